Context: an optimization exercise on an open-source flow, tuned for small area and a short achievable clock period. The choices shown serve that exercise and are no tape-out recipe.
At most, simulation tests tie the RTL to the original design; equivalence was not proved.
The runs stand in the order in which they began. Some may have run side by side, so a run need not build on the results above it, and the first need not be the original design.
Not every run is shown, and edits may drop behaviour that the tests do not exercise.
No functional check of the RTL was part of runs 1 and 2.
No activity file was given, so power comes from the tool's default toggle rates.

**flow/run.sh**
```bash
#!/bin/bash
# synth_recipe.tcl (not shown) runs the flow's synth.tcl, then flattens the netlist and writes it again
# the make line also repeats each setting of config.mk as NAME=value (left out here)
make -C /OpenROAD-flow-scripts/flow DESIGN_CONFIG=/design/flow/config.mk WORK_HOME=/design/flow/orfs CLKGATE_MAP_FILE= SYNTH_SCRIPT=/design/flow/synth_recipe.tcl finish
```
**flow/config.mk**
```make
export PLATFORM = sky130hd
export DESIGN_NAME = cpu
export DESIGN_NICKNAME = cpu
export VERILOG_FILES = /design/flow/design.v
export SDC_FILE = /design/flow/constraint.sdc
export NUM_CORES = 4
export LEC_CHECK = 0
export ABC_CLOCK_PERIOD_IN_PS = 5000
export CAP_MARGIN = 20
export CORE_MARGIN = 2
export CORE_UTILIZATION = 40
export SETUP_SLACK_MARGIN = 4
export SLEW_MARGIN = 20
```
**flow/constraint.sdc**
```tcl
create_clock -name core_clock -period 10.0 [get_ports {clk}]
set_input_delay 2.0000 -clock core_clock [delete_from_list [all_inputs] [get_ports {clk}]]
set_output_delay 2.0000 -clock core_clock [all_outputs]
set_load 0.01 [all_outputs]
```
**flow/design.v**
```verilog
`timescale 1ns / 1ps
module mux2 #(parameter WIDTH=32) (
    input [WIDTH-1:0] d0, d1,
	 input s,
	 output [WIDTH-1:0] out
    );
assign out = s === 1 ? d1 : d0;
endmodule
module mux4 #(parameter WIDTH=32) (
    input [WIDTH-1:0] d0, d1, d2, d3,
	 input [1:0] s,
	 output reg [WIDTH-1:0] out
	 );
always @(*)
case (s)
	2'b00: out = d0;
	2'b01: out = d1;
	2'b10: out = d2;
	2'b11: out = d3;
	default: out = 0;
endcase
endmodule 
module mux8 #(parameter WIDTH=32) (
    input [WIDTH-1:0] d0, d1, d2, d3, d4, d5, d6, d7,
	 input [2:0] s,
	 output reg [WIDTH-1:0] out
	 );
always @(*)
case (s)
	3'b000: out = d0;
	3'b001: out = d1;
	3'b010: out = d2;
	3'b011: out = d3;
	3'b100: out = d4;
	3'b101: out = d5;
	3'b110: out = d6;
	3'b111: out = d7;
	default: out = 0;
endcase
endmodule 
`timescale 1ns / 1ps
module adder(
    input [31:0] A,
    input [31:0] B,
    output [31:0] Out
    );
assign Out = A + B;
endmodule
`timescale 1ns / 1ps
module alu(
    input [31:0] A,
    input [31:0] B,
    input [3:0] Op,
    output reg [31:0] Out,
	 output Overflow
    );
reg t32;
assign Overflow = t32 ^ Out[31];
always @(*) begin
t32 = 1'b0;
case (Op)
	4'b0000: {t32, Out} = {A[31], A} + {B[31], B};
	4'b0001: {t32, Out} = {A[31], A} - {B[31], B};
	4'b0010: Out = A & B;
	4'b0011: Out = A | B;
	4'b0100: Out = B >> A[4:0];
	4'b0101: Out = $signed(B) >>> A[4:0];
	4'b0110: Out = B << A[4:0];
	4'b0111: Out = $signed($signed(A) < $signed(B)) ? 1 : 0;
	4'b1000: Out = A < B ? 1 : 0;
	4'b1001: Out = ~(A | B);
	4'b1010: Out = A ^ B;
	4'b1011: Out = A;
	4'b1100: Out = B;
	4'b1101: Out = (B << 32 - A[4:0])| (B >> A[4:0]);
	default: Out = 32'b0;
endcase
end
endmodule
`timescale 1ns / 1ps
module cmp(
    input [31:0] Rs,
    input [31:0] Rt,
    input [3:0] Op,
    output reg Jump
    );
always @(*) begin
case (Op)
	0: Jump = ($signed(Rs) == $signed(Rt)) ? 1 : 0;
	1: Jump = ($signed(Rs) >= 0) ? 1 : 0;
	2: Jump = ($signed(Rs) > 0) ? 1 : 0;
	3: Jump = ($signed(Rs) <= 0) ? 1 : 0;
	4: Jump = ($signed(Rs) < 0) ? 1 : 0;
	5: Jump = ($signed(Rs) != $signed(Rt)) ? 1 : 0;
	default: Jump = (Rs == Rt) ? 1 : 0;
endcase
end
endmodule
`timescale 1ns / 1ps
module ext(
    input [15:0] In,
    output reg [31:0] Out,
    input [1:0] Op
    );
always @(*)
case (Op)
	2'b00: begin
		Out = {{16{In[15]}}, In};
	end
	2'b01: begin
		Out = {{16{1'b0}}, In};
	end
	2'b10: begin
		Out = {In, {16{1'b0}}};
	end
	2'b11: begin
		Out = {{16{In[15]}}, In} << 2;
	end
	default: Out = 32'b0;
endcase
endmodule
`timescale 1ns / 1ps
module npc(
    input [31:0] PC,
    input [25:0] Add,
	 input [1:0] npcOp,
	 input Jump,
    output reg [31:0] NPC
    );
wire [31:0] PC4;
assign PC4 = PC + 4;
always @(*) begin
case (npcOp)
	0: begin
		if (Jump)
			NPC = PC + 4 + ({{16{Add[15]}}, Add[15:0]} << 2);
		else
			NPC = PC + 8;
	end
	1: NPC = {PC4[31:28], Add, 2'b00};
	default: NPC = 32'h3000;
endcase
end
endmodule
`timescale 1ns / 1ps
module grf(
    input [4:0] RA1,
    input [4:0] RA2,
    input [4:0] WA,
    input [31:0] WD,
    output [31:0] RD1,
    output [31:0] RD2,
    input Reset,
    input clk,
    input WE,
	 input [31:0] PC
    );
reg [31:0] R[0:31];
assign RD1 = R[RA1];
assign RD2 = R[RA2];
integer i;
always @(posedge clk) begin
	if (Reset) begin
		for (i = 0; i < 32; i = i + 1)
			R[i] <= 0;
	end else if (WE && WA != 5'b00000) begin
		R[WA] <= WD;
	end
end
endmodule
`timescale 1ns / 1ps
module dmInput(
		input [1:0] A,
		input [2:0] DMIOp,
		input [31:0] WD,
		input [31:0] DM_Out,
		output reg [31:0] DMIn
		);
wire [31:0] MUX_SB_Out;
mux4 MUX_SB(.out(MUX_SB_Out), .s(A[1:0]),
				.d0({DM_Out[31:8], WD[7:0]}), .d1({DM_Out[31:16], WD[7:0], DM_Out[7:0]}),
				.d2({DM_Out[31:24], WD[7:0], DM_Out[15:0]}), .d3({WD[7:0], DM_Out[23:0]}) );
wire [31:0] MUX_SH_Out;
mux2 MUX_SH(.out(MUX_SH_Out), .s(A[1]),
				.d0( {DM_Out[31:16], WD[15:0]} ),
				.d1( {WD[15:0], DM_Out[15:0]} )
				);
always @(*) begin
case (DMIOp)
	0: DMIn = WD;
	1: DMIn = MUX_SB_Out;
	2: DMIn = MUX_SH_Out;
	default: DMIn = WD;
endcase
end						  
endmodule
module dmOutput(
		input [1:0] A,
		input [2:0] DMOOp,
		input [31:0] RD,
		output reg [31:0] DMOut
		);
wire [31:0] MUX_LB_Out;
mux4 MUX_LB(.out(MUX_LB_Out), .s(A[1:0]),
			   .d0({{24{RD[7]}}, RD[7:0]}),
			   .d1({{24{RD[15]}}, RD[15:8]}),
			   .d2({{24{RD[23]}}, RD[23:16]}),
			   .d3({{24{RD[31]}}, RD[31:24]})
				);
wire [31:0] MUX_LBU_Out;
mux4 MUX_LBU(.out(MUX_LBU_Out), .s(A[1:0]),
			   .d0({{24{1'b0}}, RD[7:0]}),
			   .d1({{24{1'b0}}, RD[15:8]}),
			   .d2({{24{1'b0}}, RD[23:16]}),
			   .d3({{24{1'b0}}, RD[31:24]})
				);
wire [31:0] MUX_LH_Out;
mux2 MUX_LH(.out(MUX_LH_Out), .s(A[1]),
				.d0( {{16{RD[15]}}, RD[15:0]} ),
				.d1( {{16{RD[31]}}, RD[31:16]} )
				);
wire [31:0] MUX_LHU_Out;
mux2 MUX_LHU(.out(MUX_LHU_Out), .s(A[1]),
				.d0( {{16{1'b0}}, RD[15:0]} ),
				.d1( {{16{1'b0}}, RD[31:16]} )
				);
always @(*)
case (DMOOp)
	0: DMOut = RD;
	1: DMOut = MUX_LBU_Out;
	2: DMOut = MUX_LB_Out;
	3: DMOut = MUX_LHU_Out;
	4: DMOut = MUX_LH_Out;
	default: DMOut = RD;
endcase
endmodule
`timescale 1ns / 1ps
module pc(
    input [31:0] NPC,
    output reg [31:0] PC,
    input clk,
	 input stall,
    input Reset
    );
always @(posedge clk) begin
	if (Reset)
		PC <= 32'h0000_3000;
	else if (!stall)
		PC <= NPC;
end
endmodule
`timescale 1ns / 1ps
module exceptionF(
	 input [31:0] PC_F,
	 output Exc_F,
	 output [4:0] ExcCode_F
    );
wire overflow = !(
					(PC_F >= 32'h0000_3000 && PC_F <= 32'h0000_4FFF) 
					) ? 1 : 0;
wire not_align = PC_F[1:0] != 0;
assign Exc_F = overflow || not_align;
assign ExcCode_F = Exc_F ? 4 : 5'b0;
endmodule
module exceptionD(
	 input [31:0] IR,
	 output Exc_D,
	 output [4:0] ExcCode_D
    );
wire normal = (IR[31:26] >= 2 && IR[31:26] <= 15) ||
				  (IR[31:26] == 32) || (IR[31:26] == 33) ||
				  (IR[31:26] == 35) || (IR[31:26] == 36) || (IR[31:26] == 37) ||
				  (IR[31:26] == 40) || (IR[31:26] == 41) ||
				  (IR[31:26] == 43);
wire rs = (IR[31:26] == 16) && (
			  IR[25:21] == 0 ||
			  IR[25:21] == 4 
			 );
wire eret = IR == 32'b010000_1000_0000_0000_0000_0000_011000;
wire rt = (IR[31:26] == 1) && (
			  IR[20:16] == 0 ||
			  IR[20:16] == 1 
			 );
wire r =  (IR[31:26] == 0) && (
			  IR[5:0] == 0 || IR[5:0] == 2 || IR[5:0] == 3 || IR[5:0] == 4 || IR[5:0] == 6 || IR[5:0] == 7 ||
 IR[5:0] == 8 || IR[5:0] == 9 || IR[5:0] == 12 || IR[5:0] == 13 ||
 IR[5:0] == 32 || IR[5:0] == 33 || IR[5:0] == 34 || IR[5:0] == 35 || IR[5:0] == 36 || IR[5:0] == 37 || IR[5:0] == 38 ||
 IR[5:0] == 39 || IR[5:0] == 42 || IR[5:0] == 43
			 );
assign Exc_D = !(normal || rs || eret || rt || r);
assign ExcCode_D = Exc_D ? 10 : 5'b0;
endmodule
module exceptionE(
	 input [31:0] IR_E,
	 input Overflow,
	 output Exc_E,
	 output [4:0] ExcCode_E
    );
wire cal = IR_E[31:26] == 6'b000000 ? (
						IR_E[5:0] == 6'b100000 	? 1 :
						IR_E[5:0] == 6'b100010 	? 1 :
						0 ) : 
					 IR_E[31:26] == 6'b001000 	? 1 :
					 0;
wire load = IR_E[31:26] == 6'b100011 ? 1 :
				IR_E[31:26] == 6'b100000 ? 1 :
				IR_E[31:26] == 6'b100100 ? 1 :
				IR_E[31:26] == 6'b100001 ? 1 :
				IR_E[31:26] == 6'b100101 ? 1 :
				0;
wire save = IR_E[31:26] == 6'b101011 ? 1 :
				IR_E[31:26] == 6'b101000 ? 1 :
				IR_E[31:26] == 6'b101001 ? 1 :
				0;
assign Exc_E = Overflow === 1 && (cal || load || save);
assign ExcCode_E = cal ? 12 :
						 load ? 4 :
						 save ? 5 :
						 5'b0;
endmodule
module exceptionM(
	 input [31:0] IR_M,
	 input [31:0] A,
	 input RE, WE,
	 output Exc_M,
	 output [4:0] ExcCode_M
    );
wire load = IR_M[31:26] == 6'b100011 ? 1 :
				IR_M[31:26] == 6'b100000 ? 1 :
				IR_M[31:26] == 6'b100100 ? 1 :
				IR_M[31:26] == 6'b100001 ? 1 :
				IR_M[31:26] == 6'b100101 ? 1 :
				0;
wire save = IR_M[31:26] == 6'b101011 ? 1 :
				IR_M[31:26] == 6'b101000 ? 1 :
				IR_M[31:26] == 6'b101001 ? 1 :
				0;
wire AOverflow = !(
					(A >= 32'h0000_0000 && A <= 32'h0000_2FFF) ||
					(A >= 32'h0000_7F00 && A <= 32'h0000_7F0B) ||
					(A >= 32'h0000_7F10 && A <= 32'h0000_7F2B) ||
					(A >= 32'h0000_7F2C && A <= 32'h0000_7F33) ||
					(A >= 32'h0000_7F34 && A <= 32'h0000_7F37) ||
					(A >= 32'h0000_7F38 && A <= 32'h0000_7F3F) ||
					(A >= 32'h0000_7F40 && A <= 32'h0000_7F43) 
					);
wire NowriteA = (A >= 32'h0000_7F08 && A <= 32'h0000_7F0B) ||
					 (A >= 32'h0000_7F18 && A <= 32'h0000_7F1B);
wire illwrite = NowriteA && save;
wire w = IR_M[31:26] == 6'b101011 ||
			IR_M[31:26] == 6'b100011;
wire h = IR_M[31:26] == 6'b101001 ||
			IR_M[31:26] == 6'b100001 ||
			IR_M[31:26] == 6'b100101;
wire timer = (A >= 32'h0000_7F00 && A <= 32'h0000_7F0B) ||
					(A >= 32'h0000_7F10 && A <= 32'h0000_7F1B);
wire illtimer = timer && (IR_M[31:26] == 6'b101001 ||
								  IR_M[31:26] == 6'b101000 || 
								  IR_M[31:26] == 6'b100001 || 
								  IR_M[31:26] == 6'b100101 || 
								  IR_M[31:26] == 6'b100000 ||
								  IR_M[31:26] == 6'b100100
								  );
wire not_align_w = w && A[1:0] != 0;
wire not_align_h = h && A[1:0] != 0 && A[1:0] != 2;
assign Exc_M = (AOverflow || not_align_w || not_align_h || illwrite || illtimer) && (RE || WE);
assign ExcCode_M = load && RE ? 4 :
						 save && WE ? 5 :
						 5'b0;
endmodule
`timescale 1ns / 1ps
module control(
	 input [31:0] IR,
	 output reg [1:0] NPCsel,
	 output reg [1:0] NPCOp,
	 output reg [3:0] CMPOp,
	 output reg [1:0] ExtOp,
	 output reg [1:0] ALUasel,
	 output reg [1:0] ALUbsel,
	 output reg [3:0] ALUOp,
	 output DM_RE,
	 output DM_WE,
	 output [2:0] DMOOp, DMIOp,
	 output reg [2:0] A3sel,
	 output reg [1:0] WDsel,
	 output reg GRF_WE,
	 output reg [1:0] Tnew, Tuse_Rs, Tuse_Rt,
	 output eret,
	 output CP0_WE
    );
assign DM_RE = IR[31:26] == 6'b100011 	? 1 :
				   IR[31:26] == 6'b100000 	? 1 :
				   IR[31:26] == 6'b100100 	? 1 :
				   IR[31:26] == 6'b100001 	? 1 :
				   IR[31:26] == 6'b100101 	? 1 :
				   IR[31:26] == 6'b101000 	? 1 :
				   IR[31:26] == 6'b101001 	? 1 :
			      0;
assign DM_WE = IR[31:26] == 6'b101011 	? 1 :
				   IR[31:26] == 6'b101000 	? 1 :
				   IR[31:26] == 6'b101001 	? 1 :
			      0;
assign DMOOp = IR[31:26] == 6'b100011 	? 0 :
					IR[31:26] == 6'b100000 	? 2 :
					IR[31:26] == 6'b100100	? 1 :
					IR[31:26] == 6'b101011 	? 0 :
					IR[31:26] == 6'b101000		? 0 :
					IR[31:26] == 6'b100001 	? 4 :
					IR[31:26] == 6'b100101 	? 3 :
					32'b0 ;
assign DMIOp = IR[31:26] == 6'b100011 ? 0 :
					IR[31:26] == 6'b100000 ? 0 :
					IR[31:26] == 6'b100100 ? 0 :
					IR[31:26] == 6'b101011 ? 0 :
					IR[31:26] == 6'b101000 ? 1 :
					IR[31:26] == 6'b101001 ? 2 :
					32'b0;
assign eret = IR == 32'b010000_1000_0000_0000_0000_0000_011000;
assign CP0_WE = IR[31:26] == 6'b010000 ? (
						IR[25:21] == 5'b00100	? 1 :
						0 ) : 
					 0;
always @(*) begin
case (IR[31:26])
	6'b000000: begin
		case (IR[5:0]) 
			6'b011000: begin
				NPCsel	= 0;
				NPCOp		= 32'b0;
				CMPOp		= 32'b0;
				ExtOp		= 32'b0;
				ALUasel	= 32'b0;
				ALUbsel	= 32'b0;
				ALUOp		= 32'b0;
				A3sel		= 32'b0;
				WDsel		= 32'b0;
				GRF_WE	= 0;
				Tnew		= 0;
				Tuse_Rs	= 1;
				Tuse_Rt	= 1;
			end		
			6'b011001: begin
				NPCsel	= 0;
				NPCOp		= 32'b0;
				CMPOp		= 32'b0;
				ExtOp		= 32'b0;
				ALUasel	= 32'b0;
				ALUbsel	= 32'b0;
				ALUOp		= 32'b0;
				A3sel		= 32'b0;
				WDsel		= 32'b0;
				GRF_WE	= 0;
				Tnew		= 0;
				Tuse_Rs	= 1;
				Tuse_Rt	= 1;
			end		
			6'b011010: begin
				NPCsel	= 0;
				NPCOp		= 32'b0;
				CMPOp		= 32'b0;
				ExtOp		= 32'b0;
				ALUasel	= 32'b0;
				ALUbsel	= 32'b0;
				ALUOp		= 32'b0;
				A3sel		= 32'b0;
				WDsel		= 32'b0;
				GRF_WE	= 0;
				Tnew		= 0;
				Tuse_Rs	= 1;
				Tuse_Rt	= 1;
			end		
			6'b011011: begin
				NPCsel	= 0;
				NPCOp		= 32'b0;
				CMPOp		= 32'b0;
				ExtOp		= 32'b0;
				ALUasel	= 32'b0;
				ALUbsel	= 32'b0;
				ALUOp		= 32'b0;
				A3sel		= 32'b0;
				WDsel		= 32'b0;
				GRF_WE	= 0;
				Tnew		= 0;
				Tuse_Rs	= 1;
				Tuse_Rt	= 1;
			end		
			6'b010001: begin
				NPCsel	= 0;
				NPCOp		= 32'b0;
				CMPOp		= 32'b0;
				ExtOp		= 32'b0;
				ALUasel	= 32'b0;
				ALUbsel	= 32'b0;
				ALUOp		= 32'b0;
				A3sel		= 32'b0;
				WDsel		= 32'b0;
				GRF_WE	= 0;
				Tnew		= 0;
				Tuse_Rs	= 1;
				Tuse_Rt	= 3;
			end		
			6'b010011: begin
				NPCsel	= 0;
				NPCOp		= 32'b0;
				CMPOp		= 32'b0;
				ExtOp		= 32'b0;
				ALUasel	= 32'b0;
				ALUbsel	= 32'b0;
				ALUOp		= 32'b0;
				A3sel		= 32'b0;
				WDsel		= 32'b0;
				GRF_WE	= 0;
				Tnew		= 0;
				Tuse_Rs	= 1;
				Tuse_Rt	= 3;
			end		
			6'b010000: begin
				NPCsel	= 0;
				NPCOp		= 32'b0;
				CMPOp		= 32'b0;
				ExtOp		= 32'b0;
				ALUasel	= 2;
				ALUbsel	= 32'b0;
				ALUOp		= 4'b1011;
				A3sel		= 0;
				WDsel		= 0;
				GRF_WE	= 1;
				Tnew		= 1;
				Tuse_Rs	= 3;
				Tuse_Rt	= 3;
			end			
			6'b010010: begin
				NPCsel	= 0;
				NPCOp		= 32'b0;
				CMPOp		= 32'b0;
				ExtOp		= 32'b0;
				ALUasel	= 2;
				ALUbsel	= 32'b0;
				ALUOp		= 4'b1011;
				A3sel		= 0;
				WDsel		= 0;
				GRF_WE	= 1;
				Tnew		= 1;
				Tuse_Rs	= 3;
				Tuse_Rt	= 3;
			end	
			6'b001010: begin: movz
				NPCsel	= 0;
				NPCOp		= 32'b0;
				CMPOp		= 32'b0;
				ExtOp		= 32'b0;
				ALUasel	= 0;
				ALUbsel	= 32'b0;
				ALUOp		= 4'b1011;
				A3sel		= 4;
				WDsel		= 0;
				GRF_WE	= 1;
				Tnew		= 1;
				Tuse_Rs	= 1;
				Tuse_Rt	= 1;
			end
			6'b100001: begin: addu
				NPCsel	= 0;
				NPCOp		= 32'b0;
				CMPOp		= 32'b0;
				ExtOp		= 32'b0;
				ALUasel	= 0;
				ALUbsel	= 0;
				ALUOp		= 4'b0000;
				A3sel		= 0;
				WDsel		= 0;
				GRF_WE	= 1;
				Tnew		= 1;
				Tuse_Rs	= 1;
				Tuse_Rt	= 1;
			end	
			6'b100000: begin: add
				NPCsel	= 0;
				NPCOp		= 32'b0;
				CMPOp		= 32'b0;
				ExtOp		= 32'b0;
				ALUasel	= 0;
				ALUbsel	= 0;
				ALUOp		= 4'b0000;
				A3sel		= 0;
				WDsel		= 0;
				GRF_WE	= 1;
				Tnew		= 1;
				Tuse_Rs	= 1;
				Tuse_Rt	= 1;
			end
			6'b100011: begin: subu
				NPCsel	= 0;
				NPCOp		= 32'b0;
				CMPOp		= 32'b0;
				ExtOp		= 32'b0;
				ALUasel	= 0;
				ALUbsel	= 0;
				ALUOp		= 4'b0001;
				A3sel		= 0;
				WDsel		= 0;
				GRF_WE	= 1;
				Tnew		= 1;
				Tuse_Rs	= 1;
				Tuse_Rt	= 1;
			end
			6'b100010: begin: sub
				NPCsel	= 0;
				NPCOp		= 32'b0;
				CMPOp		= 32'b0;
				ExtOp		= 32'b0;
				ALUasel	= 0;
				ALUbsel	= 0;
				ALUOp		= 4'b0001;
				A3sel		= 0;
				WDsel		= 0;
				GRF_WE	= 1;
				Tnew		= 1;
				Tuse_Rs	= 1;
				Tuse_Rt	= 1;
			end
			6'b101010: begin: slt
				NPCsel	= 0;
				NPCOp		= 32'b0;
				CMPOp		= 32'b0;
				ExtOp		= 32'b0;
				ALUasel	= 0;
				ALUbsel	= 0;
				ALUOp		= 4'b0111;
				A3sel		= 0;
				WDsel		= 0;
				GRF_WE	= 1;
				Tnew		= 1;
				Tuse_Rs	= 1;
				Tuse_Rt	= 1;
			end
			6'b101011: begin: sltu
				NPCsel	= 0;
				NPCOp		= 32'b0;
				CMPOp		= 32'b0;
				ExtOp		= 32'b0;
				ALUasel	= 0;
				ALUbsel	= 0;
				ALUOp		= 4'b1000;
				A3sel		= 0;
				WDsel		= 0;
				GRF_WE	= 1;
				Tnew		= 1;
				Tuse_Rs	= 1;
				Tuse_Rt	= 1;
			end
			6'b000000: begin: sll
				NPCsel	= 0;
				NPCOp		= 32'b0;
				CMPOp		= 32'b0;
				ExtOp		= 32'b0;
				ALUasel	= 1;
				ALUbsel	= 0;
				ALUOp		= 4'b0110;
				A3sel		= 0;
				WDsel		= 0;
				GRF_WE	= 1;
				Tnew		= 1;
				Tuse_Rs	= 3;
				Tuse_Rt	= 1;
			end
			6'b000011: begin: sra
				NPCsel	= 0;
				NPCOp		= 32'b0;
				CMPOp		= 32'b0;
				ExtOp		= 32'b0;
				ALUasel	= 1;
				ALUbsel	= 0;
				ALUOp		= 4'b0101;
				A3sel		= 0;
				WDsel		= 0;
				GRF_WE	= 1;
				Tnew		= 1;
				Tuse_Rs	= 3;
				Tuse_Rt	= 1;
			end
			6'b00010: begin: srl
			case (IR[25:21])
				0: begin: R0
					NPCsel	= 0;
					NPCOp		= 32'b0;
					CMPOp		= 32'b0;
					ExtOp		= 32'b0;
					ALUasel	= 1;
					ALUbsel	= 0;
					ALUOp		= 4'b0100;
					A3sel		= 0;
					WDsel		= 0;
					GRF_WE	= 1;
					Tnew		= 1;
					Tuse_Rs	= 3;
					Tuse_Rt	= 1;
				end
				1: begin: R1
					NPCsel	= 0;
					NPCOp		= 32'b0;
					CMPOp		= 32'b0;
					ExtOp		= 32'b0;
					ALUasel	= 1;
					ALUbsel	= 0;
					ALUOp		= 4'b1101;
					A3sel		= 0;
					WDsel		= 0;
					GRF_WE	= 1;
					Tnew		= 1;
					Tuse_Rs	= 3;
					Tuse_Rt	= 1;
				end
				default: begin
					NPCsel	= 0;
					NPCOp		= 32'b0;
					CMPOp		= 32'b0;
					ExtOp		= 32'b0;
					ALUasel	= 32'b0;
					ALUbsel	= 32'b0;
					ALUOp		= 4'b0000;
					A3sel		= 32'b0;
					WDsel		= 32'b0;
					GRF_WE	= 32'b0;
					Tnew		= 0;
					Tuse_Rs	= 3;
					Tuse_Rt	= 3;
				end
			endcase
			end
			6'b100100: begin: and_
				NPCsel	= 0;
				NPCOp		= 32'b0;
				CMPOp		= 32'b0;
				ExtOp		= 32'b0;
				ALUasel	= 0;
				ALUbsel	= 0;
				ALUOp		= 4'b0010;
				A3sel		= 0;
				WDsel		= 0;
				GRF_WE	= 1;
				Tnew		= 1;
				Tuse_Rs	= 1;
				Tuse_Rt	= 1;
			end
			6'b100111: begin: nor_
				NPCsel	= 0;
				NPCOp		= 32'b0;
				CMPOp		= 32'b0;
				ExtOp		= 32'b0;
				ALUasel	= 0;
				ALUbsel	= 0;
				ALUOp		= 4'b1001;
				A3sel		= 0;
				WDsel		= 0;
				GRF_WE	= 1;
				Tnew		= 1;
				Tuse_Rs	= 1;
				Tuse_Rt	= 1;
			end
			6'b100101: begin: or_
				NPCsel	= 0;
				NPCOp		= 32'b0;
				CMPOp		= 32'b0;
				ExtOp		= 32'b0;
				ALUasel	= 0;
				ALUbsel	= 0;
				ALUOp		= 4'b0011;
				A3sel		= 0;
				WDsel		= 0;
				GRF_WE	= 1;
				Tnew		= 1;
				Tuse_Rs	= 1;
				Tuse_Rt	= 1;
			end
			6'b100110: begin: xor_
				NPCsel	= 0;
				NPCOp		= 32'b0;
				CMPOp		= 32'b0;
				ExtOp		= 32'b0;
				ALUasel	= 0;
				ALUbsel	= 0;
				ALUOp		= 4'b1010;
				A3sel		= 0;
				WDsel		= 0;
				GRF_WE	= 1;
				Tnew		= 1;
				Tuse_Rs	= 1;
				Tuse_Rt	= 1;
			end
			6'b000100: begin: sllv
				NPCsel	= 0;
				NPCOp		= 32'b0;
				CMPOp		= 32'b0;
				ExtOp		= 32'b0;
				ALUasel	= 0;
				ALUbsel	= 0;
				ALUOp		= 4'b0110;
				A3sel		= 0;
				WDsel		= 0;
				GRF_WE	= 1;
				Tnew		= 1;
				Tuse_Rs	= 1;
				Tuse_Rt	= 1;
			end
			6'b000111: begin: srav
				NPCsel	= 0;
				NPCOp		= 32'b0;
				CMPOp		= 32'b0;
				ExtOp		= 32'b0;
				ALUasel	= 0;
				ALUbsel	= 0;
				ALUOp		= 4'b0101;
				A3sel		= 0;
				WDsel		= 0;
				GRF_WE	= 1;
				Tnew		= 1;
				Tuse_Rs	= 1;
				Tuse_Rt	= 1;
			end
			6'b000110: begin: srlv
				NPCsel	= 0;
				NPCOp		= 32'b0;
				CMPOp		= 32'b0;
				ExtOp		= 32'b0;
				ALUasel	= 0;
				ALUbsel	= 0;
				ALUOp		= 4'b0100;
				A3sel		= 0;
				WDsel		= 0;
				GRF_WE	= 1;
				Tnew		= 1;
				Tuse_Rs	= 1;
				Tuse_Rt	= 1;
			end
			6'b001001: begin: jalr
				NPCsel	= 2;
				NPCOp		= 32'b0;
				CMPOp		= 32'b0;
				ExtOp		= 32'b0;
				ALUasel	= 32'b0;
				ALUbsel	= 2;
				ALUOp		= 4'b1100;
				A3sel		= 0;
				WDsel		= 0;
				GRF_WE	= 1;
				Tnew		= 0;
				Tuse_Rs	= 0;
				Tuse_Rt	= 3;
			end
			6'b001000: begin: jr
				NPCsel	= 2;
				NPCOp		= 32'b0;
				CMPOp		= 32'b0;
				ExtOp		= 32'b0;
				ALUasel	= 32'b0;
				ALUbsel	= 32'b0;
				ALUOp		= 32'b0;
				A3sel		= 32'b0;
				WDsel		= 32'b0;
				GRF_WE	= 0;
				Tnew		= 0;
				Tuse_Rs	= 0;
				Tuse_Rt	= 3;
			end
			default: begin
				NPCsel	= 0;
				NPCOp		= 32'b0;
				CMPOp		= 32'b0;
				ExtOp		= 32'b0;
				ALUasel	= 32'b0;
				ALUbsel	= 32'b0;
				ALUOp		= 4'b0000;
				A3sel		= 32'b0;
				WDsel		= 32'b0;
				GRF_WE	= 0;
				Tnew		= 0;
				Tuse_Rs	= 3;
				Tuse_Rt	= 3;
			end
		endcase
	end
	6'b000001: begin
		case (IR[20:16]) 
			5'b00001: begin: bgez
				NPCsel	= 1;
				NPCOp		= 0;
				CMPOp		= 1;
				ExtOp		= 32'b0;
				ALUasel	= 32'b0;
				ALUbsel	= 32'b0;
				ALUOp		= 32'b0;
				A3sel		= 32'b0;
				WDsel		= 32'b0;
				GRF_WE	= 32'b0;
				Tnew		= 0;
				Tuse_Rs	= 0;
				Tuse_Rt	= 3;
			end
			5'b00000: begin: bltz
				NPCsel	= 1;
				NPCOp		= 0;
				CMPOp		= 4;
				ExtOp		= 32'b0;
				ALUasel	= 32'b0;
				ALUbsel	= 32'b0;
				ALUOp		= 32'b0;
				A3sel		= 32'b0;
				WDsel		= 32'b0;
				GRF_WE	= 32'b0;
				Tnew		= 0;
				Tuse_Rs	= 0;
				Tuse_Rt	= 3;
			end
			5'b10001: begin: bgezal
				NPCsel	= 1;
				NPCOp		= 0;
				CMPOp		= 1;
				ExtOp		= 32'b0;
				ALUasel	= 32'b0;
				ALUbsel	= 2;
				ALUOp		= 4'b1100;
				A3sel		= 5;
				WDsel		= 0;
				GRF_WE	= 1;
				Tnew		= 1;
				Tuse_Rs	= 0;
				Tuse_Rt	= 0;
			end
			default: begin
				NPCsel	= 0;
				NPCOp		= 32'b0;
				CMPOp		= 32'b0;
				ExtOp		= 32'b0;
				ALUasel	= 32'b0;
				ALUbsel	= 32'b0;
				ALUOp		= 4'b0000;
				A3sel		= 32'b0;
				WDsel		= 32'b0;
				GRF_WE	= 0;
				Tnew		= 0;
				Tuse_Rs	= 3;
				Tuse_Rt	= 3;
			end
		endcase
	end
	6'b011100: begin: special2
	case (IR[5:0])
		0: begin: madd
			NPCsel	= 0;
			NPCOp		= 32'b0;
			CMPOp		= 32'b0;
			ExtOp		= 32'b0;
			ALUasel	= 32'b0;
			ALUbsel	= 32'b0;
			ALUOp		= 32'b0;
			A3sel		= 32'b0;
			WDsel		= 32'b0;
			GRF_WE	= 0;
			Tnew		= 0;
			Tuse_Rs	= 1;
			Tuse_Rt	= 1;
		end		
		1: begin: maddu
			NPCsel	= 0;
			NPCOp		= 32'b0;
			CMPOp		= 32'b0;
			ExtOp		= 32'b0;
			ALUasel	= 32'b0;
			ALUbsel	= 32'b0;
			ALUOp		= 32'b0;
			A3sel		= 32'b0;
			WDsel		= 32'b0;
			GRF_WE	= 0;
			Tnew		= 0;
			Tuse_Rs	= 1;
			Tuse_Rt	= 1;
		end	
		6'b000010: begin: mul
			NPCsel	= 0;
			NPCOp		= 32'b0;
			CMPOp		= 32'b0;
			ExtOp		= 32'b0;
			ALUasel	= 2;
			ALUbsel	= 32'b0;
			ALUOp		= 4'b1011;
			A3sel		= 0;
			WDsel		= 0;
			GRF_WE	= 1;
			Tnew		= 0;
			Tuse_Rs	= 1;
			Tuse_Rt	= 1;
		end
		default: begin
			NPCsel	= 0;
			NPCOp		= 32'b0;
			CMPOp		= 32'b0;
			ExtOp		= 32'b0;
			ALUasel	= 32'b0;
			ALUbsel	= 32'b0;
			ALUOp		= 4'b0000;
			A3sel		= 32'b0;
			WDsel		= 32'b0;
			GRF_WE	= 32'b0;
			Tnew		= 0;
			Tuse_Rs	= 3;
			Tuse_Rt	= 3;
		end
	endcase
	end
	6'b010000: begin: COP0
	case (IR[25:21])
		5'b10000: begin: eret
			NPCsel	= 32'b0;
			NPCOp		= 32'b0;
			CMPOp		= 32'b0;
			ExtOp		= 32'b0;
			ALUasel	= 32'b0;
			ALUbsel	= 32'b0;
			ALUOp		= 4'b0000;
			A3sel		= 32'b0;
			WDsel		= 32'b0;
			GRF_WE	= 0;
			Tnew		= 0;
			Tuse_Rs	= 3;
			Tuse_Rt	= 3;
		end
		5'b00100: begin: mtc0
			NPCsel	= 0;
			NPCOp		= 32'b0;
			CMPOp		= 32'b0;
			ExtOp		= 32'b0;
			ALUasel	= 32'b0;
			ALUbsel	= 32'b0;
			ALUOp		= 32'b0;
			A3sel		= 32'b0;
			WDsel		= 32'b0;
			GRF_WE	= 0;
			Tnew		= 0;
			Tuse_Rs	= 3;
			Tuse_Rt	= 1;
		end
		5'b00000: begin: mfc0
			NPCsel	= 0;
			NPCOp		= 32'b0;
			CMPOp		= 32'b0;
			ExtOp		= 32'b0;
			ALUasel	= 32'b0;
			ALUbsel	= 32'b0;
			ALUOp		= 32'b0;
			A3sel		= 1;
			WDsel		= 3;
			GRF_WE	= 1;
			Tnew		= 2;
			Tuse_Rs	= 3;
			Tuse_Rt	= 3;
		end
		default: begin
			NPCsel	= 0;
			NPCOp		= 32'b0;
			CMPOp		= 32'b0;
			ExtOp		= 32'b0;
			ALUasel	= 32'b0;
			ALUbsel	= 32'b0;
			ALUOp		= 4'b0000;
			A3sel		= 32'b0;
			WDsel		= 32'b0;
			GRF_WE	= 32'b0;
			Tnew		= 0;
			Tuse_Rs	= 3;
			Tuse_Rt	= 3;
		end
	endcase
	end
	6'b101011: begin: sw
		NPCsel	= 0;
		NPCOp		= 32'b0;
		CMPOp		= 32'b0;
		ExtOp		= 0;
		ALUasel	= 0;
	   ALUbsel	= 1;
		ALUOp		= 4'b0000;
		A3sel		= 32'b0;
		WDsel		= 32'b0;
		GRF_WE	= 0;
		Tnew		= 0;
		Tuse_Rs	= 1;
		Tuse_Rt	= 2;
	end
	6'b101000: begin: sb
		NPCsel	= 0;
		NPCOp		= 32'b0;
		CMPOp		= 32'b0;
		ExtOp		= 0;
		ALUasel	= 0;
	   ALUbsel	= 1;
		ALUOp		= 4'b0000;
		A3sel		= 32'b0;
		WDsel		= 32'b0;
		GRF_WE	= 0;
		Tnew		= 0;
		Tuse_Rs	= 1;
		Tuse_Rt	= 1;
	end
	6'b101001: begin: sh
		NPCsel	= 0;
		NPCOp		= 32'b0;
		CMPOp		= 32'b0;
		ExtOp		= 0;
		ALUasel	= 0;
	   ALUbsel	= 1;
		ALUOp		= 4'b0000;
		A3sel		= 32'b0;
		WDsel		= 32'b0;
		GRF_WE	= 0;
		Tnew		= 0;
		Tuse_Rs	= 1;
		Tuse_Rt	= 1;
	end
	6'b100011: begin: lw
		NPCsel	= 0;
		NPCOp		= 32'b0;
		CMPOp		= 32'b0;
		ExtOp		= 0;
		ALUasel	= 0;
	   ALUbsel	= 1;
		ALUOp		= 4'b0000;
		A3sel		= 1;
		WDsel		= 1;
		GRF_WE	= 1;
		Tnew		= 2;
		Tuse_Rs	= 1;
		Tuse_Rt	= 3;
	end
	6'b100000: begin: lb
		NPCsel	= 0;
		NPCOp		= 32'b0;
		CMPOp		= 32'b0;
		ExtOp		= 0;
		ALUasel	= 0;
	   ALUbsel	= 1;
		ALUOp		= 4'b0000;
		A3sel		= 1;
		WDsel		= 1;
		GRF_WE	= 1;
		Tnew		= 2;
		Tuse_Rs	= 1;
		Tuse_Rt	= 3;
	end
	6'b100100: begin: lbu
		NPCsel	= 0;
		NPCOp		= 32'b0;
		CMPOp		= 32'b0;
		ExtOp		= 0;
		ALUasel	= 0;
	   ALUbsel	= 1;
		ALUOp		= 4'b0000;
		A3sel		= 1;
		WDsel		= 1;
		GRF_WE	= 1;
		Tnew		= 2;
		Tuse_Rs	= 1;
		Tuse_Rt	= 3;
	end
	6'b100001: begin: lh
		NPCsel	= 0;
		NPCOp		= 32'b0;
		CMPOp		= 32'b0;
		ExtOp		= 0;
		ALUasel	= 0;
	   ALUbsel	= 1;
		ALUOp		= 4'b0000;
		A3sel		= 1;
		WDsel		= 1;
		GRF_WE	= 1;
		Tnew		= 2;
		Tuse_Rs	= 1;
		Tuse_Rt	= 3;
	end
	6'b100101: begin: lhu
		NPCsel	= 0;
		NPCOp		= 32'b0;
		CMPOp		= 32'b0;
		ExtOp		= 0;
		ALUasel	= 0;
	   ALUbsel	= 1;
		ALUOp		= 4'b0000;
		A3sel		= 1;
		WDsel		= 1;
		GRF_WE	= 1;
		Tnew		= 2;
		Tuse_Rs	= 1;
		Tuse_Rt	= 3;
	end
	6'b001010: begin: slti
		NPCsel	= 0;
		NPCOp		= 32'b0;
		CMPOp		= 32'b0;
		ExtOp		= 0;
		ALUasel	= 0;
	   ALUbsel	= 1;
		ALUOp		= 4'b0111;
		A3sel		= 1;
		WDsel		= 0;
		GRF_WE	= 1;
		Tnew		= 1;
		Tuse_Rs	= 1;
		Tuse_Rt	= 3;
	end
	6'b001011: begin: sltiu
		NPCsel	= 0;
		NPCOp		= 32'b0;
		CMPOp		= 32'b0;
		ExtOp		= 0;
		ALUasel	= 0;
	   ALUbsel	= 1;
		ALUOp		= 4'b1000;
		A3sel		= 1;
		WDsel		= 0;
		GRF_WE	= 1;
		Tnew		= 1;
		Tuse_Rs	= 1;
		Tuse_Rt	= 3;
	end
	6'b001100: begin: andi
		NPCsel	= 0;
		NPCOp		= 32'b0;
		CMPOp		= 32'b0;
		ExtOp		= 1;
		ALUasel	= 0;
	   ALUbsel	= 1;
		ALUOp		= 4'b0010;
		A3sel		= 1;
		WDsel		= 0;
		GRF_WE	= 1;
		Tnew		= 1;
		Tuse_Rs	= 1;
		Tuse_Rt	= 3;
	end
	6'b001101: begin: ori
		NPCsel	= 0;
		NPCOp		= 32'b0;
		CMPOp		= 32'b0;
		ExtOp		= 1;
		ALUasel	= 0;
	   ALUbsel	= 1;
		ALUOp		= 4'b0011;
		A3sel		= 1;
		WDsel		= 0;
		GRF_WE	= 1;
		Tnew		= 1;
		Tuse_Rs	= 1;
		Tuse_Rt	= 3;
	end
	6'b001110: begin: xori
		NPCsel	= 0;
		NPCOp		= 32'b0;
		CMPOp		= 32'b0;
		ExtOp		= 1;
		ALUasel	= 0;
	   ALUbsel	= 1;
		ALUOp		= 4'b1010;
		A3sel		= 1;
		WDsel		= 0;
		GRF_WE	= 1;
		Tnew		= 1;
		Tuse_Rs	= 1;
		Tuse_Rt	= 3;
	end
	6'b001111: begin: lui
		NPCsel	= 0;
		NPCOp		= 32'b0;
		CMPOp		= 32'b0;
		ExtOp		= 2;
		ALUasel	= 32'b0;
	   ALUbsel	= 1;
		ALUOp		= 4'b1100;
		A3sel		= 1;
		WDsel		= 0;
		GRF_WE	= 1;
		Tnew		= 1;
		Tuse_Rs	= 1;
		Tuse_Rt	= 3;
	end
	6'b001001: begin: addiu
		NPCsel	= 0;
		NPCOp		= 32'b0;
		CMPOp		= 32'b0;
		ExtOp		= 0;
		ALUasel	= 0;
	   ALUbsel	= 1;
		ALUOp		= 4'b0000;
		A3sel		= 1;
		WDsel		= 0;
		GRF_WE	= 1;
		Tnew		= 1;
		Tuse_Rs	= 1;
		Tuse_Rt	= 3;
	end
	6'b001000: begin: addi
		NPCsel	= 0;
		NPCOp		= 32'b0;
		CMPOp		= 32'b0;
		ExtOp		= 0;
		ALUasel	= 0;
	   ALUbsel	= 1;
		ALUOp		= 4'b0000;
		A3sel		= 1;
		WDsel		= 0;
		GRF_WE	= 1;
		Tnew		= 1;
		Tuse_Rs	= 1;
		Tuse_Rt	= 3;
	end
	6'b000100: begin: beq
		NPCsel	= 1;
		NPCOp		= 0;
		CMPOp		= 0;
		ExtOp		= 32'b0;
		ALUasel	= 32'b0;
	   ALUbsel	= 32'b0;
		ALUOp		= 32'b0;
		A3sel		= 32'b0;
		WDsel		= 32'b0;
		GRF_WE	= 0;
		Tnew		= 0;
		Tuse_Rs	= 0;
		Tuse_Rt	= 0;
	end
	6'b010100: begin: beql
		NPCsel	= 1;
		NPCOp		= 0;
		CMPOp		= 0;
		ExtOp		= 32'b0;
		ALUasel	= 32'b0;
	   ALUbsel	= 32'b0;
		ALUOp		= 32'b0;
		A3sel		= 32'b0;
		WDsel		= 32'b0;
		GRF_WE	= 0;
		Tnew		= 0;
		Tuse_Rs	= 0;
		Tuse_Rt	= 0;
	end
	6'b000111: begin: bgtz
		NPCsel	= 1;
		NPCOp		= 0;
		CMPOp		= 2;
		ExtOp		= 32'b0;
		ALUasel	= 32'b0;
	   ALUbsel	= 32'b0;
		ALUOp		= 32'b0;
		A3sel		= 32'b0;
		WDsel		= 32'b0;
		GRF_WE	= 0;
		Tnew		= 0;
		Tuse_Rs	= 0;
		Tuse_Rt	= 0;
	end
	6'b000110: begin: blez
		NPCsel	= 1;
		NPCOp		= 0;
		CMPOp		= 3;
		ExtOp		= 32'b0;
		ALUasel	= 32'b0;
	   ALUbsel	= 32'b0;
		ALUOp		= 32'b0;
		A3sel		= 32'b0;
		WDsel		= 32'b0;
		GRF_WE	= 0;
		Tnew		= 0;
		Tuse_Rs	= 0;
		Tuse_Rt	= 0;
	end
	6'b000101: begin: bne
		NPCsel	= 1;
		NPCOp		= 0;
		CMPOp		= 5;
		ExtOp		= 32'b0;
		ALUasel	= 32'b0;
	   ALUbsel	= 32'b0;
		ALUOp		= 32'b0;
		A3sel		= 32'b0;
		WDsel		= 32'b0;
		GRF_WE	= 0;
		Tnew		= 0;
		Tuse_Rs	= 0;
		Tuse_Rt	= 0;
	end
	6'b000010: begin: j
		NPCsel	= 1;
		NPCOp		= 1;
		CMPOp		= 32'b0;
		ExtOp		= 32'b0;
		ALUasel	= 32'b0;
	   ALUbsel	= 32'b0;
		ALUOp		= 32'b0;
		A3sel		= 32'b0;
		WDsel		= 32'b0;
		GRF_WE	= 0;
		Tnew		= 0;
		Tuse_Rs	= 3;
		Tuse_Rt	= 3;
	end
	6'b000011: begin: jal
		NPCsel	= 1;
		NPCOp		= 1;
		CMPOp		= 32'b0;
		ExtOp		= 32'b0;
		ALUasel	= 32'b0;
	   ALUbsel	= 2;
		ALUOp		= 4'b1100;
		A3sel		= 3;
		WDsel		= 0;
		GRF_WE	= 1;
		Tnew		= 0;
		Tuse_Rs	= 3;
		Tuse_Rt	= 3;
	end
	default: begin
		NPCsel	= 0;
		NPCOp		= 32'b0;
		CMPOp		= 32'b0;
		ExtOp		= 32'b0;
		ALUasel	= 32'b0;
	   ALUbsel	= 32'b0;
		ALUOp		= 4'b0000;
		A3sel		= 32'b0;
		WDsel		= 32'b0;
		GRF_WE	= 32'b0;
		Tnew		= 0;
		Tuse_Rs	= 3;
		Tuse_Rt	= 3;
	end
endcase
end
endmodule
`timescale 1ns / 1ps
module forward(
	 input [31:0] IR_D,
	 input [31:0] IR_E,
	 input [31:0] IR_M,
	 input [31:0] IR_W,
	 input RWE_E,
	 input RWE_M,
	 input RWE_W,
	 input [4:0] A3_E, A3_M, A3_W,
	 output reg [1:0] ForwardRS_D,
	 output reg [1:0] ForwardRT_D,
	 output reg [1:0] ForwardRS_E,
	 output reg [1:0] ForwardRT_E,
	 output reg [1:0] ForwardRT_M,
	 output reg Forward_RD1,
	 output reg Forward_RD2,
	 input CP0_WE_E, CP0_WE_M,
	 output reg [1:0] Forward_EPC
    );
always @(*) begin
	if (IR_D == 32'b010000_1000_0000_0000_0000_0000_011000 && CP0_WE_E && IR_E[15:11] == 14)
		Forward_EPC = 1;
	else if (IR_D == 32'b010000_1000_0000_0000_0000_0000_011000 && CP0_WE_M && IR_M[15:11] == 14) 
		Forward_EPC = 2;
	else
		Forward_EPC = 0;
	if ((IR_D[25:21] == A3_W) && (A3_W != 0) && RWE_W)  
		Forward_RD1 = 1;
	else 
		Forward_RD1 = 0;
	if ((IR_D[20:16] == A3_W) && (A3_W != 0) && RWE_W)  
		Forward_RD2 = 1;
	else 
		Forward_RD2 = 0;
	if ((A3_M != 0) && (IR_D[25:21] == A3_M) && RWE_M) begin
		ForwardRS_D = 1;
	end else if ((A3_W != 0) && (IR_D[25:21] == A3_W) && RWE_W) begin
		ForwardRS_D = 2;
	end else if ((A3_E != 0) && (IR_D[25:21] == A3_E) && RWE_E) begin
		ForwardRS_D = 3;
	end else begin
		ForwardRS_D = 0;
	end
	if ((A3_M != 0) && (IR_D[20:16] == A3_M) && RWE_M) begin
		ForwardRT_D = 1;
	end else if ((A3_W != 0) && (IR_D[20:16] == A3_W) && RWE_W) begin
		ForwardRT_D = 2;
	end else if ((A3_E != 0) && (IR_D[20:16] == A3_E) && RWE_E) begin
		ForwardRT_D = 3;
	end else begin
		ForwardRT_D = 0;
	end
	if ((A3_M != 0) && (IR_E[25:21] == A3_M) && RWE_M) begin
		ForwardRS_E = 1;
	end else if ((A3_W != 0) && (IR_E[25:21] == A3_W) && RWE_W) begin
		ForwardRS_E = 2;
	end else begin
		ForwardRS_E = 0;
	end
	if ((A3_M != 0) && (IR_E[20:16] == A3_M) && RWE_M) begin
		ForwardRT_E = 1;
	end else if ((A3_W != 0) && (IR_E[20:16] == A3_W) && RWE_W) begin
		ForwardRT_E = 2;
	end else begin
		ForwardRT_E = 0;
	end
	if ((A3_W != 0) && (IR_M[20:16] == A3_W) && RWE_W) begin
		ForwardRT_M = 1;
	end else begin
		ForwardRT_M = 0;
	end
end
endmodule
`timescale 1ns / 1ps
module pause(
	 input [1:0] Tuse_Rs_D, Tuse_Rt_D,
	 input [1:0] Tnew_E, Tnew_M, Tnew_W,
	 input [31:0] IR_D, IR_E, IR_M, IR_W,
	 input GRF_WE_E, GRF_WE_M, GRF_WE_W,
	 input CP0_WE_E, CP0_WE_M, 
	 input [4:0] A3_E, A3_M, A3_W,
	 input DM_WE_D,
	 input [1:0] WDsel_E,
	 input DM_RE_E,
	 input [1:0] WDsel_M,
	 input DM_RE_M,
	 input [1:0] NPCsel_D,
	 input IntReq,
    output pause
    );
wire eret = 
				(IR_D == 32'b010000_1000_0000_0000_0000_0000_011000 && CP0_WE_E && IR_E[15:11] == 14) ||
				(IR_D == 32'b010000_1000_0000_0000_0000_0000_011000 && CP0_WE_M && IR_M[15:11] == 14) 
				;
wire stall_Rs = 
					((IR_D[25:21] == A3_E) && (A3_E != 0) && (GRF_WE_E) && (Tuse_Rs_D < Tnew_E)) ||
					((IR_D[25:21] == A3_M) && (A3_M != 0) && (GRF_WE_M) && (Tuse_Rs_D < Tnew_M)) ||
					((IR_D[25:21] == A3_W) && (A3_W != 0) && (GRF_WE_W) && (Tuse_Rs_D < Tnew_W)) ;
wire stall_Rt = 
					((IR_D[20:16] == A3_E) && (A3_E != 0) && (GRF_WE_E) && (Tuse_Rt_D < Tnew_E)) ||
					((IR_D[20:16] == A3_M) && (A3_M != 0) && (GRF_WE_M) && (Tuse_Rt_D < Tnew_M)) ||
					((IR_D[20:16] == A3_W) && (A3_W != 0) && (GRF_WE_W) && (Tuse_Rt_D < Tnew_W)) ;
assign pause = !(IntReq === 1) && (eret === 1 || stall_Rs === 1 || stall_Rt === 1);
endmodule
`timescale 1ns / 1ps
module F_D_reg(
    input [31:0] IR_F,
    input [31:0] PC_F,
    input [31:0] PC8_F,
	 input Exc_F, slot_F,
	 input [4:0] ExcCode_F,
    output reg [31:0] IR_D,
    output reg [31:0] PC_D,
    output reg [31:0] PC8_D,
	 output reg Exc_D, slot_D,
	 output reg [4:0] ExcCode_D,
	 input clk,
    input stall,
	 input clr,
	 input reset
    );
always @(posedge clk) begin
	if (reset || clr) begin
		IR_D <= 32'b0;
		PC_D <= 32'b0;
		PC8_D <= 32'b0;
		Exc_D <= 0;
		slot_D <= 0;
	end else
	if (!stall) begin
		IR_D  <= IR_F ;
		PC_D <= PC_F;
		PC8_D <= PC8_F;
		Exc_D <= Exc_F;
		ExcCode_D <= ExcCode_F;
		slot_D <= slot_F;
	end
end
endmodule
module D_E_reg(
    input [31:0] IR_D,
    input [31:0] PC_D,
    input [31:0] PC8_D,
    input [31:0] Rs_D,
    input [31:0] Rt_D,
    input [31:0] Ext_D,
	 input [1:0] Tnew_D,
	 input Jump_D,
	 input pause_D,
	 output reg [31:0] IR_E,
	 output reg [31:0] PC_E,
	 output reg [31:0] PC8_E,
	 output reg [31:0] Rs_E,
	 output reg [31:0] Rt_E,
	 output reg [31:0] Ext_E,
	 output reg [1:0] Tnew_E,
	 output reg Jump_E,
	 output reg pause_E,
	 input Exc_D, slot_D,
	 input [4:0] ExcCode_D,
	 output reg Exc_E, slot_E,
	 output reg [4:0] ExcCode_E,
	 input clk,
	 input clr,
	 input reset,
	 input [1:0] NPCsel_D,
	 input [1:0] NPCOp_D,
	 input [3:0] CMPOp_D,
	 input [1:0] ExtOp_D,
	 input [1:0] ALUasel_D,
	 input [1:0] ALUbsel_D,
	 input [3:0] ALUOp_D,
	 input DM_RE_D,
	 input DM_WE_D,
	 input [2:0] DMOOp_D, DMIOp_D,
	 input [2:0] A3sel_D,
	 input [1:0] WDsel_D,
	 input GRF_WE_D,
	 input [1:0] Tuse_Rs_D, Tuse_Rt_D,
	 input eret_D,
	 input CP0_WE_D,
	 output reg [1:0] NPCsel_E,
	 output reg [1:0] NPCOp_E,
	 output reg [3:0] CMPOp_E,
	 output reg [1:0] ExtOp_E,
	 output reg [1:0] ALUasel_E,
	 output reg [1:0] ALUbsel_E,
	 output reg [3:0] ALUOp_E,
	 output reg DM_RE_E,
	 output reg DM_WE_E,
	 output reg [2:0] DMOOp_E, DMIOp_E,
	 output reg [2:0] A3sel_E,
	 output reg [1:0] WDsel_E,
	 output reg GRF_WE_E,
	 output reg [1:0] Tuse_Rs_E, Tuse_Rt_E,
	 output reg eret_E,
	 output reg CP0_WE_E
    );
always @(posedge clk) begin
	if (reset || clr) begin
		IR_E	<= 32'b0; 
		PC_E	<= 32'b0; 
		PC8_E	<= 32'b0; 
		Rs_E	<= 32'b0; 
		Rt_E	<= 32'b0; 
		Ext_E	<= 32'b0; 
		Tnew_E <= 0;
		Jump_E <= 0;
		Exc_E <= 0;
		slot_E <= 0;
		ExcCode_E <= 0;
		pause_E <= pause_D;
		NPCsel_E <= 0; NPCOp_E <= 0; CMPOp_E <= 0; ExtOp_E <= 0; ALUasel_E <= 0; ALUbsel_E <= 0; ALUOp_E <= 0; DM_RE_E <= 0; DM_WE_E <= 0;
 DMOOp_E <= 0; DMIOp_E <= 0; A3sel_E <= 0; WDsel_E <= 0; GRF_WE_E <= 0; Tuse_Rs_E <= 0; Tuse_Rt_E <= 0; eret_E <= 0; CP0_WE_E <= 0;
	end else begin
		IR_E	<= IR_D; 
		PC_E	<= PC_D; 
		PC8_E	<= PC8_D; 
		Rs_E	<= Rs_D; 
		Rt_E	<= Rt_D; 
		Ext_E	<= Ext_D; 
		Jump_E <= Jump_D;
		Exc_E <= Exc_D;
		slot_E <= slot_D;
		ExcCode_E <= ExcCode_D;
		pause_E <= pause_D;
		if (Tnew_D > 0)
			Tnew_E <= Tnew_D;
		else
			Tnew_E <= 0;
		NPCsel_E <= NPCsel_D; NPCOp_E <= NPCOp_D; CMPOp_E <= CMPOp_D; ExtOp_E <= ExtOp_D; ALUasel_E <= ALUasel_D;
 ALUbsel_E <= ALUbsel_D; ALUOp_E <= ALUOp_D; DM_RE_E <= DM_RE_D; DM_WE_E <= DM_WE_D;
 DMOOp_E <= DMOOp_D; DMIOp_E <= DMIOp_D; A3sel_E <= A3sel_D; WDsel_E <= WDsel_D; GRF_WE_E <= GRF_WE_D; Tuse_Rs_E <= Tuse_Rs_D;
 Tuse_Rt_E <= Tuse_Rt_D; eret_E <= eret_D; CP0_WE_E <= CP0_WE_D;
	end
end
endmodule
module E_M_reg(
    input [31:0] IR_E,
    input [31:0] PC_E,
    input [31:0] PC8_E,
    input [31:0] ALUOut_E,
    input [31:0] Rt_E,
	 input [4:0] A3_E,
	 input [1:0] Tnew_E,
	 input Exc_E, slot_E,
	 input [4:0] ExcCode_E,
	 input pause_E,
	 output reg Exc_M, slot_M,
	 output reg [4:0] ExcCode_M,
	 output reg [31:0] IR_M,
	 output reg [31:0] PC_M,
	 output reg [31:0] PC8_M,
	 output reg [31:0] ALUOut_M,
	 output reg [31:0] Rt_M,
	 output reg [4:0] A3_M,
	 output reg [1:0] Tnew_M,
	 output reg pause_M,
	 input clk,
	 input reset,
	 input [1:0] NPCsel_E,
	 input [1:0] NPCOp_E,
	 input [3:0] CMPOp_E,
	 input [1:0] ExtOp_E,
	 input [1:0] ALUasel_E,
	 input [1:0] ALUbsel_E,
	 input [3:0] ALUOp_E,
	 input DM_RE_E,
	 input DM_WE_E,
	 input [2:0] DMOOp_E, DMIOp_E,
	 input [2:0] A3sel_E,
	 input [1:0] WDsel_E,
	 input GRF_WE_E,
	 input [1:0] Tuse_Rs_E, Tuse_Rt_E,
	 input eret_E,
	 input CP0_WE_E,
	 output reg [1:0] NPCsel_M,
	 output reg [1:0] NPCOp_M,
	 output reg [3:0] CMPOp_M,
	 output reg [1:0] ExtOp_M,
	 output reg [1:0] ALUasel_M,
	 output reg [1:0] ALUbsel_M,
	 output reg [3:0] ALUOp_M,
	 output reg DM_RE_M,
	 output reg DM_WE_M,
	 output reg [2:0] DMOOp_M, DMIOp_M,
	 output reg [2:0] A3sel_M,
	 output reg [1:0] WDsel_M,
	 output reg GRF_WE_M,
	 output reg [1:0] Tuse_Rs_M, Tuse_Rt_M,
	 output reg eret_M,
	 output reg CP0_WE_M
    );
always @(posedge clk) begin
	if (reset) begin
		IR_M	<= 32'b0;
		PC_M <= 32'b0;
		PC8_M <= 32'b0;
		ALUOut_M <= 32'b0;
		Rt_M <= 32'b0;
		Tnew_M <= 0;
		A3_M <= 0;
		Exc_M <= 0;
		slot_M <= 0;
		ExcCode_M <= 0;
		pause_M <= 0;
		NPCsel_M <= 0; NPCOp_M <= 0; CMPOp_M <= 0; ExtOp_M <= 0; ALUasel_M <= 0; ALUbsel_M <= 0; ALUOp_M <= 0; DM_RE_M <= 0; DM_WE_M <= 0;
 DMOOp_M <= 0; DMIOp_M <= 0; A3sel_M <= 0; WDsel_M <= 0; GRF_WE_M <= 0; Tuse_Rs_M <= 0; Tuse_Rt_M <= 0; eret_M <= 0; CP0_WE_M <= 0;
	end else begin
		IR_M	<= 		IR_E;
		PC_M <=       PC_E;
		PC8_M <=       PC8_E;
		ALUOut_M <=    ALUOut_E;
		Rt_M <=        Rt_E;
		A3_M <=	A3_E;
		Exc_M <= Exc_E;
		slot_M <= slot_E;
		ExcCode_M <= ExcCode_E;
		pause_M <= pause_E;
		if (Tnew_E > 0)
			Tnew_M <= Tnew_E - 1;
		else 
			Tnew_M <= 0;
		NPCsel_M <= NPCsel_E; NPCOp_M <= NPCOp_E; CMPOp_M <= CMPOp_E; ExtOp_M <= ExtOp_E; ALUasel_M <= ALUasel_E;
 ALUbsel_M <= ALUbsel_E; ALUOp_M <= ALUOp_E; DM_RE_M <= DM_RE_E; DM_WE_M <= DM_WE_E;
 DMOOp_M <= DMOOp_E; DMIOp_M <= DMIOp_E; A3sel_M <= A3sel_E; WDsel_M <= WDsel_E; GRF_WE_M <= GRF_WE_E; Tuse_Rs_M <= Tuse_Rs_E;
 Tuse_Rt_M <= Tuse_Rt_E; eret_M <= eret_E; CP0_WE_M <= CP0_WE_E;
	end
end
endmodule
module M_W_reg(
    input [31:0] IR_M,
    input [31:0] PC_M,
    input [31:0] PC8_M,
    input [31:0] ALUOut_M,
    input [31:0] DM_M,
    input [31:0] CP0_M,
	 input [4:0] A3_M,
	 input [1:0] Tnew_M,
	 output reg [31:0] IR_W,
	 output reg [31:0] PC_W,
	 output reg [31:0] PC8_W,
	 output reg [31:0] ALUOut_W,
	 output reg [31:0] DM_W,
	 output reg [31:0] CP0_W,
	 output reg [4:0] A3_W,
	 output reg [1:0] Tnew_W,
	 input clk,
	 input reset,
	 input [1:0] NPCsel_M,
	 input [1:0] NPCOp_M,
	 input [3:0] CMPOp_M,
	 input [1:0] ExtOp_M,
	 input [1:0] ALUasel_M,
	 input [1:0] ALUbsel_M,
	 input [3:0] ALUOp_M,
	 input DM_RE_M,
	 input DM_WE_M,
	 input [2:0] DMOOp_M, DMIOp_M,
	 input [2:0] A3sel_M,
	 input [1:0] WDsel_M,
	 input GRF_WE_M,
	 input [1:0] Tuse_Rs_M, Tuse_Rt_M,
	 input eret_M,
	 input CP0_WE_M,
	 output reg [1:0] NPCsel_W,
	 output reg [1:0] NPCOp_W,
	 output reg [3:0] CMPOp_W,
	 output reg [1:0] ExtOp_W,
	 output reg [1:0] ALUasel_W,
	 output reg [1:0] ALUbsel_W,
	 output reg [3:0] ALUOp_W,
	 output reg DM_RE_W,
	 output reg DM_WE_W,
	 output reg [2:0] DMOOp_W, DMIOp_W,
	 output reg [2:0] A3sel_W,
	 output reg [1:0] WDsel_W,
	 output reg GRF_WE_W,
	 output reg [1:0] Tuse_Rs_W, Tuse_Rt_W,
	 output reg eret_W,
	 output reg CP0_WE_W
    );
always @(posedge clk) begin
	if (reset) begin
		IR_W		<= 32'b0;
		PC_W		<= 32'b0;
		PC8_W		<= 32'b0;
		ALUOut_W	<= 32'b0;
		DM_W		<= 32'b0;
		CP0_W		<= 32'b0;
		Tnew_W	<= 0;
		A3_W		<= 0;
		NPCsel_W <= 0; NPCOp_W <= 0; CMPOp_W <= 0; ExtOp_W <= 0; ALUasel_W <= 0; ALUbsel_W <= 0; ALUOp_W <= 0; DM_RE_W <= 0; DM_WE_W <= 0;
 DMOOp_W <= 0; DMIOp_W <= 0; A3sel_W <= 0; WDsel_W <= 0; GRF_WE_W <= 0; Tuse_Rs_W <= 0; Tuse_Rt_W <= 0; eret_W <= 0; CP0_WE_W <= 0;
	end else begin
		IR_W		<= IR_M;
		PC_W		<= PC_M;
		PC8_W		<= PC8_M;
		ALUOut_W	<= ALUOut_M;
		DM_W		<= DM_M;
		CP0_W		<= CP0_M;
		A3_W 		<= A3_M;
		if (Tnew_M > 0)
			Tnew_W <= Tnew_M - 1;
		else 
			Tnew_W <= 0;
		NPCsel_W <= NPCsel_M; NPCOp_W <= NPCOp_M; CMPOp_W <= CMPOp_M; ExtOp_W <= ExtOp_M; ALUasel_W <= ALUasel_M;
 ALUbsel_W <= ALUbsel_M; ALUOp_W <= ALUOp_M; DM_RE_W <= DM_RE_M; DM_WE_W <= DM_WE_M;
 DMOOp_W <= DMOOp_M; DMIOp_W <= DMIOp_M; A3sel_W <= A3sel_M; WDsel_W <= WDsel_M; GRF_WE_W <= GRF_WE_M; Tuse_Rs_W <= Tuse_Rs_M;
 Tuse_Rt_W <= Tuse_Rt_M; eret_W <= eret_M; CP0_WE_W <= CP0_WE_M;
	end
end
endmodule
`timescale 1ns / 1ps
module stageF(
	 input [31:0] PC,
	 input [31:0] Instr,
    output [31:0] IR_F,
    output [31:0] PC4_F,
    output [31:0] PC8_F,
	 input clk,
	 input reset
    );
assign IR_F = Instr;
adder ADD4(.A(PC), .B(32'd4), .Out(PC4_F));
adder ADD8(.A(PC4_F), .B(32'd4), .Out(PC8_F));
endmodule
module stageD(
	 input [4:0] GRF_A1,
	 input [4:0] GRF_A2,
	 output [31:0] GRF_RD1,
	 output [31:0] GRF_RD2,
	 input [31:0] CMP_D1,
	 input [31:0] CMP_D2,
	 input [3:0] CMPOp,
	 input [15:0] Ext_In,
	 output [31:0] Ext_Out,
	 input [1:0] ExtOp,
	 input [31:0] NPC_PC,
	 input [25:0] NPC_Addr,
	 input [1:0] npcOp,
	 output [31:0] NPCOut,
	 input clk,
	 input reset,
	 output Jump,
	 input [4:0] GRF_A3,
	 input [31:0] GRF_WD,
	 input GRF_WE,
	 input [31:0] PC
    );
grf GRF(.RA1(GRF_A1), .RA2(GRF_A2), .WA(GRF_A3), .WD(GRF_WD), .RD1(GRF_RD1), .RD2(GRF_RD2), .Reset(reset), .clk(clk), .WE(GRF_WE), .PC(PC));
cmp CMP(.Rs(CMP_D1), .Rt(CMP_D2), .Op(CMPOp), .Jump(Jump));
ext Ext(.In(Ext_In), .Out(Ext_Out), .Op(ExtOp));
npc NPC(.PC(NPC_PC), .Add(NPC_Addr), .npcOp(npcOp), .Jump(Jump), .NPC(NPCOut));
endmodule
module stageE(
	 input [31:0] ALUa,
	 input [31:0] ALUb,
	 input [3:0] ALUop,
	 output [31:0] ALU_Out,
	 output Overflow,
	 input clk, reset
    );
alu ALU(.A(ALUa), .B(ALUb), .Op(ALUop), .Out(ALU_Out), .Overflow(Overflow));
endmodule
module stageM(
	 input [31:0] DM_A,
	 input [31:0] DM_WD,
	 output [31:0] DM_Out,
	 input DM_RE,
	 input DM_WE,
	 input [2:0] DMIOp,
	 input clk,
	 input reset,
	 input [31:0] PC,
	 output [31:0] dm_addr,
	 output [31:0] dm_wdata,
	 output dm_we,
	 input [31:0] dm_rdata
    );
wire [31:0] DMIn;
dmInput DMInput(.A(DM_A[1:0]), .DMIOp(DMIOp), .WD(DM_WD), .DM_Out(DM_Out), .DMIn(DMIn));
wire [31:0] dm_a = (DM_A >= 32'h0000_0000 && DM_A <= 32'h0000_2fff) ? DM_A : 32'b0;
assign dm_addr = {dm_a[31:2], 2'b00};
assign dm_wdata = DMIn;
assign dm_we = DM_WE;
assign DM_Out = dm_rdata;
endmodule
`timescale 1ns / 1ps
module cp0(
	 input [31:0] IR_M, IR_E, IR_D,
    input [4:0] RA,
    input [4:0] WA,
    input [31:0] DIn,
    output [31:0] DOut,
    input reset, clk,
    input WE,
	input [31:0] PC_M, PC_E, PC_D,
	input Exc,
	input [6:2] ExcCode, 
	input [7:2] HWInt,
	input EXLClr,
	output IntReq,
	output [31:0] EPC,
	input slot_M, slot_E, slot_D, 
	input eret, pause_M, pause_E
    );
reg [31:0] R[12:15];
assign DOut = RA == 12 ? R[12] :
			  RA == 13 ? R[13] :
			  RA == 14 ? {R[14][31:2], {2'b00}} :
			  RA == 15 ? R[15] :
			  32'b0;
assign EPC = R[14];
wire [31:0] CAUSE = R[13];
wire [7:2] IntBit = R[12][15:10] & HWInt;
wire Inte = R[12][0] && !R[12][1] && (|IntBit);
wire slot = pause_M ? (pause_E ? slot_D === 1 : slot_E === 1) : slot_M === 1;
always @(posedge clk) begin
	if (reset) begin
		R[12] <= 32'h0000_ff11;
		R[13] <= 0;
		R[14] <= 0;
		R[15] <= "ZZYC"; 
	end else if (WE) begin
		R[WA] <= DIn;
	end
	if (EXLClr)
		R[12][1] <= 0;
	if (Inte) begin
		R[13][15:10] <= HWInt;
		if (slot) begin
			R[14] <= pause_M ? (pause_E ? PC_D-4 : PC_E-4) : PC_M - 4;
			R[13][31] <= 1;
		end else begin
			R[14] <= pause_M ? (pause_E ? PC_D : PC_E) : PC_M;
		end
		R[12][1] <= 1;
		R[13][6:2] <= 0;
		R[13][9:8] <= 0;
	end else
	if (Exc) begin
		R[13][15:10] <= HWInt;
		if (slot) begin
			R[14] <= pause_M ? (pause_E ? PC_D-4 : PC_E-4) : PC_M - 4;
			R[13][31] <= 1;
		end else begin
			R[14] <= pause_M ? (pause_E ? PC_D : PC_E) : PC_M;
		end
		R[13][6:2] <= ExcCode;
		R[13][9:8] <= 0;
		R[12][1] <= 1;
	end
	if (eret) begin
		R[13][31] <= 0;
	end
end
assign IntReq = Inte;
wire EXL = R[12][1];
endmodule
`timescale 1ns / 1ps
module cpu(
    input clk,
    input reset,
	 output [31:0] i_addr,
	 input [31:0] i_data,
	 output [31:0] dm_addr,
	 output [31:0] dm_wdata,
	 output dm_we,
	 input [31:0] dm_rdata,
	 output [31:0] PrAddr,
	 output [31:0] PrWD,
	 input [31:0] PrRD,
	 output PrWE,
	 input [7:2] HWInt
    );
wire [31:0] PC_F, IR_F, PC_W, IR_W;
wire [31:0] Bridge_Out;
wire [31:0] GRF_WD, MUX_WD_Out;
wire [1:0] ForwardRS_D, ForwardRT_D, ForwardRS_E, ForwardRT_E, ForwardRT_M;
wire [31:0] IR_D, IR_E, IR_M;
wire GRF_WE_E, GRF_WE_M, GRF_WE_W;
wire [2:0] A3sel_D, A3sel_M, A3sel_W, A3sel_E;
wire [1:0] WDsel_E, WDsel_M, NPCsel_D;
wire [31:0] NPC;
wire Jump_D, Jump_E;
wire [31:0] PC4_F, NPC_Out, MF_RS_D_Out;
wire pause;
wire [31:0] PC;
wire [31:0] PC8_F;
wire [31:0]   PC_D, PC8_D;
wire [1:0] ExtOp_D, NPCOp_D;
wire [1:0] ALUasel_D, ALUbsel_D;
wire [3:0] ALUOp_D, CMPOp_D;
wire DM_RE_D, DM_WE_D, GRF_WE_D;
wire [1:0] WDsel_D;
wire [31:0] GRF_RD1, GRF_RD2, Ext_Out;
wire [4:0] GRF_A3;
wire GRF_WE;
wire [31:0] MF_RT_D_Out;
wire [31:0] ALUOut_M;
wire [31:0]   PC_E, PC8_E, Rs_E, Rt_E, Ext_E;
wire [1:0] ExtOp_E, NPCOp_E;
wire [1:0] ALUasel_E, ALUbsel_E, NPCsel_E;
wire [3:0] ALUOp_E, CMPOp_E;
wire DM_RE_E, DM_WE_E;
wire [31:0] MF_RS_E_Out, MF_RT_E_Out;
wire [31:0] ALUa, ALUb;
wire [31:0] ALU_Out;
wire [31:0]   PC_M, PC8_M,   Rt_M;
wire [1:0] ExtOp_M, NPCOp_M;
wire [1:0] ALUasel_M, ALUbsel_M, NPCsel_M;
wire [3:0] ALUOp_M, CMPOp_M;
wire DM_RE_M, DM_WE_M ;
wire [31:0] MF_RT_M_Out;
wire [31:0] DM_Out;
wire [31:0]   PC8_W, ALUOut_W, DM_W;
wire [1:0] ExtOp_W, NPCOp_W;
wire [1:0] ALUasel_W, ALUbsel_W, NPCsel_W;
wire [3:0] ALUOp_W, CMPOp_W;
wire DM_RE_W, DM_WE_W ;
wire [1:0]   WDsel_W;
wire [4:0] A3_E, A3_M, A3_W;
wire [2:0] DMOOp_D, DMOOp_E, DMOOp_M, DMOOp_W;
wire [2:0] DMIOp_D, DMIOp_E, DMIOp_M, DMIOp_W;
wire [31:0] GRF_RD1_Out, GRF_RD2_Out;
wire [31:0] DMOut;
wire Busy;
wire [1:0] Tnew_D, Tnew_E, Tnew_M, Tnew_W, Tuse_Rs_D, Tuse_Rt_D;
wire Exc_F, Exc_D, Exc_E, Exc_M;
wire Exc_FD, Exc_DE, Exc_EM;
wire [4:0] ExcCode_F, ExcCode_D, ExcCode_E, ExcCode_M;
wire [4:0] ExcCode_FD, ExcCode_DE, ExcCode_EM;
wire [31:0] MUX_NPC_Out, MUX_NPC_CP0_Out, MUX_ERET_Out;
wire [31:0] EPC;
wire [31:0] CP0_Out, CP0_W;
wire CP0_WE_E, CP0_WE_M;
wire slot_F, slot_D, slot_E, slot_M;
wire Start;
wire [31:0] MF_EPC_Out;
wire [1:0] Forward_EPC;
wire eret_nop;
wire [1:0] Tuse_Rt_E, Tuse_Rt_M, Tuse_Rt_W;
wire [1:0] Tuse_Rs_E, Tuse_Rs_M, Tuse_Rs_W;
forward Forward(
	.IR_D(IR_D), .IR_E(IR_E), .IR_M(IR_M), .IR_W(IR_W), 
	.RWE_E(GRF_WE_E), .RWE_M(GRF_WE_M), .RWE_W(GRF_WE_W),
	.A3_E(A3_E), .A3_M(A3_M), .A3_W(A3_W),
	.ForwardRS_D(ForwardRS_D), .ForwardRT_D(ForwardRT_D), .ForwardRS_E(ForwardRS_E),
	.ForwardRT_E(ForwardRT_E), .ForwardRT_M(ForwardRT_M),
	.Forward_RD1(Forward_RD1), .Forward_RD2(Forward_RD2),
	.CP0_WE_E(CP0_WE_E), .CP0_WE_M(CP0_WE_M), .Forward_EPC(Forward_EPC)
);
pause Pause(.Tuse_Rs_D(Tuse_Rs_D), .Tuse_Rt_D(Tuse_Rt_D), .Tnew_E(Tnew_E), .Tnew_M(Tnew_M), .Tnew_W(Tnew_W),
				.IR_D(IR_D), .IR_E(IR_E), .IR_M(IR_M), .IR_W(IR_W),
				.A3_E(A3_E), .A3_M(A3_M), .A3_W(A3_W),
				.GRF_WE_E(GRF_WE_E), .GRF_WE_M(GRF_WE_M), .GRF_WE_W(GRF_WE_W), 
				.CP0_WE_E(CP0_WE_E), .CP0_WE_M(CP0_WE_M),
				.WDsel_E(WDsel_E), .WDsel_M(WDsel_M), 
				.DM_WE_D(DM_WE_D), .DM_RE_E(DM_RE_E), .DM_RE_M(DM_RE_M),
				.NPCsel_D(NPCsel_D), 
				.pause(pause),
				.IntReq(IntReq)
);
mux4 MUX_NPC(.out(MUX_NPC_Out), .s(NPCsel_D), .d0(PC4_F), .d1(NPC_Out), .d2(MF_RS_D_Out), .d3(32'b0));
mux2 MUX_NPC_CP0(.out(MUX_NPC_CP0_Out), .s(IntReq), .d0(MUX_NPC_Out), .d1(32'h0000_4180));
mux2 MUX_ERET(.out(NPC), .s(eret_D), .d0(MUX_NPC_CP0_Out), .d1(EPC));
pc ProgramC(.NPC(NPC),  .PC(PC),
		.stall(pause), 
		.clk(clk), .Reset(reset)
);
assign i_addr = PC;
stageF F(.PC(PC), .Instr(i_data), .clk(clk), .reset(reset),
			.IR_F(IR_F), .PC4_F(PC4_F), .PC8_F(PC8_F));
exceptionF ExceptionF(
    .PC_F(PC), 
    .Exc_F(Exc_F), 
    .ExcCode_F(ExcCode_F)
    );
assign eret_nop = IR_D == 32'b010000_1000_0000_0000_0000_0000_011000 && !(pause === 1);
F_D_reg F_D(.IR_F(IR_F), .PC_F(PC), .PC8_F(PC8_F), .clk(clk), .stall(pause), .reset(reset || IntReq || eret_nop), .clr(1'b0),
				.IR_D(IR_D), .PC_D(PC_D), .PC8_D(PC8_D), 
				.Exc_F(Exc_F), .ExcCode_F(ExcCode_F), .Exc_D(Exc_FD), .ExcCode_D(ExcCode_FD),
				.slot_F(!(NPCsel_D === 0)), .slot_D(slot_D)
				);
control Control(.IR(IR_D), 
					  .NPCsel(NPCsel_D), .ExtOp(ExtOp_D), .NPCOp(NPCOp_D), .CMPOp(CMPOp_D),
					  .ALUasel(ALUasel_D), .ALUbsel(ALUbsel_D), .ALUOp(ALUOp_D), 
					  .DM_RE(DM_RE_D), .DM_WE(DM_WE_D), .DMOOp(DMOOp_D), .DMIOp(DMIOp_D),
					  .A3sel(A3sel_D), .WDsel(WDsel_D), .GRF_WE(GRF_WE_D),
					  .Tnew(Tnew_D), .Tuse_Rs(Tuse_Rs_D), .Tuse_Rt(Tuse_Rt_D),
					  .eret(eret_D), .CP0_WE(CP0_WE_D)
					  );
mux2 MF_RD1(.s(Forward_RD1), .out(GRF_RD1), .d0(GRF_RD1_Out), .d1(GRF_WD));
mux2 MF_RD2(.s(Forward_RD2), .out(GRF_RD2), .d0(GRF_RD2_Out), .d1(GRF_WD));
mux4 MF_RS_D(.s(ForwardRS_D), .out(MF_RS_D_Out), .d0(GRF_RD1), .d1(ALUOut_M), .d2(MUX_WD_Out), .d3(PC8_E));
mux4 MF_RT_D(.s(ForwardRT_D), .out(MF_RT_D_Out), .d0(GRF_RD2), .d1(ALUOut_M), .d2(MUX_WD_Out), .d3(PC8_E));
stageD D(.GRF_A1(IR_D[25:21]), .GRF_A2(IR_D[20:16]), .GRF_RD1(GRF_RD1_Out), .GRF_RD2(GRF_RD2_Out),
			.CMP_D1(MF_RS_D_Out), .CMP_D2(MF_RT_D_Out), .CMPOp(CMPOp_D), .Jump(Jump_D),
			.Ext_In(IR_D[15:0]), .Ext_Out(Ext_Out), .ExtOp(ExtOp_D),
			.NPC_PC(PC_D), .NPC_Addr(IR_D[25:0]), .npcOp(NPCOp_D), .NPCOut(NPC_Out),
			.clk(clk), .reset(reset), .PC(PC_W),
			.GRF_A3(GRF_A3),
			.GRF_WD(GRF_WD),
			.GRF_WE(GRF_WE_W)
);
exceptionD ExceptionD (
    .IR(IR_D), 
    .Exc_D(Exc_D), 
    .ExcCode_D(ExcCode_D)
    );
D_E_reg D_E(.IR_D(IR_D), .PC_D(PC_D), .PC8_D(PC8_D), .Rs_D(MF_RS_D_Out), .Rt_D(MF_RT_D_Out), .Ext_D(Ext_Out), .clk(clk), .clr(pause), .reset(reset || IntReq), .Tnew_D(Tnew_D), .Jump_D(Jump_D), .pause_D(pause),
				.IR_E(IR_E), .PC_E(PC_E), .PC8_E(PC8_E), .Rs_E(Rs_E), .Rt_E(Rt_E), .Ext_E(Ext_E), .Tnew_E(Tnew_E), .Jump_E(Jump_E), .pause_E(pause_E),
				.Exc_D(Exc_FD || Exc_D), .ExcCode_D(Exc_FD ? ExcCode_FD : ExcCode_D), .Exc_E(Exc_DE), .ExcCode_E(ExcCode_DE),
				.slot_D(slot_D), .slot_E(slot_E),
					  .NPCsel_D(NPCsel_D), .ExtOp_D(ExtOp_D), .NPCOp_D(NPCOp_D), .CMPOp_D(CMPOp_D),
					  .ALUasel_D(ALUasel_D), .ALUbsel_D(ALUbsel_D), .ALUOp_D(ALUOp_D), 
					  .DM_RE_D(DM_RE_D), .DM_WE_D(DM_WE_D), .DMOOp_D(DMOOp_D), .DMIOp_D(DMIOp_D),
					  .A3sel_D(A3sel_D), .WDsel_D(WDsel_D), .GRF_WE_D(GRF_WE_D),
					  .Tuse_Rs_D(Tuse_Rs_D), .Tuse_Rt_D(Tuse_Rt_D),
					  .eret_D(eret_D), .CP0_WE_D(CP0_WE_D),
					  .NPCsel_E(NPCsel_E), .ExtOp_E(ExtOp_E), .NPCOp_E(NPCOp_E), .CMPOp_E(CMPOp_E),
					  .ALUasel_E(ALUasel_E), .ALUbsel_E(ALUbsel_E), .ALUOp_E(ALUOp_E), 
					  .DM_RE_E(DM_RE_E), .DM_WE_E(DM_WE_E), .DMOOp_E(DMOOp_E), .DMIOp_E(DMIOp_E),
					  .A3sel_E(A3sel_E), .WDsel_E(WDsel_E), .GRF_WE_E(GRF_WE_E),
					  .Tuse_Rs_E(Tuse_Rs_E), .Tuse_Rt_E(Tuse_Rt_E),
					  .eret_E(eret_E), .CP0_WE_E(CP0_WE_E)
				);
mux4 MF_RS_E(.s(ForwardRS_E), .out(MF_RS_E_Out), .d0(Rs_E), .d1(ALUOut_M), .d2(MUX_WD_Out), .d3(32'b0));
mux4 MF_RT_E(.s(ForwardRT_E), .out(MF_RT_E_Out), .d0(Rt_E), .d1(ALUOut_M), .d2(MUX_WD_Out), .d3(32'b0));
mux4 MUX_ALUa(.s(ALUasel_E), .out(ALUa), .d0(MF_RS_E_Out), .d1({{27{1'b0}}, IR_E[10:6]}), .d2(32'b0), .d3(32'b0));
mux4 MUX_ALUb(.s(ALUbsel_E), .out(ALUb), .d0(MF_RT_E_Out), .d1(Ext_E), .d2(PC8_E), .d3(32'b0));
stageE E(.ALUa(ALUa), .ALUb(ALUb), .ALUop(ALUOp_E), .ALU_Out(ALU_Out), .Overflow(Overflow),
			.clk(clk), .reset(reset)
);
mux8 #(5) MUX_A3(.s(A3sel_E), .out(A3_E), 
					  .d0(IR_E[15:11]), .d1(IR_E[20:16]), .d2(IR_E[25:21]), .d3(5'd31),
					  .d4(MF_RT_E_Out == 0 ? IR_E[15:11] : 5'b0),
					  .d5(Jump_E ? 5'd31 : 5'b0), .d6(5'b0), .d7(5'b0)
					  );
exceptionE ExceptionE (
	 .IR_E(IR_E),
    .Overflow(Overflow), 
    .Exc_E(Exc_E), 
    .ExcCode_E(ExcCode_E)
    );
E_M_reg E_M(.IR_E(IR_E), .PC_E(PC_E), .PC8_E(PC8_E), .ALUOut_E(ALU_Out), .Rt_E(MF_RT_E_Out), .clk(clk), .reset(reset || IntReq), .A3_E(A3_E), .Tnew_E(Tnew_E), .pause_E(pause_E),
				.IR_M(IR_M), .PC_M(PC_M), .PC8_M(PC8_M), .ALUOut_M(ALUOut_M), .Rt_M(Rt_M), .A3_M(A3_M), .Tnew_M(Tnew_M), .pause_M(pause_M),
				.Exc_E(Exc_DE || Exc_E), .ExcCode_E(Exc_DE ? ExcCode_DE : ExcCode_E), .Exc_M(Exc_EM), .ExcCode_M(ExcCode_EM),
				.slot_E(slot_E), .slot_M(slot_M),
					  .NPCsel_E(NPCsel_E), .ExtOp_E(ExtOp_E), .NPCOp_E(NPCOp_E), .CMPOp_E(CMPOp_E),
					  .ALUasel_E(ALUasel_E), .ALUbsel_E(ALUbsel_E), .ALUOp_E(ALUOp_E), 
					  .DM_RE_E(DM_RE_E), .DM_WE_E(DM_WE_E), .DMOOp_E(DMOOp_E), .DMIOp_E(DMIOp_E),
					  .A3sel_E(A3sel_E), .WDsel_E(WDsel_E), .GRF_WE_E(GRF_WE_E),
					  .Tuse_Rs_E(Tuse_Rs_E), .Tuse_Rt_E(Tuse_Rt_E),
					  .eret_E(eret_E), .CP0_WE_E(CP0_WE_E),
					  .NPCsel_M(NPCsel_M), .ExtOp_M(ExtOp_M), .NPCOp_M(NPCOp_M), .CMPOp_M(CMPOp_M),
					  .ALUasel_M(ALUasel_M), .ALUbsel_M(ALUbsel_M), .ALUOp_M(ALUOp_M), 
					  .DM_RE_M(DM_RE_M), .DM_WE_M(DM_WE_M), .DMOOp_M(DMOOp_M), .DMIOp_M(DMIOp_M),
					  .A3sel_M(A3sel_M), .WDsel_M(WDsel_M), .GRF_WE_M(GRF_WE_M),
					  .Tuse_Rs_M(Tuse_Rs_M), .Tuse_Rt_M(Tuse_Rt_M),
					  .eret_M(eret_M), .CP0_WE_M(CP0_WE_M)
				);
mux4 MF_RT_M(.s(ForwardRT_M), .out(MF_RT_M_Out), .d0(Rt_M), .d1(MUX_WD_Out), .d2(32'b0), .d3(32'b0));
assign PrAddr = {ALUOut_M[31:2], 2'b00};
assign PrWD = MF_RT_M_Out;
assign PrWE = DM_WE_M && !(IntReq === 1);
wire Pr = ALUOut_M > 32'h0000_4FFF ? 1 : 0;
assign Bridge_Out = Pr ? PrRD : DM_Out;
stageM M(.DM_A(ALUOut_M), .DM_WD(MF_RT_M_Out), .DM_Out(DM_Out),
			.DM_RE(DM_RE_M), .DM_WE(DM_WE_M && !(IntReq === 1) && !(Pr === 1)), .DMIOp(DMIOp_M),
			.clk(clk), .reset(reset), .PC(PC_M),
			.dm_addr(dm_addr), .dm_wdata(dm_wdata), .dm_we(dm_we), .dm_rdata(dm_rdata)
);
exceptionM ExceptionM (
	 .IR_M(IR_M),
    .A(ALUOut_M), 
	 .RE(DM_RE_M),
    .WE(DM_WE_M), 
    .Exc_M(Exc_M), 
    .ExcCode_M(ExcCode_M)
    );
cp0 CP0 (
	 .IR_M(IR_M), .IR_E(IR_E), .IR_D(IR_D),
    .RA(IR_M[15:11]), 
    .WA(IR_M[15:11]), 
    .DIn(MF_RT_M_Out), 
    .DOut(CP0_Out), 
    .reset(reset), 
    .clk(clk), 
    .WE(CP0_WE_M && !(IntReq === 1)), 
    .PC_M(PC_M), .PC_E(PC_E), .PC_D(PC_D), 
	 .Exc(Exc_EM || Exc_M),
    .ExcCode(Exc_EM ? ExcCode_EM : ExcCode_M), 
    .HWInt(HWInt), 
    .IntReq(IntReq), 
    .EPC(EPC),
	 .eret(eret_M),
	 .slot_M(slot_M), .slot_E(slot_E), .slot_D(slot_D),
	 .pause_M(pause_M), .pause_E(pause_E),
	 .EXLClr(EXLClr)
    );
M_W_reg M_W(.IR_M(IR_M), .PC_M(PC_M), .PC8_M(PC8_M), .ALUOut_M(ALUOut_M), .DM_M(Bridge_Out), .clk(clk), .reset(reset || IntReq), .A3_M(A3_M), .Tnew_M(Tnew_M), .CP0_M(CP0_Out),
				.IR_W(IR_W), .PC_W(PC_W), .PC8_W(PC8_W), .ALUOut_W(ALUOut_W), .DM_W(DM_W), .A3_W(A3_W), .Tnew_W(Tnew_W), .CP0_W(CP0_W),
					  .NPCsel_M(NPCsel_M), .ExtOp_M(ExtOp_M), .NPCOp_M(NPCOp_M), .CMPOp_M(CMPOp_M),
					  .ALUasel_M(ALUasel_M), .ALUbsel_M(ALUbsel_M), .ALUOp_M(ALUOp_M), 
					  .DM_RE_M(DM_RE_M), .DM_WE_M(DM_WE_M), .DMOOp_M(DMOOp_M), .DMIOp_M(DMIOp_M),
					  .A3sel_M(A3sel_M), .WDsel_M(WDsel_M), .GRF_WE_M(GRF_WE_M),
					  .Tuse_Rs_M(Tuse_Rs_M), .Tuse_Rt_M(Tuse_Rt_M),
					  .eret_M(eret_M), .CP0_WE_M(CP0_WE_M),
					  .NPCsel_W(NPCsel_W), .ExtOp_W(ExtOp_W), .NPCOp_W(NPCOp_W), .CMPOp_W(CMPOp_W),
					  .ALUasel_W(ALUasel_W), .ALUbsel_W(ALUbsel_W), .ALUOp_W(ALUOp_W), 
					  .DM_RE_W(DM_RE_W), .DM_WE_W(DM_WE_W), .DMOOp_W(DMOOp_W), .DMIOp_W(DMIOp_W),
					  .A3sel_W(A3sel_W), .WDsel_W(WDsel_W), .GRF_WE_W(GRF_WE_W),
					  .Tuse_Rs_W(Tuse_Rs_W), .Tuse_Rt_W(Tuse_Rt_W),
					  .eret_W(eret_W), .CP0_WE_W(CP0_WE_W));
assign EXLClr = eret_W;
dmOutput DMOutput(.A(ALUOut_W[1:0]), .DMOOp(DMOOp_W), .RD(DM_W), .DMOut(DMOut));
mux4 MUX_WD(.s(WDsel_W), .out(MUX_WD_Out), .d0(ALUOut_W), .d1(DMOut), .d2(PC8_W), .d3(CP0_W));
assign GRF_A3 = A3_W;
assign GRF_WD = MUX_WD_Out;
endmodule
```
==> results.toml, run 1 <==
[run_status]
status = "finished clean"

[logic_synthesis]
synth-edff-count = 1152
synth_top_family_by_area = "multiplexers"
synth_compound_area_share_pct = 12.3
synth_xor_area_share_pct = 2.11
synth_warnings = 30
ys_seq_area_share_pct = 46.6
muxShareOfSynthArea_pct = 17.3
synth.cell_area_mm2 = 0.103
synth.distinct_cells = 97
async_reset_ff_share_pct = 0
synth-simple-area-share_pct = 15.4
synth_ff_type = "edfxtp_1"
synthAdderAreaFrac_pct = 1.80
synthesis.instances = 9964
avgSynthCellArea_um2 = 10.3
synth_seq_cells = 1818

[setup_path]
worst_ep_arrival_time_ns = 7.77
required_ns = 10.79
crit_path_top_delay_cell = "nor4_4"
cp_max_fo = 8
endpoint_kind = "flip-flop"
path_class = "reg -> reg"
cpMostUsedCell = "buf_4"
cp-start-kind = "flip-flop"
critPathMaxStageDelay_ns = 0.43

[timing]
fin_ws_ns = 3.02
fin_hold_ws_ns = 0.419
worst_pin_slew_ns = 1.23
finClkSkew_ns = 0.0929
min_period_ns = 6.98
maxSlewHeadroom_pct = 18.1
rsz0062_at_grt = "yes"
tns_ns = 0
hold_violations = 0
slew_viol_final = 0
setup_viol = 0
fmax_ghz = 0.143
min_period_over_period_pct = 69.8

[place]
gp_congestion = 1.05
io_buffers = 243
post_dp_cell_area_mm2 = 0.109
placed_cells = 13012
post-place-ws_ns = 0.810
place_hpwl_mm = 316

[floorplan]
fp.dieW_um = 511
std_cell_rows = 186
fp.dieH_um = 511
die-area_mm2 = 0.261
start_util_pct = 40.1
core_area_mm2 = 0.256
ios = 266

[clocking]
cts_buffers = 194
clock_path_buffers = 3
clock_sinks = 1818
postCtsHoldBufs = 0
cts_tree = "built"
clk_pin_slew_ns = 0.06
cts_root_buffer = "clkbuf_16"
cts.htree.levels = 4
clock_latency_ns = 0.91

[routing]
routed_wl_mm = 489
ant_nets = 0
vias_per_cell = 6.55
wl_per_cell_um = 35.3
drtPass1Iterations = 9
route.detailed.drc = 0
vias = 90681
first_iter_violations = 14115

[worst_hold_path]
hp-class = "reg -> reg"

[global_route]
globalRouteOverflowTotal = 0
antenna_found_initial = 64
grt_pass1_vias = 85960
grt_pass1_wl_mm = 668
grt_max_degree = 152
grt_usage_pct = 36.0

[pwr]
powerDensity_mw_per_mm2 = 227
finalPower_mw = 28.1
seqPwrFrac_pct = 32.9
power.share.combinational_pct = 40.5
p_clk_share_pct = 26.7
swShare_pct = 40.2
p_sw_mw = 11.3
vdd_drop_max_mv = 0.189
p_int_mw = 16.8
p_leak_nw = 43.2

[run]
maxCapViolCount = 0

[cells_and_area]
drive_gt1_share_pct = 22.9
mostFrequentLayoutCells = "1,742 x nor2_1, 1,152 x edfxtp_1, 834 x nand2_1"
fillers = 23135
final_area_mm2 = 0.124
areaGrowthSynthToFinish_pct = 20.4
post_layout_nonfiller_instances = 13855
fin_util_pct = 48.3
final_common_cell = "nor2_1"
nets = 10536
==> cells in the mapped netlist, types with 127 or more instances <==
cell type  number  area (um2)
a21oi_1       648        3240
and2_1        252        1580
buf_1         127         477
clkbuf_1      756        2840
dfxtp_1       666       13300
edfxtp_1     1152       34600
ha_1          143        1790
inv_1         221         830
mux2i_1       219        2190
mux4_2        644       14500
nand2_1       858        3220
nand3_1       146         731
nor2_1       1773        6660
nor3_1        131         656
o21ai_0       413        2070
xnor2_1       139        1220
==> power groups by stage <==
stage	Sequential [mW]	Clock (mW)	Combinational, mW
floorplan	8.91	0	6.15
finish	9.25	7.50	11.4
CTS	9.21	7.49	10.5
global route	9.28	7.79	11.8
detailed placement	9.36	0	9.58
global placement	9.34	0	9.57
==> registers in the layout, indices dropped and copies added (netlist names), 31 cells and up, named ones only <==
register      count
D_E.Ext_E        32
D.GRF.R        1024
M_W.PC8_W        32
M_W.CP0_W        32
E_M.PC8_M        32
CP0.R           128
E_M.ALUOut_M     32
M_W.DM_W         32
D_E.PC8_E        32
E_M.Rt_M         32
ProgramC.PC      32
F_D.IR_D         32
D_E.Rt_E         32
D_E.IR_E         31
F_D.PC8_D        32
D_E.Rs_E         32
M_W.ALUOut_W     32
==> what timing repair did <==
item,in CTS,in global routing
resized for setup,562,309
setup buffers,311,101
endpoints found under the setup margin,449,313
pin swaps,223,144
cloned,42,8
==> metal layers <==
metal / vias to the layer above / global-route usage [%] / part of all wire, %
li1: 37034 / - / -
met1: 45058 / 45.2 / 36
met2: 6903 / 53.0 / 43
met3: 1632 / 12.4 / 14
met4: 54 / 22.7 / 7.5
met5: - / 0 / 0.085
==> cell type report <==
type,count,area (um2),area share [%]
Multi-Input combinational cell,7027,53900,43.5
Inverter,227,895,0.722
Tap cell,3384,4230,3.42
Timing Repair Buffer,1017,10200,8.24
Clock buffer,258,5340,4.31
Timing Repair inverter,1,7.51,0.00606
Clock inverter,100,1220,0.982
Antenna cell,23,57.6,0.0465
Sequential cell,1818,48000,38.7
==> path summary, 6_finish.rpt <==
| path | start | end | slack [ns] | depth (start not counted) |
|---|---|---|---|---|
| setup / recovery | M_W.ALUOut_W[0] | ProgramC.PC[12] | 3.02 | 32 |
| hold / removal | E_M.PC8_M[17] | M_W.PC8_W[17] | 0.42 | 1 |
| setup reg to reg | M_W.ALUOut_W[0] | ProgramC.PC[12] | 3.02 | 32 |
| hold reg to reg | E_M.PC8_M[17] | M_W.PC8_W[17] | 0.42 | 1 |
==> cells by family (layout without fill, tap and decap cells) <==
logic type	after synthesis	after routing
flops	1818	1818
simple gates	3612	3627
xor+xnor	248	248
other cells	1	77
mux	957	957
compound gates	1992	1995
buf+inv	1190	1603
fa+ha+maj	146	146
==> critical path: cells and delay by family (launching register included) <==
kind	cells	cell delay (ns)
AO/OA/AOI/OAI	7	1.49
XOR/XNOR	1	0.07
buffers and inverters	12	1.97
flip-flops	1	0.39
multiplexers	3	1.04
AND/OR/NAND/NOR	9	1.90
==> inputs of run 2 (changes only) <==
--- a/flow/design.v
+++ b/flow/design.v
@@ -2001,260 +2001,430 @@
     input clk,
     input reset,
-	 output [31:0] i_addr,
-	 input [31:0] i_data,
-	 output [31:0] dm_addr,
-	 output [31:0] dm_wdata,
-	 output dm_we,
-	 input [31:0] dm_rdata,
-	 output [31:0] PrAddr,
-	 output [31:0] PrWD,
-	 input [31:0] PrRD,
-	 output PrWE,
-	 input [7:2] HWInt
+    output [31:0] i_addr,
+    input [31:0] i_data,
+    output [31:0] dm_addr,
+    output [31:0] dm_wdata,
+    output dm_we,
+    input [31:0] dm_rdata,
+    output [31:0] PrAddr,
+    output [31:0] PrWD,
+    input [31:0] PrRD,
+    output PrWE,
+    input [7:2] HWInt
     );
-wire [31:0] PC_F, IR_F, PC_W, IR_W;
-wire [31:0] Bridge_Out;
-wire [31:0] GRF_WD, MUX_WD_Out;
-wire [1:0] ForwardRS_D, ForwardRT_D, ForwardRS_E, ForwardRT_E, ForwardRT_M;
-wire [31:0] IR_D, IR_E, IR_M;
-wire GRF_WE_E, GRF_WE_M, GRF_WE_W;
-wire [2:0] A3sel_D, A3sel_M, A3sel_W, A3sel_E;
-wire [1:0] WDsel_E, WDsel_M, NPCsel_D;
-wire [31:0] NPC;
-wire Jump_D, Jump_E;
-wire [31:0] PC4_F, NPC_Out, MF_RS_D_Out;
-wire pause;
-wire [31:0] PC;
-wire [31:0] PC8_F;
-wire [31:0]   PC_D, PC8_D;
-wire [1:0] ExtOp_D, NPCOp_D;
-wire [1:0] ALUasel_D, ALUbsel_D;
-wire [3:0] ALUOp_D, CMPOp_D;
-wire DM_RE_D, DM_WE_D, GRF_WE_D;
-wire [1:0] WDsel_D;
-wire [31:0] GRF_RD1, GRF_RD2, Ext_Out;
-wire [4:0] GRF_A3;
-wire GRF_WE;
-wire [31:0] MF_RT_D_Out;
-wire [31:0] ALUOut_M;
-wire [31:0]   PC_E, PC8_E, Rs_E, Rt_E, Ext_E;
-wire [1:0] ExtOp_E, NPCOp_E;
-wire [1:0] ALUasel_E, ALUbsel_E, NPCsel_E;
-wire [3:0] ALUOp_E, CMPOp_E;
-wire DM_RE_E, DM_WE_E;
-wire [31:0] MF_RS_E_Out, MF_RT_E_Out;
-wire [31:0] ALUa, ALUb;
-wire [31:0] ALU_Out;
-wire [31:0]   PC_M, PC8_M,   Rt_M;
-wire [1:0] ExtOp_M, NPCOp_M;
-wire [1:0] ALUasel_M, ALUbsel_M, NPCsel_M;
-wire [3:0] ALUOp_M, CMPOp_M;
-wire DM_RE_M, DM_WE_M ;
-wire [31:0] MF_RT_M_Out;
-wire [31:0] DM_Out;
-wire [31:0]   PC8_W, ALUOut_W, DM_W;
-wire [1:0] ExtOp_W, NPCOp_W;
-wire [1:0] ALUasel_W, ALUbsel_W, NPCsel_W;
-wire [3:0] ALUOp_W, CMPOp_W;
-wire DM_RE_W, DM_WE_W ;
-wire [1:0]   WDsel_W;
-wire [4:0] A3_E, A3_M, A3_W;
-wire [2:0] DMOOp_D, DMOOp_E, DMOOp_M, DMOOp_W;
-wire [2:0] DMIOp_D, DMIOp_E, DMIOp_M, DMIOp_W;
-wire [31:0] GRF_RD1_Out, GRF_RD2_Out;
-wire [31:0] DMOut;
-wire Busy;
-wire [1:0] Tnew_D, Tnew_E, Tnew_M, Tnew_W, Tuse_Rs_D, Tuse_Rt_D;
-wire Exc_F, Exc_D, Exc_E, Exc_M;
-wire Exc_FD, Exc_DE, Exc_EM;
-wire [4:0] ExcCode_F, ExcCode_D, ExcCode_E, ExcCode_M;
-wire [4:0] ExcCode_FD, ExcCode_DE, ExcCode_EM;
-wire [31:0] MUX_NPC_Out, MUX_NPC_CP0_Out, MUX_ERET_Out;
-wire [31:0] EPC;
-wire [31:0] CP0_Out, CP0_W;
-wire CP0_WE_E, CP0_WE_M;
-wire slot_F, slot_D, slot_E, slot_M;
-wire Start;
-wire [31:0] MF_EPC_Out;
-wire [1:0] Forward_EPC;
-wire eret_nop;
-wire [1:0] Tuse_Rt_E, Tuse_Rt_M, Tuse_Rt_W;
-wire [1:0] Tuse_Rs_E, Tuse_Rs_M, Tuse_Rs_W;
-forward Forward(
-	.IR_D(IR_D), .IR_E(IR_E), .IR_M(IR_M), .IR_W(IR_W), 
-	.RWE_E(GRF_WE_E), .RWE_M(GRF_WE_M), .RWE_W(GRF_WE_W),
-	.A3_E(A3_E), .A3_M(A3_M), .A3_W(A3_W),
-	.ForwardRS_D(ForwardRS_D), .ForwardRT_D(ForwardRT_D), .ForwardRS_E(ForwardRS_E),
-	.ForwardRT_E(ForwardRT_E), .ForwardRT_M(ForwardRT_M),
-	.Forward_RD1(Forward_RD1), .Forward_RD2(Forward_RD2),
-	.CP0_WE_E(CP0_WE_E), .CP0_WE_M(CP0_WE_M), .Forward_EPC(Forward_EPC)
-);
-pause Pause(.Tuse_Rs_D(Tuse_Rs_D), .Tuse_Rt_D(Tuse_Rt_D), .Tnew_E(Tnew_E), .Tnew_M(Tnew_M), .Tnew_W(Tnew_W),
-				.IR_D(IR_D), .IR_E(IR_E), .IR_M(IR_M), .IR_W(IR_W),
-				.A3_E(A3_E), .A3_M(A3_M), .A3_W(A3_W),
-				.GRF_WE_E(GRF_WE_E), .GRF_WE_M(GRF_WE_M), .GRF_WE_W(GRF_WE_W), 
-				.CP0_WE_E(CP0_WE_E), .CP0_WE_M(CP0_WE_M),
-				.WDsel_E(WDsel_E), .WDsel_M(WDsel_M), 
-				.DM_WE_D(DM_WE_D), .DM_RE_E(DM_RE_E), .DM_RE_M(DM_RE_M),
-				.NPCsel_D(NPCsel_D), 
-				.pause(pause),
-				.IntReq(IntReq)
-);
-mux4 MUX_NPC(.out(MUX_NPC_Out), .s(NPCsel_D), .d0(PC4_F), .d1(NPC_Out), .d2(MF_RS_D_Out), .d3(32'b0));
-mux2 MUX_NPC_CP0(.out(MUX_NPC_CP0_Out), .s(IntReq), .d0(MUX_NPC_Out), .d1(32'h0000_4180));
-mux2 MUX_ERET(.out(NPC), .s(eret_D), .d0(MUX_NPC_CP0_Out), .d1(EPC));
-pc ProgramC(.NPC(NPC),  .PC(PC),
-		.stall(pause), 
-		.clk(clk), .Reset(reset)
-);
+reg [31:0] PC;
+reg [31:0] IR_D, PC_D;
+reg ExcF_D, slot_D;
+reg [31:0] Rs_E, Rt_E, PC_E;
+reg [15:0] imm_E;
+reg [3:0] ALUOp_E;
+reg [1:0] ALUasel_E, ALUbsel_E, ExtOp_E;
+reg [4:0] A3_E;
+reg wrS_E, movz_E;
+reg [1:0] Tnew_E;
+reg fMs_E, fWs_E, fMt_E, fWt_E;
+reg DM_RE_E, DM_WE_E;
+reg [2:0] DMOOp_E, DMIOp_E;
+reg [1:0] WDsel_E;
+reg eret_E, CP0_WE_E;
+reg excEn_E;
+reg [4:0] excCode_E;
+reg ExcD_E, ExcDAdEL_E;
+reg slot_E, pause_E;
+reg ld_E, w_E, h_E, bh_E;
+reg [31:0] ALUOut_M, Rt_M, PC_M;
+reg [4:0] A3_M, rd_M;
+reg wr_M, Tnew1_M, fWt_M;
+reg DM_RE_M, DM_WE_M;
+reg [2:0] DMOOp_M, DMIOp_M;
+reg [1:0] WDsel_M;
+reg eret_M, CP0_WE_M;
+reg ExcD_M, excEn_M, sum32_M;
+reg [4:0] ExcCode_EM;
+reg slot_M, pause_M;
+reg ld_M, w_M, h_M, bh_M;
+reg [31:0] WD_W;
+reg [4:0] A3_W;
+reg wr_W, eret_W;
+reg [31:0] SR, CAUSE, EPC, PrID;
+reg [32*32-1:32] Rv;
+wire IntReq = SR[0] & ~SR[1] & (|(SR[15:10] & HWInt));
+wire [1:0] NPCsel_D, NPCOp_D, ExtOp_D, ALUasel_D, ALUbsel_D, WDsel_D;
+wire [3:0] CMPOp_D, ALUOp_D;
+wire DM_RE_D, DM_WE_D, GRF_WE_D, eret_ctl_D, CP0_WE_D;
+wire [2:0] DMOOp_D, DMIOp_D, A3sel_D;
+wire [1:0] Tnew_D, Tuse_Rs_D, Tuse_Rt_D;
+control Control(.IR(IR_D),
+	.NPCsel(NPCsel_D), .ExtOp(ExtOp_D), .NPCOp(NPCOp_D), .CMPOp(CMPOp_D),
+	.ALUasel(ALUasel_D), .ALUbsel(ALUbsel_D), .ALUOp(ALUOp_D),
+	.DM_RE(DM_RE_D), .DM_WE(DM_WE_D), .DMOOp(DMOOp_D), .DMIOp(DMIOp_D),
+	.A3sel(A3sel_D), .WDsel(WDsel_D), .GRF_WE(GRF_WE_D),
+	.Tnew(Tnew_D), .Tuse_Rs(Tuse_Rs_D), .Tuse_Rt(Tuse_Rt_D),
+	.eret(eret_ctl_D), .CP0_WE(CP0_WE_D));
+wire Exc_D;
+wire [4:0] ExcCode_D_unused;
+exceptionD ExceptionD(.IR(IR_D), .Exc_D(Exc_D), .ExcCode_D(ExcCode_D_unused));
+wire [5:0] op_D = IR_D[31:26];
+wire [5:0] fn_D = IR_D[5:0];
+wire [4:0] rs_D = IR_D[25:21];
+wire [4:0] rt_D = IR_D[20:16];
+wire [4:0] rd_D = IR_D[15:11];
+wire eret_D = IR_D == 32'b010000_1000_0000_0000_0000_0000_011000;
+wire cal_D  = (op_D == 6'b000000) ? (fn_D == 6'b100000 || fn_D == 6'b100010) : (op_D == 6'b001000);
+wire load_D = op_D == 6'b100011 || op_D == 6'b100000 || op_D == 6'b100100 || op_D == 6'b100001 || op_D == 6'b100101;
+wire save_D = op_D == 6'b101011 || op_D == 6'b101000 || op_D == 6'b101001;
+wire w_D    = op_D == 6'b101011 || op_D == 6'b100011;
+wire h_D    = op_D == 6'b101001 || op_D == 6'b100001 || op_D == 6'b100101;
+wire bh_D   = op_D == 6'b101001 || op_D == 6'b101000 || op_D == 6'b100001 || op_D == 6'b100101 || op_D == 6'b100000 || op_D == 6'b100100;
+function [31:0] grf_read(input [4:0] a);
+	integer k;
+	begin
+		grf_read = 32'b0;
+		for (k = 1; k < 32; k = k + 1)
+			grf_read = grf_read | (Rv[k*32 +: 32] & {32{a == k}});
+	end
+endfunction
+reg [31:0] RP1_D, RP2_D;
+wire [31:0] GRF_RD1 = RP1_D;
+wire [31:0] GRF_RD2 = RP2_D;
+wire [31:0] fRt_E;
+wire wrE = wrS_E & (~movz_E | (fRt_E == 32'b0));
+wire [31:0] PC8_E = PC_E + 32'd8;
+wire mM_s = wr_M & (A3_M == rs_D);
+wire mW_s = wr_W & (A3_W == rs_D);
+wire mE_s = wrE  & (A3_E == rs_D);
+wire mM_t = wr_M & (A3_M == rt_D);
+wire mW_t = wr_W & (A3_W == rt_D);
+wire mE_t = wrE  & (A3_E == rt_D);
+wire [4:0] rs_F = i_data[25:21];
+wire [4:0] rt_F = i_data[20:16];
+wire [31:0] rdF1 = (wr_W & (A3_W == rs_F)) ? WD_W : grf_read(rs_F);
+wire [31:0] rdF2 = (wr_W & (A3_W == rt_F)) ? WD_W : grf_read(rt_F);
+always @(posedge clk) begin
+	RP1_D <= pause ? (mW_s ? WD_W : RP1_D) : rdF1;
+	RP2_D <= pause ? (mW_t ? WD_W : RP2_D) : rdF2;
+end
+wire [31:0] MF_RS_D = mM_s ? ALUOut_M : mW_s ? WD_W : mE_s ? PC8_E : GRF_RD1;
+wire [31:0] MF_RT_D = mM_t ? ALUOut_M : mW_t ? WD_W : mE_t ? PC8_E : GRF_RD2;
+reg Jump_D;
+always @(*) begin
+	case (CMPOp_D)
+	1: Jump_D = ~MF_RS_D[31];
+	2: Jump_D = ~MF_RS_D[31] & (MF_RS_D != 32'b0);
+	3: Jump_D = MF_RS_D[31] | (MF_RS_D == 32'b0);
+	4: Jump_D = MF_RS_D[31];
+	5: Jump_D = MF_RS_D != MF_RT_D;
+	default: Jump_D = MF_RS_D == MF_RT_D;
+	endcase
+end
+wire [31:0] PC4_F = PC + 32'd4;
+wire [31:0] PC4_D = PC_D + 32'd4;
+wire [31:0] BrT_D = PC4_D + {{14{IR_D[15]}}, IR_D[15:0], 2'b00};
+wire [31:0] PC8_D = PC_D + 32'd8;
+reg [31:0] NPC_base;
+always @(*) begin
+	if (eret_D) NPC_base = EPC;
+	else if (IntReq) NPC_base = 32'h0000_4180;
+	else case (NPCsel_D)
+	0: NPC_base = PC4_F;
+	1: NPC_base = (NPCOp_D == 2'd0) ? PC8_D : (NPCOp_D == 2'd1) ? {PC4_D[31:28], IR_D[25:0], 2'b00} : 32'h3000;
+	2: NPC_base = MF_RS_D;
+	default: NPC_base = 32'b0;
+	endcase
+end
+wire take_br = ~eret_D & ~IntReq & (NPCsel_D == 2'd1) & (NPCOp_D == 2'd0) & Jump_D;
+wire [31:0] NPC = take_br ? BrT_D : NPC_base;
+wire eret_stall = eret_D & ((CP0_WE_E & (imm_E[15:11] == 5'd14)) | (CP0_WE_M & (rd_M == 5'd14)));
+wire stall_Rs = (mE_s & (Tuse_Rs_D < Tnew_E)) | (mM_s & (Tuse_Rs_D < {1'b0, Tnew1_M}));
+wire stall_Rt = (mE_t & (Tuse_Rt_D < Tnew_E)) | (mM_t & (Tuse_Rt_D < {1'b0, Tnew1_M}));
+wire pause = ~IntReq & (eret_stall | stall_Rs | stall_Rt);
+wire eret_nop = eret_D & ~pause;
+reg [4:0] A3c_D;
+always @(*) begin
+	case (A3sel_D)
+	0: A3c_D = rd_D;
+	1: A3c_D = rt_D;
+	2: A3c_D = rs_D;
+	3: A3c_D = 5'd31;
+	4: A3c_D = rd_D;
+	5: A3c_D = 5'd31;
+	default: A3c_D = 5'd0;
+	endcase
+end
+wire wrS_D = GRF_WE_D & (A3c_D != 5'd0) & ((A3sel_D != 3'd5) | Jump_D);
 assign i_addr = PC;
-stageF F(.PC(PC), .Instr(i_data), .clk(clk), .reset(reset),
-			.IR_F(IR_F), .PC4_F(PC4_F), .PC8_F(PC8_F));
-exceptionF ExceptionF(
-    .PC_F(PC), 
-    .Exc_F(Exc_F), 
-    .ExcCode_F(ExcCode_F)
-    );
-assign eret_nop = IR_D == 32'b010000_1000_0000_0000_0000_0000_011000 && !(pause === 1);
-F_D_reg F_D(.IR_F(IR_F), .PC_F(PC), .PC8_F(PC8_F), .clk(clk), .stall(pause), .reset(reset || IntReq || eret_nop), .clr(1'b0),
-				.IR_D(IR_D), .PC_D(PC_D), .PC8_D(PC8_D), 
-				.Exc_F(Exc_F), .ExcCode_F(ExcCode_F), .Exc_D(Exc_FD), .ExcCode_D(ExcCode_FD),
-				.slot_F(!(NPCsel_D === 0)), .slot_D(slot_D)
-				);
-control Control(.IR(IR_D), 
-					  .NPCsel(NPCsel_D), .ExtOp(ExtOp_D), .NPCOp(NPCOp_D), .CMPOp(CMPOp_D),
-					  .ALUasel(ALUasel_D), .ALUbsel(ALUbsel_D), .ALUOp(ALUOp_D), 
-					  .DM_RE(DM_RE_D), .DM_WE(DM_WE_D), .DMOOp(DMOOp_D), .DMIOp(DMIOp_D),
-					  .A3sel(A3sel_D), .WDsel(WDsel_D), .GRF_WE(GRF_WE_D),
-					  .Tnew(Tnew_D), .Tuse_Rs(Tuse_Rs_D), .Tuse_Rt(Tuse_Rt_D),
-					  .eret(eret_D), .CP0_WE(CP0_WE_D)
-					  );
-mux2 MF_RD1(.s(Forward_RD1), .out(GRF_RD1), .d0(GRF_RD1_Out), .d1(GRF_WD));
-mux2 MF_RD2(.s(Forward_RD2), .out(GRF_RD2), .d0(GRF_RD2_Out), .d1(GRF_WD));
-mux4 MF_RS_D(.s(ForwardRS_D), .out(MF_RS_D_Out), .d0(GRF_RD1), .d1(ALUOut_M), .d2(MUX_WD_Out), .d3(PC8_E));
-mux4 MF_RT_D(.s(ForwardRT_D), .out(MF_RT_D_Out), .d0(GRF_RD2), .d1(ALUOut_M), .d2(MUX_WD_Out), .d3(PC8_E));
-stageD D(.GRF_A1(IR_D[25:21]), .GRF_A2(IR_D[20:16]), .GRF_RD1(GRF_RD1_Out), .GRF_RD2(GRF_RD2_Out),
-			.CMP_D1(MF_RS_D_Out), .CMP_D2(MF_RT_D_Out), .CMPOp(CMPOp_D), .Jump(Jump_D),
-			.Ext_In(IR_D[15:0]), .Ext_Out(Ext_Out), .ExtOp(ExtOp_D),
-			.NPC_PC(PC_D), .NPC_Addr(IR_D[25:0]), .npcOp(NPCOp_D), .NPCOut(NPC_Out),
-			.clk(clk), .reset(reset), .PC(PC_W),
-			.GRF_A3(GRF_A3),
-			.GRF_WD(GRF_WD),
-			.GRF_WE(GRF_WE_W)
-);
-exceptionD ExceptionD (
-    .IR(IR_D), 
-    .Exc_D(Exc_D), 
-    .ExcCode_D(ExcCode_D)
-    );
-D_E_reg D_E(.IR_D(IR_D), .PC_D(PC_D), .PC8_D(PC8_D), .Rs_D(MF_RS_D_Out), .Rt_D(MF_RT_D_Out), .Ext_D(Ext_Out), .clk(clk), .clr(pause), .reset(reset || IntReq), .Tnew_D(Tnew_D), .Jump_D(Jump_D), .pause_D(pause),
-				.IR_E(IR_E), .PC_E(PC_E), .PC8_E(PC8_E), .Rs_E(Rs_E), .Rt_E(Rt_E), .Ext_E(Ext_E), .Tnew_E(Tnew_E), .Jump_E(Jump_E), .pause_E(pause_E),
-				.Exc_D(Exc_FD || Exc_D), .ExcCode_D(Exc_FD ? ExcCode_FD : ExcCode_D), .Exc_E(Exc_DE), .ExcCode_E(ExcCode_DE),
-				.slot_D(slot_D), .slot_E(slot_E),
-					  .NPCsel_D(NPCsel_D), .ExtOp_D(ExtOp_D), .NPCOp_D(NPCOp_D), .CMPOp_D(CMPOp_D),
-					  .ALUasel_D(ALUasel_D), .ALUbsel_D(ALUbsel_D), .ALUOp_D(ALUOp_D), 
-					  .DM_RE_D(DM_RE_D), .DM_WE_D(DM_WE_D), .DMOOp_D(DMOOp_D), .DMIOp_D(DMIOp_D),
-					  .A3sel_D(A3sel_D), .WDsel_D(WDsel_D), .GRF_WE_D(GRF_WE_D),
-					  .Tuse_Rs_D(Tuse_Rs_D), .Tuse_Rt_D(Tuse_Rt_D),
-					  .eret_D(eret_D), .CP0_WE_D(CP0_WE_D),
-					  .NPCsel_E(NPCsel_E), .ExtOp_E(ExtOp_E), .NPCOp_E(NPCOp_E), .CMPOp_E(CMPOp_E),
-					  .ALUasel_E(ALUasel_E), .ALUbsel_E(ALUbsel_E), .ALUOp_E(ALUOp_E), 
-					  .DM_RE_E(DM_RE_E), .DM_WE_E(DM_WE_E), .DMOOp_E(DMOOp_E), .DMIOp_E(DMIOp_E),
-					  .A3sel_E(A3sel_E), .WDsel_E(WDsel_E), .GRF_WE_E(GRF_WE_E),
-					  .Tuse_Rs_E(Tuse_Rs_E), .Tuse_Rt_E(Tuse_Rt_E),
-					  .eret_E(eret_E), .CP0_WE_E(CP0_WE_E)
-				);
-mux4 MF_RS_E(.s(ForwardRS_E), .out(MF_RS_E_Out), .d0(Rs_E), .d1(ALUOut_M), .d2(MUX_WD_Out), .d3(32'b0));
-mux4 MF_RT_E(.s(ForwardRT_E), .out(MF_RT_E_Out), .d0(Rt_E), .d1(ALUOut_M), .d2(MUX_WD_Out), .d3(32'b0));
-mux4 MUX_ALUa(.s(ALUasel_E), .out(ALUa), .d0(MF_RS_E_Out), .d1({{27{1'b0}}, IR_E[10:6]}), .d2(32'b0), .d3(32'b0));
-mux4 MUX_ALUb(.s(ALUbsel_E), .out(ALUb), .d0(MF_RT_E_Out), .d1(Ext_E), .d2(PC8_E), .d3(32'b0));
-stageE E(.ALUa(ALUa), .ALUb(ALUb), .ALUop(ALUOp_E), .ALU_Out(ALU_Out), .Overflow(Overflow),
-			.clk(clk), .reset(reset)
-);
-mux8 #(5) MUX_A3(.s(A3sel_E), .out(A3_E), 
-					  .d0(IR_E[15:11]), .d1(IR_E[20:16]), .d2(IR_E[25:21]), .d3(5'd31),
-					  .d4(MF_RT_E_Out == 0 ? IR_E[15:11] : 5'b0),
-					  .d5(Jump_E ? 5'd31 : 5'b0), .d6(5'b0), .d7(5'b0)
-					  );
-exceptionE ExceptionE (
-	 .IR_E(IR_E),
-    .Overflow(Overflow), 
-    .Exc_E(Exc_E), 
-    .ExcCode_E(ExcCode_E)
-    );
-E_M_reg E_M(.IR_E(IR_E), .PC_E(PC_E), .PC8_E(PC8_E), .ALUOut_E(ALU_Out), .Rt_E(MF_RT_E_Out), .clk(clk), .reset(reset || IntReq), .A3_E(A3_E), .Tnew_E(Tnew_E), .pause_E(pause_E),
-				.IR_M(IR_M), .PC_M(PC_M), .PC8_M(PC8_M), .ALUOut_M(ALUOut_M), .Rt_M(Rt_M), .A3_M(A3_M), .Tnew_M(Tnew_M), .pause_M(pause_M),
-				.Exc_E(Exc_DE || Exc_E), .ExcCode_E(Exc_DE ? ExcCode_DE : ExcCode_E), .Exc_M(Exc_EM), .ExcCode_M(ExcCode_EM),
-				.slot_E(slot_E), .slot_M(slot_M),
-					  .NPCsel_E(NPCsel_E), .ExtOp_E(ExtOp_E), .NPCOp_E(NPCOp_E), .CMPOp_E(CMPOp_E),
-					  .ALUasel_E(ALUasel_E), .ALUbsel_E(ALUbsel_E), .ALUOp_E(ALUOp_E), 
-					  .DM_RE_E(DM_RE_E), .DM_WE_E(DM_WE_E), .DMOOp_E(DMOOp_E), .DMIOp_E(DMIOp_E),
-					  .A3sel_E(A3sel_E), .WDsel_E(WDsel_E), .GRF_WE_E(GRF_WE_E),
-					  .Tuse_Rs_E(Tuse_Rs_E), .Tuse_Rt_E(Tuse_Rt_E),
-					  .eret_E(eret_E), .CP0_WE_E(CP0_WE_E),
-					  .NPCsel_M(NPCsel_M), .ExtOp_M(ExtOp_M), .NPCOp_M(NPCOp_M), .CMPOp_M(CMPOp_M),
-					  .ALUasel_M(ALUasel_M), .ALUbsel_M(ALUbsel_M), .ALUOp_M(ALUOp_M), 
-					  .DM_RE_M(DM_RE_M), .DM_WE_M(DM_WE_M), .DMOOp_M(DMOOp_M), .DMIOp_M(DMIOp_M),
-					  .A3sel_M(A3sel_M), .WDsel_M(WDsel_M), .GRF_WE_M(GRF_WE_M),
-					  .Tuse_Rs_M(Tuse_Rs_M), .Tuse_Rt_M(Tuse_Rt_M),
-					  .eret_M(eret_M), .CP0_WE_M(CP0_WE_M)
-				);
-mux4 MF_RT_M(.s(ForwardRT_M), .out(MF_RT_M_Out), .d0(Rt_M), .d1(MUX_WD_Out), .d2(32'b0), .d3(32'b0));
-assign PrAddr = {ALUOut_M[31:2], 2'b00};
-assign PrWD = MF_RT_M_Out;
-assign PrWE = DM_WE_M && !(IntReq === 1);
-wire Pr = ALUOut_M > 32'h0000_4FFF ? 1 : 0;
-assign Bridge_Out = Pr ? PrRD : DM_Out;
-stageM M(.DM_A(ALUOut_M), .DM_WD(MF_RT_M_Out), .DM_Out(DM_Out),
-			.DM_RE(DM_RE_M), .DM_WE(DM_WE_M && !(IntReq === 1) && !(Pr === 1)), .DMIOp(DMIOp_M),
-			.clk(clk), .reset(reset), .PC(PC_M),
-			.dm_addr(dm_addr), .dm_wdata(dm_wdata), .dm_we(dm_we), .dm_rdata(dm_rdata)
-);
-exceptionM ExceptionM (
-	 .IR_M(IR_M),
-    .A(ALUOut_M), 
-	 .RE(DM_RE_M),
-    .WE(DM_WE_M), 
-    .Exc_M(Exc_M), 
-    .ExcCode_M(ExcCode_M)
-    );
-cp0 CP0 (
-	 .IR_M(IR_M), .IR_E(IR_E), .IR_D(IR_D),
-    .RA(IR_M[15:11]), 
-    .WA(IR_M[15:11]), 
-    .DIn(MF_RT_M_Out), 
-    .DOut(CP0_Out), 
-    .reset(reset), 
-    .clk(clk), 
-    .WE(CP0_WE_M && !(IntReq === 1)), 
-    .PC_M(PC_M), .PC_E(PC_E), .PC_D(PC_D), 
-	 .Exc(Exc_EM || Exc_M),
-    .ExcCode(Exc_EM ? ExcCode_EM : ExcCode_M), 
-    .HWInt(HWInt), 
-    .IntReq(IntReq), 
-    .EPC(EPC),
-	 .eret(eret_M),
-	 .slot_M(slot_M), .slot_E(slot_E), .slot_D(slot_D),
-	 .pause_M(pause_M), .pause_E(pause_E),
-	 .EXLClr(EXLClr)
-    );
-M_W_reg M_W(.IR_M(IR_M), .PC_M(PC_M), .PC8_M(PC8_M), .ALUOut_M(ALUOut_M), .DM_M(Bridge_Out), .clk(clk), .reset(reset || IntReq), .A3_M(A3_M), .Tnew_M(Tnew_M), .CP0_M(CP0_Out),
-				.IR_W(IR_W), .PC_W(PC_W), .PC8_W(PC8_W), .ALUOut_W(ALUOut_W), .DM_W(DM_W), .A3_W(A3_W), .Tnew_W(Tnew_W), .CP0_W(CP0_W),
-					  .NPCsel_M(NPCsel_M), .ExtOp_M(ExtOp_M), .NPCOp_M(NPCOp_M), .CMPOp_M(CMPOp_M),
-					  .ALUasel_M(ALUasel_M), .ALUbsel_M(ALUbsel_M), .ALUOp_M(ALUOp_M), 
-					  .DM_RE_M(DM_RE_M), .DM_WE_M(DM_WE_M), .DMOOp_M(DMOOp_M), .DMIOp_M(DMIOp_M),
-					  .A3sel_M(A3sel_M), .WDsel_M(WDsel_M), .GRF_WE_M(GRF_WE_M),
-					  .Tuse_Rs_M(Tuse_Rs_M), .Tuse_Rt_M(Tuse_Rt_M),
-					  .eret_M(eret_M), .CP0_WE_M(CP0_WE_M),
-					  .NPCsel_W(NPCsel_W), .ExtOp_W(ExtOp_W), .NPCOp_W(NPCOp_W), .CMPOp_W(CMPOp_W),
-					  .ALUasel_W(ALUasel_W), .ALUbsel_W(ALUbsel_W), .ALUOp_W(ALUOp_W), 
-					  .DM_RE_W(DM_RE_W), .DM_WE_W(DM_WE_W), .DMOOp_W(DMOOp_W), .DMIOp_W(DMIOp_W),
-					  .A3sel_W(A3sel_W), .WDsel_W(WDsel_W), .GRF_WE_W(GRF_WE_W),
-					  .Tuse_Rs_W(Tuse_Rs_W), .Tuse_Rt_W(Tuse_Rt_W),
-					  .eret_W(eret_W), .CP0_WE_W(CP0_WE_W));
-assign EXLClr = eret_W;
-dmOutput DMOutput(.A(ALUOut_W[1:0]), .DMOOp(DMOOp_W), .RD(DM_W), .DMOut(DMOut));
-mux4 MUX_WD(.s(WDsel_W), .out(MUX_WD_Out), .d0(ALUOut_W), .d1(DMOut), .d2(PC8_W), .d3(CP0_W));
-assign GRF_A3 = A3_W;
-assign GRF_WD = MUX_WD_Out;
+wire Exc_F = !(PC >= 32'h0000_3000 && PC <= 32'h0000_4FFF) || (PC[1:0] != 2'b00);
+always @(posedge clk) begin
+	if (reset)
+		PC <= 32'h0000_3000;
+	else if (!pause)
+		PC <= NPC;
+end
+always @(posedge clk) begin
+	if (reset || IntReq || eret_nop) begin
+		IR_D <= 32'b0;
+		PC_D <= 32'b0;
+		ExcF_D <= 1'b0;
+		slot_D <= 1'b0;
+	end else if (!pause) begin
+		IR_D <= i_data;
+		PC_D <= PC;
+		ExcF_D <= Exc_F;
+		slot_D <= NPCsel_D != 2'b0;
+	end
+end
+wire flushE = reset | IntReq | pause;
+always @(posedge clk) begin
+	Rs_E <= MF_RS_D;
+	Rt_E <= MF_RT_D;
+	imm_E <= IR_D[15:0];
+	ALUOp_E <= ALUOp_D;
+	ALUasel_E <= ALUasel_D;
+	ALUbsel_E <= ALUbsel_D;
+	ExtOp_E <= ExtOp_D;
+	A3_E <= A3c_D;
+	movz_E <= A3sel_D == 3'd4;
+	Tnew_E <= Tnew_D;
+	fMs_E <= wrE & (A3_E == rs_D);
+	fWs_E <= wr_M & (A3_M == rs_D);
+	fMt_E <= wrE & (A3_E == rt_D);
+	fWt_E <= wr_M & (A3_M == rt_D);
+	DMOOp_E <= DMOOp_D;
+	DMIOp_E <= DMIOp_D;
+	WDsel_E <= WDsel_D;
+	ExcDAdEL_E <= ExcF_D;
+	ld_E <= load_D;
+	w_E <= w_D;
+	h_E <= h_D;
+	bh_E <= bh_D;
+	excCode_E <= cal_D ? 12 : load_D ? 4 : save_D ? 5 : 5'd0;
+	pause_E <= pause;
+	if (flushE) begin
+		PC_E <= 32'b0;
+		wrS_E <= 1'b0;
+		DM_RE_E <= 1'b0;
+		DM_WE_E <= 1'b0;
+		eret_E <= 1'b0;
+		CP0_WE_E <= 1'b0;
+		excEn_E <= 1'b0;
+		ExcD_E <= 1'b0;
+		slot_E <= 1'b0;
+	end else begin
+		PC_E <= PC_D;
+		wrS_E <= wrS_D;
+		DM_RE_E <= DM_RE_D;
+		DM_WE_E <= DM_WE_D;
+		eret_E <= eret_ctl_D;
+		CP0_WE_E <= CP0_WE_D;
+		excEn_E <= cal_D | load_D | save_D;
+		ExcD_E <= ExcF_D | Exc_D;
+		slot_E <= slot_D;
+	end
+end
+wire [31:0] fRs_E = fMs_E ? ALUOut_M : fWs_E ? WD_W : Rs_E;
+assign fRt_E = fMt_E ? ALUOut_M : fWt_E ? WD_W : Rt_E;
+reg [31:0] Ext_E;
+always @(*) begin
+	case (ExtOp_E)
+	0: Ext_E = {{16{imm_E[15]}}, imm_E};
+	1: Ext_E = {16'b0, imm_E};
+	2: Ext_E = {imm_E, 16'b0};
+	default: Ext_E = {{14{imm_E[15]}}, imm_E, 2'b00};
+	endcase
+end
+wire [31:0] ALUa = (ALUasel_E == 2'd0) ? fRs_E : (ALUasel_E == 2'd1) ? {27'b0, imm_E[10:6]} : 32'b0;
+wire [31:0] ALUb = (ALUbsel_E == 2'd0) ? fRt_E : (ALUbsel_E == 2'd1) ? Ext_E : 32'b0;
+wire [31:0] passB = (ALUbsel_E == 2'd2) ? PC8_E : ALUb;
+wire subop = (ALUOp_E == 4'b0001) | (ALUOp_E == 4'b0111) | (ALUOp_E == 4'b1000);
+wire [32:0] sA = {ALUa[31], ALUa};
+wire [32:0] sB = {ALUb[31], ALUb} ^ {33{subop}};
+wire [32:0] sum = sA + sB + {32'b0, subop};
+wire slt_r = sum[32];
+wire sltu_r = sum[32] ^ ALUa[31] ^ ALUb[31];
+function [31:0] rev32(input [31:0] x);
+	integer k;
+	begin
+		for (k = 0; k < 32; k = k + 1) rev32[k] = x[31 - k];
+	end
+endfunction
+wire isll = ALUOp_E == 4'b0110;
+wire isra = ALUOp_E == 4'b0101;
+wire irot = ALUOp_E == 4'b1101;
+wire [31:0] shLo = isll ? rev32(ALUb) : ALUb;
+wire [31:0] shHi = irot ? ALUb : (isra ? {32{ALUb[31]}} : 32'b0);
+wire [63:0] shF = {shHi, shLo} >> ALUa[4:0];
+wire [31:0] shR = isll ? rev32(shF[31:0]) : shF[31:0];
+reg [31:0] ALU_Out;
+always @(*) begin
+	case (ALUOp_E)
+	4'b0000: ALU_Out = sum[31:0];
+	4'b0001: ALU_Out = sum[31:0];
+	4'b0010: ALU_Out = ALUa & ALUb;
+	4'b0011: ALU_Out = ALUa | ALUb;
+	4'b0100: ALU_Out = shR;
+	4'b0101: ALU_Out = shR;
+	4'b0110: ALU_Out = shR;
+	4'b0111: ALU_Out = {31'b0, slt_r};
+	4'b1000: ALU_Out = {31'b0, sltu_r};
+	4'b1001: ALU_Out = ~(ALUa | ALUb);
+	4'b1010: ALU_Out = ALUa ^ ALUb;
+	4'b1011: ALU_Out = ALUa;
+	4'b1100: ALU_Out = passB;
+	4'b1101: ALU_Out = shR;
+	default: ALU_Out = 32'b0;
+	endcase
+end
+wire flushM = reset | IntReq;
+always @(posedge clk) begin
+	ALUOut_M <= ALU_Out;
+	Rt_M <= fRt_E;
+	A3_M <= A3_E;
+	rd_M <= imm_E[15:11];
+	Tnew1_M <= Tnew_E == 2'd2;
+	fWt_M <= fMt_E;
+	DMOOp_M <= DMOOp_E;
+	DMIOp_M <= DMIOp_E;
+	WDsel_M <= WDsel_E;
+	ld_M <= ld_E;
+	w_M <= w_E;
+	h_M <= h_E;
+	bh_M <= bh_E;
+	ExcCode_EM <= ExcD_E ? (ExcDAdEL_E ? 4 : 10) : excCode_E;
+	sum32_M <= sum[32];
+	if (flushM) begin
+		PC_M <= 32'b0;
+		wr_M <= 1'b0;
+		DM_RE_M <= 1'b0;
+		DM_WE_M <= 1'b0;
+		eret_M <= 1'b0;
+		CP0_WE_M <= 1'b0;
+		ExcD_M <= 1'b0;
+		excEn_M <= 1'b0;
+		slot_M <= 1'b0;
+		pause_M <= 1'b0;
+	end else begin
+		PC_M <= PC_E;
+		wr_M <= wrE;
+		DM_RE_M <= DM_RE_E;
+		DM_WE_M <= DM_WE_E;
+		eret_M <= eret_E;
+		CP0_WE_M <= CP0_WE_E;
+		ExcD_M <= ExcD_E;
+		excEn_M <= excEn_E;
+		slot_M <= slot_E;
+		pause_M <= pause_E;
+	end
+end
+wire [31:0] fRt_M = fWt_M ? WD_W : Rt_M;
+wire [31:0] A_M = ALUOut_M;
+wire Pr = A_M > 32'h0000_4FFF;
+wire inDM = A_M <= 32'h0000_2FFF;
+assign PrAddr = {A_M[31:2], 2'b00};
+assign PrWD = fRt_M;
+assign PrWE = DM_WE_M & ~IntReq;
+assign dm_addr = inDM ? {A_M[31:2], 2'b00} : 32'b0;
+assign dm_we = DM_WE_M & ~IntReq & ~Pr;
+reg [31:0] DMIn;
+always @(*) begin
+	case (DMIOp_M)
+	1: case (A_M[1:0])
+		0: DMIn = {dm_rdata[31:8], fRt_M[7:0]};
+		1: DMIn = {dm_rdata[31:16], fRt_M[7:0], dm_rdata[7:0]};
+		2: DMIn = {dm_rdata[31:24], fRt_M[7:0], dm_rdata[15:0]};
+		default: DMIn = {fRt_M[7:0], dm_rdata[23:0]};
+	   endcase
+	2: DMIn = A_M[1] ? {fRt_M[15:0], dm_rdata[15:0]} : {dm_rdata[31:16], fRt_M[15:0]};
+	default: DMIn = fRt_M;
+	endcase
+end
+assign dm_wdata = DMIn;
+wire [31:0] Bridge_Out = Pr ? PrRD : dm_rdata;
+reg [31:0] DMOut;
+wire [7:0] lbyte = A_M[1] ? (A_M[0] ? Bridge_Out[31:24] : Bridge_Out[23:16]) : (A_M[0] ? Bridge_Out[15:8] : Bridge_Out[7:0]);
+wire [15:0] lhalf = A_M[1] ? Bridge_Out[31:16] : Bridge_Out[15:0];
+always @(*) begin
+	case (DMOOp_M)
+	1: DMOut = {24'b0, lbyte};
+	2: DMOut = {{24{lbyte[7]}}, lbyte};
+	3: DMOut = {16'b0, lhalf};
+	4: DMOut = {{16{lhalf[15]}}, lhalf};
+	default: DMOut = Bridge_Out;
+	endcase
+end
+wire AOk = (A_M <= 32'h0000_2FFF) ||
+           (A_M >= 32'h0000_7F00 && A_M <= 32'h0000_7F0B) ||
+           (A_M >= 32'h0000_7F10 && A_M <= 32'h0000_7F43);
+wire NowriteA = (A_M >= 32'h0000_7F08 && A_M <= 32'h0000_7F0B) ||
+                (A_M >= 32'h0000_7F18 && A_M <= 32'h0000_7F1B);
+wire timer = (A_M >= 32'h0000_7F00 && A_M <= 32'h0000_7F0B) ||
+             (A_M >= 32'h0000_7F10 && A_M <= 32'h0000_7F1B);
+wire memop_M = DM_RE_M | DM_WE_M;
+wire Exc_M = memop_M & (~AOk | (w_M & (A_M[1:0] != 2'b00)) | (h_M & A_M[0]) |
+                        (NowriteA & ~ld_M) | (timer & bh_M));
+wire [4:0] ExcCode_M = ld_M ? 4 : 5;
+wire [4:0] RA = rd_M;
+wire [31:0] CP0_Out = (RA == 5'd12) ? SR :
+                      (RA == 5'd13) ? CAUSE :
+                      (RA == 5'd14) ? {EPC[31:2], 2'b00} :
+                      (RA == 5'd15) ? PrID : 32'b0;
+wire Exc_EM = ExcD_M | (excEn_M & (sum32_M ^ ALUOut_M[31]));
+wire Exc = Exc_EM | Exc_M;
+wire [4:0] ExcCode = Exc_EM ? ExcCode_EM : ExcCode_M;
+wire slot = pause_M ? (pause_E ? slot_D : slot_E) : slot_M;
+wire [31:0] pcSel = pause_M ? (pause_E ? PC_D : PC_E) : PC_M;
+wire [31:0] epcNew = slot ? pcSel - 32'd4 : pcSel;
+wire CP0_WE = CP0_WE_M & ~IntReq;
+always @(posedge clk) begin
+	if (reset) begin
+		SR <= 32'h0000_ff11;
+		CAUSE <= 32'b0;
+		EPC <= 32'b0;
+		PrID <= "ZZYC";
+	end else if (CP0_WE) begin
+		if (RA == 5'd12) SR <= fRt_M;
+		if (RA == 5'd13) CAUSE <= fRt_M;
+		if (RA == 5'd14) EPC <= fRt_M;
+		if (RA == 5'd15) PrID <= fRt_M;
+	end
+	if (eret_W)
+		SR[1] <= 1'b0;
+	if (IntReq | Exc) begin
+		CAUSE[15:10] <= HWInt;
+		EPC <= epcNew;
+		if (slot) CAUSE[31] <= 1'b1;
+		SR[1] <= 1'b1;
+		CAUSE[6:2] <= IntReq ? 0 : ExcCode;
+		CAUSE[9:8] <= 2'b0;
+	end
+	if (eret_M)
+		CAUSE[31] <= 1'b0;
+end
+reg [31:0] WD_M;
+always @(*) begin
+	case (WDsel_M)
+	1: WD_M = DMOut;
+	3: WD_M = CP0_Out;
+	default: WD_M = A_M;
+	endcase
+end
+always @(posedge clk) begin
+	WD_W <= WD_M;
+	A3_W <= A3_M;
+	if (flushM) begin
+		wr_W <= 1'b0;
+		eret_W <= 1'b0;
+	end else begin
+		wr_W <= wr_M;
+		eret_W <= eret_M;
+	end
+end
+wire [31:0] WD_G = WD_W & {32{~reset}};
+genvar gi;
+generate
+	for (gi = 1; gi < 32; gi = gi + 1) begin : regs
+		always @(posedge clk)
+			if (reset | (wr_W & (A3_W == gi)))
+				Rv[gi*32 +: 32] <= WD_G;
+	end
+endgenerate
 endmodule
--- a/flow/config.mk
+++ b/flow/config.mk
@@ -6,8 +6,7 @@
 export NUM_CORES = 4
 export LEC_CHECK = 0
-export ABC_CLOCK_PERIOD_IN_PS = 5000
 export CAP_MARGIN = 20
 export CORE_MARGIN = 2
 export CORE_UTILIZATION = 40
-export SETUP_SLACK_MARGIN = 4
+export SETUP_SLACK_MARGIN = 5
 export SLEW_MARGIN = 20
==> run 2 against run 1 <==
Effect of this change:
- still clean on timing, DRC and antenna
- setup slack gained 1.3 ns
- global-route usage grew 5.7 points
- flip-flop and latch count fell by 206
- register-to-register slack improved by 1.3 ns
- cell area decreased by 19%
- core utilization is 0.33 points lower
- sequential power up 14%
- first-iteration DRC count is 5.0% higher
- critical path depth is 9 lower
- count of clock-buffer cells in the layout fell by 38
- clock power down 2.9%
- critical path type unchanged
==> results.toml, run 2 <==
[cells_and_area]
final_area_mm2 = 0.100
largest_register_ffs = 992
regMostFlops = "Rv"
multi_input_comb_area_mm2 = 0.0393
drive_gt1_share_pct = 16.0
areaGrowthSynthToFinish_pct = 19.6
fin_util_pct = 48.0
seq_area_mm2 = 0.0434
fillers = 19017
final_common_cell = "edfxtp_1"
post_layout_nonfiller_instances = 11330
mostFrequentLayoutCells = "1,099 x edfxtp_1, 662 x nand2_1, 543 x nor2_1"
nets = 8597

[timing]
tns_ns = 0
slew_viol_final = 0
min_period_ns = 5.69
hold_violations = 0
rsz0062_at_grt = "yes"
maxSlewHeadroom_pct = 17.6
finClkSkew_ns = 0.0681
worst_pin_slew_ns = 1.23
setup_viol = 0
fin_hold_ws_ns = 0.327
fmax_ghz = 0.176
min_period_over_period_pct = 56.9

[worst_hold_path]
hold-path-endpoint = "DMOOp_M[1]"
hold-path-cell-count = 0
hold_path_startpoint = "DMOOp_E[1]"
hp-class = "reg -> reg"

[pwr]
p_leak_nw = 37.1
vdd_drop_max_mv = 0.231
powerDensity_mw_per_mm2 = 296

[floorplan]
die-area_mm2 = 0.214
fp.dieW_um = 462
start_util_pct = 40.1
fp.dieH_um = 462
core_area_mm2 = 0.209
ios = 266
std_cell_rows = 168

[logic_synthesis]
synth.most_common_cell = "edfxtp_1"
synthTopCellsByArea = "edfxtp_1 39%, dfxtp_1 12%, a22oi_1 4.1%"
synth_seq_cells = 1612
synth-edff-count = 1099
synth_top_area_share_pct = 39.3
synth_common_cells = "1,099 x edfxtp_1, 678 x nand2_1, 617 x nor2_1"
avgSynthCellArea_um2 = 10.3
yosysTopAreaCell = "edfxtp_1"
synth.distinct_cells = 101
synth_warnings = 2
synth_ff_type = "edfxtp_1"
ys_seq_area_share_pct = 51.6
synthesis.instances = 8127
async_reset_ff_share_pct = 0
synth.cell_area_mm2 = 0.0839

[clocking]
cts_root_buffer = "clkbuf_16"
cts_tree = "built"
clock_latency_ns = 0.89
cts_buffers = 174
clk_pin_slew_ns = 0.06
clock_path_buffers = 3
clock_sinks = 1612
postCtsHoldBufs = 0
cts.htree.levels = 4

[setup_path]
cp-start-kind = "flip-flop"
required_ns = 10.71
reg2reg_depth = 23
cp_max_fo = 6
path_class = "reg -> reg"
endpoint_kind = "flip-flop"
rr_startpoint = "fWt_E"
worst_ep_arrival_time_ns = 6.40
r2r_setup_slack_ns = 4.31
r2r_end = "ALUOut_M[31]"

[place]
place_hpwl_mm = 295
placed_cells = 10830
gp_congestion = 1.03
post_dp_cell_area_mm2 = 0.0907
io_buffers = 243

[routing]
routed_wl_mm = 463
m1WireLength_mm = 159
route.detailed.drc = 0
vias = 80631
met3WireLength_mm = 67.1
wl_per_cell_um = 40.8
wl_met2_mm = 190
ant_nets = 0
first_iter_violations = 14827
drtPass1Iterations = 14
highest_layer = "met5"
vias_per_cell = 7.12

[global_route]
grt_pass1_vias = 74336
globalRouteOverflowTotal = 0
grt_usage_pct = 41.7
grt_pass1_wl_mm = 618
grt_max_degree = 74
antenna_found_initial = 33

[run]
maxCapViolCount = 0

[run_status]
status = "finished clean"
==> run 2: stage by stage <==
| step | worst slack [ns] | power, mW |
|---|---|---|
| 6_report | 4.31 | 29.7 |
| 5_1_grt | 4.18 | 30.5 |
| 4_1_cts | 4.56 | 28.8 |
| 3_5_place_dp | 2.73 | 21.0 |
| 3_3_place_gp | 2.80 | 21.0 |
| 2_1_floorplan | 5.00 | 15.8 |
==> run 2: report_power, final <==
| part | switching, mW | internal [mW] |
|---|---|---|
| registers | 1.56 | 8.97 |
| clock network | 3.04 | 4.24 |
| logic | 7.91 | 4.01 |
==> run 2: cells by family (layout without fill, tap and decap cells) <==
kind of cell             after synthesis  in the layout  share of synthesized area (%)
AO/OA/AOI/OAI                       2574           2575                           22.0
XOR/XNOR                             286            286                           2.98
adder cells (fa/ha/maj)              136            136                           2.05
buffers and inverters                925           1281                           4.50
flip-flops                          1612           1612                           51.6
multiplexers                         372            372                           4.58
other                                  1             41                        0.00447
AND/OR/NAND/NOR                     2221           2222                           12.3
==> run 2: worst max-delay path by stage <==
stage | to | slack, ns | from
2_1_floorplan | ALUOut_M[31] | 5.00 | fWs_E
3_3_place_gp | PC[7] | 2.80 | fMt_E
3_5_place_dp | PC[7] | 2.73 | fMt_E
4_1_cts | PC[2] | 4.56 | fWt_E
5_1_grt | ALUOut_M[31] | 4.18 | fWt_E
6_report | ALUOut_M[31] | 4.31 | fWt_E
==> run 2: worst max-delay path, cell delays in order, from the launching register on <==
cell       delay, ns
dfxtp_4         0.45
buf_12          0.13
buf_16          0.13
mux2i_4         0.22
o21ai_2         0.11
a222oi_1        0.88
buf_4           0.27
xor2_2          0.13
ha_1            0.26
o21ai_1         0.16
a21boi_1        0.09
o211a_1         0.23
nand2b_4        0.15
o2111ai_4       0.10
a31oi_4         0.13
a2111o_1        0.47
a21oi_2         0.18
o21bai_2        0.10
and2_4          0.16
a41o_4          0.25
a21o_1          0.22
a221oi_2        0.31
mux2i_1         0.13
a221o_1         0.30
==> run 2: what timing repair did <==
item | CTS | global route
resized for setup | 453 | 188
pin swaps | 95 | 64
endpoints found under the setup margin | 317 | 174
buffers inserted | 83 | 58
gates cloned | 13 | 1
==> run 2: layout make-up <==
cell class	instances	area share, %
Sequential cell	1612	43.2
Multi-Input combinational cell	5613	39.1
Timing Repair Buffer	768	6.93
Clock buffer	220	4.79
Tap cell	2805	3.50
Clock inverter	105	1.63
Inverter	187	0.750
Antenna cell	19	0.0474
Timing Repair inverter	1	0.0299
==> run 2: metal layers <==
metal	global-route usage [%]	vias up
met2	60.4	7581
met3	14.5	2192
met5	0.317	-
met4	32.1	26
met1	50.8	39014
li1	-	31818
==> inputs of run 3 (changes only) <==
--- a/flow/design.v
+++ b/flow/design.v
@@ -2018,10 +2018,13 @@
 reg [31:0] Rs_E, Rt_E, PC_E;
 reg [15:0] imm_E;
-reg [3:0] ALUOp_E;
-reg [1:0] ALUasel_E, ALUbsel_E, ExtOp_E;
+reg aM_E, aW_E, aR_E, aS_E;
+reg bM_E, bW_E, bR_E, bXs_E, bXz_E, bXl_E, bX2_E;
+reg oSum_E, oLog_E, oSh_E, oSlt_E, oSltu_E, oPC_E;
+reg [3:0] lut_E;
+reg sub_E, sll_E, sra_E, rot_E;
 reg [4:0] A3_E;
 reg wrS_E, movz_E;
 reg [1:0] Tnew_E;
-reg fMs_E, fWs_E, fMt_E, fWt_E;
+reg fMt_E, fWt_E;
 reg DM_RE_E, DM_WE_E;
 reg [2:0] DMOOp_E, DMIOp_E;
@@ -2175,19 +2178,47 @@
 end
 wire flushE = reset | IntReq | pause;
+wire fMs_n = wrE & (A3_E == rs_D);
+wire fWs_n = wr_M & (A3_M == rs_D);
+wire fMt_n = wrE & (A3_E == rt_D);
+wire fWt_n = wr_M & (A3_M == rt_D);
 always @(posedge clk) begin
 	Rs_E <= MF_RS_D;
 	Rt_E <= MF_RT_D;
 	imm_E <= IR_D[15:0];
-	ALUOp_E <= ALUOp_D;
-	ALUasel_E <= ALUasel_D;
-	ALUbsel_E <= ALUbsel_D;
-	ExtOp_E <= ExtOp_D;
+	aM_E <= (ALUasel_D == 2'd0) & fMs_n;
+	aW_E <= (ALUasel_D == 2'd0) & ~fMs_n & fWs_n;
+	aR_E <= (ALUasel_D == 2'd0) & ~fMs_n & ~fWs_n;
+	aS_E <= ALUasel_D == 2'd1;
+	bM_E <= (ALUbsel_D == 2'd0) & fMt_n;
+	bW_E <= (ALUbsel_D == 2'd0) & ~fMt_n & fWt_n;
+	bR_E <= (ALUbsel_D == 2'd0) & ~fMt_n & ~fWt_n;
+	bXs_E <= (ALUbsel_D == 2'd1) & (ExtOp_D == 2'd0);
+	bXz_E <= (ALUbsel_D == 2'd1) & (ExtOp_D == 2'd1);
+	bXl_E <= (ALUbsel_D == 2'd1) & (ExtOp_D == 2'd2);
+	bX2_E <= (ALUbsel_D == 2'd1) & (ExtOp_D == 2'd3);
+	oSum_E <= (ALUOp_D == 4'b0000) | (ALUOp_D == 4'b0001);
+	oLog_E <= (ALUOp_D == 4'b0010) | (ALUOp_D == 4'b0011) | (ALUOp_D == 4'b1001) |
+	          (ALUOp_D == 4'b1010) | (ALUOp_D == 4'b1011) | ((ALUOp_D == 4'b1100) & (ALUbsel_D != 2'd2));
+	oSh_E <= (ALUOp_D == 4'b0100) | (ALUOp_D == 4'b0101) | (ALUOp_D == 4'b0110) | (ALUOp_D == 4'b1101);
+	oSlt_E <= ALUOp_D == 4'b0111;
+	oSltu_E <= ALUOp_D == 4'b1000;
+	oPC_E <= (ALUOp_D == 4'b1100) & (ALUbsel_D == 2'd2);
+	case (ALUOp_D)
+	4'b0010: lut_E <= 4'b1000;
+	4'b0011: lut_E <= 4'b1110;
+	4'b1001: lut_E <= 4'b0001;
+	4'b1010: lut_E <= 4'b0110;
+	4'b1011: lut_E <= 4'b1100;
+	default: lut_E <= 4'b1010;
+	endcase
+	sub_E <= (ALUOp_D == 4'b0001) | (ALUOp_D == 4'b0111) | (ALUOp_D == 4'b1000);
+	sll_E <= ALUOp_D == 4'b0110;
+	sra_E <= ALUOp_D == 4'b0101;
+	rot_E <= ALUOp_D == 4'b1101;
 	A3_E <= A3c_D;
 	movz_E <= A3sel_D == 3'd4;
 	Tnew_E <= Tnew_D;
-	fMs_E <= wrE & (A3_E == rs_D);
-	fWs_E <= wr_M & (A3_M == rs_D);
-	fMt_E <= wrE & (A3_E == rt_D);
-	fWt_E <= wr_M & (A3_M == rt_D);
+	fMt_E <= fMt_n;
+	fWt_E <= fWt_n;
 	DMOOp_E <= DMOOp_D;
 	DMIOp_E <= DMIOp_D;
@@ -2222,22 +2253,15 @@
 	end
 end
-wire [31:0] fRs_E = fMs_E ? ALUOut_M : fWs_E ? WD_W : Rs_E;
 assign fRt_E = fMt_E ? ALUOut_M : fWt_E ? WD_W : Rt_E;
-reg [31:0] Ext_E;
-always @(*) begin
-	case (ExtOp_E)
-	0: Ext_E = {{16{imm_E[15]}}, imm_E};
-	1: Ext_E = {16'b0, imm_E};
-	2: Ext_E = {imm_E, 16'b0};
-	default: Ext_E = {{14{imm_E[15]}}, imm_E, 2'b00};
-	endcase
-end
-wire [31:0] ALUa = (ALUasel_E == 2'd0) ? fRs_E : (ALUasel_E == 2'd1) ? {27'b0, imm_E[10:6]} : 32'b0;
-wire [31:0] ALUb = (ALUbsel_E == 2'd0) ? fRt_E : (ALUbsel_E == 2'd1) ? Ext_E : 32'b0;
-wire [31:0] passB = (ALUbsel_E == 2'd2) ? PC8_E : ALUb;
-wire subop = (ALUOp_E == 4'b0001) | (ALUOp_E == 4'b0111) | (ALUOp_E == 4'b1000);
+wire [31:0] ALUa = ({32{aM_E}} & ALUOut_M) | ({32{aW_E}} & WD_W) | ({32{aR_E}} & Rs_E) |
+                   ({32{aS_E}} & {27'b0, imm_E[10:6]});
+wire [31:0] ALUb = ({32{bM_E}} & ALUOut_M) | ({32{bW_E}} & WD_W) | ({32{bR_E}} & Rt_E) |
+                   ({32{bXs_E}} & {{16{imm_E[15]}}, imm_E}) |
+                   ({32{bXz_E}} & {16'b0, imm_E}) |
+                   ({32{bXl_E}} & {imm_E, 16'b0}) |
+                   ({32{bX2_E}} & {{14{imm_E[15]}}, imm_E, 2'b00});
 wire [32:0] sA = {ALUa[31], ALUa};
-wire [32:0] sB = {ALUb[31], ALUb} ^ {33{subop}};
-wire [32:0] sum = sA + sB + {32'b0, subop};
+wire [32:0] sB = {ALUb[31], ALUb} ^ {33{sub_E}};
+wire [32:0] sum = sA + sB + {32'b0, sub_E};
 wire slt_r = sum[32];
 wire sltu_r = sum[32] ^ ALUa[31] ^ ALUb[31];
@@ -2248,31 +2272,15 @@
 	end
 endfunction
-wire isll = ALUOp_E == 4'b0110;
-wire isra = ALUOp_E == 4'b0101;
-wire irot = ALUOp_E == 4'b1101;
-wire [31:0] shLo = isll ? rev32(ALUb) : ALUb;
-wire [31:0] shHi = irot ? ALUb : (isra ? {32{ALUb[31]}} : 32'b0);
+wire [31:0] shLo = sll_E ? rev32(ALUb) : ALUb;
+wire [31:0] shHi = rot_E ? ALUb : (sra_E ? {32{ALUb[31]}} : 32'b0);
 wire [63:0] shF = {shHi, shLo} >> ALUa[4:0];
-wire [31:0] shR = isll ? rev32(shF[31:0]) : shF[31:0];
-reg [31:0] ALU_Out;
-always @(*) begin
-	case (ALUOp_E)
-	4'b0000: ALU_Out = sum[31:0];
-	4'b0001: ALU_Out = sum[31:0];
-	4'b0010: ALU_Out = ALUa & ALUb;
-	4'b0011: ALU_Out = ALUa | ALUb;
-	4'b0100: ALU_Out = shR;
-	4'b0101: ALU_Out = shR;
-	4'b0110: ALU_Out = shR;
-	4'b0111: ALU_Out = {31'b0, slt_r};
-	4'b1000: ALU_Out = {31'b0, sltu_r};
-	4'b1001: ALU_Out = ~(ALUa | ALUb);
-	4'b1010: ALU_Out = ALUa ^ ALUb;
-	4'b1011: ALU_Out = ALUa;
-	4'b1100: ALU_Out = passB;
-	4'b1101: ALU_Out = shR;
-	default: ALU_Out = 32'b0;
-	endcase
-end
+wire [31:0] shR = sll_E ? rev32(shF[31:0]) : shF[31:0];
+reg [31:0] logR;
+integer li;
+always @(*)
+	for (li = 0; li < 32; li = li + 1)
+		logR[li] = lut_E[{ALUa[li], ALUb[li]}];
+wire [31:0] ALU_Out = ({32{oSum_E}} & sum[31:0]) | ({32{oLog_E}} & logR) | ({32{oSh_E}} & shR) |
+                      {31'b0, (oSlt_E & slt_r) | (oSltu_E & sltu_r)} | ({32{oPC_E}} & PC8_E);
 wire flushM = reset | IntReq;
 always @(posedge clk) begin
==> run 3 against run 2 <==
Effect of this change:
- setup slack improved by 0.12 ns
- combinational power decreased by 8%
- sequential power is essentially flat
- critical path depth shrank 1
- hold slack worse by 0.0018 ns
- clock power shrank 8.8%
- first-iteration DRC count increased by 7.0%
- via count rose by 0.26%
- critical endpoint is now PC[23]
- cell area decreased by 1.2%
- routed wire length increased by 1.8%
- core utilization down 0.17 points
- clock skew down 0.013 ns
==> results.toml, run 3 <==
[worst_hold_path]
hp-class = "reg -> reg"

[setup_path]
required_ns = 10.75
path_class = "reg -> reg"
cp-endpoint = "PC[23]"
endpoint_kind = "flip-flop"
reg2reg_depth = 22
r2r_setup_slack_ns = 4.43
r2r_end = "PC[23]"
critPathLaunch = "ALUOut_M[15]"
rr_startpoint = "ALUOut_M[15]"
cp_max_fo = 12
cp-start-kind = "flip-flop"
worst_ep_arrival_time_ns = 6.32

[floorplan]
std_cell_rows = 167
core_area_mm2 = 0.207
ios = 266
fp.dieW_um = 461
die-area_mm2 = 0.212
fp.dieH_um = 461
start_util_pct = 40.3

[routing]
vias_per_cell = 7.28
drtPass1Iterations = 14
route.detailed.drc = 0
wl_per_cell_um = 42.4
routed_wl_mm = 471
first_iter_violations = 15868
ant_nets = 0
vias = 80841

[place]
place_hpwl_mm = 304
post_dp_cell_area_mm2 = 0.0902
gp_congestion = 1.06
placed_cells = 10636
io_buffers = 243

[clocking]
cts_root_buffer = "clkbuf_16"
clk_pin_slew_ns = 0.06
clock_sinks = 1625
clock_latency_ns = 0.89
cts_buffers = 174
postCtsHoldBufs = 0
cts.htree.levels = 4
clock_path_buffers = 3
cts_tree = "built"

[timing]
tns_ns = 0
worst_pin_slew_ns = 1.26
fmax_ghz = 0.180
min_period_ns = 5.57
min_period_over_period_pct = 55.7
slew_viol_final = 0
hold_violations = 0
maxSlewHeadroom_pct = 15.7
setup_viol = 0
rsz0062_at_grt = "yes"
finClkSkew_ns = 0.0553

[run_status]
status = "finished clean"

[logic_synthesis]
synth-edff-count = 1099
synth.distinct_cells = 94
synth_common_cells = "1,099 x edfxtp_1, 627 x nand2_1, 600 x clkbuf_1"
synth_ff_type = "edfxtp_1"
synth_top_area_share_pct = 39.5
async_reset_ff_share_pct = 0
avgSynthCellArea_um2 = 10.5
synthesis.instances = 7960
yosysTopAreaCell = "edfxtp_1"
ys_seq_area_share_pct = 52.1
synthTopCellsByArea = "edfxtp_1 40%, dfxtp_1 13%, a22oi_1 4.7%"
synth.cell_area_mm2 = 0.0835
synth_seq_cells = 1625
synth_warnings = 2
synth.most_common_cell = "edfxtp_1"

[pwr]
p_leak_nw = 35.5
finalPower_mw = 28.4
vdd_drop_max_mv = 0.205
powerDensity_mw_per_mm2 = 286

[global_route]
grt.busiest_layer = "met2"
grt_use_met3_pct = 15.3
grt_pass1_vias = 74416
antenna_found_initial = 64
grt_max_degree = 88
gr-usage-met1_pct = 50.5
grt_pass1_wl_mm = 627
globalRouteOverflowTotal = 0
grtUsageMet2_pct = 61.3
grt_usage_pct = 42.7

[cells_and_area]
fin_util_pct = 47.8
regMostFlops = "Rv"
largest_register_ffs = 992
final_area_mm2 = 0.0991
areaGrowthSynthToFinish_pct = 18.7
drive_gt1_share_pct = 16.0
final_common_cell = "edfxtp_1"
mostFrequentLayoutCells = "1,099 x edfxtp_1, 610 x nand2_1, 516 x a22oi_1"
nets = 8319
post_layout_nonfiller_instances = 11112

[run]
maxCapViolCount = 0
[run 3: changes by cell type in the layout (fill, tap and decap cells not counted), moves of 45 or more]
cell / change
ha_1: -63
a21oi_1: -72
nand2_1: -52
nor2_1: -52
a22oi_1: +66
a221oi_1: -57
mux2_2: +45
inv_1: -47
[run 3: layout make-up]
| cell class | instances | area, um2 |
|---|---|---|
| inverters | 136 | 532 |
| multi-input cells | 5477 | 38900 |
| clock buffers | 235 | 4680 |
| diodes | 40 | 100 |
| clock inverters | 82 | 1010 |
| repair buffers | 729 | 6820 |
| well taps | 2788 | 3490 |
| fillers | 18889 | 108000 |
| flip-flops and latches | 1625 | 43600 |
[run 3: worst min-delay path by stage]
stage,from,endpoint,slack [ns],cells past startpoint
after CTS,h_E,h_M,0.33,0
after detailed placement,DMIOp_E[0],DMIOp_M[0],0.31,0
final,WDsel_E[1],WDsel_M[1],0.32,0
after floorplan,DMIOp_E[0],DMIOp_M[0],0.31,0
after global placement,DMOOp_E[1],DMOOp_M[1],0.32,0
after global routing,h_E,h_M,0.33,0
[run 3: per-stage QoR]
stage | hold slack (ns) | worst slack (ns)
after detailed placement | 0.312 | 3.07
after global placement | 0.317 | 2.99
final | 0.325 | 4.43
after CTS | 0.325 | 4.65
after global routing | 0.333 | 4.49
after floorplan | 0.310 | 5.00
[run 3: report_power, final]
group	switching, mW	leakage (nW)	total (mW)	internal [mW]
Sequential	1.77	15.7	10.7	8.95
Clock	2.96	2.75	6.64	3.68
Combinational	7.50	17.1	11.0	3.55
Total	12.2	35.5	28.4	16.2
[run 3: timing repair]
| item | in CTS | in global routing |
|---|---|---|
| pin swaps | 60 | 73 |
| gates resized for setup | 464 | 177 |
| endpoints found under the setup margin | 307 | 251 |
| buffers inserted | 70 | 30 |
| gates cloned | 14 | 4 |
| hold endpoints to repair | 0 | 0 |
[run 3: routing by layer]
| layer | up-vias | share of wire (%) |
|---|---|---|
| met5 | - | 0.072 |
| met4 | 44 | 11 |
| met3 | 2397 | 14 |
| met2 | 7974 | 41 |
| met1 | 39106 | 33 |
| li1 | 31320 | - |
[run 3: logic make-up (layout without fill, tap and decap cells)]
group	count (synthesis)	after routing	synth area share, %
other	1	63	0.00449
multiplexers	432	432	5.51
AND/OR/NAND/NOR	2122	2124	11.9
adder cells (fa/ha/maj)	72	72	1.10
buffers and inverters	883	1182	4.33
XOR/XNOR	292	292	3.06
flip-flops	1625	1625	52.1
AO/OA/AOI/OAI	2533	2534	22.0
[run 3: critical path, cell delays in order, from the launching register on]
cell,delay (ns)
dfxtp_1,0.60
nand2_1,0.15
o21ai_1,0.14
nor4_4,0.53
nand4_1,0.21
o21a_1,0.27
buf_12,0.15
nor2_4,0.14
buf_6,0.15
buf_12,0.14
buf_12,0.13
o21ai_0,0.07
o21ai_1,0.51
xor2_1,0.56
nor4b_4,0.12
and3_4,0.18
a311o_2,0.41
a21oi_4,0.18
buf_12,0.16
buf_12,0.15
buf_4,0.14
nor2_1,0.07
a2111oi_4,0.28
==> inputs of run 4 (changes only) <==
--- a/flow/design.v
+++ b/flow/design.v
@@ -2019,5 +2019,6 @@
 reg [15:0] imm_E;
 reg aM_E, aW_E, aR_E, aS_E;
-reg bM_E, bW_E, bR_E, bXs_E, bXz_E, bXl_E, bX2_E;
+reg hM_E, hW_E, hR_E, hS_E;
+reg bM_E, bW_E, bR_E, bXs_E, bXz_E, bXl_E, bX2_E, bZ_E;
 reg oSum_E, oLog_E, oSh_E, oSlt_E, oSltu_E, oPC_E;
 reg [3:0] lut_E;
@@ -2052,5 +2053,6 @@
 reg [31:0] SR, CAUSE, EPC, PrID;
 reg [32*32-1:32] Rv;
-wire IntReq = SR[0] & ~SR[1] & (|(SR[15:10] & HWInt));
+reg [7:2] IntMask;
+wire IntReq = |(IntMask & HWInt);
 wire [1:0] NPCsel_D, NPCOp_D, ExtOp_D, ALUasel_D, ALUbsel_D, WDsel_D;
 wire [3:0] CMPOp_D, ALUOp_D;
@@ -2074,4 +2076,6 @@
 wire [4:0] rd_D = IR_D[15:11];
 wire eret_D = IR_D == 32'b010000_1000_0000_0000_0000_0000_011000;
+wire [4:0] rs_F = i_data[25:21];
+wire [4:0] rt_F = i_data[20:16];
 wire cal_D  = (op_D == 6'b000000) ? (fn_D == 6'b100000 || fn_D == 6'b100010) : (op_D == 6'b001000);
 wire load_D = op_D == 6'b100011 || op_D == 6'b100000 || op_D == 6'b100100 || op_D == 6'b100001 || op_D == 6'b100101;
@@ -2094,12 +2098,13 @@
 wire wrE = wrS_E & (~movz_E | (fRt_E == 32'b0));
 wire [31:0] PC8_E = PC_E + 32'd8;
-wire mM_s = wr_M & (A3_M == rs_D);
-wire mW_s = wr_W & (A3_W == rs_D);
-wire mE_s = wrE  & (A3_E == rs_D);
-wire mM_t = wr_M & (A3_M == rt_D);
-wire mW_t = wr_W & (A3_W == rt_D);
-wire mE_t = wrE  & (A3_E == rt_D);
-wire [4:0] rs_F = i_data[25:21];
-wire [4:0] rt_F = i_data[20:16];
+reg sM_s, sW_s, sE_s, sM_t, sW_t, sE_t;
+wire mM_s = sM_s;
+wire mW_s = sW_s;
+wire mE_s = sE_s;
+wire mM_t = sM_t;
+wire mW_t = sW_t;
+wire mE_t = sE_t;
+wire mEd_s = wrE & (A3_E == rs_D);
+wire mEd_t = wrE & (A3_E == rt_D);
 wire [31:0] rdF1 = (wr_W & (A3_W == rs_F)) ? WD_W : grf_read(rs_F);
 wire [31:0] rdF2 = (wr_W & (A3_W == rt_F)) ? WD_W : grf_read(rt_F);
@@ -2139,6 +2144,6 @@
 wire [31:0] NPC = take_br ? BrT_D : NPC_base;
 wire eret_stall = eret_D & ((CP0_WE_E & (imm_E[15:11] == 5'd14)) | (CP0_WE_M & (rd_M == 5'd14)));
-wire stall_Rs = (mE_s & (Tuse_Rs_D < Tnew_E)) | (mM_s & (Tuse_Rs_D < {1'b0, Tnew1_M}));
-wire stall_Rt = (mE_t & (Tuse_Rt_D < Tnew_E)) | (mM_t & (Tuse_Rt_D < {1'b0, Tnew1_M}));
+wire stall_Rs = (mEd_s & (Tuse_Rs_D < Tnew_E)) | (mM_s & (Tuse_Rs_D < {1'b0, Tnew1_M}));
+wire stall_Rt = (mEd_t & (Tuse_Rt_D < Tnew_E)) | (mM_t & (Tuse_Rt_D < {1'b0, Tnew1_M}));
 wire pause = ~IntReq & (eret_stall | stall_Rs | stall_Rt);
 wire eret_nop = eret_D & ~pause;
@@ -2156,4 +2161,17 @@
 end
 wire wrS_D = GRF_WE_D & (A3c_D != 5'd0) & ((A3sel_D != 3'd5) | Jump_D);
+wire link_D = GRF_WE_D & (A3c_D != 5'd0) & (A3sel_D != 3'd5) & (Tnew_D == 2'd0);
+always @(posedge clk) begin
+	if (reset || IntReq || eret_nop) begin
+		sM_s <= 1'b0; sW_s <= 1'b0; sE_s <= 1'b0;
+		sM_t <= 1'b0; sW_t <= 1'b0; sE_t <= 1'b0;
+	end else if (pause) begin
+		sM_s <= mEd_s; sW_s <= wr_M & (A3_M == rs_D); sE_s <= 1'b0;
+		sM_t <= mEd_t; sW_t <= wr_M & (A3_M == rt_D); sE_t <= 1'b0;
+	end else begin
+		sM_s <= wrE & (A3_E == rs_F); sW_s <= wr_M & (A3_M == rs_F); sE_s <= link_D & (A3c_D == rs_F);
+		sM_t <= wrE & (A3_E == rt_F); sW_t <= wr_M & (A3_M == rt_F); sE_t <= link_D & (A3c_D == rt_F);
+	end
+end
 assign i_addr = PC;
 wire Exc_F = !(PC >= 32'h0000_3000 && PC <= 32'h0000_4FFF) || (PC[1:0] != 2'b00);
@@ -2178,7 +2196,8 @@
 end
 wire flushE = reset | IntReq | pause;
-wire fMs_n = wrE & (A3_E == rs_D);
+wire shop_D = (ALUOp_D == 4'b0100) | (ALUOp_D == 4'b0101) | (ALUOp_D == 4'b0110) | (ALUOp_D == 4'b1101);
+wire fMs_n = mEd_s;
 wire fWs_n = wr_M & (A3_M == rs_D);
-wire fMt_n = wrE & (A3_E == rt_D);
+wire fMt_n = mEd_t;
 wire fWt_n = wr_M & (A3_M == rt_D);
 always @(posedge clk) begin
@@ -2190,4 +2209,8 @@
 	aR_E <= (ALUasel_D == 2'd0) & ~fMs_n & ~fWs_n;
 	aS_E <= ALUasel_D == 2'd1;
+	hM_E <= shop_D & (ALUasel_D == 2'd0) & fMs_n;
+	hW_E <= shop_D & (ALUasel_D == 2'd0) & ~fMs_n & fWs_n;
+	hR_E <= shop_D & (ALUasel_D == 2'd0) & ~fMs_n & ~fWs_n;
+	hS_E <= shop_D & (ALUasel_D == 2'd1);
 	bM_E <= (ALUbsel_D == 2'd0) & fMt_n;
 	bW_E <= (ALUbsel_D == 2'd0) & ~fMt_n & fWt_n;
@@ -2197,8 +2220,9 @@
 	bXl_E <= (ALUbsel_D == 2'd1) & (ExtOp_D == 2'd2);
 	bX2_E <= (ALUbsel_D == 2'd1) & (ExtOp_D == 2'd3);
+	bZ_E <= (ALUbsel_D[1] == 1'b1) & ((ALUOp_D == 4'b0001) | (ALUOp_D == 4'b0111) | (ALUOp_D == 4'b1000));
 	oSum_E <= (ALUOp_D == 4'b0000) | (ALUOp_D == 4'b0001);
 	oLog_E <= (ALUOp_D == 4'b0010) | (ALUOp_D == 4'b0011) | (ALUOp_D == 4'b1001) |
 	          (ALUOp_D == 4'b1010) | (ALUOp_D == 4'b1011) | ((ALUOp_D == 4'b1100) & (ALUbsel_D != 2'd2));
-	oSh_E <= (ALUOp_D == 4'b0100) | (ALUOp_D == 4'b0101) | (ALUOp_D == 4'b0110) | (ALUOp_D == 4'b1101);
+	oSh_E <= shop_D;
 	oSlt_E <= ALUOp_D == 4'b0111;
 	oSltu_E <= ALUOp_D == 4'b1000;
@@ -2256,14 +2280,16 @@
 wire [31:0] ALUa = ({32{aM_E}} & ALUOut_M) | ({32{aW_E}} & WD_W) | ({32{aR_E}} & Rs_E) |
                    ({32{aS_E}} & {27'b0, imm_E[10:6]});
-wire [31:0] ALUb = ({32{bM_E}} & ALUOut_M) | ({32{bW_E}} & WD_W) | ({32{bR_E}} & Rt_E) |
-                   ({32{bXs_E}} & {{16{imm_E[15]}}, imm_E}) |
-                   ({32{bXz_E}} & {16'b0, imm_E}) |
-                   ({32{bXl_E}} & {imm_E, 16'b0}) |
-                   ({32{bX2_E}} & {{14{imm_E[15]}}, imm_E, 2'b00});
+wire [31:0] SX = {32{sub_E}};
+wire [31:0] ALUbx = ({32{bM_E}} & (ALUOut_M ^ SX)) | ({32{bW_E}} & (WD_W ^ SX)) | ({32{bR_E}} & (Rt_E ^ SX)) |
+                    ({32{bXs_E}} & ({{16{imm_E[15]}}, imm_E} ^ SX)) |
+                    ({32{bXz_E}} & ({16'b0, imm_E} ^ SX)) |
+                    ({32{bXl_E}} & ({imm_E, 16'b0} ^ SX)) |
+                    ({32{bX2_E}} & ({{14{imm_E[15]}}, imm_E, 2'b00} ^ SX)) |
+                    {32{bZ_E}};
 wire [32:0] sA = {ALUa[31], ALUa};
-wire [32:0] sB = {ALUb[31], ALUb} ^ {33{sub_E}};
+wire [32:0] sB = {ALUbx[31], ALUbx};
 wire [32:0] sum = sA + sB + {32'b0, sub_E};
 wire slt_r = sum[32];
-wire sltu_r = sum[32] ^ ALUa[31] ^ ALUb[31];
+wire sltu_r = sum[32] ^ ALUa[31] ^ ALUbx[31] ^ sub_E;
 function [31:0] rev32(input [31:0] x);
 	integer k;
@@ -2272,7 +2298,9 @@
 	end
 endfunction
-wire [31:0] shLo = sll_E ? rev32(ALUb) : ALUb;
-wire [31:0] shHi = rot_E ? ALUb : (sra_E ? {32{ALUb[31]}} : 32'b0);
-wire [63:0] shF = {shHi, shLo} >> ALUa[4:0];
+wire [31:0] shLo = sll_E ? rev32(fRt_E) : fRt_E;
+wire [31:0] shHi = rot_E ? fRt_E : (sra_E ? {32{fRt_E[31]}} : 32'b0);
+wire [4:0] shamt = ({5{hM_E}} & ALUOut_M[4:0]) | ({5{hW_E}} & WD_W[4:0]) | ({5{hR_E}} & Rs_E[4:0]) |
+                   ({5{hS_E}} & imm_E[10:6]);
+wire [63:0] shF = {shHi, shLo} >> shamt;
 wire [31:0] shR = sll_E ? rev32(shF[31:0]) : shF[31:0];
 reg [31:0] logR;
@@ -2280,5 +2308,5 @@
 always @(*)
 	for (li = 0; li < 32; li = li + 1)
-		logR[li] = lut_E[{ALUa[li], ALUb[li]}];
+		logR[li] = lut_E[{ALUa[li], ALUbx[li]}];
 wire [31:0] ALU_Out = ({32{oSum_E}} & sum[31:0]) | ({32{oLog_E}} & logR) | ({32{oSh_E}} & shR) |
                       {31'b0, (oSlt_E & slt_r) | (oSltu_E & sltu_r)} | ({32{oPC_E}} & PC8_E);
@@ -2383,23 +2411,34 @@
 wire [31:0] epcNew = slot ? pcSel - 32'd4 : pcSel;
 wire CP0_WE = CP0_WE_M & ~IntReq;
+reg [31:0] SR_n;
+always @(*) begin
+	SR_n = SR;
+	if (reset)
+		SR_n = 32'h0000_ff11;
+	else if (CP0_WE && (RA == 5'd12))
+		SR_n = fRt_M;
+	if (eret_W)
+		SR_n[1] = 1'b0;
+	if (IntReq | Exc)
+		SR_n[1] = 1'b1;
+end
+always @(posedge clk) begin
+	SR <= SR_n;
+	IntMask <= SR_n[15:10] & {6{SR_n[0] & ~SR_n[1]}};
+end
 always @(posedge clk) begin
 	if (reset) begin
-		SR <= 32'h0000_ff11;
 		CAUSE <= 32'b0;
 		EPC <= 32'b0;
 		PrID <= "ZZYC";
 	end else if (CP0_WE) begin
-		if (RA == 5'd12) SR <= fRt_M;
 		if (RA == 5'd13) CAUSE <= fRt_M;
 		if (RA == 5'd14) EPC <= fRt_M;
 		if (RA == 5'd15) PrID <= fRt_M;
 	end
-	if (eret_W)
-		SR[1] <= 1'b0;
 	if (IntReq | Exc) begin
 		CAUSE[15:10] <= HWInt;
 		EPC <= epcNew;
 		if (slot) CAUSE[31] <= 1'b1;
-		SR[1] <= 1'b1;
 		CAUSE[6:2] <= IntReq ? 0 : ExcCode;
 		CAUSE[9:8] <= 2'b0;
==> flow/flow/run.sh (new file) <==
#!/bin/bash
set -euo pipefail
bash standard.sh MATCH_CELL_FOOTPRINT=0 SETUP_SLACK_MARGIN=5.6 finish > standard.log 2>&1
==> flow/standard.sh (new file) <==
#!/bin/bash
# synth_recipe.tcl (not shown) runs the flow's synth.tcl, then flattens the netlist and writes it again
# the make line also repeats each setting of config.mk as NAME=value (left out here)
make -C /OpenROAD-flow-scripts/flow DESIGN_CONFIG=/design/flow/config.mk WORK_HOME=/design/flow/orfs CLKGATE_MAP_FILE= SYNTH_SCRIPT=/design/flow/synth_recipe.tcl "${@:-finish}"
--- a/flow/config.mk
+++ b/flow/config.mk
@@ -9,4 +9,3 @@
 export CORE_MARGIN = 2
 export CORE_UTILIZATION = 40
-export SETUP_SLACK_MARGIN = 5
 export SLEW_MARGIN = 20
removed: flow/run.sh
==> run 4 against run 3 <==
Effect of this change:
- still clean on timing, DRC and antenna
- setup slack better by 0.53 ns
- global-route usage up 0.31 points
- combinational power up 9%
==> results.toml, run 4 <==
[run_status]
status = "finished clean"

[logic_synthesis]
synth.distinct_cells = 104
synth.most_common_cell = "edfxtp_1"
async_reset_ff_share_pct = 0
synth_seq_cells = 1642
synthTopCellsByArea = "edfxtp_1 39%, dfxtp_1 13%, a221oi_1 4.8%"
avgSynthCellArea_um2 = 10.5
synth_warnings = 2
ys_seq_area_share_pct = 51.3
synth_ff_type = "edfxtp_1"
synth-edff-count = 1099
synth.cell_area_mm2 = 0.0855
synthesis.instances = 8141
synth_top_area_share_pct = 38.6
synth_common_cells = "1,099 x edfxtp_1, 620 x nand2_1, 571 x clkbuf_1"
yosysTopAreaCell = "edfxtp_1"

[clocking]
postCtsHoldBufs = 0
cts_buffers = 176
cts_root_buffer = "clkbuf_16"
cts.htree.levels = 4
cts_tree = "built"
clock_sinks = 1642
clk_pin_slew_ns = 0.06
clock_path_buffers = 3
clock_latency_ns = 0.91

[timing]
hold_violations = 0
min_period_over_period_pct = 50.4
worst_pin_slew_ns = 1.26
tns_ns = 0
maxSlewHeadroom_pct = 16.2
finClkSkew_ns = 0.0801
fin_ws_ns = 4.96
slew_viol_final = 0
rsz0062_at_grt = "yes"
setup_viol = 0
min_period_ns = 5.04
fmax_ghz = 0.199

[cells_and_area]
mostFrequentLayoutCells = "1,099 x edfxtp_1, 587 x nand2_1, 579 x buf_4"
regMostFlops = "Rv"
final_common_cell = "edfxtp_1"
nets = 8740
drive_gt1_share_pct = 20.0
areaGrowthSynthToFinish_pct = 22.2
largest_register_ffs = 992

[setup_path]
cp-start-kind = "primary input"
critPathLaunch = "HWInt[3]"
required_ns = 8.00
path_class = "in -> out"
worst_ep_arrival_time_ns = 3.04
rr_startpoint = "aM_E"
endpoint_kind = "output port"
reg2reg_depth = 16
cp-endpoint = "dm_we"
cp_max_fo = 2
r2r_setup_slack_ns = 5.38
r2r_end = "ALUOut_M[0]"

[run]
maxCapViolCount = 0

[routing]
vias_per_cell = 7.32
routed_wl_mm = 490
route.detailed.drc = 0
first_iter_violations = 16350
ant_nets = 0
drtPass1Iterations = 14
wl_per_cell_um = 42.4
vias = 84555

[floorplan]
ios = 266
std_cell_rows = 169
fp.dieH_um = 466
fp.dieW_um = 466
start_util_pct = 40.3
core_area_mm2 = 0.212
die-area_mm2 = 0.217

[pwr]
powerDensity_mw_per_mm2 = 286
p_leak_nw = 38.3
vdd_drop_max_mv = 0.204

[place]
gp_congestion = 1.04
place_hpwl_mm = 306
post-place-ws_ns = 2.57
io_buffers = 243

[global_route]
grt_pass1_vias = 78075
grt_pass1_wl_mm = 650
globalRouteOverflowTotal = 0
grt_max_degree = 75
antenna_found_initial = 36
grt_usage_pct = 43.0

[worst_hold_path]
hp-class = "reg -> reg"
## run 4: cell count changes in the layout (fill, tap and decap cells not counted), sizes merged, moves of 30 or more
cell           previous run  this run
and3                    123        78
nor3                    151       114
a21oi                   450       383
nand3                   195       165
nor2                    569       524
a22oi                   528       219
buf                     515       761
inv                     140       251
o22ai                   104        71
and2                     51        83
a221oi                  287       470
a22o                    262       420
clkdlybuf4s50           166       119
o21ai                   320       404
## run 4: worst max-delay path, cell delays in order
cell and delay (ns):
buf_6 0.09, a22oi_2 0.19, and3_4 0.23, buf_12 0.12
and2_4 0.16, and2_4 0.14, buf_6 0.09
## run 4: logic make-up after synthesis
family | share of synthesized area (%)
flops | 51.3
other cells | 0.00439
compound gates | 23.4
xor+xnor | 2.83
simple gates | 11.4
mux | 5.22
fa+ha+maj | 1.09
buf+inv | 4.77
## run 4: repair_timing
| action | in CTS | in global routing |
|---|---|---|
| pin swaps | 119 | 112 |
| cloned | 21 | 8 |
| setup buffers | 192 | 106 |
| setup endpoints to repair | 391 | 312 |
| gates resized for setup | 770 | 290 |
## run 4: area by class of cell
class	instances	area [um2]
diodes	26	65.1
well taps	2821	3530
flip-flops and latches	1642	44000
fillers	18910	108000
clock inverters	104	1500
repair inverters	3	33.8
repair buffers	955	8830
inverters	261	1090
multi-input cells	5524	40500
clock buffers	222	4870
## run 4: worst min path at each step
stage,startpoint,to,slack [ns],cells after the start
2_1_floorplan,DMIOp_E[0],DMIOp_M[0],0.31,0
3_3_place_gp,w_E,w_M,0.31,0
3_5_place_dp,w_E,w_M,0.31,0
4_1_cts,w_E,w_M,0.30,0
5_1_grt,w_E,w_M,0.31,0
6_report,w_E,w_M,0.30,0
## run 4: report_power, final
part / internal [mW] / switching [mW] / leakage [nW]
clock network: 4.21 / 3.06 / 3.05
logic: 4.10 / 7.90 / 19.4
registers: 9.05 / 1.55 / 15.8
## run 4: routing by layer
metal | vias to the layer above | wire length [um] | part of all wire, % | global-route usage [%]
li1 | 32759 | - | - | -
met1 | 40486 | 160000 | 33 | 49.4
met2 | 8383 | 199000 | 41 | 61.7
met3 | 2891 | 73300 | 15 | 17.0
met4 | 36 | 56800 | 12 | 38.2
met5 | - | 421 | 0.086 | 0.307
## run 4: stage by stage
stage	area [um2]	power (mW)	std cells	utilization [%]	hold slack, ns
6_report	105000	29.9	11558	49.2	0.299
5_1_grt	104000	30.3	11533	49.2	0.307
4_1_cts	103000	28.6	11411	48.3	0.300
3_5_place_dp	92300	20.4	10872	43.5	0.313
3_3_place_gp	92300	20.4	10868	43.5	0.314
2_1_floorplan	85700	15.3	8164	-	0.310

-- re-timing with driven ports --
Ports are ideal in the flow. The routed layouts listed here were re-timed in OpenROAD. Step 1 (the two cells are an assumption about what drives the block):
set clk [get_ports {clk}]
set_driving_cell -lib_cell sky130_fd_sc_hd__clkbuf_16 $clk
set_driving_cell -lib_cell sky130_fd_sc_hd__buf_2 [delete_from_list [all_inputs] $clk]
Step 2 adds t to the input delays and takes it off the output delays; t is the mean of the earliest and latest rising clock arrival at the registers after step 1. Input paths then give back, and output paths get back, about the clock's delay inside the block. a / b / c = no drivers / after step 1 / after step 2; a / b = the first two.
run | t, ns | slack for setup (ns) | worst setup path at the end
run 1 | 0.956 | 3.021 / 3.021 / 3.021 | register to register
run 2 | 0.943 | 4.312 / 4.312 / 3.961 | input to register
run 3 | 0.964 | 4.430 / 4.430 / 3.844 | input to register
run 4 | 0.972 | 4.964 / 4.933 / 4.538 | input to register
After both steps setup and hold are still met in every run listed. For run 3, which loses most, drivers alone change the setup slack by 0.000 ns; drivers and shift together by -0.586 ns.
